This is an optimization exercise on Yosys and OpenROAD, whose aim is small area and a short achievable clock period, not a production implementation. Where RTL was checked, it was by simulation tests only, not by an equivalence proof against the original. Runs are listed by start time; runs that overlapped did not see each other's results, and the first one shown may already differ from the original design. Some runs may be left out. An edit can pass the tests and still lose a function that they never use. Only the layout flow was run in runs 3 to 8 and 14 to 18; the RTL was not checked for function there. No activity file was given, so power comes from the tool's default toggle rates.

--- design/flow/config.mk ---
export PLATFORM = sky130hd
export DESIGN_NAME = heap
export DESIGN_NICKNAME = heap
export VERILOG_FILES = /design/flow/design.v
export SDC_FILE = /design/flow/constraint.sdc
export NUM_CORES = 4
export LEC_CHECK = 0
export CAP_MARGIN = 20
export CORE_MARGIN = 2
export CORE_UTILIZATION = 40
export SLEW_MARGIN = 20
--- design/flow/design.v ---
`timescale 1ns / 1ps
module dpram
#(
parameter DATA_WIDTH = 32,
parameter ADDR_WIDTH = 5,
parameter LEVEL = 1
)
(
	input clk,
	input [DATA_WIDTH-1:0] data_a,
	input we_a,
	input [ADDR_WIDTH-1:0] addr_a,
	output reg [DATA_WIDTH-1:0] q_a,
	input [DATA_WIDTH-1:0] data_b,
	input we_b,
	input [ADDR_WIDTH-1:0] addr_b,
	output reg [DATA_WIDTH-1:0] q_b
 );
(* ram_style = "block" *)
	localparam MEM_SIZE = 1<<LEVEL;
	reg [DATA_WIDTH-1:0] ram[MEM_SIZE-1:0];   
generate
	if (MEM_SIZE==1) begin
		reg [DATA_WIDTH-1:0] ram;
		always@(posedge clk) begin
			if (we_a) begin
				q_a <= data_a;
				q_b <= data_a;
				ram <= data_a;
			end
			else if (we_b) begin
				q_a <= data_b;
				q_b <= data_b;
				ram <= data_b;
			end
			else begin
				q_a <= ram;
				q_b <= ram;
			end
		end
	end
	else begin	
		always@(posedge clk) begin		
			if (we_a) begin
				ram[addr_a] <= data_a;
			end
				q_a <= ram[addr_a];
		end
		always@(posedge clk) begin
			if (we_b) begin
				ram[addr_b] <= data_b;
			end
			q_b <= ram[addr_b];
		end
	end
endgenerate
endmodule
`timescale 1ns / 1ps
module data_store
#(
	parameter DATA_WIDTH = 32,
	parameter ADDR_WIDTH = 5,
	parameter LEVEL = 1
)
(
	input clk,
	input [DATA_WIDTH-1:0] lm_din,
	input [ADDR_WIDTH-1:0] lm_addr,
	input lm_we,
	output [DATA_WIDTH-1:0] lm_dout,
	input [DATA_WIDTH-1:0] rm_din,
	input [ADDR_WIDTH-1:0] rm_addr,
	input rm_we,
	output [DATA_WIDTH-1:0] rm_dout,
	input [DATA_WIDTH-1:0] nl_din,
	input [ADDR_WIDTH-1:0] nl_addr,
	input nl_we,
	input nl_branch,	 
	output [DATA_WIDTH-1:0] nl_dout
    );
	wire we_b_lm;
	wire we_b_rm;
	wire [DATA_WIDTH-1:0] q_b_lm;
	wire [DATA_WIDTH-1:0] q_b_rm;
	assign we_b_lm = nl_we & !nl_branch;
	assign we_b_rm = nl_we & nl_branch;
	assign nl_dout = nl_branch ? q_b_rm : q_b_lm;
	dpram #(.DATA_WIDTH(DATA_WIDTH), .ADDR_WIDTH(ADDR_WIDTH), .LEVEL(LEVEL)) lm(
		.clk(clk), 
		.data_a(lm_din), 
		.we_a(lm_we), 
		.addr_a(lm_addr), 
		.q_a(lm_dout), 
		.data_b(nl_din), 
		.we_b(we_b_lm), 
		.addr_b(nl_addr), 
		.q_b(q_b_lm)
	);
	dpram #(.DATA_WIDTH(DATA_WIDTH), .ADDR_WIDTH(ADDR_WIDTH), .LEVEL(LEVEL)) rm(
		.clk(clk),
		.data_a(rm_din), 
		.we_a(rm_we), 
		.addr_a(rm_addr), 
		.q_a(rm_dout), 
		.data_b(nl_din), 
		.we_b(we_b_rm), 
		.addr_b(nl_addr), 
		.q_b(q_b_rm)
	);
endmodule
`timescale 1ns / 1ps
module sort_node
	#(
	parameter DATA_WIDTH = 32,
	parameter KEY_WIDTH = 16,
	parameter ADDR_WIDTH = 5,
	parameter INIT_DATA = {2'b01,{(DATA_WIDTH-2-KEY_WIDTH){1'b0}},{KEY_WIDTH{1'b0}}},
	parameter LEVEL = 1
	)
	(
	input clk,
	input rstn,
	input init,
	input [DATA_WIDTH-1:0] um_in,     
	output [DATA_WIDTH-1:0] um_out,
	output [ADDR_WIDTH-1:0] um_addr,
	output um_we,
	input [DATA_WIDTH-1:0] lm_in,
	output [DATA_WIDTH-1:0] lm_out,
	output [ADDR_WIDTH-1:0] lm_addr,
	output reg lm_we,
	input [DATA_WIDTH-1:0] rm_in,
	output [DATA_WIDTH-1:0] rm_out,
	output [ADDR_WIDTH-1:0] rm_addr,
	output reg rm_we,
	input pl_update_in,						
	input [ADDR_WIDTH-1:0] pl_addr_in,
	input pl_branch_in,                  
	input [DATA_WIDTH-1:0] pl_in,
	output reg [DATA_WIDTH-1:0] pl_out,
	output reg pl_update_out,
	output [ADDR_WIDTH-1:0] pl_addr_out,
	output reg pl_branch_out,
	input nl_update_in,     				 
	input [ADDR_WIDTH-1:0] nl_addr_in,
	input nl_branch_in,
	input [DATA_WIDTH-1:0] nl_in,
	output reg [DATA_WIDTH-1:0] nl_out,
	output reg nl_update_out,				 
	output [ADDR_WIDTH-1:0] nl_addr_out,
	output reg nl_branch_out                
    );
localparam ADDR_MAX = 1<<LEVEL;
localparam IDLE		= 2'b00;	 
localparam INIT		= 2'b01;	 
localparam SWAP		= 2'b10;	 
reg [1:0] pstate;
reg [1:0] nstate;
reg nl_update_in_r;
reg [DATA_WIDTH-1:0] pl_in_r;	 
reg [DATA_WIDTH-1:0] nl_in_r;	 
reg [DATA_WIDTH-1:0] lm_in_r;   
reg [DATA_WIDTH-1:0] rm_in_r;   
reg [DATA_WIDTH-1:0] lm_in_r_reg;  
reg [DATA_WIDTH-1:0] rm_in_r_reg;
reg [DATA_WIDTH-1:0] pl_out_reg;
reg [DATA_WIDTH-1:0] nl_out_reg;
reg [ADDR_WIDTH-1:0] nl_addr_in_r;
reg [ADDR_WIDTH-1:0] pl_addr_in_r;
reg nl_branch_in_r;
reg [ADDR_WIDTH-1:0] lrm_addr;
reg [ADDR_WIDTH-1:0] lrm_addr_r;
reg [ADDR_WIDTH-1:0] addr;	  
always@(posedge clk or negedge rstn) begin
	if (!rstn)
		pstate <= IDLE;
	else
		pstate <= nstate;
end
always@(*) begin
	case (pstate)
	IDLE: nstate = init ? INIT : (pl_update_in ? SWAP : IDLE);
	INIT: nstate = addr==ADDR_MAX-1 ? IDLE : INIT;
	SWAP: nstate = IDLE;
	default: nstate = IDLE;
	endcase
end
assign lm_addr = lrm_addr;
assign lm_out = nl_out;
assign rm_addr = lrm_addr;	
assign rm_out = nl_out;
assign um_we = pl_update_out;
assign um_out = pl_out;
assign um_addr = pl_addr_in_r;	
assign nl_addr_out = lrm_addr;
assign pl_addr_out = pl_addr_in_r;
always@(*) begin
	case (pstate)
	IDLE: begin
		pl_out = pl_out_reg;
		pl_update_out = 0;
		nl_out = nl_out_reg;
		nl_update_out = 0;
		lrm_addr = (pl_addr_in << 1) + pl_branch_in; 
		lm_we = 0;
		rm_we = 0;
		lm_in_r = lm_in_r_reg;
		rm_in_r = rm_in_r_reg;
		nl_branch_out = 0;
	end
	INIT: begin
		pl_out = INIT_DATA;
		pl_update_out = 0;
		nl_out = INIT_DATA;
		nl_update_out = 1;
		lm_we = 1;
		rm_we = 1;
		lrm_addr = addr;
		lm_in_r = lm_in_r_reg;
		rm_in_r = rm_in_r_reg;
		nl_branch_out = 0;
	end
	SWAP: begin
		lrm_addr = lrm_addr_r; 
		if (nl_update_in_r && nl_addr_in_r==lrm_addr_r) begin
			if (!nl_branch_in_r) begin
				lm_in_r = nl_in_r;
				rm_in_r = rm_in;
			end
			else begin
				lm_in_r = lm_in;
				rm_in_r = nl_in_r;
			end
		end
		else begin
			lm_in_r = lm_in;
			rm_in_r = rm_in;
		end	
        if (cmp_lt(pl_in_r, lm_in_r) && cmp_lte(rm_in_r, lm_in_r)) 
        begin
			pl_out = lm_in_r;
			nl_out = pl_in_r;
			pl_update_out = 1;
			nl_update_out = 1;
			lm_we = 1;
			rm_we = 0;
			nl_branch_out = 0;
		end
		else if (cmp_lt(pl_in_r, rm_in_r) && cmp_lt(lm_in_r, rm_in_r))
		begin
			pl_out = rm_in_r;
			nl_out = pl_in_r;
			pl_update_out = 1;
			nl_update_out = 1;
			lm_we = 0;
			rm_we = 1;
			nl_branch_out = 1;
		end
		else begin
			pl_out = pl_in_r;
			nl_out = nl_in_r;
            pl_update_out = 1;
            nl_update_out = 0;
			lm_we = 0;
			rm_we = 0;
			nl_branch_out = 0;
		end
	end
	default: begin
		pl_out = pl_out_reg;
		pl_update_out = 0;
		nl_out = nl_out_reg;
		nl_update_out = 0;
		lrm_addr = lrm_addr_r;
		lm_we = 0;
		rm_we = 0;
		lm_in_r = lm_in_r_reg;
		rm_in_r = rm_in_r_reg;
		nl_branch_out = 0;
	end
	endcase
end
always@(posedge clk or negedge rstn) begin
	if (!rstn) begin
		pl_addr_in_r <= 0;
		nl_addr_in_r <= 0;
		lrm_addr_r <= 0;
		nl_update_in_r <= 0;
		nl_branch_in_r <= 0;
		addr <= 0;
		pl_in_r <= 0;
		nl_in_r <= 0;
		pl_branch_out <= 0;
		lm_in_r_reg <= 0;
		rm_in_r_reg <= 0;
		pl_out_reg <= 0;
		nl_out_reg <= 0;
	end
	else begin
		pl_addr_in_r <= pl_addr_in;
		nl_addr_in_r <= nl_addr_in;
		lrm_addr_r <= lrm_addr;
		nl_update_in_r <= nl_update_in;
		nl_branch_in_r <= nl_branch_in;
		pl_branch_out <= pl_branch_in;
		lm_in_r_reg <= lm_in_r;
		rm_in_r_reg <= rm_in_r;
		pl_out_reg <= pl_out;
		nl_out_reg <= nl_out;
		if (pstate==INIT)
			addr <= addr==ADDR_MAX-1 ? 0 : addr+1;	
		if (pl_update_in) begin
			pl_in_r <= pl_in;
			nl_in_r <= nl_in;
		end
	end
end
function cmp_lt;         
	input [DATA_WIDTH-1:0] d1; 
	input [DATA_WIDTH-1:0] d2;
	reg [1:0] d1_flag;
	reg [1:0] d2_flag;
	reg [KEY_WIDTH-1:0] d1_key;
	reg [KEY_WIDTH-1:0] d2_key;	
	begin
		d1_flag = d1[DATA_WIDTH-1:DATA_WIDTH-2];
		d2_flag = d2[DATA_WIDTH-1:DATA_WIDTH-2];
		d1_key = d1[KEY_WIDTH-1:0];
		d2_key = d2[KEY_WIDTH-1:0];
		case (d1_flag)
		2'b01: begin     
		    case (d2_flag)
		    2'b11: cmp_lt = 1;   
		    2'b00: cmp_lt = 1;   
		    2'b01: cmp_lt = 0;   
		    default: cmp_lt = 0;
		    endcase
        end
        2'b11: begin     
            cmp_lt = 0;
        end
        2'b00: begin     
            case(d2_flag)
            2'b11: cmp_lt = 1;   
            2'b01: cmp_lt = 0;   
            2'b00: cmp_lt = d1_key < d2_key;   
            default: cmp_lt = 0;
            endcase
        end
        default:
            cmp_lt = 0;
        endcase
    end
endfunction
function cmp_lte;         
	input [DATA_WIDTH-1:0] d1; 
	input [DATA_WIDTH-1:0] d2;
	reg [1:0] d1_flag;
	reg [1:0] d2_flag;
	reg [KEY_WIDTH-1:0] d1_key;
	reg [KEY_WIDTH-1:0] d2_key;	
	begin
		d1_flag = d1[DATA_WIDTH-1:DATA_WIDTH-2];
		d2_flag = d2[DATA_WIDTH-1:DATA_WIDTH-2];
		d1_key = d1[KEY_WIDTH-1:0];
		d2_key = d2[KEY_WIDTH-1:0];
		d1_flag = d1[DATA_WIDTH-1:DATA_WIDTH-2];
        d2_flag = d2[DATA_WIDTH-1:DATA_WIDTH-2];
        d1_key = d1[KEY_WIDTH-1:0];
        d2_key = d2[KEY_WIDTH-1:0];
        case (d1_flag)
        2'b01: begin     
            case (d2_flag)
            2'b11: cmp_lte = 1;   
            2'b00: cmp_lte = 1;   
            2'b01: cmp_lte = 1;   
            default: cmp_lte = 0;
            endcase
        end
        2'b11: begin     
            case (d2_flag)
            2'b11: cmp_lte = 1;   
            default: cmp_lte = 0;
            endcase
        end
        2'b00: begin     
            case(d2_flag)
            2'b11: cmp_lte = 1;   
            2'b01: cmp_lte = 0;   
            2'b00: cmp_lte = d1_key < d2_key || d1_key == d2_key;   
            default: cmp_lte = 0;
            endcase
        end
        default:
            cmp_lte = 0;
        endcase
    end
endfunction
wire [KEY_WIDTH-1:0] lm_in_key, rm_in_key, pl_in_key;
wire [KEY_WIDTH-1:0] lm_out_key, rm_out_key, pl_out_key;
assign pl_in_key = pl_in_r[KEY_WIDTH-1:0];
assign lm_in_key = lm_in_r[KEY_WIDTH-1:0];
assign rm_in_key = rm_in_r[KEY_WIDTH-1:0];
assign pl_out_key = pl_out[KEY_WIDTH-1:0];
assign lm_out_key = lm_out[KEY_WIDTH-1:0];
assign rm_out_key = rm_out[KEY_WIDTH-1:0];
endmodule
`timescale 1ns / 1ps
module heap
#(
	parameter DATA_WIDTH = 32,
	parameter KEY_WIDTH = 16,
	parameter NLEVELS = 5
	)
(
	input clk,
	input rstn,
	input [DATA_WIDTH-1:0] din,
	input en,
	input init,
	input flush,
	output reg [DATA_WIDTH-1:0] dout,
	output reg valid
    );
localparam ADDR_WIDTH = NLEVELS;
localparam INIT_DATA = {2'b11,{(DATA_WIDTH-2-KEY_WIDTH){1'b0}},{KEY_WIDTH{1'b1}}};
localparam FLUSH_DATA = {2'b01,{(DATA_WIDTH-2-KEY_WIDTH){1'b0}},{KEY_WIDTH{1'b0}}};
localparam HEAP_SIZE = (1<<(NLEVELS+1))-1;
wire [(NLEVELS+1)*DATA_WIDTH-1:0] um_in;
wire [(NLEVELS+1)*DATA_WIDTH-1:0] um_out;
wire [(NLEVELS+1)*ADDR_WIDTH-1:0] um_addr;
wire [(NLEVELS+1)-1:0] um_we;
wire [NLEVELS*DATA_WIDTH-1:0] lm_in;
wire [NLEVELS*DATA_WIDTH-1:0] lm_out;
wire [NLEVELS*ADDR_WIDTH-1:0] lm_addr;
wire [NLEVELS-1:0] lm_we;
wire [NLEVELS*DATA_WIDTH-1:0] rm_in;
wire [NLEVELS*DATA_WIDTH-1:0] rm_out;
wire [NLEVELS*ADDR_WIDTH-1:0] rm_addr;
wire [NLEVELS-1:0] rm_we;
wire [NLEVELS-1:0] pl_update_in;
wire [NLEVELS*ADDR_WIDTH-1:0] pl_addr_in;
wire [NLEVELS-1:0] pl_branch_in;
wire [NLEVELS*DATA_WIDTH-1:0] pl_in;
wire [NLEVELS*DATA_WIDTH-1:0] pl_out;
wire [NLEVELS-1:0] pl_update_out;
wire [NLEVELS*ADDR_WIDTH-1:0] pl_addr_out;
wire [NLEVELS+1-1:0] pl_branch_out;
wire [NLEVELS-1:0] nl_update_in;
wire [NLEVELS*ADDR_WIDTH-1:0] nl_addr_in;
wire [NLEVELS-1:0] nl_branch_in;
wire [NLEVELS*DATA_WIDTH-1:0] nl_in;
wire [NLEVELS*DATA_WIDTH-1:0] nl_out;
wire [NLEVELS*ADDR_WIDTH-1:0] nl_addr_out;
wire [NLEVELS-1:0] nl_update_out;
wire [NLEVELS-1:0] nl_branch_out;
assign um_out[NLEVELS*DATA_WIDTH +: DATA_WIDTH] = 0;
assign um_addr[NLEVELS*ADDR_WIDTH +: ADDR_WIDTH] = 0;
assign um_we[NLEVELS] = 0;
assign pl_branch_out[NLEVELS] = 0;
reg [DATA_WIDTH-1:0] pl_in_r;   
reg [DATA_WIDTH-1:0] pl_out_r;   
reg [DATA_WIDTH-1:0] din_r;
reg en_r;
reg flush_flag;
reg flush_en;
reg [NLEVELS:0] flush_cnt;
always@(posedge clk or negedge rstn) begin
	if (!rstn) begin
		pl_out_r <= 0;
		din_r <= 0;
		dout <= 0;
		en_r <= 0;
		valid <= 0;
		flush_flag <= 0;
		flush_cnt <= 0;
		flush_en <= 0;
	end
	else begin
		valid <= (en_r || flush_en) && pl_out_r[DATA_WIDTH-1:DATA_WIDTH-2]==2'b00;
		en_r <= en;
		din_r <= din;
		if (init) begin
			pl_out_r <= INIT_DATA;
			flush_flag <= 0;
		end
		if (en_r)
            if (cmp_lt(din_r, pl_out_r))
                dout <= pl_out_r;
            else
                dout <= din_r;
        else if (flush_en)
            dout <= pl_out_r;        
	    if (flush) begin
			flush_flag <= 1;
		end
		else if (flush_cnt==HEAP_SIZE)
			flush_flag <= 0;
		if (pl_update_out[0])
			pl_out_r <= pl_out[DATA_WIDTH-1:0];
		if (flush_flag) begin
			flush_en <= flush_cnt == HEAP_SIZE ? 0 : ~flush_en;
			if (flush_en)
			    flush_cnt <= flush_cnt == HEAP_SIZE ? 0 : flush_cnt+1;
        end
		else begin
			flush_en <= 0;
			flush_cnt <= 0;
        end
	end
end
reg [DATA_WIDTH-1:0] pl_in_reg;
always@(*) begin
    if (en_r)
        if (cmp_lt(din_r, pl_out_r))
            pl_in_r = din_r;
        else
            pl_in_r = pl_out_r;
    else if (flush_en & flush_flag)
        pl_in_r = FLUSH_DATA;
    else
        pl_in_r = pl_in_reg;
end
always@(posedge clk or negedge rstn) begin
    if (!rstn)
        pl_in_reg <= 0;
    else
        pl_in_reg <= pl_in_r;
end
genvar i;
generate for (i=0; i<NLEVELS; i=i+1) begin: loop_a
	sort_node 
# (.DATA_WIDTH(DATA_WIDTH),
	.KEY_WIDTH(KEY_WIDTH),
	.ADDR_WIDTH(ADDR_WIDTH),
	.INIT_DATA(INIT_DATA),
	.LEVEL(i)) U_SN
	(
		.clk(clk), 
		.rstn(rstn), 
		.init(init), 
		.um_in(um_in[i*DATA_WIDTH +: DATA_WIDTH]), 
		.um_out(um_out[i*DATA_WIDTH +: DATA_WIDTH]), 
		.um_addr(um_addr[i*ADDR_WIDTH +: ADDR_WIDTH]), 
		.um_we(um_we[i]), 
		.lm_in(lm_in[i*DATA_WIDTH +: DATA_WIDTH]), 
		.lm_out(lm_out[i*DATA_WIDTH +: DATA_WIDTH]), 
		.lm_addr(lm_addr[i*ADDR_WIDTH +: ADDR_WIDTH]), 
		.lm_we(lm_we[i]), 
		.rm_in(rm_in[i*DATA_WIDTH +: DATA_WIDTH]), 
		.rm_out(rm_out[i*DATA_WIDTH +: DATA_WIDTH]), 
		.rm_addr(rm_addr[i*ADDR_WIDTH +: ADDR_WIDTH]), 
		.rm_we(rm_we[i]), 
		.pl_update_in(pl_update_in[i]), 
		.pl_addr_in(pl_addr_in[i*ADDR_WIDTH +: ADDR_WIDTH]), 
		.pl_branch_in(pl_branch_in[i]), 
		.pl_in(pl_in[i*DATA_WIDTH +: DATA_WIDTH]), 
		.pl_out(pl_out[i*DATA_WIDTH +: DATA_WIDTH]), 
		.pl_update_out(pl_update_out[i]),
		.pl_addr_out(pl_addr_out[i*ADDR_WIDTH +: ADDR_WIDTH]),
		.pl_branch_out(pl_branch_out[i]), 
		.nl_update_in(nl_update_in[i]), 
		.nl_addr_in(nl_addr_in[i*ADDR_WIDTH +: ADDR_WIDTH]), 
		.nl_branch_in(nl_branch_in[i]),
		.nl_in(nl_in[i*DATA_WIDTH +: DATA_WIDTH]), 
		.nl_out(nl_out[i*DATA_WIDTH +: DATA_WIDTH]), 
		.nl_update_out(nl_update_out[i]), 
		.nl_addr_out(nl_addr_out[i*ADDR_WIDTH +: ADDR_WIDTH]),
		.nl_branch_out(nl_branch_out[i])
	);
	data_store #(.DATA_WIDTH(DATA_WIDTH),.ADDR_WIDTH(ADDR_WIDTH),.LEVEL(i)) U_DS 
	(
		.clk(clk), 
		.lm_din(lm_out[i*DATA_WIDTH +: DATA_WIDTH]), 
		.lm_addr(lm_addr[i*ADDR_WIDTH +: ADDR_WIDTH]), 
		.lm_we(lm_we[i]), 
		.lm_dout(lm_in[i*DATA_WIDTH +: DATA_WIDTH]), 
		.rm_din(rm_out[i*DATA_WIDTH +: DATA_WIDTH]), 
		.rm_addr(rm_addr[i*ADDR_WIDTH +: ADDR_WIDTH]), 
		.rm_we(rm_we[i]), 
		.rm_dout(rm_in[i*DATA_WIDTH +: DATA_WIDTH]), 
		.nl_din(um_out[(i+1)*DATA_WIDTH +: DATA_WIDTH]), 
		.nl_addr(um_addr[(i+1)*ADDR_WIDTH +: ADDR_WIDTH]),
		.nl_we(um_we[i+1]), 
		.nl_branch(pl_branch_out[i+1]), 
		.nl_dout(um_in[(i+1)*DATA_WIDTH +: DATA_WIDTH])
	);	
	if (i==0) begin
		assign pl_in[0*DATA_WIDTH +: DATA_WIDTH] = pl_in_r; 
		assign pl_update_in[0] = en_r|flush_en;
		assign pl_branch_in[0] = 0;
		assign pl_addr_in[0*ADDR_WIDTH +: ADDR_WIDTH] = 0;
		assign um_in[0*DATA_WIDTH +: DATA_WIDTH] = pl_in_r;
	end
	else begin
		assign pl_in[i*DATA_WIDTH +: DATA_WIDTH] = nl_out[(i-1)*DATA_WIDTH +: DATA_WIDTH];
		assign pl_update_in[i] = nl_update_out[i-1];
		assign pl_branch_in[i] = nl_branch_out[i-1];
		assign pl_addr_in[i*ADDR_WIDTH +: ADDR_WIDTH] = nl_addr_out[(i-1)*ADDR_WIDTH +: ADDR_WIDTH];
	end
	if (i==NLEVELS-1) begin
		assign nl_in[i*DATA_WIDTH +: DATA_WIDTH] = 0;
		assign nl_update_in[i] = 0;
		assign nl_branch_in[i] = 0;
		assign nl_addr_in[i*ADDR_WIDTH +: ADDR_WIDTH] = 0;	
	end
	else begin
		assign nl_in[i*DATA_WIDTH +: DATA_WIDTH] = pl_out[(i+1)*DATA_WIDTH +: DATA_WIDTH];
		assign nl_update_in[i] = pl_update_out[i+1];
		assign nl_branch_in[i] = pl_branch_out[i+1];
		assign nl_addr_in[i*ADDR_WIDTH +: ADDR_WIDTH] = pl_addr_out[(i+1)*ADDR_WIDTH +: ADDR_WIDTH];
	end
end
endgenerate
function cmp_lt;         
	input [DATA_WIDTH-1:0] d1; 
	input [DATA_WIDTH-1:0] d2;
	reg [1:0] d1_flag;
	reg [1:0] d2_flag;
	reg [KEY_WIDTH-1:0] d1_key;
	reg [KEY_WIDTH-1:0] d2_key;	
	begin
		d1_flag = d1[DATA_WIDTH-1:DATA_WIDTH-2];
		d2_flag = d2[DATA_WIDTH-1:DATA_WIDTH-2];
		d1_key = d1[KEY_WIDTH-1:0];
		d2_key = d2[KEY_WIDTH-1:0];
		case (d1_flag)
		2'b01: begin     
		    case (d2_flag)
		    2'b11: cmp_lt = 1;   
		    2'b00: cmp_lt = 1;   
		    2'b01: cmp_lt = 0;   
		    default: cmp_lt = 0;
		    endcase
        end
        2'b11: begin     
            cmp_lt = 0;
        end
        2'b00: begin     
            case(d2_flag)
            2'b11: cmp_lt = 1;   
            2'b01: cmp_lt = 0;   
            2'b00: cmp_lt = d1_key < d2_key;   
            default: cmp_lt = 0;
            endcase
        end
        default:
            cmp_lt = 0;
        endcase
    end
endfunction
endmodule
--- design/flow/constraint.sdc ---
create_clock -name core_clock -period 8.0 [get_ports {clk}]
set_input_delay 1.6000 -clock core_clock [delete_from_list [all_inputs] [get_ports {clk}]]
set_output_delay 1.6000 -clock core_clock [all_outputs]
set_load 0.01 [all_outputs]
--- design/flow/run.sh ---
#!/bin/bash
# synth_recipe.tcl (not shown) runs the flow's synth.tcl, then flattens the netlist and writes it again
# the make line also repeats each setting of config.mk as NAME=value (left out here)
make -C /OpenROAD-flow-scripts/flow DESIGN_CONFIG=/design/flow/config.mk WORK_HOME=/design/flow/orfs CLKGATE_MAP_FILE= SYNTH_SCRIPT=/design/flow/synth_recipe.tcl finish
==> summary.txt, run 1 <==
CP Launch Point: loop_a[2].U_SN.pl_addr_in_r[4]
Initial DRC Count: 8,986
most numerous cell on the critical path: buf_4
Detailed Place HPWL: 268 mm
global-route wire length before repair: 631 mm
slowest cell delay on critical path: 580 ps
Yosys reg bits: 3,045
htree depth: 5
warnings from Yosys: 11
ys flop type: edfxtp_1
CORE AREA: 349,000 µm²
Max-Slew Margin vs Limit: 19.4%
register area share after synthesis: 60.6%
most frequent cells after synthesis: 1,984 x edfxtp_1, 1,945 x mux2i_1, 1,371 x nand2_1, 805 x dfrtp_1, 562 x clkbuf_1
Syn Inst Count: 11,200
WL final: 423 mm
worst-path cell chain: xor2_1 > nor4_1 > buf_4 > nand2_1 > mux2i_1 > inv_1 > ha_1 > and3_1 > a221oi_1 > o21ai_0 > or3_1 > a221oi_2 > nor2_1 > buf_4 > nor2_2 > buf_4 > buf_4 > mux2_2 > a22oi_1 > mux2i_1
Setup Buffers After CTS: 0
Worst-Margin Slew: 1210 ps
RSZ-0062 raised after global routing: false
Synth area leader: edfxtp_1
Hold Buf Count CTS: 0
placed inst area: 148,000 µm²
period utilisation layout: 86.7%
final hold vios: 0
largest net degree at the start of global routing: 172
Num CTS Buffers: 327
Setup TNS Final: 0 ps
Cell Rows: 217
vias in the first global route: 94,500
Sink Count: 3,045
Yosys cell types: 92
max-cap viol count: 0
Top Registers: loop_a.U_DS.lm.ram: 960 flops, loop_a.U_DS.rm.ram: 960 flops
DR pass1 iterations: 6
Synth area leaders: edfxtp_1 43%, dfrtp_1 14%, mux2i_1 14%
Slew Limit Fails: 0
initial antenna violation count: 8
via-per-instance ratio: 5.80
DRC Markers: 0
count leader, synth: edfxtp_1
routed length per instance: 26.3 µm
post_cts resized: 0
Die Width: 596 µm
Clock transition at path regs: 60 ps
crit-path leading delay family: simple AND/OR/NAND/NOR gates
Max Freq: 0.144 GHz
root buffer cell: clkbuf_16
CP arrival: 7550 ps
clock latency at the later pin of the worst-skew pair: 960 ps
via count: 93,400
number of synthesized flops with an enable pin: 1,984
worst path required time: 8610 ps
Placed Instances: 15,500
fin cells: 16,100
IO buf count: 69
# setup viols final: 0
worst min path class: reg2reg
Tot GR Track Use: 23.4%
CP Class: reg2reg
Chip Height: 596 µm
final worst hold slack: 406 ps
Max Fanout on Critical Path: 28
mean post-synth cell area: 12.5 µm²
CP Launch Type: flip-flop
Post-Syn Area: 140,000 µm²
CTS tree: done
Buf/Inv on CP: 5
asr flop ratio synth: 26.4%
clk buf depth: 4
R2R setup slack: 1060 ps
Area Overhead vs Synth: 13.7%
share of layout cells above drive strength 1: 12.6%
Tmin final: 6940 ps
worst r2r src: loop_a[2].U_SN.pl_addr_in_r[4]
final net count: 11,600
die area: 355,000 µm²
Crit. End Element: flip-flop
Initial Util: 40.1%
gr ovfl total: 0
slowest stage cell, crit path: a22oi_1
Routability Congestion: 0.878
Max Clock Skew: 76.8 ps
Final Cell Area: 159,000 µm²
post-route ant nets: 0
post-synth top area share: 42.6%
I/O pin cnt: 70
status: no timing/DRC/antenna violations
[layer usage]
| metal | vias up | track usage [%] | routed length (µm) |
|---|---|---|---|
| li1 | 41500 | - | - |
| met1 | 47900 | 31.5 | 179000 |
| met2 | 3219 | 38.9 | 203000 |
| met3 | 733 | 3.20 | 25700 |
| met4 | 6 | 7.94 | 15200 |
| met5 | - | 0 | 43 |
[area by class of cell]
class	instances	area, µm²
inverter	467	1770
clock buffer	461	9360
multi-input combinational	6868	51100
clock inverter	149	1460
tap	4599	5750
timing repair buffer	509	4770
fill	31000	190000
antenna	5	12.5
sequential	3045	84900
[cells by family after synthesis]
kind of cell	synth area share, %
mux	15.4
buf+inv	3.65
fa+ha+maj	2.74
xor+xnor	0.232
compound gates	9.21
flops	60.6
simple gates	8.16
[cells in the final DEF, fill, tap and decap left out, types with 204 or more instances in the layout]
| master | synthesis | routed |
|---|---|---|
| nand3_1 | 264 | 261 |
| clkbuf_16 | 0 | 346 |
| nor2_1 | 384 | 343 |
| mux2i_1 | 1945 | 1945 |
| inv_1 | 459 | 455 |
| dfrtp_1 | 805 | 803 |
| o21ai_0 | 231 | 204 |
| edfxtp_1 | 1984 | 1984 |
| a21oi_1 | 449 | 423 |
| dfxtp_1 | 256 | 256 |
| nand2_1 | 1371 | 1363 |
| buf_4 | 16 | 384 |
| ha_1 | 306 | 305 |
[per-stage QoR]
step | utilization [%] | worst slack, ps
6_report | 45.6 | 1060
3_5_place_dp | 42.5 | 1040
4_1_cts | 45.6 | 1020
5_1_grt | 45.6 | 696
2_1_floorplan | - | 610
3_3_place_gp | 42.4 | 1010
[final timing paths]
path                                                   to  depth (start not counted)
setup / recovery             loop_a[1].U_DS.lm.ram[0][21]                         20
hold / removal             loop_a[3].U_SN.nl_addr_in_r[3]                          0
setup reg to reg             loop_a[1].U_DS.lm.ram[0][21]                         20
hold reg to reg            loop_a[3].U_SN.nl_addr_in_r[3]                          0
max in group asynchronous      loop_a[1].U_SN.nl_in_r[18]                          3
min in group asynchronous    loop_a[2].U_SN.pl_out_reg[9]                          1
Power of run 1 is not shown: the default activity estimate is doubtful for this run.
==> inputs of run 2 (changes only) <==
==> design/flow/design.v (replaced) <==
module dpram
#(
	parameter NP = 2,
	parameter AW = 1,
	parameter DW = 62
)
(
	input [AW-1:0] sel,
	input [NP*DW-1:0] din,
	output [DW-1:0] dout
);
	assign dout = din[sel*DW +: DW];
endmodule
module data_store
#(
	parameter K = 1,
	parameter W = 31
)
(
	input clk,
	input clr,
	input we,
	input [(K>0?K:1)-1:0] wa,
	input [W-1:0] wd,
	input [(K>1?K-1:1)-1:0] ra,
	output [(K>0?2*W:W)-1:0] q
);
	localparam N = 1 << K;
	wire [W-1:0] wdc = {wd[W-1:17], wd[16:0] | {17{clr}}};
	wire [N*W-1:0] flat;
	genvar i;
	generate for (i = 0; i < N; i = i + 1) begin: g_node
		reg [W-1:0] v;
		always @(posedge clk)
			if (clr | (we & (K == 0 || wa == i)))
				v <= wdc;
		assign flat[i*W +: W] = v;
	end
	endgenerate
	generate
		if (K == 0)
			assign q = flat;
		else if (K == 1)
			assign q = flat;
		else
			dpram #(.NP(N/2), .AW(K-1), .DW(2*W)) U_RD (.sel(ra), .din(flat), .dout(q));
	endgenerate
endmodule
module sort_node
#(
	parameter K = 0,
	parameter W = 31
)
(
	input clk,
	input rstn,
	input a,                     
	input [(K>0?K:1)-1:0] p,     
	input [W-1:0] x,             
	input [2*W-1:0] pr,          
	output we,                   
	output [W-1:0] wd,
	output reg a_n,              
	output reg [K:0] p_n,
	output reg [W-1:0] x_n
);
	wire [W-1:0] c0 = pr[W-1:0];
	wire [W-1:0] c1 = pr[2*W-1:W];
	wire s   = c1[16:0] > c0[16:0];
	wire g0  = c0[16:0] > x[16:0];
	wire g1  = c1[16:0] > x[16:0];
	wire swp = s ? g1 : g0;
	assign we = a;
	assign wd = swp ? (s ? c1 : c0) : x;
	always @(posedge clk or negedge rstn) begin
		if (!rstn)
			a_n <= 1'b0;
		else
			a_n <= a & swp;
	end
	always @(posedge clk) begin
		x_n <= x;
		if (K == 0)
			p_n <= s;
		else
			p_n <= {p, s};
	end
endmodule
module heap
#(
	parameter DATA_WIDTH = 32,
	parameter KEY_WIDTH = 16,
	parameter NLEVELS = 5
	)
(
	input clk,
	input rstn,
	input [DATA_WIDTH-1:0] din,
	input en,
	input init,
	input flush,
	output reg [DATA_WIDTH-1:0] dout,
	output reg valid
    );
localparam W = 31;
reg         op0;         
reg [W-1:0] x0;          
reg         init_r;
reg         live;        
reg [5:0]   fcnt;        
reg         fwait;       
wire fop = (fcnt != 6'd0) & ~fwait;
always @(posedge clk or negedge rstn) begin
	if (!rstn) begin
		op0 <= 1'b0;
		init_r <= 1'b0;
		live <= 1'b0;
		fcnt <= 6'd0;
		fwait <= 1'b0;
	end
	else begin
		op0 <= en | fop;
		init_r <= init;
		if (init)
			live <= 1'b1;
		if (flush) begin
			fcnt <= 6'd63;
			fwait <= 1'b0;
		end
		else if (fcnt != 6'd0) begin
			fwait <= ~fwait;
			if (fop)
				fcnt <= fcnt - 6'd1;
		end
	end
end
always @(posedge clk) begin
	x0[W-1:17] <= din[29:16];
	x0[16:0]   <= fop ? 17'd0 : {din[15], ~din[15], din[14:0]};
end
wire [W-1:0] r0;                  
wire [2*W-1:0] pr1, pr2, pr3, pr4, pr5;    
wire         we0, we1, we2, we3, we4, we5;
wire [W-1:0] wd0, wd1, wd2, wd3, wd4, wd5;
wire [3:0]   wa4;
wire [2:0]   wa3;
wire [1:0]   wa2;
wire         wa1;
wire [4:0]   wa5;
wire         a1, a2, a3, a4, a5;
wire [0:0]   p1;
wire [1:0]   p2;
wire [2:0]   p3;
wire [3:0]   p4;
wire [4:0]   p5;
wire [W-1:0] x1, x2, x3, x4, x5;
data_store #(.K(0)) U_L0 (.clk(clk), .clr(init_r), .we(we0), .wa(1'b0), .wd(wd0), .ra(1'b0), .q(r0));
data_store #(.K(1)) U_L1 (.clk(clk), .clr(init_r), .we(we1), .wa(wa1), .wd(wd1), .ra(1'b0), .q(pr1));
data_store #(.K(2)) U_L2 (.clk(clk), .clr(init_r), .we(we2), .wa(wa2), .wd(wd2), .ra(p1),   .q(pr2));
data_store #(.K(3)) U_L3 (.clk(clk), .clr(init_r), .we(we3), .wa(wa3), .wd(wd3), .ra(p2),   .q(pr3));
data_store #(.K(4)) U_L4 (.clk(clk), .clr(init_r), .we(we4), .wa(wa4), .wd(wd4), .ra(p3),   .q(pr4));
data_store #(.K(5)) U_L5 (.clk(clk), .clr(init_r), .we(we5), .wa(wa5), .wd(wd5), .ra(p4),   .q(pr5));
wire gt_rx = r0[16:0] > x0[16:0];
wire [W-1:0] out = gt_rx ? r0 : x0;
always @(posedge clk) begin
	dout <= {2'b00, out[30:17], out[16], out[14:0]};
end
always @(posedge clk or negedge rstn) begin
	if (!rstn)
		valid <= 1'b0;
	else
		valid <= op0 & live & (out[16] ^ out[15]);
end
sort_node #(.K(0)) U_N0 (.clk(clk), .rstn(rstn), .a(op0 & gt_rx), .p(1'b0), .x(x0), .pr(pr1),
	.we(we0), .wd(wd0), .a_n(a1), .p_n(p1), .x_n(x1));
sort_node #(.K(1)) U_N1 (.clk(clk), .rstn(rstn), .a(a1), .p(p1), .x(x1), .pr(pr2),
	.we(we1), .wd(wd1), .a_n(a2), .p_n(p2), .x_n(x2));
sort_node #(.K(2)) U_N2 (.clk(clk), .rstn(rstn), .a(a2), .p(p2), .x(x2), .pr(pr3),
	.we(we2), .wd(wd2), .a_n(a3), .p_n(p3), .x_n(x3));
sort_node #(.K(3)) U_N3 (.clk(clk), .rstn(rstn), .a(a3), .p(p3), .x(x3), .pr(pr4),
	.we(we3), .wd(wd3), .a_n(a4), .p_n(p4), .x_n(x4));
sort_node #(.K(4)) U_N4 (.clk(clk), .rstn(rstn), .a(a4), .p(p4), .x(x4), .pr(pr5),
	.we(we4), .wd(wd4), .a_n(a5), .p_n(p5), .x_n(x5));
assign wa1 = p1;
assign wa2 = p2;
assign wa3 = p3;
assign wa4 = p4;
assign we5 = a5;
assign wa5 = p5;
assign wd5 = x5;
endmodule
==> run 2 against run 1 <==
Effect of this change:
- highest routed layer is now met4
- worst setup slack better by 280 ps
- still clean
- core utilization up 0.18 points
- die area down 36%
==> summary.txt, run 2 <==
initial antenna violation count: 3 (-5)
Routability Congestion: 0.868 (-1.2%)
Num CTS Buffers: 219 (-33%)
Slew Limit Fails: 0 (unchanged)
slowest stage cell, crit path: dfxtp_4
post-route ant nets: 0 (unchanged)
htree depth: 4 (-1)
root buffer cell: clkbuf_16
worst min path class: reg2reg
global-route wire length before repair: 327 mm (-48%)
Die Width: 477 µm (-20%)
post-synth top area share: 65.6% (+23 points)
post_cts resized: 0 (unchanged)
Yosys cell types: 82 (-11%)
IO buf count: 65 (-5.8%)
status: no timing/DRC/antenna violations
share of layout cells above drive strength 1: 21.9% (+9.3 points)
Setup Buffers After CTS: 0 (unchanged)
clock latency at the later pin of the worst-skew pair: 890 ps (-70 ps)
Hold Buf Count CTS: 0 (unchanged)
Chip Height: 477 µm (-20%)
slowest cell delay on critical path: 840 ps (+260 ps)
most frequent cells in the layout: 1,953 x edfxtp_1, 438 x mux4_2, 274 x ha_1
Tot GR Track Use: 19.6% (-3.8 points)
Top reg by flops: U_L5.g_node.v
CP Class: reg2reg
R2R cell count: 14 (-30%)
asr flop ratio synth: 0.727% (-26 points)
most common cell after layout, fill and taps aside: edfxtp_1
register area share after synthesis: 71.3% (+11 points)
final net count: 5,438 (-53%)
hold_sp: U_N0.x_n[20]
Syn Inst Count: 4,948 (-56%)
via-per-instance ratio: 5.69 (-2.0%)
Buf/Inv on CP: 3 (-2)
# setup viols final: 0 (unchanged)
Detailed Place HPWL: 133 mm (-50%)
Worst Hold Path Cells: 0 (unchanged)
CTS tree: done
Max Clock Skew: 82.2 ps (+5.32 ps)
max-cap viol count: 0 (unchanged)
period utilisation layout: 83.2% (-3.5 points)
most numerous cell on the critical path: buf_4
crit-path leading delay family: compound AO/OA/AOI/OAI gates
clk buf depth: 3 (-1)
max reg flops: 992
die area: 227,000 µm² (-36%)
worst r2r src: U_N3.p_n[0]
DRC Markers: 0 (unchanged)
via count: 47,200 (-49%)
Synth area leaders: edfxtp_1 66%, mux4_2 11%, dfxtp_1 5.2%
Clock transition at path regs: 60 ps (about the same)
WL final: 225 mm (-47%)
reg2reg end: U_L4.g_node[8].v[8]
final hold vios: 0 (unchanged)
Yosys reg bits: 2,200 (-28%)
Cell Rows: 173 (-20%)
DR pass1 iterations: 6 (unchanged)
CP Launch Type: flip-flop
Max Fanout on Critical Path: 34 (+21%)
Final Cell Area: 102,000 µm² (-36%)
largest net degree at the start of global routing: 105 (-39%)
Tmin final: 6660 ps (-281 ps)
placed inst area: 94,500 µm² (-36%)
Hold EP: U_N1.x_n[20]
Setup TNS Final: 0 ps (unchanged)
R2R setup slack: 1340 ps (+280 ps)
Placed Instances: 7,881 (-49%)
I/O pin cnt: 70 (unchanged)
count leader, synth: edfxtp_1
Initial Util: 40.2% (+0.12 points)
most frequent cells after synthesis: 1,953 x edfxtp_1, 438 x mux4_2, 274 x ha_1, 231 x dfxtp_1, 190 x inv_1
Synth area leader: edfxtp_1
Initial DRC Count: 4,786 (-47%)
CP arrival: 7310 ps (-240 ps)
worst-path cell chain: buf_12 > mux4_2 > a22o_1 > a221oi_1 > ha_1 > nand4_1 > and4bb_1 > a221o_1 > a211oi_2 > nor2_4 > a31oi_4 > buf_4 > mux2i_1 > buf_4
Max Freq: 0.150 GHz (+4.2%)
CORE AREA: 222,000 µm² (-36%)
routed length per instance: 27.1 µm (+3.3%)
fin cells: 8,304 (-48%)
vias in the first global route: 46,900 (-50%)
Crit. End Element: flip-flop
Top Registers: U_L5.g_node.v: 992 flops, U_L4.g_node.v: 496 flops, U_L3.g_node.v: 248 flops
Area Overhead vs Synth: 13.8%
mean post-synth cell area: 18.1 µm² (+44%)
worst path required time: 8650 ps (+40 ps)
Sink Count: 2,200 (-28%)
RSZ-0062 raised after global routing: false
Post-Syn Area: 89,400 µm² (-36%)
ys flop type: edfxtp_1
gr ovfl total: 0 (unchanged)
warnings from Yosys: 12 (+1)
number of synthesized flops with an enable pin: 1,953 (-1.6%)
Worst-Margin Slew: 1100 ps (-113 ps)
Max-Slew Margin vs Limit: 26.9% (+7.5 points)
[run 2: per-stage QoR]
stage / worst slack, ps / utilization (%) / hold slack, ps
4_1_cts: 1320 / 45.8 / 355
5_1_grt: 1060 / 45.8 / 361
3_5_place_dp: 1390 / 42.6 / 337
2_1_floorplan: 3010 / - / 326
6_report: 1340 / 45.8 / 353
3_3_place_gp: 1480 / 42.6 / 339
[run 2: cell type report]
type,instances,area (µm²)
repair buffers,219,1890
well taps,2975,3720
fillers,18800,120000
multi-input cells,2295,24500
clock buffers,312,6070
clock inverters,108,1100
diodes,3,7.51
flip-flops and latches,2200,63700
inverters,192,726
[run 2: layer usage]
layer	global-route usage, %	vias up	wire, µm
met3	3.06	321	14900
met1	28.0	24900	98200
met4	5.42	0	5910
li1	-	20400	-
met2	31.2	1613	106000
met5	0	-	0
[run 2: how the worst max path moves through the flow]
stage / from / endpoint / depth (start not counted) / slack [ps]
after floorplan: U_N3.p_n[0] / U_L4.g_node[0].v[10] / 17 / 3010
after global placement: U_N3.p_n[0] / U_L4.g_node[0].v[12] / 14 / 1480
after detailed placement: U_N3.p_n[0] / U_L4.g_node[2].v[12] / 14 / 1390
after CTS: U_N3.p_n[0] / U_L4.g_node[0].v[12] / 14 / 1320
after global routing: U_N3.p_n[0] / U_L4.g_node[0].v[8] / 14 / 1060
final: U_N3.p_n[0] / U_L4.g_node[8].v[8] / 14 / 1340
[run 2: cells by family after synthesis]
| group | after synthesis | share of synthesized area (%) |
|---|---|---|
| mux | 688 | 14.1 |
| compound gates | 631 | 4.87 |
| simple gates | 694 | 3.87 |
| buf+inv | 454 | 2.05 |
| fa+ha+maj | 274 | 3.84 |
| xor+xnor | 6 | 0.0588 |
| other cells | 1 | 0.00420 |
| flops | 2200 | 71.3 |
[run 2: worst reg2reg max path: cells and delay by family, from the launching register on]
family	cells	cell delay, ps
AO/OA/AOI/OAI	5	1920
adder cells (fa/ha/maj)	1	400
buffers and inverters	3	1330
flip-flops	1	840
multiplexers	2	1300
AND/OR/NAND/NOR	3	630
Power of run 2 is not shown: the default activity estimate is doubtful for this run.
==> inputs of run 3 (changes only) <==
--- a/design/flow/design.v
+++ b/design/flow/design.v
@@ -68,5 +68,5 @@
 	wire [W-1:0] c1 = pr[2*W-1:W];
-	wire s   = c1[16:0] > c0[16:0];
-	wire g0  = c0[16:0] > x[16:0];
-	wire g1  = c1[16:0] > x[16:0];
+	wire s   = gt17(c1[16:0], c0[16:0]);
+	wire g0  = gt17(c0[16:0], x[16:0]);
+	wire g1  = gt17(c1[16:0], x[16:0]);
 	wire swp = s ? g1 : g0;
@@ -87,2 +87,14 @@
 	end
+function gt17;
+	input [16:0] ga;
+	input [16:0] gb;
+	integer gi;
+	reg gr;
+	begin
+		gr = 1'b0;
+		for (gi = 0; gi < 17; gi = gi + 1)
+			gr = (ga[gi] & ~gb[gi]) | ((ga[gi] | ~gb[gi]) & gr);
+		gt17 = gr;
+	end
+endfunction
 endmodule
@@ -162,3 +174,3 @@
 data_store #(.K(5)) U_L5 (.clk(clk), .clr(init_r), .we(we5), .wa(wa5), .wd(wd5), .ra(p4),   .q(pr5));
-wire gt_rx = r0[16:0] > x0[16:0];
+wire gt_rx = gt17(r0[16:0], x0[16:0]);
 wire [W-1:0] out = gt_rx ? r0 : x0;
@@ -190,2 +202,14 @@
 assign wd5 = x5;
-endmodule
+function gt17;
+	input [16:0] ga;
+	input [16:0] gb;
+	integer gi;
+	reg gr;
+	begin
+		gr = 1'b0;
+		for (gi = 0; gi < 17; gi = gi + 1)
+			gr = (ga[gi] & ~gb[gi]) | ((ga[gi] | ~gb[gi]) & gr);
+		gt17 = gr;
+	end
+endfunction
+endmodule
--- a/design/flow/config.mk
+++ b/design/flow/config.mk
@@ -10,2 +10,3 @@
 export CORE_UTILIZATION = 40
+export SETUP_SLACK_MARGIN = 4.5
 export SLEW_MARGIN = 20
==> run 3 against run 2 <==
Effect of this change:
- wire length grew 4.1%
- largest cell class unchanged
- still clean
- cell count decreased by 0.94%
- register-to-register slack better by 1700 ps
- synthesized cell count down 7.9%
==> summary.txt, run 3 <==
crit-path leading delay family: multiplexers
ys flop type: edfxtp_1
die area: 222,000 µm² (-2.5%)
post-synth top area share: 67.3% (+1.7 points)
Die Width: 471 µm (-1.3%)
gr ovfl total: 0 (unchanged)
Tmin final: 4990 ps (-1670 ps)
Top reg by flops: U_L5.g_node.v
number of synthesized flops with an enable pin: 1,953 (unchanged)
most common cell after layout, fill and taps aside: edfxtp_1
stages on the worst setup path: 19 (+5)
Max Fanout on Critical Path: 8 (-76%)
largest net degree at the start of global routing: 108 (+2.9%)
Synth area leaders: edfxtp_1 67%, mux4_2 13%, dfxtp_1 5.3%
clock latency at the later pin of the worst-skew pair: 880 ps (about the same)
global-route wire length before repair: 335 mm (+2.3%)
CTS tree: done
Worst Hold Path Cells: 0 (unchanged)
Yosys reg bits: 2,200 (unchanged)
Max-Slew Margin vs Limit: 23.6% (-3.3 points)
RSZ-0062 raised after global routing: true
Synth area leader: edfxtp_1
Area Overhead vs Synth: 25.2%
I/O pin cnt: 70 (unchanged)
Post-Syn Area: 87,100 µm² (-2.5%)
IO buf count: 65 (unchanged)
warnings from Yosys: 12 (unchanged)
R2R cell count: 19 (+5)
Max Clock Skew: 72.0 ps (-10.1 ps)
Yosys cell types: 98 (+20%)
Buf/Inv on CP: 7 (+4)
final hold vios: 0 (unchanged)
routed length per instance: 28.5 µm (+5.1%)
Cell Rows: 171 (-1.2%)
Chip Height: 471 µm (-1.3%)
Initial DRC Count: 5,492 (+15%)
max-cap viol count: 0 (unchanged)
CP Launch Type: flip-flop
worst-path cell chain: buf_12 > buf_12 > buf_16 > mux4_2 > mux4_2 > nor2b_4 > a211oi_2 > maj3_2 > nor4_1 > a21oi_1 > a2bb2oi_2 > nand3b_1 > buf_4 > buf_12 > a211oi_4 > buf_12 > buf_16 > nor2_4 > mux2_4
via count: 47,500 (+0.49%)
worst min path class: reg2reg
Slew Limit Fails: 0 (unchanged)
Sink Count: 2,200 (unchanged)
worst path required time: 8610 ps (-40 ps)
WL final: 234 mm (+4.1%)
CP Class: reg2reg
CP arrival: 5590 ps (-1720 ps)
CORE AREA: 217,000 µm² (-2.4%)
FILL cells: 17,100 (-9.0%)
slowest cell delay on critical path: 610 ps (-230 ps)
Worst-Margin Slew: 1140 ps (+44.0 ps)
via-per-instance ratio: 5.77 (+1.4%)
status: no timing/DRC/antenna violations
Hold Buf Count CTS: 0 (unchanged)
Initial Util: 40.2% (-0.044 points)
Setup TNS Final: 0 ps (unchanged)
most frequent cells after synthesis: 1,953 x edfxtp_1, 515 x mux4_2, 231 x dfxtp_1, 170 x o21ai_0, 159 x mux2i_1
DRC Markers: 0 (unchanged)
clk buf depth: 3 (unchanged)
Tot GR Track Use: 20.7% (+1.1 points)
count leader, synth: edfxtp_1
register area share after synthesis: 73.1% (+1.8 points)
Routability Congestion: 0.793 (-8.6%)
final net count: 5,221 (-4.0%)
mean post-synth cell area: 19.1 µm² (+5.9%)
share of layout cells above drive strength 1: 38.1% (+16 points)
Max Freq: 0.200 GHz (+33%)
slowest stage cell, crit path: mux4_2
Syn Inst Count: 4,555 (-7.9%)
asr flop ratio synth: 0.727% (unchanged)
root buffer cell: clkbuf_16
max reg flops: 992 (unchanged)
most frequent cells in the layout: 1,953 x edfxtp_1, 515 x mux4_2, 263 x buf_4
most numerous cell on the critical path: buf_12
DR pass1 iterations: 6 (unchanged)
period utilisation layout: 62.3% (-21 points)
# setup viols final: 0 (unchanged)
Crit. End Element: flip-flop
Num CTS Buffers: 212 (-3.2%)
post-route ant nets: 0 (unchanged)
Detailed Place HPWL: 121 mm (-9.7%)
Top Registers: U_L5.g_node.v: 992 flops, U_L4.g_node.v: 496 flops, U_L3.g_node.v: 248 flops
htree depth: 4 (unchanged)
vias in the first global route: 47,400 (+0.89%)
Clock transition at path regs: 60 ps (about the same)
initial antenna violation count: 9 (+6)
[run 3: cell types whose count changed in the layout (fill, tap and decap cells not counted), moves of 79 or more]
cell and delta:
ha_1 -272, buf_4 +116, buf_12 +101, buf_6 +93, mux2_2 -92, inv_1 -81
o21ai_4 +79
[run 3: cells by family after synthesis]
logic type / synth area share [%]
AND/OR/NAND/NOR: 3.39
flip-flops: 73.1
XOR/XNOR: 0.0503
multiplexers: 16.2
buffers and inverters: 1.88
other: 0.00430
AO/OA/AOI/OAI: 4.56
adder cells (fa/ha/maj): 0.793
[run 3: path summary, 6_finish.rpt]
check	to	startpoint	slack (ps)
worst min-delay path	U_N1.x_n[28]	U_N0.x_n[28]	350
worst min register to register	U_N1.x_n[28]	U_N0.x_n[28]	350
worst max-delay path	U_L4.g_node[3].v[30]	U_N3.p_n[0]	3010
min in group asynchronous	U_N2.a_n	rstn	1160
worst max register to register	U_L4.g_node[3].v[30]	U_N3.p_n[0]	3010
max in group asynchronous	init_r	rstn	6510
[run 3: layer usage]
layer | global-route usage, % | routed length (µm) | vias to the layer above
met4 | 6.25 | 7120 | 4
met1 | 28.7 | 97200 | 25200
met5 | 0 | 27 | -
met2 | 33.8 | 115000 | 1834
li1 | - | - | 20000
met3 | 3.24 | 15500 | 408
[run 3: final cells by class]
class | instances | area [µm²] | area share (%)
Tap cell | 2854 | 3570 | 3.27
Clock inverter | 120 | 1250 | 1.14
Inverter | 123 | 483 | 0.443
Sequential cell | 2200 | 63700 | 58.4
Antenna cell | 4 | 10.0 | 0.00918
Multi-Input combinational cell | 2036 | 26400 | 24.2
Timing Repair Buffer | 609 | 7790 | 7.15
Clock buffer | 280 | 5820 | 5.33
[run 3: stage by stage]
stage / hold WS (ps) / instances / util [%] / setup WS (ps) / cell area (µm²)
6_report: 350 / 8226 / 50.3 / 3010 / 109000
3_5_place_dp: 337 / 7359 / 42.8 / 1830 / 92700
3_3_place_gp: 338 / 7359 / 42.8 / 1830 / 92700
4_1_cts: 354 / 8139 / 49.4 / 3130 / 107000
5_1_grt: 359 / 8224 / 50.3 / 2950 / 109000
2_1_floorplan: 325 / 4556 / - / 3750 / 88900
[run 3: what timing repair did]
item | CTS | global route
cloned | 53 | 12
endpoints found under the hold margin | 0 | 0
setup endpoints to repair | 1040 | 1013
buffers inserted | 327 | 68
pin swaps | 156 | 121
resized for setup | 585 | 259
Power of run 3 is not shown: the default activity estimate is doubtful for this run.
==> inputs of run 4 (changes only) <==
--- a/design/flow/design.v
+++ b/design/flow/design.v
@@ -16,3 +16,4 @@
 	parameter K = 1,
-	parameter W = 31
+	parameter W = 31,
+	parameter PEND = 0
 )
@@ -28,4 +29,32 @@
 	localparam N = 1 << K;
-	wire [W-1:0] wdc = {wd[W-1:17], wd[16:0] | {17{clr}}};
 	wire [N*W-1:0] flat;
+	wire         we_i;
+	wire [(K>0?K:1)-1:0] wa_i;
+	wire [W-1:0] wd_i;
+	wire [(K>0?2*W:W)-1:0] rq;
+	generate
+		if (PEND) begin: g_pend
+			reg         pv;
+			reg [K-1:0] pa;
+			reg [W-1:0] pd;
+			always @(posedge clk) begin
+				pv <= we;
+				pa <= wa;
+				pd <= wd;
+			end
+			assign we_i = pv;
+			assign wa_i = pa;
+			assign wd_i = pd;
+			wire hit = pv & (pa[K-1:1] == ra);
+			assign q[W-1:0]   = (hit & ~pa[0]) ? pd : rq[W-1:0];
+			assign q[2*W-1:W] = (hit &  pa[0]) ? pd : rq[2*W-1:W];
+		end
+		else begin: g_direct
+			assign we_i = we;
+			assign wa_i = wa;
+			assign wd_i = wd;
+			assign q = rq;
+		end
+	endgenerate
+	wire [W-1:0] wdc = {wd_i[W-1:17], wd_i[16:0] | {17{clr}}};
 	genvar i;
@@ -34,3 +63,3 @@
 		always @(posedge clk)
-			if (clr | (we & (K == 0 || wa == i)))
+			if (clr | (we_i & (K == 0 || wa_i == i)))
 				v <= wdc;
@@ -40,8 +69,6 @@
 	generate
-		if (K == 0)
-			assign q = flat;
-		else if (K == 1)
-			assign q = flat;
+		if (K <= 1)
+			assign rq = flat;
 		else
-			dpram #(.NP(N/2), .AW(K-1), .DW(2*W)) U_RD (.sel(ra), .din(flat), .dout(q));
+			dpram #(.NP(N/2), .AW(K-1), .DW(2*W)) U_RD (.sel(ra), .din(flat), .dout(rq));
 	endgenerate
@@ -170,5 +197,5 @@
 data_store #(.K(1)) U_L1 (.clk(clk), .clr(init_r), .we(we1), .wa(wa1), .wd(wd1), .ra(1'b0), .q(pr1));
-data_store #(.K(2)) U_L2 (.clk(clk), .clr(init_r), .we(we2), .wa(wa2), .wd(wd2), .ra(p1),   .q(pr2));
-data_store #(.K(3)) U_L3 (.clk(clk), .clr(init_r), .we(we3), .wa(wa3), .wd(wd3), .ra(p2),   .q(pr3));
-data_store #(.K(4)) U_L4 (.clk(clk), .clr(init_r), .we(we4), .wa(wa4), .wd(wd4), .ra(p3),   .q(pr4));
+data_store #(.K(2), .PEND(1)) U_L2 (.clk(clk), .clr(init_r), .we(we2), .wa(wa2), .wd(wd2), .ra(p1),   .q(pr2));
+data_store #(.K(3), .PEND(1)) U_L3 (.clk(clk), .clr(init_r), .we(we3), .wa(wa3), .wd(wd3), .ra(p2),   .q(pr3));
+data_store #(.K(4), .PEND(1)) U_L4 (.clk(clk), .clr(init_r), .we(we4), .wa(wa4), .wd(wd4), .ra(p3),   .q(pr4));
 data_store #(.K(5)) U_L5 (.clk(clk), .clr(init_r), .we(we5), .wa(wa5), .wd(wd5), .ra(p4),   .q(pr5));
==> run 4 against run 3 <==
Effect of this change:
- clock skew down 26 ps
- non-clock buffer count fell by 126
- die area rose by 5.5%
- still clean on timing, DRC and antenna
- first-iteration DRC count grew 1.1%
- fmax up 5.5%
- global-route usage about the same
- worst hold slack improved by 5.5 ps
- synthesized area up 5.5%
- core utilization fell by 1.7 points
- wire length grew 5.7%
- count of clock-buffer cells in the layout is 40 higher
==> summary.txt, run 4 <==
status: no timing/DRC/antenna violations
CTS tree: done
CP Launch Type: flip-flop
Yosys cell types: 99 (+1.0%)
placed inst area: 97,300 µm² (+4.9%)
Initial DRC Count: 5,553 (+1.1%)
post-synth top area share: 63.8% (-3.5 points)
register area share after synthesis: 71.4% (-1.7 points)
max-cap viol count: 0 (unchanged)
WL final: 248 mm (+5.7%)
DR pass1 iterations: 6 (unchanged)
Worst-Margin Slew: 1150 ps (+4.58 ps)
most frequent cells in the layout: 1,953 x edfxtp_1, 395 x mux4_2, 312 x dfxtp_1
Max Fanout on Critical Path: 7 (-1)
number of synthesized flops with an enable pin: 1,953 (unchanged)
Tmin final: 4730 ps (-260 ps)
final hold vios: 0 (unchanged)
die area: 234,000 µm² (+5.5%)
CP Class: reg2reg
Final Cell Area: 111,000 µm² (+1.5%)
count leader, synth: edfxtp_1
largest net degree at the start of global routing: 104 (-3.7%)
htree depth: 4 (unchanged)
top sig layer: met4
global-route wire length before repair: 354 mm (+5.8%)
vias in the first global route: 50,300 (+6.1%)
Cell Rows: 175 (+2.3%)
Top reg by flops: U_L5.g_node.v
Initial Util: 40.3% (+0.14 points)
final worst hold slack: 356 ps (+5.54 ps)
met2 WL: 119 mm (+3.6%)
period utilisation layout: 59.1% (-3.3 points)
Synth area leader: edfxtp_1
I/O pin cnt: 70 (unchanged)
post-layout util: 48.6% (-1.7 points)
R2R setup slack: 3270 ps (+260 ps)
# setup viols final: 0 (unchanged)
DR WL met3: 15.9 mm (+3.0%)
Setup TNS Final: 0 ps (unchanged)
root buffer cell: clkbuf_16
ys flop type: edfxtp_1
initial antenna violation count: 5 (-4)
routed length per instance: 27.7 µm (-3.0%)
Synth area leaders: edfxtp_1 64%, mux4_2 9.7%, dfxtp_1 7.1%
Chip Height: 483 µm (+2.7%)
Max-Slew Margin vs Limit: 23.6% (+0.050 points)
Num CTS Buffers: 227 (+7.1%)
Clock transition at path regs: 70 ps (about the same)
worst min path class: reg2reg
Slew Limit Fails: 0 (unchanged)
Tot GR Track Use: 20.7% (-0.022 points)
slowest stage cell, crit path: mux4_2
share of layout cells above drive strength 1: 29.8% (-8.3 points)
FILL cells: 18,500 (+8.5%)
max reg flops: 992 (unchanged)
via count: 51,400 (+8.4%)
worst-path cell chain: buf_12 > bufbuf_16 > mux4_2 > mux2_2 > mux2i_2 > inv_1 > maj3_1 > a41oi_2 > o21a_1 > maj3_2 > a21oi_2 > or3_1 > a32o_2 > a31oi_4 > buf_6 > buf_12 > mux2_4
Sink Count: 2,296 (+4.4%)
Worst Hold Path Cells: 0 (unchanged)
clock latency at the later pin of the worst-skew pair: 880 ps (about the same)
most frequent cells after synthesis: 1,953 x edfxtp_1, 395 x mux4_2, 333 x mux2i_1, 327 x dfxtp_1, 277 x nor2_1
IO buf count: 65 (unchanged)
Syn Inst Count: 5,294 (+16%)
final net count: 5,782 (+11%)
Yosys reg bits: 2,296 (+4.4%)
clk buf depth: 3 (unchanged)
asr flop ratio synth: 0.697% (-0.030 points)
Die Width: 483 µm (+2.7%)
Detailed Place HPWL: 129 mm (+6.9%)
RSZ-0062 raised after global routing: true
most numerous cell on the critical path: buf_12
Met1 Wirelength: 104 mm (+6.6%)
warnings from Yosys: 12 (unchanged)
via-per-instance ratio: 5.74 (-0.49%)
R2R cell count: 17 (-2)
CORE AREA: 228,000 µm² (+5.2%)
Max Clock Skew: 46.2 ps (-25.8 ps)
Post-Syn Area: 91,900 µm² (+5.5%)
Area Overhead vs Synth: 20.4%
post-route ant nets: 0 (unchanged)
CP arrival: 5470 ps (-120 ps)
gr ovfl total: 0 (unchanged)
worst path required time: 8750 ps (+140 ps)
slowest cell delay on critical path: 480 ps (-130 ps)
DRC Markers: 0 (unchanged)
most common cell after layout, fill and taps aside: edfxtp_1
Crit. End Element: flip-flop
Routability Congestion: 0.870 (+9.7%)
Max Freq: 0.212 GHz (+5.5%)
mean post-synth cell area: 17.4 µm² (-9.2%)
Top Registers: U_L5.g_node.v: 992 flops, U_L4.g_node.v: 496 flops, U_L3.g_node.v: 248 flops
## run 4: cell count changes in the layout (fill, tap and decap cells not counted), moves of 39 or more
cell | before | now
buf_6 | 93 | 54
nor2_1 | 128 | 260
buf_12 | 108 | 62
mux2i_1 | 93 | 300
dfxtp_1 | 212 | 312
or2_2 | 27 | 81
mux4_2 | 515 | 395
o21ai_0 | 45 | 104
a221o_1 | 3 | 63
nand2_1 | 126 | 182
a21oi_1 | 63 | 107
mux2_2 | 35 | 97
o21ai_4 | 110 | 40
## run 4: critical path, delay by kind of cell (launching register included)
kind | cells | cell delay [ps]
mux | 4 | 1410
buf+inv | 5 | 890
compound gates | 5 | 820
fa+ha+maj | 2 | 620
flops | 1 | 460
simple gates | 1 | 380
## run 4: cells by family after synthesis
family / after synthesis / share of synthesized area, %
AOI/OAI and AO/OA: 783 / 5.98
and+or+nand+nor: 836 / 4.42
xor gates and xnor gates: 14 / 0.150
adders and majority gates: 69 / 0.774
buffers and inverters: 402 / 1.98
DFF: 2296 / 71.4
other: 1 / 0.00408
muxes: 893 / 15.3
## run 4: worst paths after layout
kind / start / end
setup / recovery: U_N2.p_n[0] / U_L3.g_pend.pd[2]
hold / removal: U_N1.x_n[28] / U_N2.x_n[28]
setup reg to reg: U_N2.p_n[0] / U_L3.g_pend.pd[2]
hold reg to reg: U_N1.x_n[28] / U_N2.x_n[28]
max in group asynchronous: rstn / init_r
min in group asynchronous: rstn / op0
## run 4: layer usage
layer  global-route usage [%]  up-vias
met3                     3.13      449
met4                     7.62        0
li1                         -    22200
met2                     33.6     1908
met1                     28.3    26900
met5                        0        -
## run 4: what timing repair did
item,in CTS,in global routing
buffers inserted,215,39
resized for setup,364,112
cloned,54,4
setup endpoints to repair,385,255
hold buffers,0,0
pin swaps,94,77
## run 4: cell type report
type                            instances  area (µm²)  share of cell area [%]
Clock buffer                          320        6450                    5.82
Sequential cell                      2296       65600                    59.3
Multi-Input combinational cell       2610       27200                    24.6
Timing Repair Buffer                  483        6140                    5.54
Inverter                              125         483                   0.436
Clock inverter                        108        1030                   0.931
Antenna cell                            7        17.5                  0.0158
Tap cell                             3009        3760                    3.40
## run 4: through the flow
| stage | instances | setup slack (ps) |
|---|---|---|
| final | 8958 | 3270 |
| after global routing | 8953 | 3150 |
| after CTS | 8908 | 3310 |
| after detailed placement | 8211 | 1840 |
| after global placement | 8210 | 1880 |
| after floorplan | 5295 | 3240 |
Power of run 4 is not shown: the default activity estimate is doubtful for this run.
==> inputs of run 5 (changes only) <==
--- a/design/flow/design.v
+++ b/design/flow/design.v
@@ -117,9 +117,17 @@
 	input [16:0] gb;
-	integer gi;
-	reg gr;
+	integer gi, gl;
+	reg [31:0] gg, ge;
 	begin
-		gr = 1'b0;
-		for (gi = 0; gi < 17; gi = gi + 1)
-			gr = (ga[gi] & ~gb[gi]) | ((ga[gi] | ~gb[gi]) & gr);
-		gt17 = gr;
+		gg = 32'd0;
+		ge = {32{1'b1}};
+		for (gi = 0; gi < 17; gi = gi + 1) begin
+			gg[gi] = ga[gi] & ~gb[gi];
+			ge[gi] = ~(ga[gi] ^ gb[gi]);
+		end
+		for (gl = 16; gl >= 1; gl = gl / 2)
+			for (gi = 0; gi < gl; gi = gi + 1) begin
+				gg[gi] = gg[2*gi+1] | (ge[2*gi+1] & gg[2*gi]);
+				ge[gi] = ge[2*gi+1] & ge[2*gi];
+			end
+		gt17 = gg[0];
 	end
@@ -232,9 +240,17 @@
 	input [16:0] gb;
-	integer gi;
-	reg gr;
+	integer gi, gl;
+	reg [31:0] gg, ge;
 	begin
-		gr = 1'b0;
-		for (gi = 0; gi < 17; gi = gi + 1)
-			gr = (ga[gi] & ~gb[gi]) | ((ga[gi] | ~gb[gi]) & gr);
-		gt17 = gr;
+		gg = 32'd0;
+		ge = {32{1'b1}};
+		for (gi = 0; gi < 17; gi = gi + 1) begin
+			gg[gi] = ga[gi] & ~gb[gi];
+			ge[gi] = ~(ga[gi] ^ gb[gi]);
+		end
+		for (gl = 16; gl >= 1; gl = gl / 2)
+			for (gi = 0; gi < gl; gi = gi + 1) begin
+				gg[gi] = gg[2*gi+1] | (ge[2*gi+1] & gg[2*gi]);
+				ge[gi] = ge[2*gi+1] & ge[2*gi];
+			end
+		gt17 = gg[0];
 	end
--- a/design/flow/config.mk
+++ b/design/flow/config.mk
@@ -10,3 +10,3 @@
 export CORE_UTILIZATION = 40
-export SETUP_SLACK_MARGIN = 4.5
+export SETUP_SLACK_MARGIN = 3.5
 export SLEW_MARGIN = 20
==> run 5 against run 4 <==
Effect of this change:
- first-iteration DRC count is 3.9% lower
- critical endpoint is now U_L4.g_pend.pd[25]
- still clean on timing, DRC and antenna
- worst setup slack better by 17 ps
- cell count is 0.22% higher
==> summary.txt, run 5 <==
status: no timing/DRC/antenna violations
placed inst area: 98,100 µm² (+0.78%)
Routability Congestion: 0.840 (-3.4%)
Initial DRC Count: 5,338 (-3.9%)
Num CTS Buffers: 225 (-0.88%)
Post-Syn Area: 92,800 µm² (+0.95%)
Setup TNS Final: 0 ps (unchanged)
Cell Rows: 176 (+0.57%)
max-cap viol count: 0 (unchanged)
hold_sp: U_N3.x_n[5]
worst r2r src: U_N3.p_n[1]
warnings from Yosys: 12 (unchanged)
Max Fanout on Critical Path: 7 (unchanged)
worst path required time: 8730 ps (-20 ps)
IO buf count: 65 (unchanged)
WL final: 246 mm (-0.79%)
post-route ant nets: 0 (unchanged)
post-synth top area share: 63.2% (-0.60 points)
CP arrival: 5440 ps (-30 ps)
root buffer cell: clkbuf_16
final worst setup slack: 3290 ps (+17.3 ps)
clock latency at the later pin of the worst-skew pair: 890 ps (about the same)
final net count: 6,038 (+4.4%)
gr ovfl total: 0 (unchanged)
via-per-instance ratio: 5.66 (-1.3%)
# setup viols final: 0 (unchanged)
R2R setup slack: 3290 ps (+20 ps)
Synth area leaders: edfxtp_1 63%, mux4_2 9.9%, dfxtp_1 7.1%
Yosys cell types: 77 (-22%)
Yosys reg bits: 2,296 (unchanged)
routed length per instance: 27.4 µm (-1.0%)
Chip Height: 486 µm (+0.47%)
DRC Markers: 0 (unchanged)
share of layout cells above drive strength 1: 25.3% (-4.6 points)
number of synthesized flops with an enable pin: 1,953 (unchanged)
Max Freq: 0.212 GHz (+0.37%)
largest net degree at the start of global routing: 108 (+3.8%)
max reg flops: 992 (unchanged)
Syn Inst Count: 5,438 (+2.7%)
Slew Limit Fails: 0 (unchanged)
Top Registers: U_L5.g_node.v: 992 flops, U_L4.g_node.v: 496 flops, U_L3.g_node.v: 248 flops
die area: 236,000 µm² (+0.95%)
R2R cell count: 17 (unchanged)
Initial Util: 40.3% (-0.041 points)
Clock transition at path regs: 70 ps (about the same)
register area share after synthesis: 70.7% (-0.67 points)
most frequent cells after synthesis: 1,953 x edfxtp_1, 408 x mux4_2, 327 x dfxtp_1, 283 x nor2_1, 263 x ha_1
DR pass1 iterations: 5 (-1)
CP Launch Type: flip-flop
mean post-synth cell area: 17.1 µm² (-1.7%)
count leader, synth: edfxtp_1
Area Overhead vs Synth: 17.9%
worst min path class: reg2reg
asr flop ratio synth: 0.697% (unchanged)
most frequent cells in the layout: 1,953 x edfxtp_1, 408 x mux4_2, 314 x dfxtp_1
Max Clock Skew: 92.6 ps (+46.4 ps)
reg2reg end: U_L4.g_pend.pd[25]
CP Class: reg2reg
htree depth: 4 (unchanged)
Final Cell Area: 109,000 µm² (-1.2%)
Worst-Margin Slew: 1040 ps (-108 ps)
Die Width: 486 µm (+0.47%)
Top reg by flops: U_L5.g_node.v
FILL cells: 19,100 (+3.1%)
Tmin final: 4710 ps (-17.3 ps)
vias in the first global route: 50,300 (+0.092%)
Tot GR Track Use: 20.6% (-0.12 points)
period utilisation layout: 58.9% (-0.22 points)
RSZ-0062 raised after global routing: true
most common cell after layout, fill and taps aside: edfxtp_1
CTS tree: done
Crit. End Element: flip-flop
clk buf depth: 3 (unchanged)
Hold EP: U_N4.x_n[5]
initial antenna violation count: 9 (+4)
pre-CTS WS: 1880 ps (+32.3 ps)
via count: 50,800 (-1.1%)
Max-Slew Margin vs Limit: 30.7% (+7.1 points)
I/O pin cnt: 70 (unchanged)
Detailed Place HPWL: 138 mm (+6.9%)
ys flop type: edfxtp_1
global-route wire length before repair: 354 mm (about the same)
Worst Hold Path Cells: 0 (unchanged)
final hold vios: 0 (unchanged)
Synth area leader: edfxtp_1
CORE AREA: 230,000 µm² (+1.1%)
Sink Count: 2,296 (unchanged)
[run 5: cell count changes after synthesis, sizes merged, moves of 63 or more]
cell	delta
a21oi	+94
a221o	-63
ha	+261
inv	+81
maj3	-66
mux2i	-116
[run 5: what timing repair did]
item	in CTS	in global routing
cloned	23	5
pin swaps	42	38
gates resized for setup	224	137
setup endpoints to repair	161	148
hold buffers	0	0
buffers inserted	88	35
[run 5: kinds of logic (layout without fill, tap and decap cells)]
kind of cell | count (synthesis) | count (layout) | synth area share [%]
adder cells (fa/ha/maj) | 264 | 264 | 3.56
AO/OA/AOI/OAI | 822 | 826 | 5.83
buffers and inverters | 489 | 981 | 2.08
multiplexers | 752 | 755 | 13.8
flip-flops | 2296 | 2296 | 70.7
AND/OR/NAND/NOR | 801 | 804 | 3.95
XOR/XNOR | 13 | 13 | 0.123
other | 1 | 13 | 0.00404
[run 5: worst max path at each step]
stage	start	end	depth (start not counted)
3_5_place_dp	U_N0.p_n	U_L1.g_node[0].v[6]	15
5_1_grt	U_N3.p_n[1]	U_L4.g_pend.pd[0]	18
4_1_cts	U_N3.p_n[1]	U_L4.g_pend.pd[25]	16
3_3_place_gp	U_N3.p_n[1]	U_L4.g_pend.pd[25]	13
6_report	U_N3.p_n[1]	U_L4.g_pend.pd[25]	17
2_1_floorplan	U_N3.p_n[1]	U_L4.g_pend.pd[24]	17
[run 5: routing by layer]
metal,wire [µm],track usage (%),part of all wire [%]
met3,16400,2.94,6.7
met2,118000,33.3,48
met5,0,0,0
met1,105000,28.8,43
met4,6940,6.28,2.8
[run 5: cell type report]
class / instances / area (µm²) / area share, %
Sequential cell: 2296 / 65600 / 60.0
Multi-Input combinational cell: 2664 / 27500 / 25.1
Clock buffer: 318 / 6500 / 5.94
Timing Repair Buffer: 345 / 4060 / 3.71
Tap cell: 3026 / 3790 / 3.46
Clock inverter: 112 / 1170 / 1.07
Inverter: 206 / 781 / 0.714
Antenna cell: 11 / 27.5 / 0.0252
[run 5: worst max-delay path: stages, from the launching register on]
cell and delay [ps]:
dfxtp_4 410, buf_12 140, buf_16 150, buf_16 140, buf_12 110, mux4_2 500
mux4_2 570, ha_4 310, nand2_2 40, or4_4 570, nor4_4 340, a2111oi_4 90
buf_4 160, o21bai_4 210, buf_12 180, nand2_8 130, nor2_1 90, a311oi_4 390
[run 5: per-stage QoR]
stage	util, %	cells	hold WS (ps)
3_3_place_gp	42.5	8382	338
4_1_cts	47.0	8927	313
6_report	47.5	8978	324
3_5_place_dp	42.6	8386	338
2_1_floorplan	-	5439	326
5_1_grt	47.5	8973	311
Power of run 5 is not shown: the default activity estimate is doubtful for this run.
==> inputs of run 6 (changes only) <==
--- a/design/flow/config.mk
+++ b/design/flow/config.mk
@@ -10,3 +10,3 @@
 export CORE_UTILIZATION = 40
-export SETUP_SLACK_MARGIN = 3.5
+export SETUP_SLACK_MARGIN = 4.5
 export SLEW_MARGIN = 20
==> run 6 against run 5 <==
Effect of this change:
- sequential share of layout area down 3.1 points
- critical path depth down 1
- highest routed layer is now met5
- fmax up 2.2%
- worst setup slack better by 100 ps
- clock skew down 36 ps
==> summary.txt, run 6 <==
status: no timing/DRC/antenna violations
via count: 52,700 (+3.7%)
post-synth top area share: 63.2% (unchanged)
fin cells: 9,193 (+2.4%)
Synth area leaders: edfxtp_1 63%, mux4_2 9.9%, dfxtp_1 7.1%
I/O pin cnt: 70 (unchanged)
final net count: 6,258 (+3.6%)
RSZ-0062 raised after global routing: true
pre-CTS WS: 2020 ps (+146 ps)
# setup viols final: 0 (unchanged)
Crit. End Element: flip-flop
worst path required time: 8730 ps (about the same)
Tot GR Track Use: 21.5% (+0.94 points)
worst-path cell chain: buf_16 > buf_12 > bufbuf_16 > mux4_2 > mux4_2 > buf_4 > ha_1 > nand4_1 > o22ai_1 > a311oi_2 > nor3_2 > o221ai_4 > buf_6 > buf_16 > a311oi_2 > a311oi_2
DRC Markers: 0 (unchanged)
Max Clock Skew: 56.7 ps (-35.9 ps)
CP Class: reg2reg
Setup TNS Final: 0 ps (unchanged)
most frequent cells in the layout: 1,953 x edfxtp_1, 408 x mux4_2, 313 x dfxtp_1
Sink Count: 2,296 (unchanged)
Synth Area in Adders: 3.56% (unchanged)
global-route wire length before repair: 370 mm (+4.4%)
Initial Util: 40.3% (unchanged)
Worst-Margin Slew: 1290 ps (+253 ps)
clock latency at the later pin of the worst-skew pair: 900 ps (about the same)
post-route ant nets: 0 (unchanged)
Max Freq: 0.217 GHz (+2.2%)
Post-Syn Area: 92,800 µm² (unchanged)
Top reg by flops: U_L5.g_node.v
via-per-instance ratio: 5.73 (+1.2%)
final worst setup slack: 3390 ps (+104 ps)
Cell Rows: 176 (unchanged)
Synth area leader: edfxtp_1
grt peak-use layer: met2
Syn Inst Count: 5,438 (unchanged)
post-synthesis compound-gate area fraction: 5.83% (unchanged)
CP Launch Type: flip-flop
mean post-synth cell area: 17.1 µm² (unchanged)
Top Registers: U_L5.g_node.v: 992 flops, U_L4.g_node.v: 496 flops, U_L3.g_node.v: 248 flops
die area: 236,000 µm² (unchanged)
Routability Congestion: 0.858 (+2.1%)
slowest stage cell, crit path: mux4_2
Max Fanout on Critical Path: 12 (+5)
most numerous cell on the critical path: a311oi_2
Placed Instances: 8,376 (-0.12%)
initial antenna violation count: 12 (+3)
met1 GRT Util: 29.2% (+0.40 points)
Hold Buf Count CTS: 0 (unchanged)
final hold vios: 0 (unchanged)
asr flop ratio synth: 0.697% (unchanged)
Slew Limit Fails: 0 (unchanged)
WL final: 258 mm (+5.0%)
CTS tree: done
routed length per instance: 28.1 µm (+2.6%)
CP arrival: 5330 ps (-110 ps)
Yosys reg bits: 2,296 (unchanged)
Die Width: 486 µm (unchanged)
gr ovfl total: 0 (unchanged)
Num CTS Buffers: 225 (unchanged)
worst min path class: reg2reg
count leader, synth: edfxtp_1
ys flop type: edfxtp_1
largest net degree at the start of global routing: 98 (-9.3%)
Max-Slew Margin vs Limit: 14.0% (-17 points)
grt met3 use: 3.50% (+0.56 points)
Detailed Place HPWL: 135 mm (-1.7%)
largest family of logic cells by synthesized area: multiplexers
Yosys cell types: 77 (unchanged)
slowest cell delay on critical path: 560 ps (about the same)
max reg flops: 992 (unchanged)
mux cell area share after synthesis: 13.8% (unchanged)
IO buf count: 65 (unchanged)
warnings from Yosys: 12 (unchanged)
period utilisation layout: 57.6% (-1.3 points)
xor and xnor area share after synthesis: 0.123% (unchanged)
register area share after synthesis: 70.7% (unchanged)
vias in the first global route: 52,600 (+4.6%)
number of synthesized flops with an enable pin: 1,953 (unchanged)
Area Overhead vs Synth: 24.4%
Initial DRC Count: 5,104 (-4.4%)
max-cap viol count: 0 (unchanged)
most frequent cells after synthesis: 1,953 x edfxtp_1, 408 x mux4_2, 327 x dfxtp_1, 283 x nor2_1, 263 x ha_1
Clock transition at path regs: 60 ps (about the same)
met2 GRT Util: 34.6% (+1.2 points)
clk buf depth: 3 (unchanged)
CORE AREA: 230,000 µm² (unchanged)
most common cell after layout, fill and taps aside: edfxtp_1
root buffer cell: clkbuf_16
Tmin final: 4610 ps (-104 ps)
FILL cells: 18,400 (-3.9%)
Simple-Gate Fraction of Synth Area: 3.95% (unchanged)
htree depth: 4 (unchanged)
share of layout cells above drive strength 1: 33.2% (+7.9 points)
DR pass1 iterations: 6 (+1)
Chip Height: 486 µm (unchanged)
==> run 6: cell counts after synthesis <==
Identical to the previous run, type by type.
==> run 6: worst paths after layout <==
check                             startpoint                  to  slack (ps)  cells past startpoint
worst max-delay path             U_N3.p_n[1]  U_L4.g_pend.pd[17]        3390                     16
worst min register to register  U_N3.x_n[15]        U_N4.x_n[15]         350                      0
worst min-delay path            U_N3.x_n[15]        U_N4.x_n[15]         350                      0
min in group asynchronous               rstn             fcnt[4]        1100                      2
max in group asynchronous               rstn              init_r        6620                      2
worst max register to register   U_N3.p_n[1]  U_L4.g_pend.pd[17]        3390                     16
==> run 6: cell type report <==
type	instances	area (µm²)	area share, %
repair buffers	557	7130	6.17
multi-input cells	2671	30300	26.2
clock buffers	330	6550	5.68
well taps	3026	3790	3.28
diodes	6	15.0	0.0130
repair inverters	1	8.76	0.00758
clock inverters	100	1220	1.06
inverters	206	812	0.703
flip-flops and latches	2296	65600	56.8
==> run 6: cell families (layout without fill, tap and decap cells) <==
family	count (synthesis)	count (layout)
AOI/OAI and AO/OA	822	825
xor gates and xnor gates	13	13
adders and majority gates	264	264
buffers and inverters	489	1194
DFF	2296	2296
muxes	752	760
other	1	8
and+or+nand+nor	801	807
==> run 6: metrics by stage <==
step / instance area (µm²) / util (%) / hold WS (ps)
final: 115000 / 50.1 / 353
after global routing: 115000 / 50.1 / 357
after CTS: 113000 / 49.1 / 337
after detailed placement: 98500 / 42.8 / 339
after global placement: 98500 / 42.8 / 340
after floorplan: 94100 / - / 326
==> run 6: layer usage <==
| layer | vias up | part of all wire [%] |
|---|---|---|
| met5 | - | 0.0097 |
| met4 | 6 | 4.3 |
| met3 | 495 | 7.2 |
| met2 | 2122 | 48 |
| met1 | 27500 | 41 |
| li1 | 22500 | - |
==> run 6: critical path: cells and delay by family, from the launching register on <==
kind,cells,cell delay (ps)
compound gates,5,1230
buf+inv,6,1160
mux,2,1040
flops,1,380
fa+ha+maj,1,310
simple gates,2,250
==> run 6: timing repair <==
action,CTS,global route
resized for setup,604,325
pin swaps,123,108
setup endpoints to repair,300,218
cloned,63,10
buffers inserted,239,69
Power of run 6 is not shown: the default activity estimate is doubtful for this run.
==> inputs of run 7 (changes only) <==
==> design/flow/design.v (replaced) <==
module dpram
#(
	parameter NP = 2,
	parameter AW = 1,
	parameter DW = 62
)
(
	input [AW-1:0] sel,
	input [NP*DW-1:0] din,
	output [DW-1:0] dout
);
	assign dout = din[sel*DW +: DW];
endmodule
module data_store
#(
	parameter K = 1,
	parameter W = 31
)
(
	input clk,
	input clr,
	input we,
	input [(K>0?K:1)-1:0] wa,
	input [W-1:0] wd,
	output [(W<<K)-1:0] q
);
	localparam N = 1 << K;
	wire [W-1:0] wdc = {wd[W-1:17], wd[16:0] | {17{clr}}};
	genvar i;
	generate for (i = 0; i < N; i = i + 1) begin: g_node
		reg [W-1:0] v;
		always @(posedge clk)
			if (clr | (we & (K == 0 || wa == i)))
				v <= wdc;
		assign q[i*W +: W] = v;
	end
	endgenerate
endmodule
module sort_node
#(
	parameter W = 31
)
(
	input [W-1:0] x,
	input [W-1:0] c0,
	input [W-1:0] c1,
	output s,
	output swp,
	output [W-1:0] wd
);
	wire g01 = gt17(c1[16:0], c0[16:0]);
	wire g0x = gt17(c0[16:0], x[16:0]);
	wire g1x = gt17(c1[16:0], x[16:0]);
	assign s   = g01;
	assign swp = g01 ? g1x : g0x;
	assign wd  = (g01 & g1x) ? c1 : ((~g01 & g0x) ? c0 : x);
function gt17;
	input [16:0] ga;
	input [16:0] gb;
	integer gi, gl;
	reg [31:0] gg, ge;
	begin
		gg = 32'd0;
		ge = {32{1'b1}};
		for (gi = 0; gi < 17; gi = gi + 1) begin
			gg[gi] = ga[gi] & ~gb[gi];
			ge[gi] = ~(ga[gi] ^ gb[gi]);
		end
		for (gl = 16; gl >= 1; gl = gl / 2)
			for (gi = 0; gi < gl; gi = gi + 1) begin
				gg[gi] = gg[2*gi+1] | (ge[2*gi+1] & gg[2*gi]);
				ge[gi] = ge[2*gi+1] & ge[2*gi];
			end
		gt17 = gg[0];
	end
endfunction
endmodule
module heap
#(
	parameter DATA_WIDTH = 32,
	parameter KEY_WIDTH = 16,
	parameter NLEVELS = 5
	)
(
	input clk,
	input rstn,
	input [DATA_WIDTH-1:0] din,
	input en,
	input init,
	input flush,
	output reg [DATA_WIDTH-1:0] dout,
	output reg valid
    );
localparam W = 31;
reg         op0;         
reg [W-1:0] x0;          
reg         init_r;
reg         live;        
reg [5:0]   fcnt;        
reg         fwait;       
wire fop = (fcnt != 6'd0) & ~fwait;
always @(posedge clk or negedge rstn) begin
	if (!rstn) begin
		op0 <= 1'b0;
		init_r <= 1'b0;
		live <= 1'b0;
		fcnt <= 6'd0;
		fwait <= 1'b0;
	end
	else begin
		op0 <= en | fop;
		init_r <= init;
		if (init)
			live <= 1'b1;
		if (flush) begin
			fcnt <= 6'd63;
			fwait <= 1'b0;
		end
		else if (fcnt != 6'd0) begin
			fwait <= ~fwait;
			if (fop)
				fcnt <= fcnt - 6'd1;
		end
	end
end
always @(posedge clk) begin
	x0[W-1:17] <= din[29:16];
	x0[16:0]   <= fop ? 17'd0 : {din[15], ~din[15], din[14:0]};
end
wire [W*1-1:0]  l0;
wire [W*2-1:0]  l1;
wire [W*4-1:0]  l2;
wire [W*8-1:0]  l3;
wire [W*16-1:0] l4;
wire [W*32-1:0] l5;
wire         we0, we1, we2;
wire [W-1:0] wd0, wd1, wd2;
reg          a1, a2, a3, a4, a5;
reg  [0:0]   p1;
reg  [1:0]   p2;
reg  [2:0]   p3;
reg  [3:0]   p4;
reg  [4:0]   p5;
reg  [W-1:0] x1, x2, x3, x4, x5;
reg          pv3, pv4;
reg  [2:0]   pa3;
reg  [3:0]   pa4;
reg  [W-1:0] pd3, pd4;
data_store #(.K(0)) U_L0 (.clk(clk), .clr(init_r), .we(we0), .wa(1'b0), .wd(wd0), .q(l0));
data_store #(.K(1)) U_L1 (.clk(clk), .clr(init_r), .we(we1), .wa(p1),   .wd(wd1), .q(l1));
data_store #(.K(2)) U_L2 (.clk(clk), .clr(init_r), .we(we2), .wa(p2),   .wd(wd2), .q(l2));
data_store #(.K(3)) U_L3 (.clk(clk), .clr(init_r), .we(pv3), .wa(pa3),  .wd(pd3), .q(l3));
data_store #(.K(4)) U_L4 (.clk(clk), .clr(init_r), .we(pv4), .wa(pa4),  .wd(pd4), .q(l4));
data_store #(.K(5)) U_L5 (.clk(clk), .clr(init_r), .we(a5),  .wa(p5),   .wd(x5),  .q(l5));
wire gt_rx;
wire s0, swp0;
sort_node U_CR (.x(x0), .c0(x0), .c1(l0), .s(gt_rx), .swp(), .wd());
sort_node U_N0 (.x(x0), .c0(l1[0 +: W]), .c1(l1[W +: W]), .s(s0), .swp(swp0), .wd(wd0));
wire [W-1:0] out = gt_rx ? l0 : x0;
assign we0 = op0 & gt_rx;
always @(posedge clk) begin
	dout <= {2'b00, out[30:17], out[16], out[14:0]};
end
always @(posedge clk or negedge rstn) begin
	if (!rstn)
		valid <= 1'b0;
	else
		valid <= op0 & live & (out[16] ^ out[15]);
end
wire s1, swp1;
wire [2*W-1:0] pr1 = p1[0] ? l2[2*W +: 2*W] : l2[0 +: 2*W];
sort_node U_N1 (.x(x1), .c0(pr1[0 +: W]), .c1(pr1[W +: W]), .s(s1), .swp(swp1), .wd(wd1));
assign we1 = a1;
reg  [4*W-1:0] pf2;
wire [4*W-1:0] rd3r = p1[0] ? l3[4*W +: 4*W] : l3[0 +: 4*W];
wire [4*W-1:0] rd3;
wire h3p = pv3 & (pa3[2] == p1[0]);
genvar j;
generate for (j = 0; j < 4; j = j + 1) begin: g_f3
	assign rd3[j*W +: W] = (h3p & (pa3[1:0] == j)) ? pd3 : rd3r[j*W +: W];
end
endgenerate
wire s2, swp2;
wire [2*W-1:0] q2 = p2[0] ? pf2[2*W +: 2*W] : pf2[0 +: 2*W];
wire h2 = pv3 & (pa3[2:1] == p2);
wire [W-1:0] c20 = (h2 & ~pa3[0]) ? pd3 : q2[0 +: W];
wire [W-1:0] c21 = (h2 &  pa3[0]) ? pd3 : q2[W +: W];
sort_node U_N2 (.x(x2), .c0(c20), .c1(c21), .s(s2), .swp(swp2), .wd(wd2));
assign we2 = a2;
reg  [4*W-1:0] pf3;
wire [4*W-1:0] rd4r, rd4;
dpram #(.NP(4), .AW(2), .DW(4*W)) U_RD4 (.sel(p2), .din(l4), .dout(rd4r));
wire h4p = pv4 & (pa4[3:2] == p2);
generate for (j = 0; j < 4; j = j + 1) begin: g_f4
	assign rd4[j*W +: W] = (h4p & (pa4[1:0] == j)) ? pd4 : rd4r[j*W +: W];
end
endgenerate
wire s3, swp3;
wire [W-1:0] wd3;
wire [2*W-1:0] q3 = p3[0] ? pf3[2*W +: 2*W] : pf3[0 +: 2*W];
wire h3 = pv4 & (pa4[3:1] == p3);
wire [W-1:0] c30 = (h3 & ~pa4[0]) ? pd4 : q3[0 +: W];
wire [W-1:0] c31 = (h3 &  pa4[0]) ? pd4 : q3[W +: W];
sort_node U_N3 (.x(x3), .c0(c30), .c1(c31), .s(s3), .swp(swp3), .wd(wd3));
reg  [4*W-1:0] pf4;
wire [4*W-1:0] rd5;
dpram #(.NP(8), .AW(3), .DW(4*W)) U_RD5 (.sel(p3), .din(l5), .dout(rd5));
wire h5 = a5 & (p5[4:2] == p3);
wire [4*W-1:0] rd5f;
generate for (j = 0; j < 4; j = j + 1) begin: g_f5
	assign rd5f[j*W +: W] = (h5 & (p5[1:0] == j)) ? x5 : rd5[j*W +: W];
end
endgenerate
wire s4, swp4;
wire [W-1:0] wd4;
wire [2*W-1:0] q4 = p4[0] ? pf4[2*W +: 2*W] : pf4[0 +: 2*W];
sort_node U_N4 (.x(x4), .c0(q4[0 +: W]), .c1(q4[W +: W]), .s(s4), .swp(swp4), .wd(wd4));
always @(posedge clk or negedge rstn) begin
	if (!rstn) begin
		a1 <= 1'b0;
		a2 <= 1'b0;
		a3 <= 1'b0;
		a4 <= 1'b0;
		a5 <= 1'b0;
		pv3 <= 1'b0;
		pv4 <= 1'b0;
	end
	else begin
		a1 <= op0 & gt_rx & swp0;
		a2 <= a1 & swp1;
		a3 <= a2 & swp2;
		a4 <= a3 & swp3;
		a5 <= a4 & swp4;
		pv3 <= a3;
		pv4 <= a4;
	end
end
always @(posedge clk) begin
	x1 <= x0;
	x2 <= x1;
	x3 <= x2;
	x4 <= x3;
	x5 <= x4;
	p1 <= s0;
	p2 <= {p1, s1};
	p3 <= {p2, s2};
	p4 <= {p3, s3};
	p5 <= {p4, s4};
	pa3 <= p3;
	pa4 <= p4;
	pd3 <= wd3;
	pd4 <= wd4;
	pf2 <= rd3;
	pf3 <= rd4;
	pf4 <= rd5f;
end
endmodule
--- a/design/flow/config.mk
+++ b/design/flow/config.mk
@@ -10,3 +10,3 @@
 export CORE_UTILIZATION = 40
-export SETUP_SLACK_MARGIN = 4.5
+export SETUP_SLACK_MARGIN = 3.5
 export SLEW_MARGIN = 20
==> run 7 against run 6 <==
Effect of this change:
- final area rose by 1.9%
- sequential cell count is 340 higher
- synthesized area is 11% higher
==> summary.txt, run 7 <==
status: no timing/DRC/antenna violations
global-route wire length before repair: 376 mm (+1.6%)
Max Freq: 0.223 GHz (+2.9%)
CORE AREA: 256,000 µm² (+11%)
Yosys cell types: 71 (-7.8%)
largest family of logic cells by synthesized area: multiplexers
post-synth top area share: 57.0% (-6.2 points)
vias in the first global route: 55,000 (+4.5%)
routed length per instance: 26.0 µm (-7.6%)
Detailed Place HPWL: 143 mm (+5.2%)
period utilisation layout: 56.0% (-1.6 points)
Max Clock Skew: 49.0 ps (-7.67 ps)
Buf/Inv on CP: 2 (-4)
most frequent cells after synthesis: 1,953 x edfxtp_1, 665 x dfxtp_1, 476 x mux2i_1, 372 x mux4_2, 292 x nor2_1
worst-path cell chain: buf_12 > mux2_2 > ha_1 > a21o_1 > a21o_1 > a21oi_1 > nor2_1 > o32ai_4 > buf_4 > a2111oi_0 > a31oi_1 > o21a_1
number of synthesized flops with an enable pin: 1,953 (unchanged)
Synth Area in Adders: 3.12% (-0.43 points)
Sink Count: 2,636 (+15%)
post-layout util: 45.9% (-4.2 points)
via count: 55,000 (+4.3%)
xor and xnor area share after synthesis: 0.102% (-0.021 points)
worst min path class: reg2reg
Top reg by flops: U_L5.g_node.v
Synth area leader: edfxtp_1
asr flop ratio synth: 0.683% (-0.014 points)
Chip Height: 511 µm (+5.3%)
share of layout cells above drive strength 1: 20.3% (-13 points)
Max Fanout on Critical Path: 26 (+14)
Final Cell Area: 118,000 µm² (+1.9%)
Routability Congestion: 0.839 (-2.2%)
IO buf count: 65 (unchanged)
slowest stage cell, crit path: a31oi_1
FILL cells: 21,700 (+18%)
initial antenna violation count: 9 (-3)
# setup viols final: 0 (unchanged)
DR pass1 iterations: 6 (unchanged)
largest net degree at the start of global routing: 130 (+33%)
Simple-Gate Fraction of Synth Area: 3.71% (-0.24 points)
final hold vios: 0 (unchanged)
CTS tree: done
via-per-instance ratio: 5.48 (-4.4%)
RSZ-0062 raised after global routing: false
Top Registers: U_L5.g_node.v: 992 flops, U_L4.g_node.v: 496 flops, U_L3.g_node.v: 248 flops
Worst-Margin Slew: 1370 ps (+75.5 ps)
warnings from Yosys: 8 (-4)
die area: 261,000 µm² (+11%)
DRC Markers: 0 (unchanged)
max reg flops: 992 (unchanged)
most numerous cell on the critical path: a21o_1
Yosys reg bits: 2,636 (+15%)
clock latency at the later pin of the worst-skew pair: 940 ps (+40 ps)
CP Launch Type: flip-flop
Max-Slew Margin vs Limit: 8.52% (-5.5 points)
I/O pin cnt: 70 (unchanged)
placed inst area: 108,000 µm² (+9.7%)
LEAKAGE: 41.6 nW
Die Width: 511 µm (+5.3%)
post-route ant nets: 0 (unchanged)
gr ovfl total: 0 (unchanged)
Initial Util: 40.2% (-0.13 points)
Tot GR Track Use: 19.6% (-1.9 points)
most common cell after layout, fill and taps aside: edfxtp_1
Cell Rows: 186 (+5.7%)
Slew Limit Fails: 0 (unchanged)
mux cell area share after synthesis: 15.3% (+1.5 points)
slowest cell delay on critical path: 1020 ps (+460 ps)
maximum VDD drop: 0.359 mV
post-synthesis compound-gate area fraction: 5.41% (-0.41 points)
worst path required time: 8880 ps (+150 ps)
Syn Inst Count: 6,250 (+15%)
Synth area leaders: edfxtp_1 57%, dfxtp_1 13%, mux4_2 8.1%
CP arrival: 5360 ps (+30 ps)
WL final: 260 mm (+0.87%)
Area Overhead vs Synth: 14.4%
Clock transition at path regs: 60 ps (about the same)
final net count: 6,728 (+7.5%)
crit-path leading delay family: compound AO/OA/AOI/OAI gates
most frequent cells in the layout: 1,953 x edfxtp_1, 637 x dfxtp_1, 471 x mux2i_1
Tmin final: 4480 ps (-129 ps)
Power Density: 431 nW/µm²
count leader, synth: edfxtp_1
mean post-synth cell area: 16.5 µm² (-3.5%)
max-cap viol count: 0 (unchanged)
htree depth: 5 (+1)
root buffer cell: clkbuf_16
ys flop type: edfxtp_1
Post-Syn Area: 103,000 µm² (+11%)
Initial DRC Count: 5,029 (-1.5%)
clk buf depth: 4 (+1)
CP Class: reg2reg
Num CTS Buffers: 279 (+24%)
Setup TNS Final: 0 ps (unchanged)
register area share after synthesis: 70.4% (-0.31 points)
Crit. End Element: flip-flop
[run 7: cell types whose count changed after synthesis, sizes merged, moves of 56 or more]
cell	previous run	this run
dfxtp	327	665
mux2i	219	476
o21ai	147	279
mux2	125	229
clkbuf	161	236
a311oi	56	0
[run 7: final timing paths]
check | startpoint | endpoint | slack, ps | cells past startpoint
worst max-delay path | p4[0] | pd4[28] | 3520 | 12
worst min-delay path | x1[29] | x2[29] | 340 | 0
worst max register to register | p4[0] | pd4[28] | 3520 | 12
worst min register to register | x1[29] | x2[29] | 340 | 0
max in group asynchronous | rstn | init_r | 6570 | 2
min in group asynchronous | rstn | valid | 1090 | 2
[run 7: timing repair]
| action | 4_1_cts | 5_1_grt |
|---|---|---|
| gates resized for setup | 61 | 66 |
| hold buffers | 0 | 0 |
| pin swaps | 5 | 11 |
| setup endpoints to repair | 251 | 203 |
| cloned | 4 | 5 |
| setup buffers | 16 | 12 |
[run 7: power breakdown]
part           internal (mW)  leakage [nW]  switching (mW)
Sequential              19.0          24.4            1.77
Combinational           7.50          13.0            10.0
Clock                   7.30          4.27            5.09
[run 7: cell type report]
class,instances,area (µm²),area share (%)
Clock inverter,79,702,0.597
Clock buffer,406,8020,6.82
Tap cell,3384,4230,3.60
Timing Repair Buffer,220,2180,1.86
Antenna cell,9,22.5,0.0191
Sequential cell,2636,72500,61.6
Inverter,212,796,0.676
Multi-Input combinational cell,3086,29200,24.8
[run 7: routing by layer]
metal / GRT usage (%) / vias up / share of wire, %
met1: 26.0 / 28500 / 42
li1: - / 24500 / -
met4: 6.91 / 0 / 3.7
met5: 0 / - / 0
met3: 2.86 / 390 / 5.5
met2: 32.7 / 1634 / 49
[run 7: logic make-up (layout without fill, tap and decap cells)]
logic type / count (synthesis) / count (layout)
flops: 2636 / 2636
mux: 1077 / 1078
simple gates: 840 / 844
buf+inv: 535 / 917
xor+xnor: 12 / 12
compound gates: 892 / 893
fa+ha+maj: 257 / 257
other cells: 1 / 11
[run 7: metrics by stage]
step           hold WS (ps)  instances  power, mW  setup WS, ps
2_1_floorplan           326       6251       31.9          3510
3_3_place_gp            343       9499       37.2          2070
3_5_place_dp            337       9500       37.6          2110
4_1_cts                 336      10000       50.5          3380
5_1_grt                 348      10000       53.3          3470
6_report                345      10000       50.7          3520
==> inputs of run 8 (changes only) <==
--- a/design/flow/config.mk
+++ b/design/flow/config.mk
@@ -10,3 +10,3 @@
 export CORE_UTILIZATION = 40
-export SETUP_SLACK_MARGIN = 3.5
+export SETUP_SLACK_MARGIN = 4.5
 export SLEW_MARGIN = 20
==> run 8 against run 7 <==
Effect of this change:
- first-iteration DRC count rose by 0.42%
- worst hold slack hardly changed
- still clean
- core utilization increased by 1.6 points
- synthesized cell count is the same
- sequential share of layout area down 2.0 points
- synthesized area stayed put
- worst setup slack improved by 510 ps
- fmax is 13% higher
- clock skew increased by 26 ps
==> summary.txt, run 8 <==
Top reg by flops: U_L5.g_node.v
mean post-synth cell area: 16.5 µm² (unchanged)
slowest stage cell, crit path: a221oi_1
maximum VDD drop: 0.384 mV (+6.9%)
Tmin final: 3970 ps (-508 ps)
Chip Height: 511 µm (unchanged)
max-cap viol count: 0 (unchanged)
register area share after synthesis: 70.4% (unchanged)
CP Class: reg2reg
Crit. End Element: flip-flop
Sink Count: 2,636 (unchanged)
die area: 261,000 µm² (unchanged)
most frequent cells after synthesis: 1,953 x edfxtp_1, 665 x dfxtp_1, 476 x mux2i_1, 372 x mux4_2, 292 x nor2_1
Tot GR Track Use: 20.0% (+0.47 points)
worst r2r src: p2[1]
final net count: 6,888 (+2.4%)
RSZ-0062 raised after global routing: true
R2R setup slack: 4030 ps (+510 ps)
Max Clock Skew: 74.6 ps (+25.6 ps)
worst-path cell chain: xnor2_4 > buf_12 > and3_4 > buf_4 > o21ai_2 > ha_1 > and4b_1 > a221oi_1 > nor3_1 > o31a_4 > bufbuf_16 > a221o_1
Setup TNS Final: 0 ps (unchanged)
CTS tree: done
largest net degree at the start of global routing: 131 (+0.77%)
root buffer cell: clkbuf_16
max reg flops: 992 (unchanged)
crit-path leading delay family: compound AO/OA/AOI/OAI gates
IO buf count: 65 (unchanged)
Top Registers: U_L5.g_node.v: 992 flops, U_L4.g_node.v: 496 flops, U_L3.g_node.v: 248 flops
DRC Markers: 0 (unchanged)
Max-Slew Margin vs Limit: 31.2% (+23 points)
Syn Inst Count: 6,250 (unchanged)
Hold Buf Count CTS: 0 (unchanged)
vias in the first global route: 56,700 (+3.1%)
count leader, synth: edfxtp_1
Clock transition at path regs: 70 ps (about the same)
CORE AREA: 256,000 µm² (unchanged)
slowest cell delay on critical path: 430 ps (-590 ps)
Cell Rows: 186 (unchanged)
Synth area leaders: edfxtp_1 57%, dfxtp_1 13%, mux4_2 8.1%
Max Freq: 0.252 GHz (+13%)
post-route ant nets: 0 (unchanged)
Worst Hold Path Cells: 0 (unchanged)
via-per-instance ratio: 5.49 (+0.19%)
initial antenna violation count: 7 (-2)
Yosys cell types: 71 (unchanged)
number of synthesized flops with an enable pin: 1,953 (unchanged)
Hold EP: x2[22]
Max Fanout on Critical Path: 23 (-12%)
most common cell after layout, fill and taps aside: edfxtp_1
status: no timing/DRC/antenna violations
Synth area leader: edfxtp_1
routed length per instance: 26.2 µm (+1.0%)
clk buf depth: 4 (unchanged)
post-synth top area share: 57.0% (unchanged)
Yosys reg bits: 2,636 (unchanged)
htree depth: 5 (unchanged)
gr ovfl total: 0 (unchanged)
# setup viols final: 0 (unchanged)
LEAKAGE: 43.2 nW (+3.7%)
Post-Syn Area: 103,000 µm² (unchanged)
worst path required time: 8650 ps (-230 ps)
CP Launch Type: flip-flop
CP arrival: 4620 ps (-740 ps)
R2R cell count: 12 (unchanged)
worst min path class: reg2reg
Initial Util: 40.2% (unchanged)
final hold vios: 0 (unchanged)
Slew Limit Fails: 0 (unchanged)
Pwr Total: 55.3 mW (+8.9%)
share of layout cells above drive strength 1: 25.4% (+5.1 points)
Power Density: 454 nW/µm² (+5.4%)
Area Overhead vs Synth: 18.2%
I/O pin cnt: 70 (unchanged)
Detailed Place HPWL: 142 mm (-0.19%)
WL final: 267 mm (+2.6%)
Initial DRC Count: 5,050 (+0.42%)
most frequent cells in the layout: 1,953 x edfxtp_1, 638 x dfxtp_1, 433 x mux2i_1
ys flop type: edfxtp_1
global-route wire length before repair: 385 mm (+2.5%)
clock latency at the later pin of the worst-skew pair: 960 ps (+20 ps)
via count: 55,900 (+1.8%)
period utilisation layout: 49.6% (-6.3 points)
DR pass1 iterations: 8 (+2)
Routability Congestion: 0.846 (+0.86%)
reg2reg end: U_L2.g_node[3].v[16]
Die Width: 511 µm (unchanged)
Worst-Margin Slew: 1030 ps (-335 ps)
hold_sp: x1[22]
Num CTS Buffers: 283 (+1.4%)
Buf/Inv on CP: 3 (+1)
stages on the worst setup path: 12 (unchanged)
FILL cells: 21,300 (-1.8%)
asr flop ratio synth: 0.683% (unchanged)
warnings from Yosys: 8 (unchanged)
==> run 8: cell counts after synthesis <==
No cell type changed its count.
==> run 8: worst reg2reg max path, delay by kind of cell (launching register included) <==
family          cells  cell delay, ps
compound gates      4            1610
buf+inv             3             660
flops               1             360
fa+ha+maj           1             320
simple gates        3             590
xor+xnor            1             160
==> run 8: worst max path at each step <==
stage | start | endpoint
floorplan | pa3[0] | U_L2.g_node[0].v[0]
global placement | p2[0] | U_L2.g_node[1].v[1]
detailed placement | p2[0] | U_L2.g_node[3].v[13]
CTS | p2[0] | U_L2.g_node[1].v[0]
global route | p3[0] | pd3[8]
finish | p2[1] | U_L2.g_node[3].v[16]
==> run 8: layout make-up <==
type / instances / area (µm²) / share of cell area [%]
Sequential cell: 2636 / 72500 / 59.6
Multi-Input combinational cell: 3086 / 30700 / 25.2
Clock buffer: 384 / 7860 / 6.46
Timing Repair Buffer: 376 / 4440 / 3.65
Tap cell: 3384 / 4230 / 3.48
Clock inverter: 110 / 1130 / 0.927
Inverter: 212 / 810 / 0.665
Antenna cell: 5 / 12.5 / 0.0103
==> run 8: cells by family after synthesis <==
kind of cell / count (synthesis) / share of synthesized area, %
compound gates: 892 / 5.41
xor+xnor: 12 / 0.102
fa+ha+maj: 257 / 3.12
buf+inv: 535 / 1.99
flops: 2636 / 70.4
mux: 1077 / 15.3
other cells: 1 / 0.00364
simple gates: 840 / 3.71
==> run 8: what timing repair did <==
item,4_1_cts,5_1_grt
setup buffers,140,23
endpoints found under the hold margin,0,0
setup endpoints to repair,454,324
gates resized for setup,363,113
pin swaps,73,36
gates cloned,24,9
==> run 8: through the flow <==
step	instance area, µm²	hold WS, ps	util (%)	setup slack (ps)	std cells
global route	122000	350	47.5	3960	10200
detailed placement	108000	333	42.2	1980	9498
finish	122000	345	47.5	4030	10200
global placement	108000	335	42.2	1980	9496
floorplan	103000	326	-	4410	6251
CTS	121000	350	47.1	4170	10200
==> run 8: layer usage <==
metal / vias to the layer above / GRT usage, % / routed length, µm
li1: 24800 / - / -
met1: 29000 / 25.9 / 110000
met2: 1667 / 33.7 / 131000
met3: 481 / 3.41 / 15500
met4: 4 / 7.84 / 10400
met5: - / 0 / 47
==> run 8: power breakdown <==
| group | leakage, nW | switching [mW] | internal, mW | total, mW |
|---|---|---|---|---|
| Clock | 4.40 | 5.20 | 7.57 | 12.8 |
| Sequential | 24.4 | 1.74 | 19.0 | 20.8 |
| Combinational | 14.4 | 11.7 | 10.1 | 21.7 |
==> inputs of run 9 (changes only) <==
--- a/design/flow/design.v
+++ b/design/flow/design.v
@@ -60,9 +60,9 @@
 	integer gi, gl;
-	reg [31:0] gg, ge;
+	reg [31:0] gg, gs;
 	begin
 		gg = 32'd0;
-		ge = {32{1'b1}};
+		gs = 32'd0;
 		for (gi = 0; gi < 17; gi = gi + 1) begin
 			gg[gi] = ga[gi] & ~gb[gi];
-			ge[gi] = ~(ga[gi] ^ gb[gi]);
+			gs[gi] = ~ga[gi] & gb[gi];
 		end
@@ -70,4 +70,4 @@
 			for (gi = 0; gi < gl; gi = gi + 1) begin
-				gg[gi] = gg[2*gi+1] | (ge[2*gi+1] & gg[2*gi]);
-				ge[gi] = ge[2*gi+1] & ge[2*gi];
+				gg[gi] = gg[2*gi+1] | (~gs[2*gi+1] & gg[2*gi]);
+				gs[gi] = gs[2*gi+1] | (~gg[2*gi+1] & gs[2*gi]);
 			end
@@ -184,5 +184,5 @@
 wire [2*W-1:0] q2 = p2[0] ? pf2[2*W +: 2*W] : pf2[0 +: 2*W];
-wire h2 = pv3 & (pa3[2:1] == p2);
-wire [W-1:0] c20 = (h2 & ~pa3[0]) ? pd3 : q2[0 +: W];
-wire [W-1:0] c21 = (h2 &  pa3[0]) ? pd3 : q2[W +: W];
+reg  [1:0] hs2;      
+wire [W-1:0] c20 = hs2[0] ? pd3 : q2[0 +: W];
+wire [W-1:0] c21 = hs2[1] ? pd3 : q2[W +: W];
 sort_node U_N2 (.x(x2), .c0(c20), .c1(c21), .s(s2), .swp(swp2), .wd(wd2));
@@ -200,5 +200,5 @@
 wire [2*W-1:0] q3 = p3[0] ? pf3[2*W +: 2*W] : pf3[0 +: 2*W];
-wire h3 = pv4 & (pa4[3:1] == p3);
-wire [W-1:0] c30 = (h3 & ~pa4[0]) ? pd4 : q3[0 +: W];
-wire [W-1:0] c31 = (h3 &  pa4[0]) ? pd4 : q3[W +: W];
+reg  [1:0] hs3;      
+wire [W-1:0] c30 = hs3[0] ? pd4 : q3[0 +: W];
+wire [W-1:0] c31 = hs3[1] ? pd4 : q3[W +: W];
 sort_node U_N3 (.x(x3), .c0(c30), .c1(c31), .s(s3), .swp(swp3), .wd(wd3));
@@ -253,2 +253,6 @@
 	pf2 <= rd3;
+	hs2[0] <= a3 & (p3[2] == p1[0]) & (p3[1] == s1) & ~p3[0];
+	hs2[1] <= a3 & (p3[2] == p1[0]) & (p3[1] == s1) &  p3[0];
+	hs3[0] <= a4 & (p4[3:2] == p2) & (p4[1] == s2) & ~p4[0];
+	hs3[1] <= a4 & (p4[3:2] == p2) & (p4[1] == s2) &  p4[0];
 	pf3 <= rd4;
--- a/design/flow/config.mk
+++ b/design/flow/config.mk
@@ -10,3 +10,3 @@
 export CORE_UTILIZATION = 40
-export SETUP_SLACK_MARGIN = 4.5
+export SETUP_SLACK_MARGIN = 3.5
 export SLEW_MARGIN = 20
==> run 9 against run 8 <==
Effect of this change:
- still clean on timing, DRC and antenna
- cell count decreased by 3.0%
- via count decreased by 1.5%
- first-iteration DRC count increased by 5.6%
- synthesized area decreased by 0.95%
- fmax decreased by 10%
- register-to-register slack got worse by 460 ps
- largest cell class unchanged
==> summary.txt, run 9 <==
count leader, synth: edfxtp_1
Max Freq: 0.226 GHz (-10%)
Area Overhead vs Synth: 14.2%
CORE AREA: 254,000 µm² (-0.99%)
Top Registers: U_L5.g_node.v: 992 flops, U_L4.g_node.v: 496 flops, U_L3.g_node.v: 248 flops
fin cells: 9,888 (-3.0%)
warnings from Yosys: 8 (unchanged)
Post-Syn Area: 102,000 µm² (-0.95%)
Syn Inst Count: 6,161 (-1.4%)
Max-Slew Margin vs Limit: 25.4% (-5.9 points)
Sink Count: 2,640 (+0.15%)
via-per-instance ratio: 5.58 (+1.6%)
post-layout util: 45.9% (-1.6 points)
CP arrival: 5190 ps (+570 ps)
IO buf count: 65 (unchanged)
slowest stage cell, crit path: dfxtp_4
CP Class: reg2reg
Worst-Margin Slew: 1120 ps (+87.8 ps)
reg2reg end: pd3[23]
R2R cell count: 12 (unchanged)
Max Fanout on Critical Path: 27 (+17%)
WL final: 256 mm (-4.2%)
grt peak-use layer: met2
final net count: 6,352 (-7.8%)
Chip Height: 509 µm (-0.47%)
grt met3 use: 2.76% (-0.65 points)
worst min path class: reg2reg
most numerous cell on the critical path: mux2i_1
Synth area leaders: edfxtp_1 58%, dfxtp_1 13%, mux4_2 8.2%
asr flop ratio synth: 0.682% (-0.0010 points)
Die Width: 509 µm (-0.47%)
R2R setup slack: 3570 ps (-460 ps)
largest net degree at the start of global routing: 111 (-15%)
RSZ-0062 raised after global routing: true
met1 GRT Util: 26.4% (+0.49 points)
die area: 259,000 µm² (-0.95%)
max reg flops: 992 (unchanged)
Synth area leader: edfxtp_1
I/O pin cnt: 70 (unchanged)
htree depth: 5 (unchanged)
Placed Instances: 9,379 (-1.3%)
Clock transition at path regs: 70 ps (about the same)
gr ovfl total: 0 (unchanged)
Routability Congestion: 0.839 (-0.85%)
mean post-synth cell area: 16.5 µm² (+0.48%)
CP Launch Type: flip-flop
initial antenna violation count: 10 (+3)
Num CTS Buffers: 280 (-1.1%)
clk buf depth: 4 (unchanged)
post-synth top area share: 57.5% (+0.55 points)
most frequent cells in the layout: 1,953 x edfxtp_1, 643 x dfxtp_1, 565 x mux2i_1
Detailed Place HPWL: 138 mm (-2.9%)
worst path required time: 8760 ps (+110 ps)
Initial Util: 40.2% (about the same)
# setup viols final: 0 (unchanged)
most common cell after layout, fill and taps aside: edfxtp_1
most frequent cells after synthesis: 1,953 x edfxtp_1, 669 x dfxtp_1, 577 x mux2i_1, 441 x nand2_1, 382 x o21ai_0
slowest cell delay on critical path: 710 ps (+280 ps)
via count: 55,100 (-1.5%)
Crit. End Element: flip-flop
worst-path cell chain: buf_6 > mux2i_1 > o21ai_0 > o22ai_1 > a21oi_1 > o22a_1 > a22oi_1 > o21ai_1 > o21ai_0 > o22a_4 > mux2i_1 > mux2i_1
Cell Rows: 185 (-0.54%)
Tot GR Track Use: 19.5% (-0.58 points)
pre-CTS WS: 2490 ps (+518 ps)
met2 GRT Util: 32.2% (-1.5 points)
final hold vios: 0 (unchanged)
DR pass1 iterations: 6 (-2)
routed length per instance: 25.9 µm (-1.2%)
Tmin final: 4430 ps (+463 ps)
Setup TNS Final: 0 ps (unchanged)
post-route ant nets: 0 (unchanged)
Slew Limit Fails: 0 (unchanged)
final worst setup slack: 3570 ps (-463 ps)
number of synthesized flops with an enable pin: 1,953 (unchanged)
global-route wire length before repair: 370 mm (-4.0%)
status: no timing/DRC/antenna violations
Yosys reg bits: 2,640 (+0.15%)
max-cap viol count: 0 (unchanged)
Top reg by flops: U_L5.g_node.v
Max Clock Skew: 67.8 ps (-6.80 ps)
CTS tree: done
DRC Markers: 0 (unchanged)
CP Launch Point: p3[0]
vias in the first global route: 54,700 (-3.5%)
Yosys cell types: 90 (+27%)
register area share after synthesis: 71.1% (+0.76 points)
clock latency at the later pin of the worst-skew pair: 940 ps (-20 ps)
worst r2r src: p3[0]
critical path endpoint: pd3[23]
ys flop type: edfxtp_1
root buffer cell: clkbuf_16
share of layout cells above drive strength 1: 20.5% (-4.9 points)
Initial DRC Count: 5,331 (+5.6%)
period utilisation layout: 55.4% (+5.8 points)
-- run 9: cell type report --
class	count	area (µm²)
multi-input cells	3109	28700
inverters	90	347
diodes	4	10.0
flip-flops and latches	2640	72500
repair buffers	192	1810
clock inverters	96	881
well taps	3366	4210
clock buffers	391	7930
fillers	21600	137000
-- run 9: critical path: cells and delay by family, from the launching register on --
| kind | cells | cell delay, ps |
|---|---|---|
| AO/OA/AOI/OAI | 8 | 2310 |
| multiplexers | 3 | 750 |
| flip-flops | 1 | 710 |
| buffers and inverters | 1 | 460 |
-- run 9: stage by stage --
step                cell area (µm²)  hold WS [ps]
global route                 116000           354
detailed placement           107000           340
finish                       116000           346
floorplan                    102000           326
CTS                          116000           355
global placement             107000           340
-- run 9: per-layer routing --
metal  up-vias  wire length (µm)
li1      24300                 -
met1     28700            109000
met2      1767            123000
met3       397             15300
met4         0              7930
met5         -                 0
-- run 9: worst min path at each step --
stage / from / depth (start not counted) / slack (ps) / end
2_1_floorplan: p1 / 0 / 330 / p2[1]
3_3_place_gp: x4[18] / 0 / 340 / x5[18]
3_5_place_dp: x1[21] / 0 / 340 / x2[21]
4_1_cts: x4[25] / 0 / 360 / x5[25]
5_1_grt: x4[20] / 0 / 350 / x5[20]
6_report: x4[25] / 0 / 350 / x5[25]
-- run 9: logic make-up after synthesis --
logic type                 Yosys count  synth area share, %
DFF                               2640                 71.1
muxes                             1185                 16.5
and+or+nand+nor                    910                 4.07
AOI/OAI and AO/OA                  909                 5.59
buffers and inverters              418                 1.74
adders and majority gates           83                0.834
xor gates and xnor gates            15                0.129
other                                1              0.00368
-- run 9: what timing repair did --
item | 4_1_cts | 5_1_grt
cloned | 2 | 3
setup buffers | 8 | 5
hold buffers | 0 | 0
endpoints found under the setup margin | 257 | 268
pin swaps | 1 | 4
gates resized for setup | 41 | 39
Power of run 9 is not shown: the default activity estimate is doubtful for this run.
==> inputs of run 10 (changes only) <==
--- a/design/flow/config.mk
+++ b/design/flow/config.mk
@@ -10,3 +10,3 @@
 export CORE_UTILIZATION = 40
-export SETUP_SLACK_MARGIN = 3.5
+export SETUP_SLACK_MARGIN = 5
 export SLEW_MARGIN = 20
==> run 10 against run 9 <==
Effect of this change:
- clock skew grew 3.6 ps
- synthesized cell count is the same
- cell count grew 3.1%
- count of clock-buffer cells in the layout is 6 higher
- via count is 3.5% higher
- sequential cell count did not move
- non-clock buffer count rose by 275
==> summary.txt, run 10 <==
final hold vios: 0 (unchanged)
clk buf depth: 4 (unchanged)
most frequent cells after synthesis: 1,953 x edfxtp_1, 669 x dfxtp_1, 577 x mux2i_1, 441 x nand2_1, 382 x o21ai_0
worst min path class: reg2reg
Clock transition at path regs: 60 ps (about the same)
Top reg by flops: U_L5.g_node.v
I/O pin cnt: 70 (unchanged)
Sink Count: 2,640 (unchanged)
WL final: 276 mm (+7.6%)
Cell Rows: 185 (unchanged)
# setup viols final: 0 (unchanged)
mean post-synth cell area: 16.5 µm² (unchanged)
post-synth top area share: 57.5% (unchanged)
CP arrival: 4460 ps (-730 ps)
Syn Inst Count: 6,161 (unchanged)
FILL cells: 20,800 (-3.4%)
worst-path cell chain: buf_12 > mux2i_2 > o21a_1 > maj3_2 > maj3_2 > maj3_2 > a2111o_1 > a211o_1 > nand2_2 > a32o_4 > buf_12 > buf_16 > mux2i_2 > o21ai_2
RSZ-0062 raised after global routing: true
clock latency at the later pin of the worst-skew pair: 960 ps (+20 ps)
R2R cell count: 14 (+2)
CP Class: reg2reg
period utilisation layout: 47.5% (-7.9 points)
global-route wire length before repair: 391 mm (+5.9%)
via count: 57,100 (+3.5%)
Yosys reg bits: 2,640 (unchanged)
Max-Slew Margin vs Limit: 25.7% (+0.35 points)
warnings from Yosys: 8 (unchanged)
Top Registers: U_L5.g_node.v: 992 flops, U_L4.g_node.v: 496 flops, U_L3.g_node.v: 248 flops
gr ovfl total: 0 (unchanged)
routed length per instance: 27.0 µm (+4.4%)
max-cap viol count: 0 (unchanged)
htree depth: 5 (unchanged)
die area: 259,000 µm² (unchanged)
Die Width: 509 µm (unchanged)
slowest stage cell, crit path: dfxtp_4
Tmin final: 3800 ps (-631 ps)
CP Launch Type: flip-flop
max reg flops: 992 (unchanged)
status: no timing/DRC/antenna violations
Post-Syn Area: 102,000 µm² (unchanged)
Detailed Place HPWL: 140 mm (+1.2%)
largest net degree at the start of global routing: 123 (+11%)
most frequent cells in the layout: 1,953 x edfxtp_1, 637 x dfxtp_1, 485 x mux2i_1
via-per-instance ratio: 5.60 (+0.42%)
share of layout cells above drive strength 1: 30.8% (+10 points)
ys flop type: edfxtp_1
final net count: 6,651 (+4.7%)
Synth area leader: edfxtp_1
Routability Congestion: 0.813 (-3.0%)
asr flop ratio synth: 0.682% (unchanged)
Setup TNS Final: 0 ps (unchanged)
CTS tree: done
register area share after synthesis: 71.1% (unchanged)
vias in the first global route: 57,000 (+4.2%)
most numerous cell on the critical path: maj3_2
Crit. End Element: flip-flop
Max Fanout on Critical Path: 8 (-70%)
Num CTS Buffers: 288 (+2.9%)
Max Clock Skew: 71.4 ps (+3.62 ps)
number of synthesized flops with an enable pin: 1,953 (unchanged)
DR pass1 iterations: 6 (unchanged)
Yosys cell types: 90 (unchanged)
Max Freq: 0.263 GHz (+17%)
DRC Markers: 0 (unchanged)
initial antenna violation count: 8 (-2)
Tot GR Track Use: 20.7% (+1.3 points)
CORE AREA: 254,000 µm² (unchanged)
most common cell after layout, fill and taps aside: edfxtp_1
Area Overhead vs Synth: 21.7%
Worst Hold Path Cells: 0 (unchanged)
slowest cell delay on critical path: 390 ps (-320 ps)
Synth area leaders: edfxtp_1 58%, dfxtp_1 13%, mux4_2 8.2%
Initial Util: 40.2% (unchanged)
Chip Height: 509 µm (unchanged)
count leader, synth: edfxtp_1
post-route ant nets: 0 (unchanged)
IO buf count: 65 (unchanged)
Slew Limit Fails: 0 (unchanged)
Worst-Margin Slew: 1110 ps (-5.29 ps)
root buffer cell: clkbuf_16
Initial DRC Count: 5,575 (+4.6%)
worst path required time: 8660 ps (-100 ps)
[run 10: cell families after synthesis]
logic type                 share of synthesized area, %
DFF                                                71.1
buffers and inverters                              1.74
AOI/OAI and AO/OA                                  5.59
muxes                                              16.5
and+or+nand+nor                                    4.07
adders and majority gates                         0.834
xor gates and xnor gates                          0.129
other                                           0.00368
[run 10: stage by stage]
step | worst slack [ps] | area [µm²] | hold slack, ps | util (%) | std cells
detailed placement | 2390 | 108000 | 338 | 42.7 | 9385
global route | 4090 | 124000 | 370 | 48.9 | 10200
global placement | 2470 | 108000 | 344 | 42.6 | 9383
CTS | 4250 | 122000 | 360 | 48.2 | 10100
floorplan | 4210 | 103000 | 329 | - | 6162
finish | 4200 | 124000 | 365 | 48.9 | 10200
[run 10: repair_timing]
action,4_1_cts,5_1_grt
setup buffers,190,48
cloned,54,11
pin swaps,140,102
resized for setup,659,196
hold buffers,0,0
endpoints found under the setup margin,1161,680
[run 10: worst max-delay path, delay by kind of cell (launching register included)]
family,cells,cell delay [ps]
AO/OA/AOI/OAI,5,1250
adder cells (fa/ha/maj),3,910
buffers and inverters,3,420
flip-flops,1,390
multiplexers,2,380
AND/OR/NAND/NOR,1,140
[run 10: layout make-up]
type                       count  area (µm²)  share of cell area, %
multi-input combinational   3125       32200                   26.0
clock inverter               105        1060                  0.851
sequential                  2640       72600                   58.5
clock buffer                 397        7970                   6.42
timing repair buffer         467        5680                   4.58
inverter                      90         350                  0.282
tap                         3366        4210                   3.39
antenna                        6        15.0                 0.0121
[run 10: final timing paths]
kind                              from                    to  slack [ps]
worst max-delay path             p2[0]  U_L2.g_node[3].v[19]        4200
worst min-delay path            x1[19]                x2[19]         370
worst max register to register   p2[0]  U_L2.g_node[3].v[19]        4200
worst min register to register  x1[19]                x2[19]         370
max in group asynchronous         rstn                init_r        6560
min in group asynchronous         rstn               fcnt[1]        1070
[run 10: layer usage]
metal / wire (µm) / global-route usage, % / vias up
li1: - / - / 25000
met1: 113000 / 27.2 / 29600
met2: 136000 / 35.0 / 1984
met3: 16800 / 2.94 / 486
met4: 9690 / 7.66 / 0
met5: 0 / 0 / -
Power of run 10 is not shown: the default activity estimate is doubtful for this run.
==> inputs of run 11 (changes only) <==
--- a/design/flow/config.mk
+++ b/design/flow/config.mk
@@ -9,3 +9,3 @@
 export CORE_MARGIN = 2
-export CORE_UTILIZATION = 40
+export CORE_UTILIZATION = 70
 export SETUP_SLACK_MARGIN = 5
==> run 11 against run 10 <==
Effect of this change:
- still clean
- register-to-register slack worse by 80 ps
- worst setup slack got worse by 80 ps
- cell count is 15% lower
- non-clock buffer count decreased by 32
- sequential share of layout area is 1.4 points higher
- core utilization grew 35 points
- final area decreased by 2.4%
- sequential cell count is the same
==> summary.txt, run 11 <==
status: no timing/DRC/antenna violations
Initial Util: 70.3% (+30 points)
Yosys cell types: 90 (unchanged)
most frequent cells after synthesis: 1,953 x edfxtp_1, 669 x dfxtp_1, 577 x mux2i_1, 441 x nand2_1, 382 x o21ai_0
DR pass1 iterations: 5 (-1)
I/O pin cnt: 70 (unchanged)
initial antenna violation count: 5 (-3)
CP Launch Point: p2[0]
most frequent cells in the layout: 1,953 x edfxtp_1, 641 x dfxtp_1, 498 x mux2i_1
Num CTS Buffers: 275 (-4.5%)
share of layout cells above drive strength 1: 29.9% (-0.87 points)
most common cell after layout, fill and taps aside: edfxtp_1
register area share after synthesis: 71.1% (unchanged)
Slew Limit Fails: 0 (unchanged)
# setup viols final: 0 (unchanged)
CP Launch Type: flip-flop
IO buf count: 65 (unchanged)
final hold vios: 0 (unchanged)
via-per-instance ratio: 6.88 (+23%)
routed length per instance: 32.1 µm (+19%)
Synth area leader: edfxtp_1
Worst-Margin Slew: 1120 ps (+3.34 ps)
Die Width: 386 µm (-24%)
worst min path class: reg2reg
warnings from Yosys: 8 (unchanged)
mean post-synth cell area: 16.5 µm² (unchanged)
CP Class: reg2reg
Max Fanout on Critical Path: 9 (+1)
max-cap viol count: 0 (unchanged)
via count: 59,700 (+4.6%)
critical path endpoint: U_L2.g_node[2].v[27]
CP arrival: 4490 ps (+30 ps)
final net count: 6,602 (-0.74%)
Tot GR Track Use: 37.1% (+16 points)
Clock transition at path regs: 60 ps (about the same)
Syn Inst Count: 6,161 (unchanged)
Initial DRC Count: 7,161 (+28%)
reg2reg end: U_L2.g_node[2].v[27]
root buffer cell: clkbuf_16
Yosys reg bits: 2,640 (unchanged)
htree depth: 5 (unchanged)
Hold Buf Count CTS: 0 (unchanged)
Max-Slew Margin vs Limit: 25.2% (-0.50 points)
R2R cell count: 14 (unchanged)
clock latency at the later pin of the worst-skew pair: 890 ps (-70 ps)
post-route ant nets: 0 (unchanged)
max reg flops: 992 (unchanged)
die area: 149,000 µm² (-43%)
DRC Markers: 0 (unchanged)
worst r2r src: p2[0]
Tmin final: 3880 ps (+79.8 ps)
global-route wire length before repair: 395 mm (+0.85%)
CORE AREA: 145,000 µm² (-43%)
Cell Rows: 140 (-24%)
Sink Count: 2,640 (unchanged)
CTS tree: done
worst path required time: 8610 ps (-50 ps)
Area Overhead vs Synth: 18.8%
asr flop ratio synth: 0.682% (unchanged)
clk buf depth: 4 (unchanged)
Detailed Place HPWL: 135 mm (-3.3%)
R2R setup slack: 4120 ps (-80 ps)
Routability Congestion: 0.841 (+3.4%)
largest net degree at the start of global routing: 67 (-46%)
period utilisation layout: 48.5% (+1.0 points)
Synth area leaders: edfxtp_1 58%, dfxtp_1 13%, mux4_2 8.2%
Top reg by flops: U_L5.g_node.v
gr ovfl total: 0 (unchanged)
Top Registers: U_L5.g_node.v: 992 flops, U_L4.g_node.v: 496 flops, U_L3.g_node.v: 248 flops
vias in the first global route: 59,100 (+3.6%)
Max Freq: 0.258 GHz (-2.1%)
WL final: 279 mm (+1.3%)
Worst Hold Path Cells: 0 (unchanged)
Setup TNS Final: 0 ps (unchanged)
count leader, synth: edfxtp_1
post-layout util: 83.5% (+35 points)
Max Clock Skew: 49.7 ps (-21.8 ps)
FILL cells: 6,728 (-68%)
Crit. End Element: flip-flop
Chip Height: 386 µm (-24%)
number of synthesized flops with an enable pin: 1,953 (unchanged)
RSZ-0062 raised after global routing: true
Post-Syn Area: 102,000 µm² (unchanged)
post-synth top area share: 57.5% (unchanged)
ys flop type: edfxtp_1
[run 11: cell types whose count changed in the layout (fill, tap and decap cells not counted), sizes merged, moves of 2 or more]
| cell | before | now |
|---|---|---|
| buf | 414 | 382 |
| clkbuf | 406 | 381 |
| clkinv | 73 | 82 |
| bufinv | 20 | 12 |
| diode | 6 | 1 |
| nand3 | 35 | 32 |
| o21ai | 403 | 401 |
| o22a | 4 | 6 |
[run 11: cell families after synthesis]
group	count (synthesis)	share of synthesized area, %
adders and majority gates	83	0.834
muxes	1185	16.5
xor gates and xnor gates	15	0.129
DFF	2640	71.1
buffers and inverters	418	1.74
AOI/OAI and AO/OA	909	5.59
and+or+nand+nor	910	4.07
other	1	0.00368
[run 11: cell type report]
cell class	count	area, µm²	area share [%]
Antenna cell	1	2.50	0.00207
Clock buffer	373	7660	6.33
Clock inverter	106	846	0.698
Inverter	90	350	0.289
Multi-Input combinational cell	3121	32000	26.4
Sequential cell	2640	72500	59.9
Tap cell	1917	2400	1.98
Timing Repair Buffer	435	5330	4.40
[run 11: worst max-delay path, cell delays in order, from the launching register on]
cell,delay [ps]
dfxtp_4,380
clkbuf_16,170
mux2i_2,170
o21a_1,190
maj3_2,310
maj3_2,300
maj3_2,310
a2111o_1,300
a211o_1,330
nand2_2,110
a32o_4,330
buf_12,180
buf_4,120
mux2i_1,230
o21ai_1,140
[run 11: metrics by stage]
| stage | area [µm²] | hold WS (ps) | cells | setup WS, ps |
|---|---|---|---|---|
| after global routing | 121000 | 363 | 8682 | 4090 |
| after floorplan | 103000 | 329 | 6162 | 4210 |
| final | 121000 | 356 | 8683 | 4120 |
| after CTS | 119000 | 357 | 8610 | 4260 |
| after global placement | 106000 | 338 | 7922 | 2620 |
| after detailed placement | 106000 | 343 | 7924 | 2590 |
[run 11: per-layer routing]
metal / track usage (%) / wire, µm / up-vias / share of wire (%)
met5: 0 / 11 / - / 0.0039
met4: 17.2 / 14800 / 2 / 5.3
met3: 6.90 / 28600 / 796 / 10
met2: 58.2 / 133000 / 3751 / 48
met1: 51.3 / 103000 / 30300 / 37
li1: - / - / 24900 / -
[run 11: worst min path at each step]
stage / from / to
after floorplan: p3[2] / p4[3]
after global placement: x4[17] / x5[17]
after detailed placement: x4[17] / x5[17]
after CTS: x3[24] / x4[24]
after global routing: x3[25] / x4[25]
final: x3[24] / x4[24]
[run 11: repair_timing]
item	in CTS	in global routing
pin swaps	116	79
buffers inserted	160	60
endpoints found under the setup margin	2160	557
cloned	47	8
gates resized for setup	623	159
Power of run 11 is not shown: the default activity estimate is doubtful for this run.
==> inputs of run 12 (changes only) <==
--- a/design/flow/config.mk
+++ b/design/flow/config.mk
@@ -9,4 +9,4 @@
 export CORE_MARGIN = 2
-export CORE_UTILIZATION = 70
-export SETUP_SLACK_MARGIN = 5
+export CORE_UTILIZATION = 60
+export SETUP_SLACK_MARGIN = 4.5
 export SLEW_MARGIN = 20
==> run 12 against run 11 <==
Effect of this change:
- count of clock-buffer cells in the layout up 37
- die area up 16%
- wire length down 3.8%
- register-to-register slack better by 80 ps
- via count down 3.4%
- worst setup slack better by 81 ps
- critical path type unchanged
- synthesized area unchanged
- synthesized cell count unchanged
- highest routed layer unchanged
- sequential share of layout area down 0.40 points
- fmax up 2.1%
- still clean
- cell count up 4.1%
- global-route usage down 6.8 points
==> summary.txt, run 12 <==
status: no timing/DRC/antenna violations
routed length per instance: 29.7 µm (-7.6%)
vias in the first global route: 56,000 (-5.3%)
Max-Slew Margin vs Limit: 21.4% (-3.8 points)
asr flop ratio synth: 0.682% (unchanged)
max reg flops: 992 (unchanged)
final net count: 6,642 (+0.61%)
post-route ant nets: 0 (unchanged)
initial antenna violation count: 4 (-1)
Num CTS Buffers: 284 (+3.3%)
Slew Limit Fails: 0 (unchanged)
mux cell area share after synthesis: 16.5% (unchanged)
Synth area leader: edfxtp_1
R2R setup slack: 4200 ps (+80 ps)
clock latency at the later pin of the worst-skew pair: 930 ps (+40 ps)
Chip Height: 416 µm (+7.9%)
Max Clock Skew: 31.0 ps (-18.7 ps)
Worst-Margin Slew: 1180 ps (+61.3 ps)
CORE AREA: 169,000 µm² (+17%)
worst path required time: 8590 ps (-20 ps)
Top reg by flops: U_L5.g_node.v
Clock transition at path regs: 60 ps (about the same)
CP Class: reg2reg
I/O pin cnt: 70 (unchanged)
mean post-synth cell area: 16.5 µm² (unchanged)
global-route wire length before repair: 380 mm (-3.8%)
IO buf count: 65 (unchanged)
largest family of logic cells by synthesized area: multiplexers
share of layout cells above drive strength 1: 29.8% (-0.17 points)
die area: 173,000 µm² (+16%)
Sink Count: 2,640 (unchanged)
Max Freq: 0.263 GHz (+2.1%)
register area share after synthesis: 71.1% (unchanged)
Synth area leaders: edfxtp_1 58%, dfxtp_1 13%, mux4_2 8.2%
Syn Inst Count: 6,161 (unchanged)
worst min path class: reg2reg
Detailed Place HPWL: 136 mm (+0.86%)
post-synthesis compound-gate area fraction: 5.59% (unchanged)
count leader, synth: edfxtp_1
CP arrival: 4390 ps (-100 ps)
Tot GR Track Use: 30.3% (-6.8 points)
ys flop type: edfxtp_1
DRC Markers: 0 (unchanged)
htree depth: 5 (unchanged)
clk buf depth: 4 (unchanged)
max-cap viol count: 0 (unchanged)
Die Width: 416 µm (+7.9%)
Synth Area in Adders: 0.834% (unchanged)
most common cell after layout, fill and taps aside: edfxtp_1
via-per-instance ratio: 6.38 (-7.2%)
Simple-Gate Fraction of Synth Area: 4.07% (unchanged)
# setup viols final: 0 (unchanged)
Setup TNS Final: 0 ps (unchanged)
period utilisation layout: 47.5% (-1.0 points)
Initial Util: 60.3% (-10 points)
most frequent cells after synthesis: 1,953 x edfxtp_1, 669 x dfxtp_1, 577 x mux2i_1, 441 x nand2_1, 382 x o21ai_0
WL final: 268 mm (-3.8%)
Top Registers: U_L5.g_node.v: 992 flops, U_L4.g_node.v: 496 flops, U_L3.g_node.v: 248 flops
final hold vios: 0 (unchanged)
via count: 57,700 (-3.4%)
root buffer cell: clkbuf_16
CTS tree: done
Crit. End Element: flip-flop
xor and xnor area share after synthesis: 0.129% (unchanged)
Area Overhead vs Synth: 19.6%
most frequent cells in the layout: 1,953 x edfxtp_1, 642 x dfxtp_1, 484 x mux2i_1
Yosys reg bits: 2,640 (unchanged)
Initial DRC Count: 6,272 (-12%)
CP Launch Type: flip-flop
gr ovfl total: 0 (unchanged)
DR pass1 iterations: 6 (+1)
Tmin final: 3800 ps (-81.3 ps)
Yosys cell types: 90 (unchanged)
RSZ-0062 raised after global routing: true
Max Fanout on Critical Path: 7 (-2)
largest net degree at the start of global routing: 106 (+58%)
Routability Congestion: 0.822 (-2.3%)
post-synth top area share: 57.5% (unchanged)
Post-Syn Area: 102,000 µm² (unchanged)
Cell Rows: 151 (+7.9%)
warnings from Yosys: 8 (unchanged)
number of synthesized flops with an enable pin: 1,953 (unchanged)
[run 12: cell counts after synthesis]
Identical to the previous run, type by type.
[run 12: through the flow]
step	instance area [µm²]	setup WS, ps	util, %	hold slack (ps)	cells
floorplan	102000	3440	-	326	6162
global placement	106000	2580	62.4	340	8226
detailed placement	106000	2510	62.4	339	8227
CTS	119000	4270	70.2	351	8910
global route	122000	4130	72.1	362	9032
finish	122000	4200	72.1	353	9038
[run 12: final timing paths]
check                       start                  end  cells past startpoint
setup / recovery            p2[0]  U_L2.g_node[1].v[6]                     13
hold / removal             x3[23]               x4[23]                      0
setup reg to reg            p2[0]  U_L2.g_node[1].v[6]                     13
hold reg to reg            x3[23]               x4[23]                      0
max in group asynchronous    rstn               init_r                      1
min in group asynchronous    rstn                fwait                      1
[run 12: cell families (layout without fill, tap and decap cells)]
logic type                 after synthesis  in the layout
muxes                                 1185           1185
other                                    1              8
adders and majority gates               83             83
AOI/OAI and AO/OA                      909            920
xor gates and xnor gates                15             15
and+or+nand+nor                        910            924
DFF                                   2640           2640
buffers and inverters                  418           1045
[run 12: repair_timing]
item,CTS,global route
pin swaps,99,117
gates resized for setup,453,418
setup buffers,148,106
setup endpoints to repair,565,705
cloned,38,16
hold buffers,0,0
hold endpoints to repair,0,0
[run 12: area by class of cell]
class / instances / area [µm²]
antenna: 6 / 15.0
clock buffer: 410 / 8070
clock inverter: 87 / 693
fill: 10400 / 47200
inverter: 90 / 353
multi-input combinational: 3129 / 32100
sequential: 2640 / 72500
tap: 2218 / 2780
timing repair buffer: 458 / 5340
[run 12: per-layer routing]
metal  track usage, %  wire, µm  vias to the layer above
met4             11.2     10800                        2
met5                0        13                        -
met1             44.1    113000                    29900
li1                 -         -                    25000
met3             4.37     19300                      557
met2             47.2    125000                     2303
[run 12: critical path, cell delays in order (launching register included)]
cell	delay [ps]
dfxtp_4	370
buf_8	140
mux2i_4	190
o21a_1	180
maj3_2	300
maj3_2	310
maj3_2	320
a2111o_1	320
a211o_1	320
nand2_2	100
buf_4	120
a32o_4	270
nor4bb_2	420
a311oi_2	110
Power of run 12 is not shown: the default activity estimate is doubtful for this run.
==> inputs of run 13 (changes only) <==
--- a/design/flow/config.mk
+++ b/design/flow/config.mk
@@ -7,2 +7,3 @@
 export LEC_CHECK = 0
+export ABC_AREA = 1
 export CAP_MARGIN = 20
==> run 13 against run 12 <==
Effect of this change:
- non-clock buffer count shrank 211
- wire length grew 16%
- worst hold slack lost 5.9 ps
- die area is 2.7% higher
- global-route usage is 3.9 points higher
==> summary.txt, run 13 <==
WL final: 311 mm (+16%)
CP arrival: 1830 ps (-2560 ps)
Area Overhead vs Synth: 12.3%
R2R setup slack: 4580 ps (+380 ps)
post-synth top area share: 56.0% (-1.5 points)
vias in the first global route: 67,900 (+21%)
root buffer cell: clkbuf_16
CORE AREA: 174,000 µm² (+2.7%)
htree depth: 5 (unchanged)
Routability Congestion: 0.890 (+8.3%)
Max-Slew Margin vs Limit: 21.9% (+0.51 points)
global-route wire length before repair: 447 mm (+18%)
register area share after synthesis: 69.3% (-1.9 points)
most frequent cells after synthesis: 2,076 x nand2_1, 1,953 x edfxtp_1, 964 x nand3_1, 751 x o21ai_0, 669 x dfxtp_1
Clock transition at path regs: 70 ps (about the same)
Setup TNS Final: 0 ps (unchanged)
Initial DRC Count: 9,258 (+48%)
via count: 73,200 (+27%)
mean post-synth cell area: 11.2 µm² (-32%)
die area: 178,000 µm² (+2.7%)
Top Registers: U_L5.g_node.v: 992 flops, U_L4.g_node.v: 496 flops, U_L3.g_node.v: 248 flops
Tot GR Track Use: 34.2% (+3.9 points)
hold_sp: x4[19]
slowest stage cell, crit path: clkdlybuf4s50_1
Cell Rows: 153 (+1.3%)
CP Class: reg2out
Buf/Inv on CP: 1 (-1)
final net count: 9,349 (+41%)
ys flop type: edfxtp_1
clock latency at the later pin of the worst-skew pair: 940 ps (about the same)
RSZ-0062 raised after global routing: true
Max Fanout on Critical Path: 1 (-6)
final worst hold slack: 348 ps (-5.89 ps)
Num CTS Buffers: 279 (-1.8%)
Yosys cell types: 50 (-44%)
R2R cell count: 15 (+2)
Synth area leader: edfxtp_1
Max Freq: 0.292 GHz (+11%)
fin cells: 11,800 (+31%)
reg2reg end: pd4[20]
number of synthesized flops with an enable pin: 1,953 (unchanged)
gr ovfl total: 0 (unchanged)
CTS tree: done
Sink Count: 2,640 (unchanged)
# setup viols final: 0 (unchanged)
DR pass1 iterations: 7 (+1)
DRC Markers: 0 (unchanged)
final hold vios: 0 (unchanged)
Post-Syn Area: 105,000 µm² (+2.7%)
routed length per instance: 26.2 µm (-12%)
I/O pin cnt: 70 (unchanged)
Worst-Margin Slew: 1170 ps (-12.0 ps)
crit-path leading delay family: buffers and inverters
max-cap viol count: 0 (unchanged)
most common cell after layout, fill and taps aside: nand2_1
Placed Instances: 11,300 (+37%)
Initial Util: 60.3% (about the same)
status: no timing/DRC/antenna violations
count leader, synth: nand2_1
IO buf count: 65 (unchanged)
via-per-instance ratio: 6.18 (-3.2%)
initial antenna violation count: 8 (+4)
CP Launch Type: flip-flop
worst-path cell chain: clkdlybuf4s50_1
FILL cells: 12,800 (+23%)
Syn Inst Count: 9,331 (+51%)
worst path required time: 6400 ps (-2190 ps)
Detailed Place HPWL: 168 mm (+23%)
warnings from Yosys: 8 (unchanged)
Crit. End Element: primary output
clk buf depth: 4 (unchanged)
max reg flops: 992 (unchanged)
Top reg by flops: U_L5.g_node.v
post-route ant nets: 0 (unchanged)
Slew Limit Fails: 0 (unchanged)
Hold EP: x5[19]
Die Width: 422 µm (+1.3%)
period utilisation layout: 42.9% (-4.6 points)
Hold Buf Count CTS: 0 (unchanged)
Max Clock Skew: 45.8 ps (+14.9 ps)
most frequent cells in the layout: 2,067 x nand2_1, 1,953 x edfxtp_1, 952 x nand3_1
Yosys reg bits: 2,640 (unchanged)
Tmin final: 3430 ps (-370 ps)
largest net degree at the start of global routing: 101 (-4.7%)
Worst Hold Path Cells: 0 (unchanged)
Chip Height: 422 µm (+1.3%)
Synth area leaders: edfxtp_1 56%, dfxtp_1 13%, nand2_1 7.4%
share of layout cells above drive strength 1: 7.61% (-22 points)
slowest cell delay on critical path: 560 ps (+140 ps)
asr flop ratio synth: 0.682% (unchanged)
worst r2r src: p4[0]
worst min path class: reg2reg
run 13: stage by stage:
step / worst slack (ps) / area [µm²] / utilization (%)
global placement: 3080 / 108000 / 62.1
detailed placement: 3090 / 108000 / 62.1
CTS: 4400 / 117000 / 67.4
floorplan: 3900 / 105000 / -
global route: 4480 / 117000 / 67.7
finish: 4570 / 118000 / 67.7
run 13: layout make-up:
type	count	area [µm²]	area share (%)
multi-input combinational	5638	29000	24.6
sequential	2640	72500	61.7
inverter	502	1990	1.69
timing repair buffer	247	2550	2.17
antenna	8	20.0	0.0170
clock inverter	81	652	0.555
timing repair inverter	2	27.5	0.0234
clock buffer	405	7880	6.70
tap	2325	2910	2.48
run 13: how the worst max path moves through the flow:
stage / cells past startpoint / slack (ps) / end / startpoint
CTS: 17 / 4400 / pd4[20] / p4[0]
global route: 17 / 4480 / pd4[20] / p4[0]
floorplan: 7 / 3900 / U_L2.g_node[3].v[0] / p2[0]
finish: 1 / 4570 / dout[27] / dout[27]
global placement: 18 / 3080 / pd4[20] / p4[0]
detailed placement: 18 / 3090 / pd4[20] / p4[0]
run 13: metal layers:
layer  GRT usage (%)  routed length (µm)  vias up
li1                -                   -    33100
met1            48.6              126000    35800
met2            53.0              141000     3661
met3            6.03               30400      639
met4            13.1               12600        2
met5               0                  17        -
run 13: worst reg2reg max path, cell delays in order, from the launching register on:
cell,delay (ps)
dfxtp_4,520
inv_4,190
buf_6,210
or2_2,290
o21ai_0,280
o21ai_1,160
nor2_1,120
o21ai_1,60
nor2_1,90
nand2_1,90
nand2_4,200
buf_8,300
inv_2,160
nand2_8,210
nand3_1,120
nand2_1,270
run 13: cell families after synthesis:
family | after synthesis | share of synthesized area [%]
fa+ha+maj | 2 | 0.0239
other cells | 1 | 0.00358
mux | 278 | 2.66
simple gates | 3987 | 16.2
flops | 2640 | 69.3
compound gates | 1363 | 7.78
buf+inv | 1059 | 4.06
xor+xnor | 1 | 0.00837
run 13: timing repair:
action / in CTS / in global routing
cloned: 7 / 7
buffers inserted: 14 / 16
pin swaps: 3 / 3
setup endpoints to repair: 400 / 356
gates resized for setup: 87 / 60
Power of run 13 is not shown: the default activity estimate is doubtful for this run.
==> inputs of run 14 (changes only) <==
--- a/design/flow/design.v
+++ b/design/flow/design.v
@@ -173,13 +173,5 @@
 assign we1 = a1;
-reg  [4*W-1:0] pf2;
-wire [4*W-1:0] rd3r = p1[0] ? l3[4*W +: 4*W] : l3[0 +: 4*W];
-wire [4*W-1:0] rd3;
-wire h3p = pv3 & (pa3[2] == p1[0]);
-genvar j;
-generate for (j = 0; j < 4; j = j + 1) begin: g_f3
-	assign rd3[j*W +: W] = (h3p & (pa3[1:0] == j)) ? pd3 : rd3r[j*W +: W];
-end
-endgenerate
 wire s2, swp2;
-wire [2*W-1:0] q2 = p2[0] ? pf2[2*W +: 2*W] : pf2[0 +: 2*W];
+wire [2*W-1:0] q2;
+dpram #(.NP(4), .AW(2), .DW(2*W)) U_RD3 (.sel(p2), .din(l3), .dout(q2));
 reg  [1:0] hs2;      
@@ -209,2 +201,3 @@
 wire [4*W-1:0] rd5f;
+genvar j;
 generate for (j = 0; j < 4; j = j + 1) begin: g_f5
@@ -252,3 +245,2 @@
 	pd4 <= wd4;
-	pf2 <= rd3;
 	hs2[0] <= a3 & (p3[2] == p1[0]) & (p3[1] == s1) & ~p3[0];
--- a/design/flow/config.mk
+++ b/design/flow/config.mk
@@ -7,3 +7,2 @@
 export LEC_CHECK = 0
-export ABC_AREA = 1
 export CAP_MARGIN = 20
==> run 14 against run 13 <==
Effect of this change:
- still clean on timing, DRC and antenna
- wire length down 21%
- final area down 1.6%
- worst hold slack improved by 11 ps
- sequential cell count fell by 124
- via count shrank 28%
- clock skew down 16 ps
- global-route usage is 4.6 points lower
- synthesized cell count shrank 40%
- first-iteration DRC count shrank 41%
- register-to-register slack got worse by 720 ps
- highest routed layer unchanged
==> summary.txt, run 14 <==
max-cap viol count: 0 (unchanged)
worst min path class: reg2reg
via-per-instance ratio: 6.28 (+1.6%)
Max Clock Skew: 30.1 ps (-15.7 ps)
Routability Congestion: 0.859 (-3.5%)
Die Width: 407 µm (-3.4%)
slowest stage cell, crit path: edfxtp_1
Max-Slew Margin vs Limit: 24.4% (+2.5 points)
Area Overhead vs Synth: 18.4%
count leader, synth: edfxtp_1
clk buf depth: 3 (-1)
Crit. End Element: flip-flop
Yosys reg bits: 2,516 (-4.7%)
CORE AREA: 162,000 µm² (-6.6%)
Top Registers: U_L5.g_node.v: 992 flops, U_L4.g_node.v: 496 flops, U_L3.g_node.v: 248 flops
Chip Height: 407 µm (-3.4%)
Tmin final: 4140 ps (+706 ps)
via count: 52,700 (-28%)
routed length per instance: 29.4 µm (+12%)
number of synthesized flops with an enable pin: 1,953 (unchanged)
largest net degree at the start of global routing: 133 (+32%)
FILL cells: 10,200 (-20%)
max reg flops: 992 (unchanged)
Clock transition at path regs: 60 ps (about the same)
post-route ant nets: 0 (unchanged)
register area share after synthesis: 71.7% (+2.5 points)
Top reg by flops: U_L5.g_node.v
Synth area leader: edfxtp_1
Sink Count: 2,516 (-4.7%)
Yosys cell types: 83 (+66%)
Initial Util: 60.2% (-0.10 points)
initial antenna violation count: 9 (+1)
status: no timing/DRC/antenna violations
gr ovfl total: 0 (unchanged)
CP Class: reg2reg
htree depth: 4 (-1)
DR pass1 iterations: 8 (+1)
DRC Markers: 0 (unchanged)
worst path required time: 8630 ps (+2230 ps)
Detailed Place HPWL: 131 mm (-22%)
ys flop type: edfxtp_1
CTS tree: done
period utilisation layout: 51.7% (+8.8 points)
Hold Buf Count CTS: 0 (unchanged)
Max Fanout on Critical Path: 8 (+7)
final hold vios: 0 (unchanged)
CP arrival: 4770 ps (+2940 ps)
Slew Limit Fails: 0 (unchanged)
warnings from Yosys: 8 (unchanged)
post-synth top area share: 60.1% (+4.0 points)
Setup TNS Final: 0 ps (unchanged)
most numerous cell on the critical path: maj3_2
most frequent cells after synthesis: 1,953 x edfxtp_1, 545 x dfxtp_1, 459 x mux2i_1, 434 x mux4_2, 340 x nand2_1
share of layout cells above drive strength 1: 30.2% (+23 points)
final net count: 6,032 (-35%)
IO buf count: 65 (unchanged)
Post-Syn Area: 97,600 µm² (-6.7%)
mean post-synth cell area: 17.5 µm² (+56%)
WL final: 246 mm (-21%)
Worst-Margin Slew: 1130 ps (-32.7 ps)
# setup viols final: 0 (unchanged)
Synth area leaders: edfxtp_1 60%, dfxtp_1 11%, mux4_2 10%
root buffer cell: clkbuf_16
Max Freq: 0.242 GHz (-17%)
Initial DRC Count: 5,491 (-41%)
vias in the first global route: 52,500 (-23%)
Cell Rows: 148 (-3.3%)
clock latency at the later pin of the worst-skew pair: 900 ps (-40 ps)
CP Launch Type: flip-flop
worst-path cell chain: nor2b_4 > maj3_2 > maj3_2 > maj3_2 > maj3_2 > maj3_2 > maj3_2 > maj3_2 > a221oi_4 > a311o_2 > or2_4 > and2_4 > a21oi_2
Tot GR Track Use: 29.6% (-4.6 points)
die area: 166,000 µm² (-6.7%)
most frequent cells in the layout: 1,953 x edfxtp_1, 521 x dfxtp_1, 434 x mux4_2
RSZ-0062 raised after global routing: true
Num CTS Buffers: 241 (-14%)
asr flop ratio synth: 0.715% (+0.034 points)
I/O pin cnt: 70 (unchanged)
Syn Inst Count: 5,586 (-40%)
global-route wire length before repair: 358 mm (-20%)
slowest cell delay on critical path: 420 ps (-140 ps)
final worst hold slack: 359 ps (+11.5 ps)
most common cell after layout, fill and taps aside: edfxtp_1
[run 14: cell count changes in the layout (fill, tap and decap cells not counted), moves of 350 or more]
cell and delta:
nand2_1 -1772, nand3_1 -936, o21ai_0 -509, nor2_1 -482
mux4_2 +434, inv_1 -350
[run 14: cell type report]
| type | instances | area (µm²) | area share, % |
|---|---|---|---|
| Sequential cell | 2516 | 70100 | 60.6 |
| Multi-Input combinational cell | 2666 | 28900 | 25.0 |
| Clock buffer | 340 | 6870 | 5.94 |
| Timing Repair Buffer | 431 | 5260 | 4.55 |
| Tap cell | 2175 | 2720 | 2.35 |
| Clock inverter | 122 | 1230 | 1.07 |
| Inverter | 135 | 518 | 0.448 |
| Timing Repair inverter | 2 | 15.0 | 0.0130 |
| Antenna cell | 2 | 5.00 | 0.00433 |
[run 14: per-layer routing]
layer  track usage, %  wire length, µm  vias to the layer above
met4             9.15             7490                        6
met5                0               35                        -
met2             49.2           123000                     1798
met3             4.25            14500                      443
li1                 -                -                    22800
met1             41.1           101000                    27600
[run 14: cell families (layout without fill, tap and decap cells)]
family                     Yosys count  in the layout  share of synthesized area [%]
AOI/OAI and AO/OA                  664            669                           4.43
xor gates and xnor gates            14             14                          0.126
adders and majority gates          117            117                           1.22
buffers and inverters              415           1030                           1.73
DFF                               2516           2516                           71.7
muxes                             1108           1108                           17.3
other                                1              4                        0.00384
and+or+nand+nor                    751            756                           3.49
[run 14: critical path, delay by kind of cell, from the launching register on]
family | cells | cell delay (ps)
compound gates | 3 | 660
fa+ha+maj | 7 | 2150
flops | 1 | 420
simple gates | 3 | 630
[run 14: metrics by stage]
stage	utilization (%)	cell area (µm²)	std cells	setup WS [ps]
CTS	70.4	114000	8314	3870
global route	71.3	116000	8387	3780
detailed placement	62.8	102000	7660	2530
global placement	62.8	102000	7660	2610
floorplan	-	98400	5587	3440
finish	71.3	116000	8389	3860
[run 14: path summary, 6_finish.rpt]
| path | end | depth (start not counted) | slack [ps] | startpoint |
|---|---|---|---|---|
| worst max-delay path | U_L0.g_node[0].v[22] | 13 | 3860 | U_L1.g_node[1].v[0] |
| worst min-delay path | x5[29] | 0 | 360 | x4[29] |
| worst max register to register | U_L0.g_node[0].v[22] | 13 | 3860 | U_L1.g_node[1].v[0] |
| worst min register to register | x5[29] | 0 | 360 | x4[29] |
| max in group asynchronous | pv4 | 2 | 6550 | rstn |
| min in group asynchronous | fcnt[5] | 2 | 1090 | rstn |
[run 14: what timing repair did]
item / in CTS / in global routing
buffers inserted: 155 / 64
pin swaps: 117 / 91
cloned: 37 / 8
endpoints found under the setup margin: 654 / 338
resized for setup: 379 / 180
Power of run 14 is not shown: the default activity estimate is doubtful for this run.
==> inputs of run 15 (changes only) <==
--- a/design/flow/design.v
+++ b/design/flow/design.v
@@ -181,13 +181,6 @@
 assign we2 = a2;
-reg  [4*W-1:0] pf3;
-wire [4*W-1:0] rd4r, rd4;
-dpram #(.NP(4), .AW(2), .DW(4*W)) U_RD4 (.sel(p2), .din(l4), .dout(rd4r));
-wire h4p = pv4 & (pa4[3:2] == p2);
-generate for (j = 0; j < 4; j = j + 1) begin: g_f4
-	assign rd4[j*W +: W] = (h4p & (pa4[1:0] == j)) ? pd4 : rd4r[j*W +: W];
-end
-endgenerate
 wire s3, swp3;
 wire [W-1:0] wd3;
-wire [2*W-1:0] q3 = p3[0] ? pf3[2*W +: 2*W] : pf3[0 +: 2*W];
+wire [2*W-1:0] q3;
+dpram #(.NP(8), .AW(3), .DW(2*W)) U_RD4 (.sel(p3), .din(l4), .dout(q3));
 reg  [1:0] hs3;      
@@ -249,3 +242,2 @@
 	hs3[1] <= a4 & (p4[3:2] == p2) & (p4[1] == s2) &  p4[0];
-	pf3 <= rd4;
 	pf4 <= rd5f;
--- a/design/flow/config.mk
+++ b/design/flow/config.mk
@@ -7,2 +7,3 @@
 export LEC_CHECK = 0
+export ABC_AREA = 1
 export CAP_MARGIN = 20
==> run 15 against run 14 <==
Effect of this change:
- global-route usage increased by 4.9 points
- core utilization decreased by 2.8 points
- worst setup slack improved by 560 ps
- final area decreased by 5.0%
- non-clock buffer count decreased by 158
- sequential cell count decreased by 124
- synthesized cell count increased by 50%
- cell count increased by 29%
- first-iteration DRC count increased by 42%
==> summary.txt, run 15 <==
FILL cells: 11,600 (+14%)
worst r2r src: p3[2]
stages on the worst setup path: 8 (-5)
initial antenna violation count: 13 (+4)
Slew Limit Fails: 0 (unchanged)
Crit. End Element: flip-flop
share of layout cells above drive strength 1: 9.40% (-21 points)
DRC Markers: 0 (unchanged)
CORE AREA: 160,000 µm² (-1.1%)
R2R setup slack: 4430 ps (+560 ps)
global-route wire length before repair: 412 mm (+15%)
Post-Syn Area: 96,700 µm² (-0.93%)
Top reg by flops: U_L5.g_node.v
register area share after synthesis: 69.8% (-1.9 points)
ys flop type: edfxtp_1
status: no timing/DRC/antenna violations
post-synth top area share: 60.6% (+0.56 points)
period utilisation layout: 44.7% (-7.0 points)
Initial DRC Count: 7,806 (+42%)
largest net degree at the start of global routing: 169 (+27%)
final net count: 8,466 (+40%)
warnings from Yosys: 8 (unchanged)
Num CTS Buffers: 230 (-4.6%)
Detailed Place HPWL: 159 mm (+22%)
R2R cell count: 8 (-5)
worst min path class: reg2reg
Die Width: 405 µm (-0.46%)
mean post-synth cell area: 11.6 µm² (-34%)
htree depth: 4 (unchanged)
final worst hold slack: 352 ps (-6.80 ps)
Yosys cell types: 52 (-37%)
Sink Count: 2,392 (-4.9%)
Max Fanout on Critical Path: 63 (+55)
CTS tree: done
root buffer cell: clkbuf_16
gr ovfl total: 0 (unchanged)
CP Launch Point: p3[2]
I/O pin cnt: 70 (unchanged)
max reg flops: 992 (unchanged)
number of synthesized flops with an enable pin: 1,953 (unchanged)
Synth area leader: edfxtp_1
max-cap viol count: 0 (unchanged)
Max-Slew Margin vs Limit: 20.5% (-3.9 points)
CP Launch Type: flip-flop
reg2reg end: pf4[68]
Max Freq: 0.280 GHz (+16%)
WL final: 289 mm (+17%)
slowest cell delay on critical path: 520 ps (+100 ps)
post-route ant nets: 0 (unchanged)
clk buf depth: 3 (unchanged)
worst path required time: 8720 ps (+90 ps)
Tmin final: 3570 ps (-563 ps)
most frequent cells in the layout: 1,953 x edfxtp_1, 1,611 x nand2_1, 731 x nand3_1
critical path endpoint: pf4[68]
RSZ-0062 raised after global routing: true
# setup viols final: 0 (unchanged)
Initial Util: 60.3% (+0.12 points)
Routability Congestion: 0.926 (+7.8%)
Buf/Inv on CP: 3 (+3)
Hold Buf Count CTS: 0 (unchanged)
slowest stage cell, crit path: buf_4
routed length per instance: 26.8 µm (-8.9%)
DR pass1 iterations: 7 (-1)
Chip Height: 405 µm (-0.46%)
Clock transition at path regs: 60 ps (about the same)
CP Class: reg2reg
Synth area leaders: edfxtp_1 61%, dfxtp_1 8.7%, nand2_1 6.4%
Cell Rows: 147 (-0.68%)
Setup TNS Final: 0 ps (unchanged)
worst-path cell chain: inv_12 > buf_6 > nand2_1 > a21oi_4 > nand3_4 > buf_4 > nand3_1 > o21ai_0
IO buf count: 65 (unchanged)
crit-path leading delay family: buffers and inverters
count leader, synth: edfxtp_1
Tot GR Track Use: 34.5% (+4.9 points)
final hold vios: 0 (unchanged)
most common cell after layout, fill and taps aside: edfxtp_1
Worst-Margin Slew: 1190 ps (+53.9 ps)
clock latency at the later pin of the worst-skew pair: 880 ps (-20 ps)
via count: 66,800 (+27%)
CP arrival: 4290 ps (-480 ps)
via-per-instance ratio: 6.18 (-1.5%)
Top Registers: U_L5.g_node.v: 992 flops, U_L4.g_node.v: 496 flops, U_L3.g_node.v: 248 flops
Yosys reg bits: 2,392 (-4.9%)
vias in the first global route: 62,300 (+19%)
asr flop ratio synth: 0.753% (+0.037 points)
Max Clock Skew: 30.9 ps (+0.779 ps)
most frequent cells after synthesis: 1,953 x edfxtp_1, 1,644 x nand2_1, 769 x o21ai_0, 751 x nand3_1, 686 x nor2_1
Syn Inst Count: 8,372 (+50%)
die area: 164,000 µm² (-0.92%)
Area Overhead vs Synth: 13.6%
==> run 15: kinds of logic (layout without fill, tap and decap cells) <==
group / after synthesis / in the layout / share of synthesized area [%]
compound gates: 1397 / 1397 / 8.74
fa+ha+maj: 2 / 2 / 0.0259
buf+inv: 1026 / 1277 / 4.19
flops: 2392 / 2392 / 69.8
mux: 314 / 314 / 3.25
other cells: 1 / 16 / 0.00388
simple gates: 3240 / 3251 / 14.0
==> run 15: how the worst min path moves through the flow <==
| stage | start | to | slack, ps | cells after the start |
|---|---|---|---|---|
| 6_report | x1[14] | x2[14] | 350 | 0 |
| 5_1_grt | x1[14] | x2[14] | 360 | 0 |
| 2_1_floorplan | p3[2] | p4[3] | 330 | 0 |
| 4_1_cts | x1[14] | x2[14] | 360 | 0 |
| 3_5_place_dp | x1[29] | x2[29] | 340 | 0 |
| 3_3_place_gp | x4[27] | x5[27] | 340 | 0 |
==> run 15: final cells by class <==
class,instances,area (µm²),share of cell area [%]
multi-input combinational,4966,26500,24.1
tap,2160,2700,2.46
sequential,2392,67600,61.5
timing repair buffer,273,3180,2.90
clock buffer,345,6600,6.01
inverter,560,2230,2.03
timing repair inverter,4,36.3,0.0330
clock inverter,95,1060,0.967
antenna,14,35.0,0.0319
==> run 15: metal layers <==
metal  vias to the layer above  track usage, %  part of all wire (%)
met5                         -               0                0.0045
met4                         2            18.2                   6.1
met2                      3375            55.8                    47
met3                       748            5.55                   8.7
met1                     32800            45.3                    38
li1                      29900               -                     -
==> run 15: timing repair <==
action | CTS | global route
setup endpoints to repair | 394 | 306
pin swaps | 9 | 12
resized for setup | 168 | 92
gates cloned | 18 | 13
buffers inserted | 37 | 17
==> run 15: through the flow <==
| step | utilization, % | cells | area, µm² | setup slack [ps] |
|---|---|---|---|---|
| after floorplan | - | 8373 | 96700 | 4380 |
| after global placement | 62.3 | 10300 | 100000 | 2390 |
| after detailed placement | 62.3 | 10300 | 100000 | 2340 |
| after CTS | 68.0 | 10800 | 109000 | 4450 |
| after global routing | 68.5 | 10800 | 110000 | 4410 |
| final | 68.5 | 10800 | 110000 | 4430 |
Power of run 15 is not shown: the default activity estimate is doubtful for this run.
==> inputs of run 16 (changes only) <==
--- a/design/flow/design.v
+++ b/design/flow/design.v
@@ -189,15 +189,6 @@
 sort_node U_N3 (.x(x3), .c0(c30), .c1(c31), .s(s3), .swp(swp3), .wd(wd3));
-reg  [4*W-1:0] pf4;
-wire [4*W-1:0] rd5;
-dpram #(.NP(8), .AW(3), .DW(4*W)) U_RD5 (.sel(p3), .din(l5), .dout(rd5));
-wire h5 = a5 & (p5[4:2] == p3);
-wire [4*W-1:0] rd5f;
-genvar j;
-generate for (j = 0; j < 4; j = j + 1) begin: g_f5
-	assign rd5f[j*W +: W] = (h5 & (p5[1:0] == j)) ? x5 : rd5[j*W +: W];
-end
-endgenerate
 wire s4, swp4;
 wire [W-1:0] wd4;
-wire [2*W-1:0] q4 = p4[0] ? pf4[2*W +: 2*W] : pf4[0 +: 2*W];
+wire [2*W-1:0] q4;
+dpram #(.NP(16), .AW(4), .DW(2*W)) U_RD5 (.sel(p4), .din(l5), .dout(q4));
 sort_node U_N4 (.x(x4), .c0(q4[0 +: W]), .c1(q4[W +: W]), .s(s4), .swp(swp4), .wd(wd4));
@@ -242,4 +233,3 @@
 	hs3[1] <= a4 & (p4[3:2] == p2) & (p4[1] == s2) &  p4[0];
-	pf4 <= rd5f;
-end
-endmodule
+end
+endmodule
==> run 16 against run 15 <==
Effect of this change:
- still clean on timing, DRC and antenna
- fmax grew 2.7%
- core utilization increased by 1.3 points
- synthesized cell count is 6.2% higher
- first-iteration DRC count down 2.1%
- critical endpoint is now pd4[17]
- largest cell class unchanged
- highest routed layer unchanged
==> summary.txt, run 16 <==
status: no timing/DRC/antenna violations
Yosys cell types: 53 (+1.9%)
WL final: 284 mm (-1.8%)
max reg flops: 992 (unchanged)
Max Clock Skew: 38.6 ps (+7.67 ps)
Crit. End Element: flip-flop
worst path required time: 8780 ps (+60 ps)
Syn Inst Count: 8,890 (+6.2%)
number of synthesized flops with an enable pin: 1,953 (unchanged)
CP Class: reg2reg
met2 GRT Util: 52.8% (-3.0 points)
Top reg by flops: U_L5.g_node.v
post-layout util: 69.9% (+1.3 points)
Initial Util: 60.3% (about the same)
final hold vios: 0 (unchanged)
DR pass1 iterations: 6 (-1)
post-synth top area share: 62.4% (+1.7 points)
largest net degree at the start of global routing: 100 (-41%)
period utilisation layout: 43.5% (-1.2 points)
# setup viols final: 0 (unchanged)
CP Launch Type: flip-flop
worst min path class: reg2reg
Area Overhead vs Synth: 15.8%
Max-Slew Margin vs Limit: 26.9% (+6.4 points)
DRC Markers: 0 (unchanged)
global-route wire length before repair: 397 mm (-3.7%)
Setup TNS Final: 0 ps (unchanged)
Initial DRC Count: 7,644 (-2.1%)
Routability Congestion: 0.898 (-3.0%)
vias in the first global route: 60,700 (-2.7%)
CP arrival: 4260 ps (-30 ps)
share of layout cells above drive strength 1: 11.0% (+1.6 points)
Post-Syn Area: 94,000 µm² (-2.8%)
IO buf count: 65 (unchanged)
register area share after synthesis: 69.2% (-0.65 points)
routed length per instance: 25.1 µm (-6.1%)
final net count: 9,089 (+7.4%)
Die Width: 400 µm (-1.4%)
Tot GR Track Use: 34.2% (-0.37 points)
grt met3 use: 6.22% (+0.68 points)
die area: 160,000 µm² (-2.7%)
Chip Height: 400 µm (-1.4%)
Top Registers: U_L5.g_node.v: 992 flops, U_L4.g_node.v: 496 flops, U_L3.g_node.v: 248 flops
Detailed Place HPWL: 148 mm (-7.4%)
count leader, synth: nand2_1
initial antenna violation count: 6 (-7)
Yosys reg bits: 2,268 (-5.2%)
gr ovfl total: 0 (unchanged)
most common cell after layout, fill and taps aside: nand2_1
clock latency at the later pin of the worst-skew pair: 840 ps (-40 ps)
max-cap viol count: 0 (unchanged)
FILL cells: 11,200 (-3.3%)
Synth area leaders: edfxtp_1 62%, nand2_1 9.5%, dfxtp_1 6.3%
Num CTS Buffers: 222 (-3.5%)
clk buf depth: 3 (unchanged)
Tmin final: 3480 ps (-94.8 ps)
grt peak-use layer: met2
warnings from Yosys: 8 (unchanged)
Max Freq: 0.288 GHz (+2.7%)
fin cells: 11,300 (+4.6%)
Placed Instances: 10,700 (+4.3%)
ys flop type: edfxtp_1
root buffer cell: clkbuf_16
via count: 67,400 (+0.95%)
via-per-instance ratio: 5.96 (-3.5%)
most frequent cells after synthesis: 2,370 x nand2_1, 1,953 x edfxtp_1, 993 x nor2_1, 681 x o21ai_0, 666 x inv_1
Slew Limit Fails: 0 (unchanged)
asr flop ratio synth: 0.794% (+0.041 points)
met1 GRT Util: 49.1% (+3.8 points)
Sink Count: 2,268 (-5.2%)
Worst-Margin Slew: 1100 ps (-92.5 ps)
post-route ant nets: 0 (unchanged)
mean post-synth cell area: 10.6 µm² (-8.4%)
Max Fanout on Critical Path: 22 (-65%)
most frequent cells in the layout: 2,295 x nand2_1, 1,953 x edfxtp_1, 973 x nor2_1
Clock transition at path regs: 60 ps (about the same)
Cell Rows: 145 (-1.4%)
Synth area leader: edfxtp_1
CORE AREA: 156,000 µm² (-2.8%)
RSZ-0062 raised after global routing: true
I/O pin cnt: 70 (unchanged)
htree depth: 4 (unchanged)
CTS tree: done
run 16: critical path, stage by stage (launching register included):
cell	delay [ps]
dfxtp_4	500
buf_6	260
buf_16	230
nand2_1	80
nand2_1	70
nand2_1	50
nand2_1	80
nand2_1	50
nand3_1	130
nand2_1	310
o22ai_1	280
nand2_1	70
nand2_1	70
nand2_1	60
nand2_2	90
nand2_1	90
a21oi_4	290
nand2_4	180
buf_12	200
nand2_1	70
nand3_2	100
nand2_1	90
run 16: final timing paths:
path | depth (start not counted) | endpoint | slack, ps | from
worst max-delay path | 21 | pd4[17] | 4520 | p4[0]
worst min-delay path | 0 | x2[21] | 350 | x1[21]
worst max register to register | 21 | pd4[17] | 4520 | p4[0]
worst min register to register | 0 | x2[21] | 350 | x1[21]
max in group asynchronous | 2 | a2 | 6520 | rstn
min in group asynchronous | 2 | init_r | 1160 | rstn
run 16: logic make-up (layout without fill, tap and decap cells):
| group | Yosys count | in the layout | synth area share (%) |
|---|---|---|---|
| simple gates | 4297 | 4303 | 18.7 |
| fa+ha+maj | 2 | 2 | 0.0266 |
| compound gates | 1170 | 1170 | 7.10 |
| mux | 16 | 16 | 0.170 |
| flops | 2268 | 2268 | 69.2 |
| buf+inv | 1136 | 1485 | 4.80 |
| other cells | 1 | 7 | 0.00399 |
run 16: routing by layer:
layer | up-vias | routed length [µm]
met5 | - | 13
met4 | 2 | 11000
met3 | 587 | 31400
met2 | 3535 | 128000
met1 | 32600 | 114000
li1 | 30700 | -
run 16: per-stage QoR:
stage          hold WS [ps]  instance area, µm²  setup WS, ps
2_1_floorplan           326               94100          3860
3_3_place_gp            339               97200          2910
3_5_place_dp            336               97200          2830
4_1_cts                 353              107000          4480
5_1_grt                 359              109000          4410
6_report                351              109000          4520
run 16: cell type report:
class,count,area [µm²],share of cell area [%]
flip-flops and latches,2268,65100,59.8
multi-input cells,5493,25900,23.8
clock buffers,307,6220,5.71
repair buffers,371,4990,4.58
inverters,687,2760,2.53
well taps,2058,2570,2.37
clock inverters,113,1310,1.20
repair inverters,7,63.8,0.0586
diodes,5,12.5,0.0115
run 16: timing repair:
item / CTS / global route
cloned: 32 / 33
setup buffers: 63 / 44
hold buffers: 0 / 0
gates resized for setup: 231 / 221
setup endpoints to repair: 353 / 291
pin swaps: 12 / 49
Power of run 16 is not shown: the default activity estimate is doubtful for this run.
==> inputs of run 17 (changes only) <==
--- a/design/flow/design.v
+++ b/design/flow/design.v
@@ -189,6 +189,15 @@
 sort_node U_N3 (.x(x3), .c0(c30), .c1(c31), .s(s3), .swp(swp3), .wd(wd3));
+reg  [4*W-1:0] pf4;
+wire [4*W-1:0] rd5;
+dpram #(.NP(8), .AW(3), .DW(4*W)) U_RD5 (.sel(p3), .din(l5), .dout(rd5));
+wire h5 = a5 & (p5[4:2] == p3);
+wire [4*W-1:0] rd5f;
+genvar j;
+generate for (j = 0; j < 4; j = j + 1) begin: g_f5
+	assign rd5f[j*W +: W] = (h5 & (p5[1:0] == j)) ? x5 : rd5[j*W +: W];
+end
+endgenerate
 wire s4, swp4;
 wire [W-1:0] wd4;
-wire [2*W-1:0] q4;
-dpram #(.NP(16), .AW(4), .DW(2*W)) U_RD5 (.sel(p4), .din(l5), .dout(q4));
+wire [2*W-1:0] q4 = p4[0] ? pf4[2*W +: 2*W] : pf4[0 +: 2*W];
 sort_node U_N4 (.x(x4), .c0(q4[0 +: W]), .c1(q4[W +: W]), .s(s4), .swp(swp4), .wd(wd4));
@@ -233,3 +242,4 @@
 	hs3[1] <= a4 & (p4[3:2] == p2) & (p4[1] == s2) &  p4[0];
-end
-endmodule
+	pf4 <= rd5f;
+end
+endmodule
--- a/design/flow/config.mk
+++ b/design/flow/config.mk
@@ -11,3 +11,3 @@
 export CORE_UTILIZATION = 60
-export SETUP_SLACK_MARGIN = 4.5
+export SETUP_SLACK_MARGIN = 5
 export SLEW_MARGIN = 20
==> run 17 against run 16 <==
Effect of this change:
- still clean
- via count increased by 3.3%
- wire length increased by 9.7%
- worst setup slack improved by 250 ps
- critical path depth increased by 4
- cell count decreased by 2.1%
- clock skew increased by 17 ps
- sequential share of layout area decreased by 2.0 points
- die area increased by 2.8%
- critical endpoint is now pd3[19]
- largest cell class unchanged
- highest routed layer unchanged
==> summary.txt, run 17 <==
status: no timing/DRC/antenna violations
global-route wire length before repair: 429 mm (+8.1%)
Initial Util: 60.3% (about the same)
most common cell after layout, fill and taps aside: edfxtp_1
Buf/Inv on CP: 10 (+7)
Die Width: 405 µm (+1.4%)
die area: 164,000 µm² (+2.8%)
final hold vios: 0 (unchanged)
final net count: 8,744 (-3.8%)
htree depth: 4 (unchanged)
RSZ-0062 raised after global routing: true
Num CTS Buffers: 230 (+3.6%)
CP arrival: 3990 ps (-270 ps)
asr flop ratio synth: 0.753% (-0.041 points)
via count: 69,700 (+3.3%)
CP Launch Type: flip-flop
Max Clock Skew: 55.9 ps (+17.3 ps)
clock latency at the later pin of the worst-skew pair: 900 ps (+60 ps)
Max Freq: 0.310 GHz (+7.8%)
Detailed Place HPWL: 147 mm (-0.50%)
initial antenna violation count: 16 (+10)
crit-path leading delay family: buffers and inverters
slowest stage cell, crit path: dfxtp_4
DRC Markers: 0 (unchanged)
largest net degree at the start of global routing: 255 (+160%)
IO buf count: 65 (unchanged)
ys flop type: edfxtp_1
Tot GR Track Use: 36.3% (+2.2 points)
most frequent cells in the layout: 1,953 x edfxtp_1, 1,428 x nand2_1, 656 x nor2_1
Yosys reg bits: 2,392 (+5.5%)
Max Fanout on Critical Path: 8 (-64%)
Syn Inst Count: 8,372 (-5.8%)
Final Cell Area: 117,000 µm² (+7.4%)
post-route ant nets: 0 (unchanged)
placed inst area: 99,900 µm² (+2.8%)
Routability Congestion: 0.918 (+2.3%)
Hold Buf Count CTS: 0 (unchanged)
Clock transition at path regs: 60 ps (about the same)
worst min path class: reg2reg
DR pass1 iterations: 7 (+1)
worst path required time: 8760 ps (-20 ps)
mean post-synth cell area: 11.6 µm² (+9.2%)
Top reg by flops: U_L5.g_node.v
Top Registers: U_L5.g_node.v: 992 flops, U_L4.g_node.v: 496 flops, U_L3.g_node.v: 248 flops
vias in the first global route: 63,500 (+4.7%)
R2R setup slack: 4770 ps (+250 ps)
CP Class: reg2reg
Cell Rows: 147 (+1.4%)
number of synthesized flops with an enable pin: 1,953 (unchanged)
I/O pin cnt: 70 (unchanged)
warnings from Yosys: 8 (unchanged)
Yosys cell types: 52 (-1.9%)
CTS tree: done
max reg flops: 992 (unchanged)
Area Overhead vs Synth: 20.9%
clk buf depth: 3 (unchanged)
gr ovfl total: 0 (unchanged)
share of layout cells above drive strength 1: 18.1% (+7.1 points)
Chip Height: 405 µm (+1.4%)
Slew Limit Fails: 0 (unchanged)
Synth area leaders: edfxtp_1 61%, dfxtp_1 8.7%, nand2_1 6.4%
register area share after synthesis: 69.8% (+0.65 points)
Synth area leader: edfxtp_1
post-synth top area share: 60.6% (-1.7 points)
period utilisation layout: 40.3% (-3.1 points)
Sink Count: 2,392 (+5.5%)
WL final: 312 mm (+9.7%)
Worst-Margin Slew: 1180 ps (+81.5 ps)
Initial DRC Count: 8,800 (+15%)
Post-Syn Area: 96,700 µm² (+2.9%)
Tmin final: 3230 ps (-251 ps)
root buffer cell: clkbuf_16
Max-Slew Margin vs Limit: 21.6% (-5.3 points)
CORE AREA: 160,000 µm² (+2.9%)
Setup TNS Final: 0 ps (unchanged)
most numerous cell on the critical path: buf_12
via-per-instance ratio: 6.29 (+5.5%)
max-cap viol count: 0 (unchanged)
slowest cell delay on critical path: 440 ps (-60 ps)
Crit. End Element: flip-flop
count leader, synth: edfxtp_1
most frequent cells after synthesis: 1,953 x edfxtp_1, 1,644 x nand2_1, 769 x o21ai_0, 751 x nand3_1, 686 x nor2_1
routed length per instance: 28.1 µm (+12%)
# setup viols final: 0 (unchanged)
[run 17: cell families (layout without fill, tap and decap cells)]
logic type | after synthesis | in the layout | share of synthesized area (%)
buf+inv | 1026 | 1537 | 4.19
other cells | 1 | 9 | 0.00388
mux | 314 | 314 | 3.25
fa+ha+maj | 2 | 2 | 0.0259
compound gates | 1397 | 1397 | 8.74
flops | 2392 | 2392 | 69.8
simple gates | 3240 | 3265 | 14.0
[run 17: area by class of cell]
class	count	area (µm²)
clock buffer	325	6410
clock inverter	111	1230
timing repair inverter	22	270
tap	2160	2700
sequential	2392	67600
multi-input combinational	4980	29200
antenna	7	17.5
timing repair buffer	519	7200
inverter	560	2270
fill	10700	43500
[run 17: metrics by stage]
| stage | util [%] | cells | worst slack (ps) | hold WS (ps) |
|---|---|---|---|---|
| after global placement | 62.3 | 10300 | 3070 | 335 |
| after floorplan | - | 8373 | 4380 | 326 |
| after detailed placement | 62.3 | 10300 | 3050 | 340 |
| after CTS | 70.6 | 11000 | 4930 | 350 |
| final | 72.9 | 11100 | 4770 | 352 |
| after global routing | 72.9 | 11100 | 4660 | 361 |
[run 17: what timing repair did]
item                       in CTS  in global routing
gates cloned                   92                 33
setup endpoints to repair    2023                711
resized for setup             684                567
buffers inserted              170                 79
pin swaps                     122                203
[run 17: final timing paths]
kind                         from      end  cells after the start
max                         p3[0]  pd3[19]                     25
min                        x4[26]   x5[26]                      0
max reg2reg                 p3[0]  pd3[19]                     25
min reg2reg                x4[26]   x5[26]                      0
max in group asynchronous    rstn       a4                      2
min in group asynchronous    rstn      pv4                      2
[run 17: per-layer routing]
| layer | vias up | GRT usage [%] | part of all wire (%) | wire, µm |
|---|---|---|---|---|
| met3 | 963 | 5.27 | 10 | 31000 |
| met1 | 34000 | 49.7 | 38 | 118000 |
| li1 | 30500 | - | - | - |
| met2 | 4234 | 57.0 | 46 | 142000 |
| met5 | - | 0 | 0.0042 | 13 |
| met4 | 2 | 18.9 | 6.5 | 20300 |
Power of run 17 is not shown: the default activity estimate is doubtful for this run.
==> inputs of run 18 (changes only) <==
--- a/design/flow/design.v
+++ b/design/flow/design.v
@@ -189,15 +189,6 @@
 sort_node U_N3 (.x(x3), .c0(c30), .c1(c31), .s(s3), .swp(swp3), .wd(wd3));
-reg  [4*W-1:0] pf4;
-wire [4*W-1:0] rd5;
-dpram #(.NP(8), .AW(3), .DW(4*W)) U_RD5 (.sel(p3), .din(l5), .dout(rd5));
-wire h5 = a5 & (p5[4:2] == p3);
-wire [4*W-1:0] rd5f;
-genvar j;
-generate for (j = 0; j < 4; j = j + 1) begin: g_f5
-	assign rd5f[j*W +: W] = (h5 & (p5[1:0] == j)) ? x5 : rd5[j*W +: W];
-end
-endgenerate
 wire s4, swp4;
 wire [W-1:0] wd4;
-wire [2*W-1:0] q4 = p4[0] ? pf4[2*W +: 2*W] : pf4[0 +: 2*W];
+wire [2*W-1:0] q4;
+dpram #(.NP(16), .AW(4), .DW(2*W)) U_RD5 (.sel(p4), .din(l5), .dout(q4));
 sort_node U_N4 (.x(x4), .c0(q4[0 +: W]), .c1(q4[W +: W]), .s(s4), .swp(swp4), .wd(wd4));
@@ -242,4 +233,3 @@
 	hs3[1] <= a4 & (p4[3:2] == p2) & (p4[1] == s2) &  p4[0];
-	pf4 <= rd5f;
-end
-endmodule
+end
+endmodule
==> run 18 against run 17 <==
Effect of this change:
- non-clock buffer count up 68
- synthesized area is 2.8% lower
- core utilization grew 0.49 points
- count of clock-buffer cells in the layout decreased by 29
- largest cell class unchanged
- first-iteration DRC count shrank 5.8%
- global-route usage increased by 0.16 points
- synthesized cell count rose by 6.2%
- sequential cell count shrank 124
- fmax down 4.3%
==> summary.txt, run 18 <==
Initial DRC Count: 8,286 (-5.8%)
post-synth top area share: 62.4% (+1.7 points)
Final Cell Area: 114,000 µm² (-2.2%)
Synth area leader: edfxtp_1
WL final: 304 mm (-2.4%)
placed inst area: 97,200 µm² (-2.8%)
share of layout cells above drive strength 1: 18.2% (+0.12 points)
post-route ant nets: 0 (unchanged)
CTS tree: done
Top reg by flops: U_L5.g_node.v
clk buf depth: 3 (unchanged)
Worst Hold Path Cells: 0 (unchanged)
max reg flops: 992 (unchanged)
most frequent cells in the layout: 2,117 x nand2_1, 1,953 x edfxtp_1, 944 x nor2_1
Num CTS Buffers: 221 (-3.9%)
Max Clock Skew: 42.1 ps (-13.7 ps)
I/O pin cnt: 70 (unchanged)
post-layout util: 73.4% (+0.49 points)
fin cells: 11,600 (+4.3%)
initial antenna violation count: 8 (-8)
warnings from Yosys: 8 (unchanged)
Top Registers: U_L5.g_node.v: 992 flops, U_L4.g_node.v: 496 flops, U_L3.g_node.v: 248 flops
Post-Syn Area: 94,000 µm² (-2.8%)
Synth area leaders: edfxtp_1 62%, nand2_1 9.5%, dfxtp_1 6.3%
htree depth: 4 (unchanged)
reg2reg end: U_L2.g_node[2].v[30]
Hold EP: x5[22]
Initial Util: 60.3% (about the same)
Max-Slew Margin vs Limit: 27.3% (+5.7 points)
worst min path class: reg2reg
hold_sp: x4[22]
slowest stage cell, crit path: dfxtp_4
via count: 70,200 (+0.70%)
Area Overhead vs Synth: 21.6%
final hold vios: 0 (unchanged)
die area: 160,000 µm² (-2.7%)
FILL cells: 10,400 (-2.4%)
root buffer cell: clkbuf_16
CORE AREA: 156,000 µm² (-2.8%)
global-route wire length before repair: 422 mm (-1.7%)
most numerous cell on the critical path: nand2_2
ys flop type: edfxtp_1
worst r2r src: p2[0]
Die Width: 400 µm (-1.4%)
Cell Rows: 145 (-1.4%)
Tot GR Track Use: 36.5% (+0.16 points)
most frequent cells after synthesis: 2,370 x nand2_1, 1,953 x edfxtp_1, 993 x nor2_1, 681 x o21ai_0, 666 x inv_1
Syn Inst Count: 8,890 (+6.2%)
slowest cell delay on critical path: 440 ps (about the same)
count leader, synth: nand2_1
final net count: 9,331 (+6.7%)
CP Launch Type: flip-flop
Yosys cell types: 53 (+1.9%)
CP arrival: 3930 ps (-60 ps)
period utilisation layout: 42.2% (+1.8 points)
Worst-Margin Slew: 1090 ps (-90.1 ps)
RSZ-0062 raised after global routing: true
largest net degree at the start of global routing: 92 (-64%)
Placed Instances: 10,700 (+4.4%)
Max Freq: 0.296 GHz (-4.3%)
Max Fanout on Critical Path: 8 (unchanged)
gr ovfl total: 0 (unchanged)
number of synthesized flops with an enable pin: 1,953 (unchanged)
Yosys reg bits: 2,268 (-5.2%)
DR pass1 iterations: 9 (+2)
via-per-instance ratio: 6.08 (-3.4%)
Hold Buf Count CTS: 0 (unchanged)
status: no timing/DRC/antenna violations
R2R setup slack: 4630 ps (-150 ps)
Slew Limit Fails: 0 (unchanged)
DRC Markers: 0 (unchanged)
area occupied by multi-input gates: 28,400 µm² (-2.9%)
worst-path cell chain: buf_6 > nor2_4 > buf_12 > buf_12 > buf_16 > a22oi_2 > nand3_1 > o21ai_2 > nor2_1 > nand2_1 > nand2_1 > nand2_2 > nand2_2 > nor2_2 > nand2_2 > nand2_4 > nand2_8 > buf_6 > nand3_4 > buf_16 > nand2_1 > nand3_1 > nand2_2
Detailed Place HPWL: 148 mm (+0.62%)
Routability Congestion: 0.902 (-1.8%)
Crit. End Element: flip-flop
register area share after synthesis: 69.2% (-0.65 points)
Clock transition at path regs: 60 ps (about the same)
routed length per instance: 26.3 µm (-6.4%)
clock latency at the later pin of the worst-skew pair: 860 ps (-40 ps)
most common cell after layout, fill and taps aside: nand2_1
Chip Height: 400 µm (-1.4%)
IO buf count: 65 (unchanged)
max-cap viol count: 0 (unchanged)
register area: 65,100 µm² (-3.7%)
Setup TNS Final: 0 ps (unchanged)
CP Class: reg2reg
Sink Count: 2,268 (-5.2%)
Tmin final: 3370 ps (+146 ps)
asr flop ratio synth: 0.794% (+0.041 points)
# setup viols final: 0 (unchanged)
R2R cell count: 23 (-8.0%)
worst path required time: 8560 ps (-200 ps)
vias in the first global route: 63,700 (+0.28%)
mean post-synth cell area: 10.6 µm² (-8.4%)
[run 18: cell count changes after synthesis, sizes merged, moves of 115 or more]
cell	delta
nor2	+310
dfxtp	-124
nand2	+730
inv	+128
nand3	-115
o221ai	-249
mux2i	-298
[run 18: per-layer routing]
metal | track usage [%] | vias up | share of wire (%)
li1 | - | 31300 | -
met1 | 50.1 | 33700 | 38
met2 | 55.6 | 4264 | 44
met5 | 0 | - | 0.0089
met4 | 18.4 | 4 | 6.4
met3 | 7.48 | 982 | 11
[run 18: through the flow]
| stage | hold WS (ps) | setup WS [ps] |
|---|---|---|
| floorplan | 326 | 4410 |
| global route | 355 | 4570 |
| detailed placement | 340 | 2620 |
| finish | 347 | 4630 |
| CTS | 349 | 4800 |
| global placement | 332 | 2630 |
[run 18: timing repair]
action,CTS,global route
endpoints found under the setup margin,850,357
resized for setup,728,652
gates cloned,90,32
endpoints found under the hold margin,0,0
pin swaps,104,238
buffers inserted,197,103
[run 18: worst max-delay path by stage]
stage | from | end | slack [ps] | cells past startpoint
6_report | p2[0] | U_L2.g_node[2].v[30] | 4630 | 23
5_1_grt | p2[1] | U_L2.g_node[2].v[30] | 4570 | 23
4_1_cts | pa3[1] | pd4[23] | 4800 | 26
3_5_place_dp | p2[1] | U_L2.g_node[0].v[26] | 2620 | 17
3_3_place_gp | p2[1] | U_L2.g_node[0].v[26] | 2630 | 17
2_1_floorplan | pa4[1] | U_L5.g_node[22].v[0] | 4410 | 5
[run 18: layout make-up]
| type | instances | share of cell area, % |
|---|---|---|
| Multi-Input combinational cell | 5505 | 24.8 |
| Tap cell | 2058 | 2.25 |
| Clock buffer | 296 | 5.39 |
| Timing Repair Buffer | 587 | 6.88 |
| Antenna cell | 2 | 0.00438 |
| Sequential cell | 2268 | 56.9 |
| Clock inverter | 126 | 1.03 |
| Timing Repair inverter | 22 | 0.251 |
| Inverter | 687 | 2.46 |
[run 18: cell families (layout without fill, tap and decap cells)]
group           after synthesis  in the layout  synth area share (%)
mux                          16             16                 0.170
fa+ha+maj                     2              2                0.0266
simple gates               4297           4315                  18.7
flops                      2268           2268                  69.2
buf+inv                    1136           1718                  4.80
compound gates             1170           1170                  7.10
other cells                   1              4               0.00399
[run 18: worst max-delay path, delay by kind of cell, from the launching register on]
family | cells | cell delay (ps)
compound gates | 2 | 260
buf+inv | 6 | 890
flops | 1 | 440
simple gates | 15 | 1490
Power of run 18 is not shown: default switching activity piles up to over one toggle a cycle in this logic, so the estimate is an artifact.
==> inputs of run 19 (changes only) <==
--- a/design/flow/design.v
+++ b/design/flow/design.v
@@ -136,3 +136,3 @@
 wire         we0, we1, we2;
-wire [W-1:0] wd0, wd1, wd2;
+wire [W-1:0] wd0, wd1, wd2, wd3, wd4;
 reg          a1, a2, a3, a4, a5;
@@ -144,6 +144,2 @@
 reg  [W-1:0] x1, x2, x3, x4, x5;
-reg          pv3, pv4;
-reg  [2:0]   pa3;
-reg  [3:0]   pa4;
-reg  [W-1:0] pd3, pd4;
 data_store #(.K(0)) U_L0 (.clk(clk), .clr(init_r), .we(we0), .wa(1'b0), .wd(wd0), .q(l0));
@@ -151,4 +147,4 @@
 data_store #(.K(2)) U_L2 (.clk(clk), .clr(init_r), .we(we2), .wa(p2),   .wd(wd2), .q(l2));
-data_store #(.K(3)) U_L3 (.clk(clk), .clr(init_r), .we(pv3), .wa(pa3),  .wd(pd3), .q(l3));
-data_store #(.K(4)) U_L4 (.clk(clk), .clr(init_r), .we(pv4), .wa(pa4),  .wd(pd4), .q(l4));
+data_store #(.K(3)) U_L3 (.clk(clk), .clr(init_r), .we(a3),  .wa(p3),   .wd(wd3), .q(l3));
+data_store #(.K(4)) U_L4 (.clk(clk), .clr(init_r), .we(a4),  .wa(p4),   .wd(wd4), .q(l4));
 data_store #(.K(5)) U_L5 (.clk(clk), .clr(init_r), .we(a5),  .wa(p5),   .wd(x5),  .q(l5));
@@ -176,5 +172,4 @@
 dpram #(.NP(4), .AW(2), .DW(2*W)) U_RD3 (.sel(p2), .din(l3), .dout(q2));
-reg  [1:0] hs2;      
-wire [W-1:0] c20 = hs2[0] ? pd3 : q2[0 +: W];
-wire [W-1:0] c21 = hs2[1] ? pd3 : q2[W +: W];
+wire [W-1:0] c20 = q2[0 +: W];
+wire [W-1:0] c21 = q2[W +: W];
 sort_node U_N2 (.x(x2), .c0(c20), .c1(c21), .s(s2), .swp(swp2), .wd(wd2));
@@ -182,11 +177,8 @@
 wire s3, swp3;
-wire [W-1:0] wd3;
 wire [2*W-1:0] q3;
 dpram #(.NP(8), .AW(3), .DW(2*W)) U_RD4 (.sel(p3), .din(l4), .dout(q3));
-reg  [1:0] hs3;      
-wire [W-1:0] c30 = hs3[0] ? pd4 : q3[0 +: W];
-wire [W-1:0] c31 = hs3[1] ? pd4 : q3[W +: W];
+wire [W-1:0] c30 = q3[0 +: W];
+wire [W-1:0] c31 = q3[W +: W];
 sort_node U_N3 (.x(x3), .c0(c30), .c1(c31), .s(s3), .swp(swp3), .wd(wd3));
 wire s4, swp4;
-wire [W-1:0] wd4;
 wire [2*W-1:0] q4;
@@ -201,4 +193,2 @@
 		a5 <= 1'b0;
-		pv3 <= 1'b0;
-		pv4 <= 1'b0;
 	end
@@ -210,4 +200,2 @@
 		a5 <= a4 & swp4;
-		pv3 <= a3;
-		pv4 <= a4;
 	end
@@ -225,11 +213,3 @@
 	p5 <= {p4, s4};
-	pa3 <= p3;
-	pa4 <= p4;
-	pd3 <= wd3;
-	pd4 <= wd4;
-	hs2[0] <= a3 & (p3[2] == p1[0]) & (p3[1] == s1) & ~p3[0];
-	hs2[1] <= a3 & (p3[2] == p1[0]) & (p3[1] == s1) &  p3[0];
-	hs3[0] <= a4 & (p4[3:2] == p2) & (p4[1] == s2) & ~p4[0];
-	hs3[1] <= a4 & (p4[3:2] == p2) & (p4[1] == s2) &  p4[0];
-end
-endmodule
+end
+endmodule
==> run 19 against run 18 <==
Effect of this change:
- critical path type unchanged
- fmax down 14%
- still clean
- worst hold slack worse by 7.0 ps
- die area down 5.5%
- worst setup slack worse by 570 ps
- final area down 1.1%
- synthesized cell count down 12%
==> summary.txt, run 19 <==
Yosys cell types: 55 (+3.8%)
CTS tree: done
count leader, synth: nand2_1
Final Cell Area: 113,000 µm² (-1.1%)
RSZ-0062 raised after global routing: true
Sink Count: 2,200 (-3.0%)
worst min path class: reg2reg
vias in the first global route: 60,100 (-5.6%)
Slew Limit Fails: 0 (unchanged)
CORE AREA: 147,000 µm² (-5.5%)
Clock transition at path regs: 60 ps (about the same)
Cell Rows: 141 (-2.8%)
Crit. End Element: flip-flop
Tot GR Track Use: 38.7% (+2.3 points)
final worst setup slack: 4060 ps (-572 ps)
Synth area leaders: edfxtp_1 66%, nand2_1 11%, dfxtp_1 5.2%
final hold vios: 0 (unchanged)
CP Launch Type: flip-flop
Chip Height: 389 µm (-2.8%)
Initial DRC Count: 8,546 (+3.1%)
gr ovfl total: 0 (unchanged)
Hold Buf Count CTS: 0 (unchanged)
max-cap viol count: 0 (unchanged)
worst path required time: 8680 ps (+120 ps)
share of layout cells above drive strength 1: 22.9% (+4.6 points)
Num CTS Buffers: 217 (-1.8%)
Max Freq: 0.254 GHz (-14%)
final worst hold slack: 340 ps (-6.98 ps)
WL final: 306 mm (+0.54%)
asr flop ratio synth: 0.727% (-0.066 points)
status: no timing/DRC/antenna violations
via-per-instance ratio: 6.28 (+3.4%)
post-route ant nets: 0 (unchanged)
die area: 151,000 µm² (-5.5%)
clk buf depth: 3 (unchanged)
I/O pin cnt: 70 (unchanged)
number of synthesized flops with an enable pin: 1,953 (unchanged)
Detailed Place HPWL: 134 mm (-9.3%)
largest net degree at the start of global routing: 65 (-29%)
DR pass1 iterations: 7 (-2)
Syn Inst Count: 7,792 (-12%)
Yosys reg bits: 2,200 (-3.0%)
Worst-Margin Slew: 1200 ps (+110 ps)
Tmin final: 3940 ps (+572 ps)
register area share after synthesis: 71.7% (+2.5 points)
Synth area leader: edfxtp_1
Max Fanout on Critical Path: 8 (unchanged)
post-synth top area share: 66.1% (+3.7 points)
Top reg by flops: U_L5.g_node.v
Initial Util: 60.3% (-0.065 points)
global-route wire length before repair: 417 mm (-1.2%)
most common cell after layout, fill and taps aside: nand2_1
clock latency at the later pin of the worst-skew pair: 870 ps (about the same)
Max-Slew Margin vs Limit: 20.2% (-7.1 points)
routed length per instance: 29.2 µm (+11%)
most frequent cells in the layout: 2,199 x nand2_1, 1,953 x edfxtp_1, 463 x inv_1
DRC Markers: 0 (unchanged)
final net count: 8,401 (-10%)
Routability Congestion: 0.888 (-1.6%)
Post-Syn Area: 88,800 µm² (-5.6%)
placed inst area: 92,200 µm² (-5.1%)
warnings from Yosys: 8 (unchanged)
CP arrival: 4620 ps (+690 ps)
IO buf count: 65 (unchanged)
most frequent cells after synthesis: 2,603 x nand2_1, 1,953 x edfxtp_1, 487 x inv_1, 477 x nand3_1, 376 x nor2_1
htree depth: 4 (unchanged)
via count: 65,800 (-6.2%)
max reg flops: 992 (unchanged)
Top Registers: U_L5.g_node.v: 992 flops, U_L4.g_node.v: 496 flops, U_L3.g_node.v: 248 flops
ys flop type: edfxtp_1
# setup viols final: 0 (unchanged)
Area Overhead vs Synth: 27.3%
mean post-synth cell area: 11.4 µm² (+7.7%)
period utilisation layout: 49.3% (+7.1 points)
Die Width: 389 µm (-2.8%)
root buffer cell: clkbuf_16
Setup TNS Final: 0 ps (unchanged)
pre-CTS WS: 2080 ps (-537 ps)
Max Clock Skew: 44.8 ps (+2.72 ps)
CP Class: reg2reg
initial antenna violation count: 7 (-1)
==> run 19: changes by cell type after synthesis, moves of 159 or more <==
cell     delta
nand3_1   -159
nand2_1   +233
inv_1     -179
a22oi_1   +323
o21ai_0   -477
a21oi_1   +162
nor2_1    -617
==> run 19: worst paths after layout <==
path / start / endpoint / slack, ps / cells past startpoint
min reg2reg: x4[18] / x5[18] / 340 / 0
min in group asynchronous: rstn / a2 / 1150 / 2
min: x4[18] / x5[18] / 340 / 0
max: p4[0] / U_L4.g_node[1].v[14] / 4060 / 25
max in group asynchronous: rstn / init_r / 6530 / 2
max reg2reg: p4[0] / U_L4.g_node[1].v[14] / 4060 / 25
==> run 19: per-stage QoR <==
step | util (%) | std cells
after floorplan | - | 7793
after CTS | 74.2 | 10300
final | 76.7 | 10500
after global placement | 62.6 | 9564
after global routing | 76.7 | 10500
after detailed placement | 62.6 | 9564
==> run 19: cell type report <==
type,count,area (µm²)
clock inverter,115,1200
timing repair inverter,21,267
multi-input combinational,4774,27900
timing repair buffer,647,9480
antenna,4,10.0
clock buffer,289,5960
inverter,501,2070
fill,8788,34300
tap,1930,2410
sequential,2200,63700
==> run 19: cells by family (layout without fill, tap and decap cells) <==
group | count (synthesis) | count (layout) | synth area share (%)
and+or+nand+nor | 3695 | 3738 | 17.0
buffers and inverters | 862 | 1573 | 3.81
DFF | 2200 | 2200 | 71.7
muxes | 18 | 18 | 0.203
xor gates and xnor gates | 1 | 1 | 0.00987
other | 1 | 6 | 0.00422
AOI/OAI and AO/OA | 1012 | 1012 | 7.24
adders and majority gates | 3 | 3 | 0.0395
==> run 19: what timing repair did <==
action	4_1_cts	5_1_grt
endpoints found under the setup margin	1526	1054
resized for setup	1230	588
buffers inserted	248	96
pin swaps	192	227
gates cloned	129	36
==> run 19: worst max-delay path, cell delays in order, from the launching register on <==
cell,delay [ps]
dfxtp_4,410
buf_16,180
nor2_4,160
buf_6,120
buf_12,150
buf_6,120
nand2_1,40
nand3_1,70
nand2_1,50
nand4_1,270
inv_1,140
nand2_1,120
nor2_2,60
nor2_1,170
nand2_1,90
nor2_1,110
nand2_1,100
nand2_2,130
nand4_4,190
buf_6,180
buf_6,110
buf_12,140
nor2_4,200
nor2_4,80
buf_6,190
nand2_8,140
==> run 19: per-layer routing <==
| metal | global-route usage [%] | share of wire [%] | wire length (µm) |
|---|---|---|---|
| met5 | 0 | 0.0043 | 13 |
| met4 | 23.1 | 7.5 | 22900 |
| met3 | 9.11 | 13 | 40000 |
| met2 | 56.7 | 43 | 133000 |
| met1 | 53.2 | 36 | 110000 |
Power of run 19 is left out for the same reason.
==> inputs of run 20 (changes only) <==
==> design/flow/design.v: back to that of run 9 <==
==> run 20 against run 19 <==
Effect of this change:
- synthesized cell count grew 20%
- cell count rose by 14%
- wire length is 5.7% higher
- critical endpoint is now U_L5.g_node[25].v[19]
- core utilization fell by 6.9 points
- critical path depth shrank 21
- global-route usage decreased by 3.8 points
- worst hold slack worse by 20 ps
- non-clock buffer count fell by 274
==> summary.txt, run 20 <==
status: no timing/DRC/antenna violations
max-cap viol count: 0 (unchanged)
global-route wire length before repair: 455 mm (+9.3%)
htree depth: 5 (+1)
routed length per instance: 26.9 µm (-7.7%)
CP Class: reg2reg
vias in the first global route: 68,500 (+14%)
Die Width: 422 µm (+8.5%)
I/O pin cnt: 70 (unchanged)
most frequent cells after synthesis: 2,076 x nand2_1, 1,953 x edfxtp_1, 964 x nand3_1, 751 x o21ai_0, 669 x dfxtp_1
ys flop type: edfxtp_1
Num CTS Buffers: 282 (+30%)
Routability Congestion: 0.892 (+0.51%)
most common cell after layout, fill and taps aside: edfxtp_1
clock latency at the later pin of the worst-skew pair: 970 ps (+100 ps)
Area Overhead vs Synth: 15.8%
Tot GR Track Use: 34.9% (-3.8 points)
R2R cell count: 4 (-84%)
Slew Limit Fails: 0 (unchanged)
slowest stage cell, crit path: dfrtp_1
final net count: 9,499 (+13%)
IO buf count: 65 (unchanged)
RSZ-0062 raised after global routing: true
# setup viols final: 0 (unchanged)
Setup TNS Final: 0 ps (unchanged)
reg2reg end: U_L5.g_node[25].v[19]
Chip Height: 422 µm (+8.5%)
period utilisation layout: 38.9% (-10 points)
post-route ant nets: 0 (unchanged)
Max-Slew Margin vs Limit: 30.0% (+9.8 points)
Detailed Place HPWL: 162 mm (+21%)
via-per-instance ratio: 6.27 (-0.17%)
post-synth top area share: 56.0% (-10 points)
root buffer cell: clkbuf_16
via count: 75,200 (+14%)
Worst-Margin Slew: 1050 ps (-148 ps)
Top Registers: U_L5.g_node.v: 992 flops, U_L4.g_node.v: 496 flops, U_L3.g_node.v: 248 flops
CP arrival: 3660 ps (-960 ps)
Max Fanout on Critical Path: 87 (+79)
final hold vios: 0 (unchanged)
Worst Hold Path Cells: 0 (unchanged)
Top reg by flops: U_L5.g_node.v
most frequent cells in the layout: 1,953 x edfxtp_1, 1,951 x nand2_1, 927 x nand3_1
DR pass1 iterations: 6 (-1)
DRC Markers: 0 (unchanged)
initial antenna violation count: 10 (+3)
Initial Util: 60.3% (about the same)
register area share after synthesis: 69.3% (-2.5 points)
worst r2r src: init_r
Sink Count: 2,640 (+20%)
Syn Inst Count: 9,331 (+20%)
CP Launch Type: flip-flop
worst min path class: reg2reg
slowest cell delay on critical path: 820 ps (+410 ps)
Cell Rows: 153 (+8.5%)
Post-Syn Area: 105,000 µm² (+18%)
worst path required time: 8540 ps (-140 ps)
WL final: 323 mm (+5.7%)
worst-path cell chain: inv_12 > buf_16 > o21ai_4 > buf_4
Clock transition at path regs: 60 ps (about the same)
Buf/Inv on CP: 3 (-6)
number of synthesized flops with an enable pin: 1,953 (unchanged)
R2R setup slack: 4890 ps (+830 ps)
largest net degree at the start of global routing: 221 (+240%)
Tmin final: 3110 ps (-834 ps)
share of layout cells above drive strength 1: 11.6% (-11 points)
Yosys reg bits: 2,640 (+20%)
max reg flops: 992 (unchanged)
gr ovfl total: 0 (unchanged)
Synth area leaders: edfxtp_1 56%, dfxtp_1 13%, nand2_1 7.4%
Yosys cell types: 50 (-9.1%)
asr flop ratio synth: 0.682% (-0.045 points)
count leader, synth: nand2_1
crit-path leading delay family: buffers and inverters
Initial DRC Count: 9,578 (+12%)
mean post-synth cell area: 11.2 µm² (-1.6%)
Synth area leader: edfxtp_1
warnings from Yosys: 8 (unchanged)
Max Clock Skew: 65.0 ps (+20.2 ps)
die area: 178,000 µm² (+18%)
clk buf depth: 4 (+1)
CORE AREA: 174,000 µm² (+18%)
hold_sp: x3[23]
CTS tree: done
Max Freq: 0.321 GHz (+27%)
Crit. End Element: flip-flop
Hold EP: x4[23]
[run 20: repair_timing]
action                     in CTS  in global routing
setup buffers                  56                 82
cloned                         37                 30
pin swaps                      17                 70
setup endpoints to repair    1533                408
gates resized for setup       378                281
hold buffers                    0                  0
[run 20: per-layer routing]
| layer | track usage [%] | wire length, µm | vias up |
|---|---|---|---|
| met5 | 0 | 26 | - |
| met4 | 14.5 | 14600 | 4 |
| met3 | 6.45 | 34500 | 786 |
| met2 | 53.6 | 146000 | 4258 |
| met1 | 49.3 | 128000 | 36800 |
| li1 | - | - | 33400 |
[run 20: cell families (layout without fill, tap and decap cells)]
family	Yosys count	in the layout	synth area share (%)
buf+inv	1059	1376	4.06
flops	2640	2640	69.3
simple gates	3987	4005	16.2
compound gates	1363	1363	7.78
xor+xnor	1	1	0.00837
mux	278	278	2.66
fa+ha+maj	2	2	0.0239
other cells	1	8	0.00358
[run 20: through the flow]
stage | util (%) | setup slack [ps] | std cells | hold slack [ps] | cell area [µm²]
finish | 69.8 | 4890 | 12000 | 320 | 121000
global route | 69.8 | 4940 | 12000 | 330 | 121000
CTS | 68.5 | 4930 | 11900 | 328 | 119000
detailed placement | 62.1 | 2820 | 11300 | 337 | 108000
global placement | 62.1 | 2880 | 11300 | 342 | 108000
floorplan | - | 4450 | 9332 | 329 | 105000
[run 20: worst max path at each step]
stage / slack (ps) / from / end / cells after the start
after floorplan: 4450 / pa4[1] / U_L5.g_node[22].v[0] / 5
after global placement: 2880 / p1 / U_L1.g_node[0].v[24] / 15
after detailed placement: 2820 / p1 / U_L1.g_node[1].v[11] / 15
after CTS: 4930 / p3[0] / pd3[14] / 20
after global routing: 4940 / p1 / U_L1.g_node[0].v[15] / 20
final: 4890 / init_r / U_L5.g_node[25].v[19] / 4
[run 20: layout make-up]
class / count / area, µm²
diodes: 6 / 15.0
clock buffers: 385 / 7890
clock inverters: 106 / 1020
fillers: 12500 / 52400
inverters: 502 / 2070
multi-input cells: 5651 / 30100
flip-flops and latches: 2640 / 72500
well taps: 2325 / 2910
repair buffers: 373 / 4560
repair inverters: 10 / 118
Power of run 20 is not shown: the default activity estimate is doubtful for this run.
==> inputs of run 21 (changes only) <==
--- a/design/flow/design.v
+++ b/design/flow/design.v
@@ -16,3 +16,4 @@
 	parameter K = 1,
-	parameter W = 31
+	parameter W = 31,
+	parameter ONEHOT = 0
 )
@@ -24,2 +25,3 @@
 	input [W-1:0] wd,
+	input [(1<<K)-1:0] weo,
 	output [(W<<K)-1:0] q
@@ -32,3 +34,3 @@
 		always @(posedge clk)
-			if (clr | (we & (K == 0 || wa == i)))
+			if (clr | (ONEHOT ? weo[i] : (we & (K == 0 || wa == i))))
 				v <= wdc;
@@ -148,8 +150,15 @@
 reg  [W-1:0] pd3, pd4;
-data_store #(.K(0)) U_L0 (.clk(clk), .clr(init_r), .we(we0), .wa(1'b0), .wd(wd0), .q(l0));
-data_store #(.K(1)) U_L1 (.clk(clk), .clr(init_r), .we(we1), .wa(p1),   .wd(wd1), .q(l1));
-data_store #(.K(2)) U_L2 (.clk(clk), .clr(init_r), .we(we2), .wa(p2),   .wd(wd2), .q(l2));
-data_store #(.K(3)) U_L3 (.clk(clk), .clr(init_r), .we(pv3), .wa(pa3),  .wd(pd3), .q(l3));
-data_store #(.K(4)) U_L4 (.clk(clk), .clr(init_r), .we(pv4), .wa(pa4),  .wd(pd4), .q(l4));
-data_store #(.K(5)) U_L5 (.clk(clk), .clr(init_r), .we(a5),  .wa(p5),   .wd(x5),  .q(l5));
+data_store #(.K(0)) U_L0 (.clk(clk), .clr(init_r), .we(we0), .wa(1'b0), .wd(wd0), .weo({1{1'b0}}), .q(l0));
+data_store #(.K(1)) U_L1 (.clk(clk), .clr(init_r), .we(we1), .wa(p1),   .wd(wd1), .weo({2{1'b0}}), .q(l1));
+data_store #(.K(2)) U_L2 (.clk(clk), .clr(init_r), .we(we2), .wa(p2),   .wd(wd2), .weo({4{1'b0}}), .q(l2));
+data_store #(.K(3)) U_L3 (.clk(clk), .clr(init_r), .we(pv3), .wa(pa3),  .wd(pd3), .weo({8{1'b0}}), .q(l3));
+data_store #(.K(4)) U_L4 (.clk(clk), .clr(init_r), .we(pv4), .wa(pa4),  .wd(pd4), .weo({16{1'b0}}), .q(l4));
+data_store #(.K(5), .ONEHOT(1)) U_L5 (.clk(clk), .clr(init_r), .we(a5), .wa(p5), .wd(x5), .weo(we5), .q(l5));
+reg  [15:0] e5;
+wire [31:0] we5;
+genvar i5;
+generate for (i5 = 0; i5 < 32; i5 = i5 + 1) begin: g_we5
+	assign we5[i5] = a5 & e5[i5/2] & (p5[0] == i5%2);
+end
+endgenerate
 wire gt_rx;
@@ -253,2 +262,3 @@
 	pf2 <= rd3;
+	e5 <= 16'd1 << p4;
 	hs2[0] <= a3 & (p3[2] == p1[0]) & (p3[1] == s1) & ~p3[0];
==> run 21 against run 20 <==
Effect of this change:
- cell count grew 2.9%
- register-to-register slack gained 80 ps
- count of clock-buffer cells in the layout grew 7
- core utilization shrank 0.55 points
- sequential cell count grew 16
- clock skew shrank 11 ps
- synthesized area grew 0.47%
- global-route usage grew 0.21 points
- largest cell class unchanged
==> summary.txt, run 21 <==
status: no timing/DRC/antenna violations
die area: 179,000 µm² (+0.47%)
Chip Height: 423 µm (+0.23%)
R2R setup slack: 4970 ps (+80 ps)
htree depth: 5 (unchanged)
worst-path cell chain: buf_12 > clkinv_16 > o21ai_0 > a31oi_1 > a21boi_0 > o21a_1 > nand2_1 > nand2_1 > nand2_2 > nand2_2 > nand2_4 > nand3_1 > nand2_1
most numerous cell on the critical path: nand2_1
Die Width: 423 µm (+0.23%)
vias in the first global route: 69,800 (+1.9%)
slowest cell delay on critical path: 390 ps (-430 ps)
CP Launch Type: flip-flop
clk buf depth: 4 (unchanged)
Max Fanout on Critical Path: 28 (-68%)
routed length per instance: 26.5 µm (-1.7%)
asr flop ratio synth: 0.678% (-0.0041 points)
via count: 76,300 (+1.4%)
post-synth top area share: 55.8% (-0.26 points)
gr ovfl total: 0 (unchanged)
mean post-synth cell area: 10.8 µm² (-4.0%)
Tmin final: 3030 ps (-76.4 ps)
Top Registers: U_L5.g_node.v: 992 flops, U_L4.g_node.v: 496 flops, U_L3.g_node.v: 248 flops
warnings from Yosys: 8 (unchanged)
Routability Congestion: 0.906 (+1.6%)
clock latency at the later pin of the worst-skew pair: 940 ps (-30 ps)
Hold Buf Count CTS: 0 (unchanged)
Synth area leaders: edfxtp_1 56%, dfxtp_1 13%, nand2_1 8.4%
FILL cells: 12,700 (+1.0%)
post-synthesis compound-gate area fraction: 8.87% (+1.1 points)
Slew Limit Fails: 0 (unchanged)
Cell Rows: 153 (unchanged)
final net count: 9,852 (+3.7%)
CP arrival: 3790 ps (+130 ps)
worst path required time: 8760 ps (+220 ps)
Synth area leader: edfxtp_1
Max Freq: 0.330 GHz (+2.5%)
Yosys cell types: 59 (+18%)
CTS tree: done
worst min path class: reg2reg
register area share after synthesis: 69.2% (about the same)
ys flop type: edfxtp_1
Sink Count: 2,656 (+0.61%)
max reg flops: 992 (unchanged)
Top reg by flops: U_L5.g_node.v
mux cell area share after synthesis: 0.133% (-2.5 points)
count leader, synth: nand2_1
Yosys reg bits: 2,656 (+0.61%)
DR pass1 iterations: 8 (+2)
Initial DRC Count: 9,453 (-1.3%)
via-per-instance ratio: 6.18 (-1.4%)
period utilisation layout: 37.9% (-0.96 points)
Tot GR Track Use: 35.1% (+0.21 points)
most frequent cells after synthesis: 2,341 x nand2_1, 1,953 x edfxtp_1, 982 x o21ai_0, 914 x nor2_1, 894 x nand3_1
WL final: 327 mm (+1.2%)
CORE AREA: 174,000 µm² (+0.22%)
# setup viols final: 0 (unchanged)
final hold vios: 0 (unchanged)
slowest stage cell, crit path: o21ai_0
global-route wire length before repair: 461 mm (+1.2%)
Syn Inst Count: 9,762 (+4.6%)
Setup TNS Final: 0 ps (unchanged)
Post-Syn Area: 105,000 µm² (+0.47%)
Synth Area in Adders: 0.0238% (-0.00011 points)
Num CTS Buffers: 283 (+0.35%)
Initial Util: 60.4% (+0.15 points)
Clock transition at path regs: 60 ps (about the same)
post-route ant nets: 0 (unchanged)
Detailed Place HPWL: 172 mm (+6.1%)
Max-Slew Margin vs Limit: 29.4% (-0.66 points)
CP Class: reg2reg
Max Clock Skew: 54.3 ps (-10.6 ps)
largest family of logic cells by synthesized area: simple AND/OR/NAND/NOR gates
IO buf count: 65 (unchanged)
Area Overhead vs Synth: 14.6%
root buffer cell: clkbuf_16
Worst-Margin Slew: 1060 ps (+11.3 ps)
DRC Markers: 0 (unchanged)
initial antenna violation count: 9 (-1)
number of synthesized flops with an enable pin: 1,953 (unchanged)
xor and xnor area share after synthesis: 0.0167% (+0.0083 points)
most frequent cells in the layout: 2,248 x nand2_1, 1,953 x edfxtp_1, 910 x nor2_1
RSZ-0062 raised after global routing: true
max-cap viol count: 0 (unchanged)
I/O pin cnt: 70 (unchanged)
Simple-Gate Fraction of Synth Area: 17.7% (+1.5 points)
Crit. End Element: flip-flop
share of layout cells above drive strength 1: 10.7% (-0.88 points)
largest net degree at the start of global routing: 234 (+5.9%)
most common cell after layout, fill and taps aside: nand2_1
==> run 21: cell count changes after synthesis, sizes merged, moves of 22 or more <==
cell and delta:
mux2i -264, nand3 -71, clkbuf +51, inv -52, o21ai +242, buf -22
or2 +28, nand2 +272, nand4 -60, nor2 +283
==> run 21: kinds of logic (layout without fill, tap and decap cells) <==
| logic type | Yosys count | after routing |
|---|---|---|
| other | 1 | 10 |
| flip-flops | 2656 | 2656 |
| AO/OA/AOI/OAI | 1591 | 1592 |
| adder cells (fa/ha/maj) | 2 | 2 |
| AND/OR/NAND/NOR | 4458 | 4479 |
| multiplexers | 14 | 14 |
| XOR/XNOR | 2 | 2 |
| buffers and inverters | 1038 | 1269 |
==> run 21: cell type report <==
type	count	area, µm²	share of cell area, %
clock buffers	392	7900	6.56
repair inverters	9	123	0.102
well taps	2325	2910	2.41
inverters	452	1900	1.58
diodes	8	20.0	0.0166
repair buffers	320	3770	3.13
clock inverters	96	805	0.668
multi-input cells	6091	30200	25.0
flip-flops and latches	2656	72900	60.5
==> run 21: repair_timing <==
item,4_1_cts,5_1_grt
setup buffers,48,49
gates resized for setup,342,251
endpoints found under the setup margin,1729,1289
cloned,23,29
pin swaps,17,68
==> run 21: per-layer routing <==
layer / routed length, µm / global-route usage, %
met4: 15900 / 15.6
met2: 149000 / 54.4
met1: 130000 / 48.7
met3: 32600 / 6.35
met5: 14 / 0
==> run 21: final timing paths <==
kind,to,start,depth (start not counted)
max,pd4[17],p4[0],13
max reg2reg,pd4[17],p4[0],13
max in group asynchronous,init_r,rstn,2
min in group asynchronous,fcnt[5],rstn,2
min reg2reg,x5[28],x4[28],0
min,x5[28],x4[28],0
==> run 21: worst max-delay path: cells and delay by family, from the launching register on <==
family          cells  cell delay (ps)
flops               1              350
buf+inv             2              290
compound gates      4             1140
simple gates        7             1050
==> run 21: stage by stage <==
stage	setup slack [ps]	std cells	hold slack [ps]	utilization, %	cell area [µm²]
2_1_floorplan	4270	9763	329	-	105000
3_3_place_gp	3110	11700	339	62.1	108000
3_5_place_dp	3130	11700	339	62.1	108000
4_1_cts	4950	12300	351	68.1	119000
5_1_grt	4900	12300	357	69.2	121000
6_report	4970	12300	342	69.3	121000
Power of run 21 is not shown: the default activity estimate is doubtful for this run.
==> inputs of run 22 (changes only) <==
==> design/flow/flow/run.sh (new file) <==
#!/bin/bash
set -euo pipefail
M=6
sed "s/SETUP_SLACK_MARGIN=5 /SETUP_SLACK_MARGIN=$M /" standard.sh > standard_m.sh
grep -q "SETUP_SLACK_MARGIN=$M " standard_m.sh
bash standard_m.sh > standard_m.log 2>&1
==> design/flow/standard.sh (new file) <==
#!/bin/bash
# synth_recipe.tcl (not shown) runs the flow's synth.tcl, then flattens the netlist and writes it again
# the make line also repeats each setting of config.mk as NAME=value (left out here)
make -C /OpenROAD-flow-scripts/flow DESIGN_CONFIG=/design/flow/config.mk WORK_HOME=/design/flow/orfs CLKGATE_MAP_FILE= SYNTH_SCRIPT=/design/flow/synth_recipe.tcl "${@:-finish}"
removed: design/flow/run.sh
==> run 22 against run 21 <==
Effect of this change:
- wire length grew 20%
- register-to-register slack about the same
- first-iteration DRC count increased by 28%
- via count increased by 11%
- global-route usage increased by 5.6 points
- cell count increased by 4.2%
- sequential share of layout area shrank 6.3 points
- synthesized cell count unchanged
==> summary.txt, run 22 <==
Synth area leader: edfxtp_1
DR pass1 iterations: 11 (+3)
max reg flops: 992 (unchanged)
die area: 179,000 µm² (unchanged)
clock latency at the later pin of the worst-skew pair: 960 ps (+20 ps)
Top Registers: U_L5.g_node.v: 992 flops, U_L4.g_node.v: 496 flops, U_L3.g_node.v: 248 flops
largest family of logic cells by synthesized area: simple AND/OR/NAND/NOR gates
Area Overhead vs Synth: 28.0%
root buffer cell: clkbuf_16
Synth area leaders: edfxtp_1 56%, dfxtp_1 13%, nand2_1 8.4%
global-route wire length before repair: 526 mm (+14%)
DRC Markers: 0 (unchanged)
# setup viols final: 0 (unchanged)
R2R setup slack: 4970 ps (about the same)
htree depth: 5 (unchanged)
Top reg by flops: U_L5.g_node.v
Die Width: 423 µm (unchanged)
final net count: 10,400 (+5.1%)
most frequent cells after synthesis: 2,341 x nand2_1, 1,953 x edfxtp_1, 982 x o21ai_0, 914 x nor2_1, 894 x nand3_1
Setup TNS Final: 0 ps (unchanged)
Hold EP: x5[19]
Initial Util: 60.4% (unchanged)
CP Class: reg2reg
WL final: 393 mm (+20%)
worst path required time: 8820 ps (+60 ps)
Yosys cell types: 59 (unchanged)
R2R cell count: 18 (+5)
Syn Inst Count: 9,762 (unchanged)
status: no timing/DRC/antenna violations
Sink Count: 2,656 (unchanged)
Num CTS Buffers: 287 (+1.4%)
Worst-Margin Slew: 1020 ps (-38.1 ps)
Simple-Gate Fraction of Synth Area: 17.7% (unchanged)
Synth Area in Adders: 0.0238% (unchanged)
Post-Syn Area: 105,000 µm² (unchanged)
Tot GR Track Use: 40.7% (+5.6 points)
CTS tree: done
post-synthesis compound-gate area fraction: 8.87% (unchanged)
Cell Rows: 153 (unchanged)
Detailed Place HPWL: 170 mm (-0.87%)
RSZ-0062 raised after global routing: true
Max Freq: 0.330 GHz (about the same)
mux cell area share after synthesis: 0.133% (unchanged)
routed length per instance: 30.6 µm (+15%)
Max Fanout on Critical Path: 8 (-71%)
Hold Buf Count CTS: 0 (unchanged)
most frequent cells in the layout: 1,953 x edfxtp_1, 1,794 x nand2_1, 859 x nor2_1
xor and xnor area share after synthesis: 0.0167% (unchanged)
via-per-instance ratio: 6.57 (+6.3%)
vias in the first global route: 76,900 (+10%)
warnings from Yosys: 8 (unchanged)
Yosys reg bits: 2,656 (unchanged)
Clock transition at path regs: 70 ps (about the same)
gr ovfl total: 0 (unchanged)
asr flop ratio synth: 0.678% (unchanged)
count leader, synth: nand2_1
CORE AREA: 174,000 µm² (unchanged)
register area share after synthesis: 69.2% (unchanged)
mean post-synth cell area: 10.8 µm² (unchanged)
post-route ant nets: 0 (unchanged)
clk buf depth: 4 (unchanged)
Worst Hold Path Cells: 0 (unchanged)
Max Clock Skew: 72.9 ps (+18.5 ps)
CP Launch Point: p4[0]
CP Launch Type: flip-flop
worst r2r src: p4[0]
max-cap viol count: 0 (unchanged)
Chip Height: 423 µm (unchanged)
post-layout util: 77.4% (+8.1 points)
Tmin final: 3030 ps (-0.360 ps)
reg2reg end: pd4[28]
I/O pin cnt: 70 (unchanged)
hold_sp: x4[19]
final hold vios: 0 (unchanged)
Slew Limit Fails: 0 (unchanged)
via count: 84,500 (+11%)
Max-Slew Margin vs Limit: 31.2% (+1.8 points)
CP arrival: 3850 ps (+60 ps)
Crit. End Element: flip-flop
initial antenna violation count: 26 (+17)
number of synthesized flops with an enable pin: 1,953 (unchanged)
largest net degree at the start of global routing: 169 (-28%)
ys flop type: edfxtp_1
period utilisation layout: 37.9% (about the same)
most common cell after layout, fill and taps aside: edfxtp_1
Routability Congestion: 0.899 (-0.73%)
post-synth top area share: 55.8% (unchanged)
IO buf count: 65 (unchanged)
share of layout cells above drive strength 1: 24.1% (+13 points)
Initial DRC Count: 12,100 (+28%)
worst min path class: reg2reg
final worst hold slack: 317 ps (-24.8 ps)
run 22: repair_timing:
item / 4_1_cts / 5_1_grt
buffers inserted: 356 / 103
pin swaps: 356 / 348
endpoints found under the hold margin: 0 / 0
cloned: 149 / 43
resized for setup: 1648 / 816
endpoints found under the setup margin: 3056 / 1485
run 22: through the flow:
step	setup slack (ps)	instances	area, µm²
3_3_place_gp	3240	11700	109000
2_1_floorplan	5430	9763	107000
5_1_grt	4870	12900	135000
4_1_cts	4970	12700	130000
3_5_place_dp	3220	11700	109000
6_report	4970	12900	135000
run 22: cell families (layout without fill, tap and decap cells):
kind of cell               count (synthesis)  count (layout)
DFF                                     2656            2656
and+or+nand+nor                         4458            4497
adders and majority gates                  2               2
muxes                                     14              14
buffers and inverters                   1038            1765
other                                      1               9
xor gates and xnor gates                   2               2
AOI/OAI and AO/OA                       1591            1592
run 22: area by class of cell:
type | count | area, µm²
sequential | 2656 | 72900
fill | 10400 | 39400
multi-input combinational | 6109 | 35800
timing repair buffer | 791 | 11800
clock buffer | 409 | 8160
tap | 2325 | 2910
inverter | 452 | 2020
clock inverter | 92 | 709
timing repair inverter | 21 | 302
antenna | 7 | 17.5
run 22: worst max-delay path by stage:
stage | to | slack [ps]
2_1_floorplan | U_L4.g_node[11].v[0] | 5430
3_3_place_gp | pd3[24] | 3240
3_5_place_dp | pd3[24] | 3220
4_1_cts | valid | 4970
5_1_grt | U_L2.g_node[1].v[6] | 4870
6_report | pd4[28] | 4970
run 22: layer usage:
metal / vias to the layer above / share of wire [%] / global-route usage, %
li1: 35600 / - / -
met5: - / 0.038 / 0
met3: 1789 / 14 / 10.7
met1: 40800 / 34 / 52.2
met4: 22 / 8.3 / 26.0
met2: 6329 / 44 / 61.7
run 22: critical path, stage by stage, from the launching register on:
cell	delay, ps
dfxtp_4	350
buf_12	170
buf_12	170
buf_16	170
o21ai_4	250
nand2_2	130
o21ai_4	80
nand4_1	290
nand3_2	190
nand2_2	80
nor2_4	110
a21oi_4	80
buf_12	150
buf_12	140
nand2_8	150
buf_12	170
nand2_4	50
nand3_4	60
nand2_4	80
Power of run 22 is not shown: the default activity estimate is doubtful for this run.
==> inputs of run 23 (changes only) <==
--- a/design/flow/design.v
+++ b/design/flow/design.v
@@ -128,4 +128,6 @@
 always @(posedge clk) begin
-	x0[W-1:17] <= din[29:16];
-	x0[16:0]   <= fop ? 17'd0 : {din[15], ~din[15], din[14:0]};
+	if (en | fop) begin
+		x0[W-1:17] <= din[29:16];
+		x0[16:0]   <= fop ? 17'd0 : {din[15], ~din[15], din[14:0]};
+	end
 end
@@ -145,3 +147,8 @@
 reg  [4:0]   p5;
-reg  [W-1:0] x1, x2, x3, x4, x5;
+reg  [W-1:0] xb, xc;      
+wire [W-1:0] x1 = x0;
+wire [W-1:0] x2 = xb;
+wire [W-1:0] x3 = xb;
+wire [W-1:0] x4 = xc;
+wire [W-1:0] x5 = xc;
 reg          pv3, pv4;
@@ -247,7 +254,6 @@
 always @(posedge clk) begin
-	x1 <= x0;
-	x2 <= x1;
-	x3 <= x2;
-	x4 <= x3;
-	x5 <= x4;
+	if (a1)
+		xb <= x0;
+	if (a3)
+		xc <= xb;
 	p1 <= s0;
==> design/flow/run.sh (new file) <==
#!/bin/bash
# synth_recipe.tcl (not shown) runs the flow's synth.tcl, then flattens the netlist and writes it again
# the make line also repeats each setting of config.mk as NAME=value (left out here)
make -C /OpenROAD-flow-scripts/flow DESIGN_CONFIG=/design/flow/config.mk WORK_HOME=/design/flow/orfs CLKGATE_MAP_FILE= SYNTH_SCRIPT=/design/flow/synth_recipe.tcl finish
removed: design/flow/flow/run.sh
removed: design/flow/standard.sh
==> run 23 against run 22 <==
Effect of this change:
- still clean
- global-route usage is 4.7 points lower
- fmax is 0.35% lower
- synthesized area is 1.5% lower
- final area is 11% lower
- worst hold slack better by 110 ps
- worst setup slack worse by 11 ps
- highest routed layer unchanged
==> summary.txt, run 23 <==
status: no timing/DRC/antenna violations
clk buf depth: 4 (unchanged)
period utilisation layout: 38.1% (+0.13 points)
fin cells: 12,100 (-6.2%)
ys flop type: edfxtp_1
Cell Rows: 152 (-0.65%)
most frequent cells after synthesis: 2,128 x nand2_1, 2,046 x edfxtp_1, 905 x nand3_1, 881 x o21ai_0, 842 x nor2_1
count leader, synth: nand2_1
max-cap viol count: 0 (unchanged)
Yosys cell types: 57 (-3.4%)
Slew Limit Fails: 0 (unchanged)
most frequent cells in the layout: 2,046 x edfxtp_1, 2,007 x nand2_1, 853 x nand3_1
Routability Congestion: 0.892 (-0.78%)
Tot GR Track Use: 36.0% (-4.7 points)
slowest cell delay on critical path: 500 ps (+150 ps)
Synth area leader: edfxtp_1
root buffer cell: clkbuf_16
Top Registers: U_L5.g_node.v: 992 flops, U_L4.g_node.v: 496 flops, U_L3.g_node.v: 248 flops
Detailed Place HPWL: 168 mm (-1.3%)
Worst Hold Path Cells: 0 (unchanged)
initial antenna violation count: 12 (-54%)
largest net degree at the start of global routing: 126 (-25%)
final worst setup slack: 4960 ps (-10.6 ps)
Syn Inst Count: 9,460 (-3.1%)
post-route ant nets: 0 (unchanged)
Chip Height: 419 µm (-0.75%)
pre-CTS WS: 2830 ps (-388 ps)
CP Class: reg2reg
CTS tree: done
Setup TNS Final: 0 ps (unchanged)
Max Fanout on Critical Path: 8 (unchanged)
Sink Count: 2,563 (-3.5%)
gr ovfl total: 0 (unchanged)
final hold vios: 0 (unchanged)
DR pass1 iterations: 8 (-3)
Area Overhead vs Synth: 15.1%
htree depth: 5 (unchanged)
Hold Buf Count CTS: 0 (unchanged)
# setup viols final: 0 (unchanged)
register area share after synthesis: 69.4% (+0.16 points)
most numerous cell on the critical path: nand2_2
Max Freq: 0.328 GHz (-0.35%)
RSZ-0062 raised after global routing: true
Max-Slew Margin vs Limit: 28.5% (-2.7 points)
mean post-synth cell area: 10.9 µm² (+1.6%)
R2R cell count: 18 (unchanged)
CORE AREA: 172,000 µm² (-1.4%)
Placed Instances: 11,400 (-2.6%)
worst min path class: reg2reg
Synth area leaders: edfxtp_1 59%, dfxtp_1 9.6%, nand2_1 7.7%
share of layout cells above drive strength 1: 11.5% (-13 points)
warnings from Yosys: 8 (unchanged)
WL final: 328 mm (-17%)
via count: 76,100 (-10%)
die area: 176,000 µm² (-1.5%)
routed length per instance: 27.2 µm (-11%)
post-synth top area share: 59.3% (+3.6 points)
DRC Markers: 0 (unchanged)
Yosys reg bits: 2,563 (-3.5%)
Crit. End Element: flip-flop
number of synthesized flops with an enable pin: 2,046 (+4.8%)
Tmin final: 3040 ps (+10.6 ps)
worst-path cell chain: buf_12 > clkbuf_16 > nand2_1 > nand3_2 > nand2_2 > nand2_2 > nand2_1 > nand2_2 > inv_2 > a21oi_4 > a21oi_2 > buf_4 > a21oi_4 > buf_12 > nand2_8 > buf_12 > nand3_1 > nand2_2
global-route wire length before repair: 461 mm (-12%)
Max Clock Skew: 57.8 ps (-15.0 ps)
I/O pin cnt: 70 (unchanged)
Initial Util: 60.4% (about the same)
slowest stage cell, crit path: dfxtp_4
Top reg by flops: U_L5.g_node.v
Initial DRC Count: 8,884 (-27%)
IO buf count: 65 (unchanged)
max reg flops: 992 (unchanged)
final net count: 9,594 (-7.4%)
most common cell after layout, fill and taps aside: edfxtp_1
Num CTS Buffers: 275 (-4.2%)
CP Launch Type: flip-flop
Die Width: 419 µm (-0.75%)
worst path required time: 8650 ps (-170 ps)
Post-Syn Area: 104,000 µm² (-1.5%)
Worst-Margin Slew: 1070 ps (+50.9 ps)
via-per-instance ratio: 6.31 (-4.0%)
vias in the first global route: 70,000 (-9.0%)
Clock transition at path regs: 60 ps (about the same)
clock latency at the later pin of the worst-skew pair: 940 ps (-20 ps)
asr flop ratio synth: 0.702% (+0.025 points)
CP arrival: 3700 ps (-150 ps)
==> run 23: layout make-up <==
type	count	area [µm²]
Clock inverter	77	505
Fill cell	12400	52300
Clock buffer	400	7810
Multi-Input combinational cell	5890	29700
Timing Repair inverter	10	97.6
Sequential cell	2563	71900
Antenna cell	3	7.51
Tap cell	2310	2890
Inverter	436	1910
Timing Repair Buffer	379	4350
==> run 23: path summary, 6_finish.rpt <==
check	to	startpoint	slack [ps]
min in group asynchronous	a2	rstn	1110
hold reg to reg	pv4	a4	430
max in group asynchronous	fcnt[1]	rstn	6500
setup / recovery	U_L2.g_node[2].v[19]	p2[0]	4960
setup reg to reg	U_L2.g_node[2].v[19]	p2[0]	4960
hold / removal	pv4	a4	430
==> run 23: routing by layer <==
| metal | global-route usage, % | part of all wire, % |
|---|---|---|
| met1 | 48.4 | 38 |
| met2 | 56.9 | 46 |
| met3 | 6.76 | 11 |
| met4 | 17.3 | 5.3 |
| met5 | 0 | 0.034 |
==> run 23: critical path, delay by kind of cell (launching register included) <==
kind / cells / cell delay [ps]
DFF: 1 / 500
buffers and inverters: 6 / 930
AOI/OAI and AO/OA: 3 / 460
and+or+nand+nor: 9 / 820
==> run 23: kinds of logic after synthesis <==
kind of cell             synth area share, %
XOR/XNOR                              0.0169
adder cells (fa/ha/maj)               0.0242
buffers and inverters                   4.02
flip-flops                              69.4
multiplexers                           0.280
AO/OA/AOI/OAI                           9.73
other                                0.00362
AND/OR/NAND/NOR                         16.5
==> run 23: per-stage QoR <==
stage               hold slack [ps]  cell area (µm²)  utilization (%)
global route                    456           119000             69.5
CTS                             430           117000             68.2
global placement                416           107000             62.1
detailed placement              404           107000             62.2
finish                          431           119000             69.5
floorplan                       329           104000                -
==> run 23: timing repair <==
item,CTS,global route
cloned,27,30
hold endpoints to repair,0,0
endpoints found under the setup margin,1959,483
setup buffers,54,76
gates resized for setup,403,295
pin swaps,19,78
Power of run 23 is not shown: the default activity estimate is doubtful for this run.
==> inputs of run 24 (changes only) <==
--- a/design/flow/config.mk
+++ b/design/flow/config.mk
@@ -10,3 +10,3 @@
 export CORE_MARGIN = 2
-export CORE_UTILIZATION = 60
+export CORE_UTILIZATION = 50
 export SETUP_SLACK_MARGIN = 5
==> run 24 against run 23 <==
Effect of this change:
- wire length up 3.1%
- clock skew up 3.4 ps
- count of clock-buffer cells in the layout up 19
- worst hold slack better by 0.96 ps
- first-iteration DRC count up 0.32%
- via count fell by 0.38%
- synthesized cell count did not move
- core utilization down 11 points
- fmax rose by 1.4%
- non-clock buffer count shrank 31
- final area rose by 0.44%
- critical endpoint is now pf4[65]
==> summary.txt, run 24 <==
Synth area leaders: edfxtp_1 59%, dfxtp_1 9.6%, nand2_1 7.7%
pre-CTS WS: 3040 ps (+210 ps)
Clock transition at path regs: 60 ps (about the same)
most frequent cells in the layout: 2,046 x edfxtp_1, 2,040 x nand2_1, 876 x nand3_1
# setup viols final: 0 (unchanged)
CP Launch Type: flip-flop
post-synth top area share: 59.3% (unchanged)
via-per-instance ratio: 6.08 (-3.5%)
mean post-synth cell area: 10.9 µm² (unchanged)
most frequent cells after synthesis: 2,128 x nand2_1, 2,046 x edfxtp_1, 905 x nand3_1, 881 x o21ai_0, 842 x nor2_1
status: no timing/DRC/antenna violations
worst path required time: 8800 ps (+150 ps)
final net count: 9,578 (-0.17%)
Hold Buf Count CTS: 0 (unchanged)
warnings from Yosys: 8 (unchanged)
die area: 211,000 µm² (+20%)
Routability Congestion: 0.873 (-2.2%)
Max Freq: 0.333 GHz (+1.4%)
register area: 71,900 µm² (about the same)
Yosys cell types: 57 (unchanged)
DR pass1 iterations: 8 (unchanged)
most common cell after layout, fill and taps aside: edfxtp_1
CORE AREA: 206,000 µm² (+20%)
final worst hold slack: 432 ps (+0.960 ps)
post-layout util: 58.0% (-11 points)
IO buf count: 65 (unchanged)
Top Registers: U_L5.g_node.v: 992 flops, U_L4.g_node.v: 496 flops, U_L3.g_node.v: 248 flops
Top reg by flops: U_L5.g_node.v
final worst setup slack: 5000 ps (+41.2 ps)
Tot GR Track Use: 30.9% (-5.2 points)
routed length per instance: 27.1 µm (-0.21%)
clock latency at the later pin of the worst-skew pair: 940 ps (about the same)
via count: 75,800 (-0.38%)
Initial Util: 50.2% (-10 points)
Detailed Place HPWL: 172 mm (+2.2%)
worst min path class: reg2reg
Chip Height: 459 µm (+9.5%)
number of synthesized flops with an enable pin: 2,046 (unchanged)
Crit. End Element: flip-flop
asr flop ratio synth: 0.702% (unchanged)
area occupied by multi-input gates: 29,500 µm² (-0.67%)
Initial DRC Count: 8,912 (+0.32%)
share of layout cells above drive strength 1: 10.8% (-0.75 points)
largest net degree at the start of global routing: 165 (+31%)
max-cap viol count: 0 (unchanged)
Worst-Margin Slew: 1120 ps (+50.8 ps)
initial antenna violation count: 22 (+10)
Num CTS Buffers: 286 (+4.0%)
Slew Limit Fails: 0 (unchanged)
Area Overhead vs Synth: 15.6%
Die Width: 459 µm (+9.5%)
Post-Syn Area: 104,000 µm² (unchanged)
Cell Rows: 167 (+9.9%)
ys flop type: edfxtp_1
register area share after synthesis: 69.4% (unchanged)
CTS tree: done
RSZ-0062 raised after global routing: true
global-route wire length before repair: 477 mm (+3.5%)
post-route ant nets: 0 (unchanged)
CP arrival: 3800 ps (+100 ps)
gr ovfl total: 0 (unchanged)
period utilisation layout: 37.5% (-0.51 points)
WL final: 338 mm (+3.1%)
Tmin final: 3000 ps (-41.2 ps)
Synth area leader: edfxtp_1
DRC Markers: 0 (unchanged)
root buffer cell: clkbuf_16
htree depth: 5 (unchanged)
final hold vios: 0 (unchanged)
Syn Inst Count: 9,460 (unchanged)
I/O pin cnt: 70 (unchanged)
count leader, synth: nand2_1
CP Class: reg2reg
Yosys reg bits: 2,563 (unchanged)
max reg flops: 992 (unchanged)
vias in the first global route: 71,300 (+1.9%)
Sink Count: 2,563 (unchanged)
clk buf depth: 4 (unchanged)
Setup TNS Final: 0 ps (unchanged)
Max Clock Skew: 61.3 ps (+3.42 ps)
Max Fanout on Critical Path: 83 (+75)
FILL cells: 17,000 (+37%)
Max-Slew Margin vs Limit: 25.1% (-3.4 points)
run 24: cell counts after synthesis:
Identical to the previous run, type by type.
run 24: stage by stage:
stage / instances / area (µm²)
after floorplan: 9461 / 104000
after global placement: 11800 / 107000
after detailed placement: 11800 / 107000
after CTS: 12400 / 118000
after global routing: 12500 / 120000
final: 12500 / 120000
run 24: path summary, 6_finish.rpt:
check                      startpoint  endpoint  slack (ps)  cells past startpoint
setup reg to reg                p3[0]   pf4[65]        5000                      9
hold reg to reg                    a4       pv4         430                      0
hold / removal                     a4       pv4         430                      0
max in group asynchronous        rstn       pv3        6560                      2
min in group asynchronous        rstn   fcnt[5]        1060                      2
setup / recovery                p3[0]   pf4[65]        5000                      9
run 24: final cells by class:
type                       instances  share of cell area, %
sequential                      2563                   60.1
multi-input combinational       5894                   24.6
clock buffer                     419                   6.85
timing repair buffer             348                   3.42
tap                             2704                   2.83
inverter                         436                   1.58
clock inverter                    84                  0.485
timing repair inverter            10                 0.0982
antenna                            5                 0.0105
run 24: worst max-delay path, cell delays in order (launching register included):
cell	delay, ps
dfxtp_4	450
buf_12	230
clkinv_8	180
clkbuf_8	340
buf_8	300
buf_16	280
o21ai_0	250
o221ai_1	160
a21oi_2	320
a21oi_1	80
run 24: kinds of logic (layout without fill, tap and decap cells):
logic type                 count (synthesis)  after routing  share of synthesized area, %
xor gates and xnor gates                   2              2                        0.0169
buffers and inverters                   1025           1297                          4.02
and+or+nand+nor                         4103           4124                          16.5
muxes                                     29             29                         0.280
other                                      1              7                       0.00362
DFF                                     2563           2563                          69.4
AOI/OAI and AO/OA                       1735           1735                          9.73
adders and majority gates                  2              2                        0.0242
run 24: timing repair:
item                                    4_1_cts  5_1_grt
pin swaps                                    14       34
buffers inserted                             49       61
cloned                                       28       29
resized for setup                           388      219
endpoints found under the setup margin     1873     1235
run 24: routing by layer:
layer	global-route usage, %	up-vias	routed length, µm
met5	0	-	50
met4	14.5	8	17100
met2	50.1	3611	158000
li1	-	33800	-
met1	40.8	37600	134000
met3	4.96	821	28600
Power of run 24 is not shown: the default activity estimate is doubtful for this run.

-- what the ideal ports hide --
The results above use ideal ports. As a check the final layouts listed here were re-extracted and re-timed, cells and wires unchanged.
Step 1, drivers: a clkbuf_16 drives clk and a buf_2 each remaining input, both assumed.
Step 2 adds t to the input delays and takes it off the output delays; t is the mean of the earliest and latest rising clock arrival at the registers after step 1. Input paths then give back, and output paths get back, about the clock's delay inside the block.
a / b / c = ideal / step 1 / step 2; a / b = the first two.
run | shift t [ns] | slack for setup (ns) | clock arrival spread, ns
run 1 | 1.019 | 1.062 / 1.062 / 1.062 | 0.080 / 0.080
run 2 | 0.932 | 1.344 / 1.344 / 1.344 | 0.083 / 0.082
run 3 | 0.936 | 3.012 / 3.012 / 3.012 | 0.075 / 0.076
run 4 | 0.952 | 3.273 / 3.273 / 3.273 | 0.053 / 0.054
run 5 | 0.941 | 3.290 / 3.290 / 3.290 | 0.101 / 0.101
run 6 | 0.963 | 3.394 / 3.394 / 3.394 | 0.058 / 0.058
run 7 | 1.014 | 3.523 / 3.523 / 3.523 | 0.055 / 0.055
run 8 | 1.020 | 4.031 / 4.031 / 4.031 | 0.078 / 0.078
run 9 | 0.994 | 3.568 / 3.568 / 3.568 | 0.069 / 0.069
run 10 | 1.010 | 4.199 / 4.199 / 4.199 | 0.079 / 0.079
run 11 | 0.962 | 4.119 / 4.119 / 4.119 | 0.054 / 0.054
run 12 | 1.008 | 4.200 / 4.200 / 4.200 | 0.040 / 0.040
run 13 | 1.013 | 4.570 / 4.473 / 4.578 | 0.059 / 0.060
run 14 | 0.968 | 3.865 / 3.865 / 3.865 | 0.033 / 0.033
run 15 | 0.949 | 4.428 / 4.428 / 4.428 | 0.036 / 0.036
run 16 | 0.916 | 4.523 / 4.523 / 4.523 | 0.048 / 0.048
run 17 | 0.963 | 4.773 / 4.773 / 4.773 | 0.059 / 0.058
run 18 | 0.921 | 4.627 / 4.627 / 4.627 | 0.044 / 0.044
run 19 | 0.926 | 4.055 / 4.055 / 4.055 | 0.050 / 0.049
run 20 | 1.026 | 4.889 / 4.889 / 4.889 | 0.072 / 0.071
run 21 | 1.007 | 4.965 / 4.914 / 4.965 | 0.056 / 0.056
run 22 | 1.028 | 4.966 / 4.901 / 4.966 | 0.079 / 0.079
run 23 | 1.003 | 4.955 / 4.935 / 4.779 | 0.067 / 0.067
run 24 | 1.004 | 4.996 / 4.909 / 4.786 | 0.062 / 0.062
After both steps setup and hold are still met in every run listed. For run 24, which loses most, drivers alone change the setup slack by -0.087 ns; drivers and shift together by -0.210 ns.
